This is an optimization exercise on Yosys and OpenROAD, whose aim is small area and a short achievable clock period, not a production implementation.
Where RTL was checked, it was by simulation tests only, not by an equivalence proof against the original.
Runs are listed by start time; runs that overlapped did not see each other's results, and the first one shown may already differ from the original design.
The series may have gaps, and a smaller design here may also do less where the tests do not look.
Function not checked in runs 5 and 6: the RTL went through the layout flow alone.

File: design/flow/run.sh
#!/bin/bash
# synth_recipe.tcl (not shown) runs the flow's synth.tcl, then flattens the netlist and writes it again
# the make line also repeats each setting of config.mk as NAME=value (left out here)
make -C /OpenROAD-flow-scripts/flow DESIGN_CONFIG=/design/flow/config.mk WORK_HOME=/design/flow/orfs CLKGATE_MAP_FILE= SYNTH_SCRIPT=/design/flow/synth_recipe.tcl finish
File: design/flow/config.mk
export PLATFORM = sky130hd
export DESIGN_NAME = CPU
export DESIGN_NICKNAME = CPU
export VERILOG_FILES = /design/flow/design.v
export SDC_FILE = /design/flow/constraint.sdc
export NUM_CORES = 4
export LEC_CHECK = 0
export CAP_MARGIN = 20
export CORE_MARGIN = 2
export CORE_UTILIZATION = 40
export SLEW_MARGIN = 20
File: design/flow/constraint.sdc
create_clock -name core_clock -period 4.5 [get_ports {clk}]
set_input_delay 0.9000 -clock core_clock [delete_from_list [all_inputs] [get_ports {clk}]]
set_output_delay 0.9000 -clock core_clock [all_outputs]
set_load 0.01 [all_outputs]
File: design/flow/design.v
module CPU(
    clk,
    rst_n,
    in_valid,
    instruction,
    out_valid,
    instruction_fail,
    out_0,
    out_1,
    out_2,
    out_3,
    out_4,
    out_5
);
input clk;
input rst_n;
input in_valid;
input [31:0] instruction;
output logic out_valid, instruction_fail;
output logic [15:0] out_0, out_1, out_2, out_3, out_4, out_5;
typedef enum logic [2:0] { 
    ADD, MULT, LS, RS, RELU, LRELU, ADDI, IDLE
} op_t;
op_t op;
logic [2:0] des_1, des_2, des_3;
logic [5:0] shamt;
logic signed [15:0] rs, rt;
logic [15:0] imm, ans, out;
logic signed [15:0][10:0] out_m;
logic  flag, shift, shift_2;
always_ff @(posedge clk or negedge rst_n) begin
    if (!rst_n) begin
        op <= IDLE;
        imm <= 0;
        des_1 <= 6;
        shamt <= 0;
        flag <= 0;
    end
    else if(in_valid) begin
        if(instruction[31:26] == 6'b001000) begin
            op <= ADDI;
            imm <= instruction[15:0];
            case (instruction[25:21])  
                5'b10001: rs <= out_0;
                5'b10010: rs <= out_1;
                5'b01000: rs <= out_2;
                5'b10111: rs <= out_3;
                5'b11111: rs <= out_4;
                5'b10000: rs <= out_5;
            endcase
            case (instruction[20:16])  
                5'b10001: des_1 <= 0;
                5'b10010: des_1 <= 1;
                5'b01000: des_1 <= 2;
                5'b10111: des_1 <= 3;
                5'b11111: des_1 <= 4;
                5'b10000: des_1 <= 5;
            endcase
        end
        else if(instruction[31:26] == 6'b0) begin
            case (instruction[5:0])  
                6'b100000: begin
                    op <= ADD;
                    flag <= 0;
                end
                6'b011000: begin
                    op <= MULT;
                    flag <= 0;
                end
                6'b000000: begin
                    op <= LS;
                    flag <= 0;
                end
                6'b000010: begin
                    op <= RS;
                    flag <= 0;
                end
                6'b110001: begin
                    op <= RELU;
                    flag <= 0;
                end
                6'b110010: begin
                    op <= LRELU;
                    flag <= 0;
                end
                default: begin
                    op <= IDLE;
                    des_1 <= 7;
                    flag <= 1;
                end
            endcase
            case (instruction[25:21])  
                5'b10001: rs <= out_0;
                5'b10010: rs <= out_1;
                5'b01000: rs <= out_2;
                5'b10111: rs <= out_3;
                5'b11111: rs <= out_4;
                5'b10000: rs <= out_5;
            endcase
            case (instruction[20:16])  
                5'b10001: rt <= out_0;
                5'b10010: rt <= out_1;
                5'b01000: rt <= out_2;
                5'b10111: rt <= out_3;
                5'b11111: rt <= out_4;
                5'b10000: rt <= out_5;
            endcase
            case (instruction[15:11])  
                5'b10001: des_1 <= 0;
                5'b10010: des_1 <= 1;
                5'b01000: des_1 <= 2;
                5'b10111: des_1 <= 3;
                5'b11111: des_1 <= 4;
                5'b10000: des_1 <= 5;
            endcase
            shamt <= instruction[10:6];
        end
        else begin
            op <= IDLE;
            flag <= 1;
        end
    end
    else begin
        op <= IDLE;
        flag <= 0;
    end
end
always_ff @(posedge clk or negedge rst_n) begin
    if (!rst_n) begin
        des_2 <= 6;
    end
    else begin
        case (op)
            IDLE: begin
                shift <= 0;
                if (flag)
                    des_2 <= 7;
                else
                    des_2 <= 6;
            end
            ADD: begin
                shift <= 0;
                out <= rs + rt;
                des_2 <= des_1;
            end
            MULT: begin
                shift <= 1;
                des_2 <= des_1;
                out_m[0] <= $signed({1'b0, rs[3:0]}) * $signed({1'b0, rt[3:0]});
                out_m[1] <= $signed({1'b0, rs[7:4]}) * $signed({1'b0, rt[3:0]});
                out_m[2] <= $signed({1'b0, rs[11:8]}) * $signed({1'b0, rt[3:0]});
                out_m[3] <= $signed(rs[15:12]) * $signed({1'b0, rt[3:0]});
                out_m[4] <= $signed({1'b0, rs[3:0]}) * $signed({1'b0, rt[7:4]});
                out_m[5] <= $signed({1'b0, rs[7:4]}) * $signed({1'b0, rt[7:4]});
                out_m[6] <= $signed({1'b0, rs[11:8]}) * $signed({1'b0, rt[7:4]});
                out_m[7] <= $signed(rs[15:12]) * $signed({1'b0, rt[7:4]});
                out_m[8] <= $signed({1'b0, rs[3:0]}) * $signed({1'b0, rt[11:8]});
                out_m[9] <= $signed({1'b0, rs[7:4]}) * $signed({1'b0, rt[11:8]});
                out_m[10] <= $signed({1'b0, rs[11:8]}) * $signed({1'b0, rt[11:8]});
                out_m[11] <= $signed(rs[15:12]) * $signed({1'b0, rt[11:8]});
                out_m[12] <= $signed({1'b0, rs[3:0]}) * $signed(rt[15:12]);
                out_m[13] <= $signed({1'b0, rs[7:4]}) * $signed(rt[15:12]);
                out_m[14] <= $signed({1'b0, rs[11:8]}) * $signed(rt[15:12]);
                out_m[15] <= $signed(rs[15:12]) * $signed(rt[15:12]);
            end
            LS: begin
                shift <= 0;
                out <= rt << shamt;
                des_2 <= des_1;
            end
            RS: begin
                shift <= 0;
                out <= rt >>> shamt;
                des_2 <= des_1;
            end
            RELU: begin
                shift <= 0;
                des_2 <= des_1;
                if (!rt[15]) 
                    out <= rt;
                else
                    out <= 0;
            end
            LRELU: begin
                if (rt[15]) begin
                    shift <= 1;
                    des_2 <= des_1;
                    out_m[0] <= $signed({1'b0, rs[3:0]}) * $signed({1'b0, rt[3:0]});
                    out_m[1] <= $signed({1'b0, rs[7:4]}) * $signed({1'b0, rt[3:0]});
                    out_m[2] <= $signed({1'b0, rs[11:8]}) * $signed({1'b0, rt[3:0]});
                    out_m[3] <= $signed(rs[15:12]) * $signed({1'b0, rt[3:0]});
                    out_m[4] <= $signed({1'b0, rs[3:0]}) * $signed({1'b0, rt[7:4]});
                    out_m[5] <= $signed({1'b0, rs[7:4]}) * $signed({1'b0, rt[7:4]});
                    out_m[6] <= $signed({1'b0, rs[11:8]}) * $signed({1'b0, rt[7:4]});
                    out_m[7] <= $signed(rs[15:12]) * $signed({1'b0, rt[7:4]});
                    out_m[8] <= $signed({1'b0, rs[3:0]}) * $signed({1'b0, rt[11:8]});
                    out_m[9] <= $signed({1'b0, rs[7:4]}) * $signed({1'b0, rt[11:8]});
                    out_m[10] <= $signed({1'b0, rs[11:8]}) * $signed({1'b0, rt[11:8]});
                    out_m[11] <= $signed(rs[15:12]) * $signed({1'b0, rt[11:8]});
                    out_m[12] <= $signed({1'b0, rs[3:0]}) * $signed(rt[15:12]);
                    out_m[13] <= $signed({1'b0, rs[7:4]}) * $signed(rt[15:12]);
                    out_m[14] <= $signed({1'b0, rs[11:8]}) * $signed(rt[15:12]);
                    out_m[15] <= $signed(rs[15:12]) * $signed(rt[15:12]);
                end
                else begin
                    shift <= 0;
                    out <= rt;
                    des_2 <= des_1;
                end
            end
            ADDI: begin
                shift <= 0;
                out <= rs + imm;
                des_2 <= des_1;
            end
        endcase
    end
end
logic signed [30:0] wb_0, wb_1, wb_2, wb_3, wb_4, wb_5, wb_6;
always_ff @(posedge clk or negedge rst_n) begin
    if (!rst_n) begin
        des_3 <= 6;
    end
    else begin
        if (shift) begin
            wb_0 <= out_m[0];
            wb_1 <= (out_m[1] + out_m[4]) << 4;
            wb_2 <= (out_m[2] + out_m[5] + out_m[8]) << 8;
            wb_3 <= $signed(out_m[3] + out_m[6] + out_m[9] + out_m[12]) << 12;
            wb_4 <= $signed(out_m[7] + out_m[10] + out_m[13]) << 16;
            wb_5 <= $signed(out_m[11] + out_m[14]) << 20;
            wb_6 <= $signed(out_m[15]) << 24;
        end
        else begin
            wb_0 <= out;
        end
        des_3 <= des_2;
        shift_2 <= shift;
    end
end
logic signed [30:0] sum1, sum2, sum3;
logic signed [15:0] wb;
always_ff @(posedge clk or negedge rst_n) begin
    if (!rst_n) begin
        out_0 <= 0;
        out_1 <= 0;
        out_2 <= 0;
        out_3 <= 0;
        out_4 <= 0;
        out_5 <= 0;
        out_valid <= 0;
        instruction_fail <= 0;
    end
    else begin
        if (des_3 == 6) begin
            out_valid <= 0;
            instruction_fail <= 0;
            out_0 <= 0;
            out_1 <= 0;
            out_2 <= 0;
            out_3 <= 0;
            out_4 <= 0;
            out_5 <= 0;
        end
        else if (des_3 == 7) begin
            out_valid <= 1;
            instruction_fail <= 1;
        end
        else begin
            out_valid <= 1;
            instruction_fail <= 0;
            case (des_3)
                0: out_0 <= wb;
                1: out_1 <= wb;
                2: out_2 <= wb;
                3: out_3 <= wb;
                4: out_4 <= wb;
                5: out_5 <= wb;
            endcase
        end
    end
end
always_comb begin
    sum1 = wb_0 + wb_1 + wb_2;
    sum2 = wb_3 + wb_4;
    sum3 = wb_5 + wb_6;
    if (shift_2) begin
        wb = (sum1 + sum2 + sum3) >>> 15;
    end
    else 
        wb = wb_0;
end
endmodule
==> impl_metrics.ini, run 1 <==
[worst_hold_path]
hp-class = in -> async

[route]
vias = 23100
viasPerCell = 5.63
postRouteAntennaNets = 0
finalWirelength_mm = 94.4
avgRoutedWirePerCell_um = 23.0
drc_errors = 0
drtIter0Drc = 1977
drt_pass1_iterations = 6

[setup_path]
setup.worst_path.start = wb_3[22]$_DFFE_PP_
cp_data_arrival_time_ns = 4.47
critPathKind = reg -> reg
ff2ff_path_depth = 13
reg2reg_slack_ns = 0.49
critPathCaptureType = flop
timing.rr.start = wb_3[22]$_DFFE_PP_
critPathLaunchType = flop
crit_required_ns = 4.95
cp_max_fo = 11

[logic_synthesis]
synth-seq-area-share_pct = 36.7
synth_async_sr_flop_share_pct = 33.8
synth_warnings = 1
synth_cell_types = 86
syn-instance-count = 2969
netlist.top_cell.by_area = edfxtp_1
syn_avg_cell_area_um2 = 10.2
ys_ff_latch = 390
synth_edf_count = 258
synth_area_um2 = 30200
synth_top_area_share_pct = 25.7
netlist_top_cells_area = edfxtp_1 26%, ha_1 14%, dfrtp_1 10%
ys.flop_type = edfxtp_1
synth.net_count = 3485

[timing]
rsz0062_at_grt = false
skew_ns = 0.0368
final-setup-viol-count = 0
worst_slew_pin_slew_ns = 1.03
timing.final.crit_share_pct = 89.2
fmaxAchievable_ghz = 0.249
setup_ws_ns = 0.487
drv_slew = 0
hold_viol_final = 0
relSlewSlack_pct = 31.2
finalCriticalPeriod_ns = 4.01

[global_route]
first_global_vias = 23400
grt_max_degree = 51
grt_pass1_wl_mm = 144
antenna_found_initial = 7
grt.overflow.total = 0
track_usage_pct = 24.3

[final_layout]
nets = 3613
nFillCells = 6864
layout-drive-gt1-share_pct = 8.87
area_growth_pct = 14.3

[cts]
cts-root-buf = clkbuf_16
clock_latency_ns = 0.60
path_clk_slew_ns = 0.06
cts_tree = built
cts_max_path_buffers = 3
cts_resized = 0
numCtsBuffers = 45
cts_hold_buf = 0
h-tree-depth = 2
clock_sinks = 390
postCtsSetupRepairBufs = 0

[floorplanning]
die_w_um = 279
rows = 100
dieArea_um2 = 77600
start_util_pct = 40.4
die_h_um = 279
coreArea_um2 = 74600
ios = 133

[place]
gp_congestion = 0.919
hpwlAfterDp_mm = 70.6
io_buffers = 132
dp_slack_ns = 0.485

[run_status]
run_status = timing/DRC/antenna clean

[run]
drv_cap = 0
## state kept, by name, summed over array words and instances (netlist names), 5 cells and up
name,count
out_m,133
imm,16
out,16
out_0,16
out_1,16
out_2,16
out_3,16
out_4,16
out_5,16
rs,16
rt,16
wb_0,16
wb_3,11
wb_4,11
wb_5,11
wb_2,10
wb_1,9
wb_6,7
shamt,5
## path summary, 6_finish.rpt
check                                                  end
worst max-delay path                 out_3[13]$_DFFE_PN0P_
worst min-delay path            instruction_fail$_DFF_PN0_
worst max register to register       out_3[13]$_DFFE_PN0P_
worst min register to register          des_3[1]$_DFF_PN1_
max in group asynchronous            out_0[12]$_DFFE_PN0P_
min in group core_clock                 des_3[1]$_DFF_PN1_
## critical path: stages, from the launching register on
cell      delay [ns]
edfxtp_1        0.49
inv_1           0.36
fa_1            0.47
inv_1           0.09
fa_1            0.42
ha_1            0.49
and4_1          0.28
and3_1          0.23
and3_1          0.17
a41oi_1         0.04
o21ai_1         0.16
o21ai_1         0.12
a31oi_2         0.41
o31ai_1         0.14
## synth_stat cells, types with 33 or more instances
cell type	n
ha_1	341
inv_1	328
edfxtp_1	258
nand2_1	231
a21oi_1	193
nor2_1	162
fa_1	140
clkbuf_1	134
and2_1	133
o21ai_0	131
dfrtp_1	123
xnor2_1	97
mux2i_1	62
mux2_2	56
a21o_1	55
nand2b_1	45
a221oi_1	40
xor2_1	35
nor3_1	33
## kinds of logic (layout without fill, tap and decap cells)
| group | after synthesis | after routing | share of synthesized area (%) |
|---|---|---|---|
| adder cells (fa/ha/maj) | 481 | 481 | 23.4 |
| AND/OR/NAND/NOR | 717 | 717 | 11.5 |
| flip-flops | 390 | 390 | 36.7 |
| buffers and inverters | 477 | 642 | 5.97 |
| multiplexers | 128 | 128 | 4.73 |
| AO/OA/AOI/OAI | 644 | 644 | 13.8 |
| other | 0 | 1 | 0 |
| XOR/XNOR | 132 | 132 | 3.83 |
## per-stage QoR
step                util [%]  instance area [µm²]  TNS (ns)  cells  hold slack (ns)
finish                  46.2                34500         0   4104            0.191
global route            46.2                34500         0   4103            0.208
CTS                     46.2                34500         0   4103            0.183
detailed placement      44.2                32900         0   4019            0.343
global placement        44.2                32900         0   4018            0.341
floorplan                  -                30200   -140.02   2969            0.331
## layer usage
metal | track usage (%) | up-vias | routed length, µm
li1 | - | 10600 | -
met1 | 32.6 | 11500 | 40500
met2 | 39.9 | 846 | 43700
met3 | 3.08 | 204 | 5940
met4 | 9.91 | 2 | 4250
met5 | 0 | - | 14
## layout make-up
type,count,area (µm²),area share [%]
repair buffers,229,2090,6.06
multi-input cells,2102,17300,50.3
clock buffers,60,1230,3.58
diodes,1,2.50,0.00726
well taps,969,1210,3.52
clock inverters,24,298,0.864
flip-flops and latches,390,11100,32.1
inverters,329,1240,3.59
## placed cells by master (no fill, tap or decap), drive strengths merged, types with 97 or more instances in the layout
| cell type | synthesis | routed |
|---|---|---|
| a21oi | 194 | 194 |
| and2 | 133 | 133 |
| buf | 14 | 98 |
| clkdlybuf4s50 | 0 | 131 |
| dfrtp | 123 | 123 |
| edfxtp | 258 | 258 |
| fa | 140 | 140 |
| ha | 341 | 341 |
| inv | 328 | 330 |
| nand2 | 231 | 231 |
| nor2 | 162 | 162 |
| o21ai | 160 | 160 |
| xnor2 | 97 | 97 |
Power of run 1 is not shown: the default activity estimate is doubtful for this run.
==> run 2: changes to the inputs <==
==> design/flow/design.v (replaced) <==
module CPU(
    clk,
    rst_n,
    in_valid,
    instruction,
    out_valid,
    instruction_fail,
    out_0,
    out_1,
    out_2,
    out_3,
    out_4,
    out_5
);
input clk;
input rst_n;
input in_valid;
input [31:0] instruction;
output logic out_valid, instruction_fail;
output logic [15:0] out_0, out_1, out_2, out_3, out_4, out_5;
function automatic [5:0] regsel(input [4:0] c);
    regsel[0] =  c[0] & ~c[1];
    regsel[1] = ~c[0] &  c[1];
    regsel[2] = ~c[4];
    regsel[3] =  c[2] & ~c[3];
    regsel[4] =  c[2] &  c[3];
    regsel[5] =  c[4] & ~c[0] & ~c[1] & ~c[2];
endfunction
wire [5:0] opc = instruction[31:26];
wire [5:0] fn  = instruction[5:0];
wire is_r    = (opc == 6'b000000);
wire is_addi = (opc == 6'b001000);
wire f_add   = is_r & (fn == 6'b100000);
wire f_mult  = is_r & (fn == 6'b011000);
wire f_sll   = is_r & (fn == 6'b000000);
wire f_sra   = is_r & (fn == 6'b000010);
wire f_relu  = is_r & (fn == 6'b110001);
wire f_lrelu = is_r & (fn == 6'b110010);
wire supported = is_addi | f_add | f_mult | f_sll | f_sra | f_relu | f_lrelu;
wire [5:0] sa = regsel(instruction[25:21]);
wire [5:0] sb = regsel(instruction[20:16]);
wire [15:0] rs_v = ({16{sa[0]}} & out_0) | ({16{sa[1]}} & out_1) | ({16{sa[2]}} & out_2) |
                   ({16{sa[3]}} & out_3) | ({16{sa[4]}} & out_4) | ({16{sa[5]}} & out_5);
wire [15:0] rt_v = ({16{sb[0]}} & out_0) | ({16{sb[1]}} & out_1) | ({16{sb[2]}} & out_2) |
                   ({16{sb[3]}} & out_3) | ({16{sb[4]}} & out_4) | ({16{sb[5]}} & out_5);
wire [4:0] dcode = is_addi ? instruction[20:16] : instruction[15:11];
logic [15:0] a0, b0;
logic [4:0]  sh0;
logic        add0, mul0, lrelu0, relu0, sll0, sra0;
logic [2:0]  d0;
logic        v0, f0;
always_ff @(posedge clk) begin
    a0 <= rs_v;
    b0 <= is_addi ? instruction[15:0] : rt_v;
    sh0 <= instruction[10:6];
    add0 <= is_addi | f_add;
    mul0 <= f_mult;
    lrelu0 <= f_lrelu;
    relu0 <= f_relu;
    sll0 <= f_sll;
    sra0 <= f_sra;
    d0 <= {dcode[3], dcode[1], dcode[0]};
end
always_ff @(posedge clk or negedge rst_n) begin
    if (!rst_n) begin
        v0 <= 1'b0;
        f0 <= 1'b0;
    end else begin
        v0 <= in_valid;
        f0 <= in_valid & ~supported;
    end
end
wire m1_d = mul0 | (lrelu0 & b0[15]);
wire [17:0] add_b = m1_d ? {a0[15], a0, 1'b0} : {{2{b0[15]}}, b0};
wire [17:0] sum1 = {{2{a0[15]}}, a0} + add_b;
wire [15:0] shl = (sh0[4]) ? 16'd0 : (b0 << sh0[3:0]);
wire [15:0] shr = $signed(b0) >>> sh0;
wire [15:0] res1 = add0 ? sum1[15:0] :
                   sll0 ? shl :
                   sra0 ? shr :
                   (relu0 & b0[15]) ? 16'd0 : b0;
function automatic [4:0] booth8(input [3:0] g);  
    case (g)
        4'b0000: booth8 = 5'b0_0000;
        4'b0001: booth8 = 5'b0_0001;
        4'b0010: booth8 = 5'b0_0001;
        4'b0011: booth8 = 5'b0_0010;
        4'b0100: booth8 = 5'b0_0010;
        4'b0101: booth8 = 5'b0_0100;
        4'b0110: booth8 = 5'b0_0100;
        4'b0111: booth8 = 5'b0_1000;
        4'b1000: booth8 = 5'b1_1000;
        4'b1001: booth8 = 5'b1_0100;
        4'b1010: booth8 = 5'b1_0100;
        4'b1011: booth8 = 5'b1_0010;
        4'b1100: booth8 = 5'b1_0010;
        4'b1101: booth8 = 5'b1_0001;
        4'b1110: booth8 = 5'b1_0001;
        default: booth8 = 5'b0_0000;
    endcase
endfunction
wire [16:0] bx = {b0, 1'b0};
wire [4:0] g0 = booth8(bx[3:0]);
wire [4:0] g1 = booth8(bx[6:3]);
wire [4:0] g2 = booth8(bx[9:6]);
wire [4:0] g3 = booth8(bx[12:9]);
wire [4:0] g4 = booth8(bx[15:12]);
wire [15:0] neg_a = ~a0 + 16'd1;
wire [15:0] r5_d = !m1_d ? res1 :
                   (b0[15] & ~b0[14]) ? neg_a :
                   (~b0[15] & b0[14]) ? a0 : 16'd0;
logic [15:0] a1, r5;
logic [17:0] t1;
logic [24:0] dg1;
logic [2:0]  d1;
logic        v1, f1;
always_ff @(posedge clk) begin
    a1 <= a0;
    t1 <= sum1;
    r5 <= r5_d;
    dg1 <= m1_d ? {g4, g3, g2, g1, g0} : 25'd0;
    d1 <= d0;
end
always_ff @(posedge clk or negedge rst_n) begin
    if (!rst_n) begin
        v1 <= 1'b0;
        f1 <= 1'b0;
    end else begin
        v1 <= v0;
        f1 <= f0;
    end
end
wire [18:0] m1x = {{3{a1[15]}}, a1};
wire [18:0] m2x = {{2{a1[15]}}, a1, 1'b0};
wire [18:0] m3x = {t1[17], t1};
wire [18:0] m4x = {a1[15], a1, 2'b0};
function automatic [18:0] ppsel(input [4:0] g, input [18:0] x1, input [18:0] x2,
                                input [18:0] x3, input [18:0] x4);
    ppsel = ({19{g[0]}} & x1) | ({19{g[1]}} & x2) | ({19{g[2]}} & x3) | ({19{g[3]}} & x4);
    ppsel = ppsel ^ {19{g[4]}};
endfunction
wire [18:0] pp0 = ppsel(dg1[4:0],   m1x, m2x, m3x, m4x);
wire [18:0] pp1 = ppsel(dg1[9:5],   m1x, m2x, m3x, m4x);
wire [18:0] pp2 = ppsel(dg1[14:10], m1x, m2x, m3x, m4x);
wire [18:0] pp3 = ppsel(dg1[19:15], m1x, m2x, m3x, m4x);
wire [18:0] pp4 = ppsel(dg1[24:20], m1x, m2x, m3x, m4x);
wire [4:0]  ng  = {dg1[24], dg1[19], dg1[14], dg1[9], dg1[4]};
wire [30:0] tx, ty;
wire ts1, tc2, ts3, tc4, ts5, tc6, ts7, tc8, ts9, tc10, ts11, tc12, ts13, tc14, ts15, tc16, ts17, tc18, ts19, tc20, ts21, tc22, ts23, tc24, ts25, tc26, ts27, tc28, ts29, tc30, ts31, tc32, ts33, tc34, ts35, tc36, ts37, tc38, ts39, tc40, ts41, tc42, ts43, tc44, ts45, tc46, ts47, tc48, ts49, tc50, ts51, tc52, ts53, tc54, ts55, tc56, ts57, tc58, ts59, tc60, ts61, tc62, ts63, tc64, ts65, tc66, ts67, tc68, ts69, tc70, ts71, tc72, ts73, tc74, ts75, tc76, ts77, tc78, ts79, tc80, ts81, tc82, ts83, tc84, ts85, tc86, ts87, tc88, ts89, tc90, ts91, tc92, ts93, tc94, ts95, tc96, ts97, tc98, ts99, tc100, ts101, tc102, ts103, tc104, ts105, tc106, ts107, tc108, ts109, tc110, ts111, tc112, ts113, tc114, ts115, tc116, ts117, tc118, ts119, tc120, ts121, tc122, ts123, tc124, ts125, tc126, ts127, tc128, ts129, tc130, ts131, tc132, ts133, tc134, ts135, tc136, ts137, tc138, ts139, tc140, ts141, tc142, ts143, tc144, ts145, tc146, ts147, tc148, ts149, tc150, ts151, tc152, ts153, tc154, ts155, tc156, ts157, tc158, ts159, tc160, ts161, tc162, ts163, tc164, ts165, tc166;
assign ts1 = pp0[9] ^ pp1[6];
assign tc2 = pp0[9] & pp1[6];
assign ts3 = pp0[10] ^ pp1[7];
assign tc4 = pp0[10] & pp1[7];
assign ts5 = pp0[11] ^ pp1[8];
assign tc6 = pp0[11] & pp1[8];
assign ts7 = pp0[12] ^ pp1[9] ^ pp2[6];
assign tc8 = (pp0[12] & pp1[9]) | (pp0[12] & pp2[6]) | (pp1[9] & pp2[6]);
assign ts9 = pp3[3] ^ pp4[0];
assign tc10 = pp3[3] & pp4[0];
assign ts11 = pp0[13] ^ pp1[10] ^ pp2[7];
assign tc12 = (pp0[13] & pp1[10]) | (pp0[13] & pp2[7]) | (pp1[10] & pp2[7]);
assign ts13 = pp3[4] ^ pp4[1];
assign tc14 = pp3[4] & pp4[1];
assign ts15 = pp0[14] ^ pp1[11] ^ pp2[8];
assign tc16 = (pp0[14] & pp1[11]) | (pp0[14] & pp2[8]) | (pp1[11] & pp2[8]);
assign ts17 = pp3[5] ^ pp4[2];
assign tc18 = pp3[5] & pp4[2];
assign ts19 = pp0[15] ^ pp1[12] ^ pp2[9];
assign tc20 = (pp0[15] & pp1[12]) | (pp0[15] & pp2[9]) | (pp1[12] & pp2[9]);
assign ts21 = pp3[6] ^ pp4[3] ^ r5[0];
assign tc22 = (pp3[6] & pp4[3]) | (pp3[6] & r5[0]) | (pp4[3] & r5[0]);
assign ts23 = pp0[16] ^ pp1[13] ^ pp2[10];
assign tc24 = (pp0[16] & pp1[13]) | (pp0[16] & pp2[10]) | (pp1[13] & pp2[10]);
assign ts25 = pp3[7] ^ pp4[4] ^ r5[1];
assign tc26 = (pp3[7] & pp4[4]) | (pp3[7] & r5[1]) | (pp4[4] & r5[1]);
assign ts27 = pp0[17] ^ pp1[14] ^ pp2[11];
assign tc28 = (pp0[17] & pp1[14]) | (pp0[17] & pp2[11]) | (pp1[14] & pp2[11]);
assign ts29 = pp3[8] ^ pp4[5] ^ r5[2];
assign tc30 = (pp3[8] & pp4[5]) | (pp3[8] & r5[2]) | (pp4[5] & r5[2]);
assign ts31 = pp0[18] ^ pp1[15] ^ pp2[12];
assign tc32 = (pp0[18] & pp1[15]) | (pp0[18] & pp2[12]) | (pp1[15] & pp2[12]);
assign ts33 = pp3[9] ^ pp4[6] ^ r5[3];
assign tc34 = (pp3[9] & pp4[6]) | (pp3[9] & r5[3]) | (pp4[6] & r5[3]);
assign ts35 = pp0[18] ^ pp1[16] ^ pp2[13];
assign tc36 = (pp0[18] & pp1[16]) | (pp0[18] & pp2[13]) | (pp1[16] & pp2[13]);
assign ts37 = pp3[10] ^ pp4[7] ^ r5[4];
assign tc38 = (pp3[10] & pp4[7]) | (pp3[10] & r5[4]) | (pp4[7] & r5[4]);
assign ts39 = pp0[18] ^ pp1[17] ^ pp2[14];
assign tc40 = (pp0[18] & pp1[17]) | (pp0[18] & pp2[14]) | (pp1[17] & pp2[14]);
assign ts41 = pp3[11] ^ pp4[8] ^ r5[5];
assign tc42 = (pp3[11] & pp4[8]) | (pp3[11] & r5[5]) | (pp4[8] & r5[5]);
assign ts43 = ~pp0[18] ^ ~pp1[18] ^ pp2[15];
assign tc44 = (~pp0[18] & ~pp1[18]) | (~pp0[18] & pp2[15]) | (~pp1[18] & pp2[15]);
assign ts45 = pp3[12] ^ pp4[9] ^ r5[6];
assign tc46 = (pp3[12] & pp4[9]) | (pp3[12] & r5[6]) | (pp4[9] & r5[6]);
assign ts47 = pp2[16] ^ pp3[13] ^ pp4[10];
assign tc48 = (pp2[16] & pp3[13]) | (pp2[16] & pp4[10]) | (pp3[13] & pp4[10]);
assign ts49 = r5[7] ^ 1'b1;
assign tc50 = r5[7] & 1'b1;
assign ts51 = pp2[17] ^ pp3[14] ^ pp4[11];
assign tc52 = (pp2[17] & pp3[14]) | (pp2[17] & pp4[11]) | (pp3[14] & pp4[11]);
assign ts53 = r5[8] ^ 1'b1;
assign tc54 = r5[8] & 1'b1;
assign ts55 = ~pp2[18] ^ pp3[15] ^ pp4[12];
assign tc56 = (~pp2[18] & pp3[15]) | (~pp2[18] & pp4[12]) | (pp3[15] & pp4[12]);
assign ts57 = pp3[16] ^ pp4[13];
assign tc58 = pp3[16] & pp4[13];
assign ts59 = pp3[17] ^ pp4[14];
assign tc60 = pp3[17] & pp4[14];
assign ts61 = pp0[6] ^ pp1[3];
assign tc62 = pp0[6] & pp1[3];
assign ts63 = pp0[7] ^ pp1[4];
assign tc64 = pp0[7] & pp1[4];
assign ts65 = pp0[8] ^ pp1[5];
assign tc66 = pp0[8] & pp1[5];
assign ts67 = pp2[3] ^ pp3[0] ^ ng[3];
assign tc68 = (pp2[3] & pp3[0]) | (pp2[3] & ng[3]) | (pp3[0] & ng[3]);
assign ts69 = pp2[4] ^ pp3[1] ^ tc2;
assign tc70 = (pp2[4] & pp3[1]) | (pp2[4] & tc2) | (pp3[1] & tc2);
assign ts71 = pp2[5] ^ pp3[2] ^ tc4;
assign tc72 = (pp2[5] & pp3[2]) | (pp2[5] & tc4) | (pp3[2] & tc4);
assign ts73 = ng[4] ^ tc6 ^ ts7;
assign tc74 = (ng[4] & tc6) | (ng[4] & ts7) | (tc6 & ts7);
assign ts75 = tc8 ^ tc10 ^ ts11;
assign tc76 = (tc8 & tc10) | (tc8 & ts11) | (tc10 & ts11);
assign ts77 = tc12 ^ tc14 ^ ts15;
assign tc78 = (tc12 & tc14) | (tc12 & ts15) | (tc14 & ts15);
assign ts79 = tc16 ^ tc18 ^ ts19;
assign tc80 = (tc16 & tc18) | (tc16 & ts19) | (tc18 & ts19);
assign ts81 = tc20 ^ tc22 ^ ts23;
assign tc82 = (tc20 & tc22) | (tc20 & ts23) | (tc22 & ts23);
assign ts83 = tc24 ^ tc26 ^ ts27;
assign tc84 = (tc24 & tc26) | (tc24 & ts27) | (tc26 & ts27);
assign ts85 = tc28 ^ tc30 ^ ts31;
assign tc86 = (tc28 & tc30) | (tc28 & ts31) | (tc30 & ts31);
assign ts87 = tc32 ^ tc34 ^ ts35;
assign tc88 = (tc32 & tc34) | (tc32 & ts35) | (tc34 & ts35);
assign ts89 = tc36 ^ tc38 ^ ts39;
assign tc90 = (tc36 & tc38) | (tc36 & ts39) | (tc38 & ts39);
assign ts91 = tc40 ^ tc42 ^ ts43;
assign tc92 = (tc40 & tc42) | (tc40 & ts43) | (tc42 & ts43);
assign ts93 = tc44 ^ tc46 ^ ts47;
assign tc94 = (tc44 & tc46) | (tc44 & ts47) | (tc46 & ts47);
assign ts95 = tc48 ^ tc50 ^ ts51;
assign tc96 = (tc48 & tc50) | (tc48 & ts51) | (tc50 & ts51);
assign ts97 = r5[9] ^ tc52 ^ tc54;
assign tc98 = (r5[9] & tc52) | (r5[9] & tc54) | (tc52 & tc54);
assign ts99 = r5[10] ^ 1'b1 ^ tc56;
assign tc100 = (r5[10] & 1'b1) | (r5[10] & tc56) | (1'b1 & tc56);
assign ts101 = r5[11] ^ 1'b1 ^ tc58;
assign tc102 = (r5[11] & 1'b1) | (r5[11] & tc58) | (1'b1 & tc58);
assign ts103 = ~pp3[18] ^ pp4[15] ^ r5[12];
assign tc104 = (~pp3[18] & pp4[15]) | (~pp3[18] & r5[12]) | (pp4[15] & r5[12]);
assign ts105 = pp4[16] ^ r5[13];
assign tc106 = pp4[16] & r5[13];
assign ts107 = pp4[17] ^ r5[14];
assign tc108 = pp4[17] & r5[14];
assign ts109 = pp4[18] ^ r5[15];
assign tc110 = pp4[18] & r5[15];
assign ts111 = pp0[3] ^ pp1[0];
assign tc112 = pp0[3] & pp1[0];
assign ts113 = pp0[4] ^ pp1[1];
assign tc114 = pp0[4] & pp1[1];
assign ts115 = pp0[5] ^ pp1[2];
assign tc116 = pp0[5] & pp1[2];
assign ts117 = pp2[0] ^ ng[2] ^ ts61;
assign tc118 = (pp2[0] & ng[2]) | (pp2[0] & ts61) | (ng[2] & ts61);
assign ts119 = pp2[1] ^ tc62 ^ ts63;
assign tc120 = (pp2[1] & tc62) | (pp2[1] & ts63) | (tc62 & ts63);
assign ts121 = pp2[2] ^ tc64 ^ ts65;
assign tc122 = (pp2[2] & tc64) | (pp2[2] & ts65) | (tc64 & ts65);
assign ts123 = ts1 ^ tc66 ^ ts67;
assign tc124 = (ts1 & tc66) | (ts1 & ts67) | (tc66 & ts67);
assign ts125 = ts3 ^ tc68 ^ ts69;
assign tc126 = (ts3 & tc68) | (ts3 & ts69) | (tc68 & ts69);
assign ts127 = ts5 ^ tc70 ^ ts71;
assign tc128 = (ts5 & tc70) | (ts5 & ts71) | (tc70 & ts71);
assign ts129 = ts9 ^ tc72 ^ ts73;
assign tc130 = (ts9 & tc72) | (ts9 & ts73) | (tc72 & ts73);
assign ts131 = ts13 ^ tc74 ^ ts75;
assign tc132 = (ts13 & tc74) | (ts13 & ts75) | (tc74 & ts75);
assign ts133 = ts17 ^ tc76 ^ ts77;
assign tc134 = (ts17 & tc76) | (ts17 & ts77) | (tc76 & ts77);
assign ts135 = ts21 ^ tc78 ^ ts79;
assign tc136 = (ts21 & tc78) | (ts21 & ts79) | (tc78 & ts79);
assign ts137 = ts25 ^ tc80 ^ ts81;
assign tc138 = (ts25 & tc80) | (ts25 & ts81) | (tc80 & ts81);
assign ts139 = ts29 ^ tc82 ^ ts83;
assign tc140 = (ts29 & tc82) | (ts29 & ts83) | (tc82 & ts83);
assign ts141 = ts33 ^ tc84 ^ ts85;
assign tc142 = (ts33 & tc84) | (ts33 & ts85) | (tc84 & ts85);
assign ts143 = ts37 ^ tc86 ^ ts87;
assign tc144 = (ts37 & tc86) | (ts37 & ts87) | (tc86 & ts87);
assign ts145 = ts41 ^ tc88 ^ ts89;
assign tc146 = (ts41 & tc88) | (ts41 & ts89) | (tc88 & ts89);
assign ts147 = ts45 ^ tc90 ^ ts91;
assign tc148 = (ts45 & tc90) | (ts45 & ts91) | (tc90 & ts91);
assign ts149 = ts49 ^ tc92 ^ ts93;
assign tc150 = (ts49 & tc92) | (ts49 & ts93) | (tc92 & ts93);
assign ts151 = ts53 ^ tc94 ^ ts95;
assign tc152 = (ts53 & tc94) | (ts53 & ts95) | (tc94 & ts95);
assign ts153 = ts55 ^ tc96 ^ ts97;
assign tc154 = (ts55 & tc96) | (ts55 & ts97) | (tc96 & ts97);
assign ts155 = ts57 ^ tc98 ^ ts99;
assign tc156 = (ts57 & tc98) | (ts57 & ts99) | (tc98 & ts99);
assign ts157 = ts59 ^ tc100 ^ ts101;
assign tc158 = (ts59 & tc100) | (ts59 & ts101) | (tc100 & ts101);
assign ts159 = tc60 ^ tc102 ^ ts103;
assign tc160 = (tc60 & tc102) | (tc60 & ts103) | (tc102 & ts103);
assign ts161 = 1'b1 ^ tc104 ^ ts105;
assign tc162 = (1'b1 & tc104) | (1'b1 & ts105) | (tc104 & ts105);
assign ts163 = 1'b1 ^ tc106 ^ ts107;
assign tc164 = (1'b1 & tc106) | (1'b1 & ts107) | (tc106 & ts107);
assign ts165 = 1'b1 ^ tc108 ^ ts109;
assign tc166 = (1'b1 & tc108) | (1'b1 & ts109) | (tc108 & ts109);
assign tx[0] = pp0[0];
assign ty[0] = ng[0];
assign tx[1] = pp0[1];
assign ty[1] = 1'b0;
assign tx[2] = pp0[2];
assign ty[2] = 1'b0;
assign tx[3] = ng[1];
assign ty[3] = ts111;
assign tx[4] = tc112;
assign ty[4] = ts113;
assign tx[5] = tc114;
assign ty[5] = ts115;
assign tx[6] = tc116;
assign ty[6] = ts117;
assign tx[7] = tc118;
assign ty[7] = ts119;
assign tx[8] = tc120;
assign ty[8] = ts121;
assign tx[9] = tc122;
assign ty[9] = ts123;
assign tx[10] = tc124;
assign ty[10] = ts125;
assign tx[11] = tc126;
assign ty[11] = ts127;
assign tx[12] = tc128;
assign ty[12] = ts129;
assign tx[13] = tc130;
assign ty[13] = ts131;
assign tx[14] = tc132;
assign ty[14] = ts133;
assign tx[15] = tc134;
assign ty[15] = ts135;
assign tx[16] = tc136;
assign ty[16] = ts137;
assign tx[17] = tc138;
assign ty[17] = ts139;
assign tx[18] = tc140;
assign ty[18] = ts141;
assign tx[19] = tc142;
assign ty[19] = ts143;
assign tx[20] = tc144;
assign ty[20] = ts145;
assign tx[21] = tc146;
assign ty[21] = ts147;
assign tx[22] = tc148;
assign ty[22] = ts149;
assign tx[23] = tc150;
assign ty[23] = ts151;
assign tx[24] = tc152;
assign ty[24] = ts153;
assign tx[25] = tc154;
assign ty[25] = ts155;
assign tx[26] = tc156;
assign ty[26] = ts157;
assign tx[27] = tc158;
assign ty[27] = ts159;
assign tx[28] = tc160;
assign ty[28] = ts161;
assign tx[29] = tc162;
assign ty[29] = ts163;
assign tx[30] = tc164;
assign ty[30] = ts165;
wire [9:0] lo2 = {1'b0, tx[8:0]} + {1'b0, ty[8:0]};
logic [21:0] x2, y2;
logic        c2;
logic [2:0]  d2;
logic        v2, f2;
always_ff @(posedge clk) begin
    x2 <= tx[30:9];
    y2 <= ty[30:9];
    c2 <= lo2[9];
    d2 <= d1;
end
always_ff @(posedge clk or negedge rst_n) begin
    if (!rst_n) begin
        v2 <= 1'b0;
        f2 <= 1'b0;
    end else begin
        v2 <= v1;
        f2 <= f1;
    end
end
wire [21:0] sum3 = x2 + y2 + {21'd0, c2};
wire [15:0] wb = sum3[21:6];
wire wr = v2 & ~f2;
wire [5:0] we;
assign we[0] = wr & ~d2[2] & ~d2[1] &  d2[0];
assign we[1] = wr & ~d2[2] &  d2[1] & ~d2[0];
assign we[2] = wr &  d2[2] & ~d2[1];
assign we[3] = wr & ~d2[2] &  d2[1] &  d2[0];
assign we[4] = wr &  d2[2] &  d2[1];
assign we[5] = wr & ~d2[2] & ~d2[1] & ~d2[0];
always_ff @(posedge clk or negedge rst_n) begin
    if (!rst_n) begin
        out_valid <= 1'b0;
        instruction_fail <= 1'b0;
        out_0 <= 16'd0;
        out_1 <= 16'd0;
        out_2 <= 16'd0;
        out_3 <= 16'd0;
        out_4 <= 16'd0;
        out_5 <= 16'd0;
    end else begin
        out_valid <= v2;
        instruction_fail <= v2 & f2;
        out_0 <= !v2 ? 16'd0 : we[0] ? wb : out_0;
        out_1 <= !v2 ? 16'd0 : we[1] ? wb : out_1;
        out_2 <= !v2 ? 16'd0 : we[2] ? wb : out_2;
        out_3 <= !v2 ? 16'd0 : we[3] ? wb : out_3;
        out_4 <= !v2 ? 16'd0 : we[4] ? wb : out_4;
        out_5 <= !v2 ? 16'd0 : we[5] ? wb : out_5;
    end
end
endmodule
==> impl_metrics.ini, run 2 <==
[route]
vias = 15800
drc_errors = 0
finalWirelength_mm = 62.4
avgRoutedWirePerCell_um = 24.0
drtIter0Drc = 1884
viasPerCell = 6.09
drt_pass1_iterations = 7
postRouteAntennaNets = 0

[logic_synthesis]
netlist_top_cells_area = dfxtp_1 19%, dfrtp_1 15%, fa_1 6.0%
synth_area_um2 = 17800
ys.flop_type = dfxtp_1
ys_ff_latch = 276
synth.net_count = 2093
yosys.cell_count.top_type = nand2_1
synth-seq-area-share_pct = 33.9
synth_async_sr_flop_share_pct = 37.7
synth_cell_types = 75
syn-instance-count = 1928
netlist.top_cell.by_area = dfxtp_1
synth_commonest_cells = 182 x nand2_1, 172 x dfxtp_1, 126 x clkbuf_1, 118 x o21ai_0, 109 x inv_1
syn_avg_cell_area_um2 = 9.24
synth_warnings = 1
synth_top_area_share_pct = 19.3
synth_edf_count = 0

[cts]
h-tree-depth = 1
postCtsSetupRepairBufs = 0
clock_sinks = 276
cts_hold_buf = 0
cts-root-buf = clkbuf_16
cts_resized = 0
clock_latency_ns = 0.59
numCtsBuffers = 31
path_clk_slew_ns = 0.06
cts_tree = built
cts_max_path_buffers = 3

[setup_path]
timing.rr.start = b0[15]$_DFF_P_
cp_max_fo = 20
cp_data_arrival_time_ns = 3.79
critPathKind = reg -> reg
crit_path_top_delay_cell = a21oi_2
ff2ff_path_depth = 12
worstPathCellList = a21oi_2, buf_4, nand2_1, o21ai_0, ha_1, o21ai_0, o21ai_0, a31oi_1, o21bai_1, xor2_1, o221ai_1, o21ai_0
cp_top_family = compound AO/OA/AOI/OAI gates
crit_buf_inv = 1
critPathLaunchType = flop
critPathCaptureType = flop
crit_required_ns = 4.93
r2r-end = r5[13]$_DFF_P_
max_stage_delay_ns = 0.53
reg2reg_slack_ns = 1.14
crit_path_frequent_cell = o21ai_0

[global_route]
first_global_vias = 15100
track_usage_pct = 26.2
antenna_found_initial = 0
grt_pass1_wl_mm = 94.2
grt.overflow.total = 0
grt_max_degree = 70

[timing]
relSlewSlack_pct = 17.5
tns_ns = 0
drv_slew = 0
skew_ns = 0.0303
fmaxAchievable_ghz = 0.297
worst_slew_pin_slew_ns = 1.23
hold_viol_final = 0
final-setup-viol-count = 0
rsz0062_at_grt = false
finalCriticalPeriod_ns = 3.36
timing.final.crit_share_pct = 74.7

[run]
drv_cap = 0

[floorplanning]
die_w_um = 215
start_util_pct = 40.4
dieArea_um2 = 46200
die_h_um = 215
ios = 133
coreArea_um2 = 44100
rows = 77

[worst_hold_path]
hp-class = reg -> reg
min_to = d1[1]$_DFF_P_
worstHoldStart = d0[1]$_DFF_P_
holdPathStages = 0

[final_layout]
layout-drive-gt1-share_pct = 10.7
largest_reg_flops = 25
finish.utilization_pct = 47.0
top_register = dg1
mostFrequentLayoutCell = nand2_1
area_growth_pct = 16.5
nets = 2147
layout.cells.most_common_list = 182 x nand2_1, 171 x dfxtp_1, 131 x clkdlybuf4s50_1
reg_top3 = dg1 x25, x2 x22, y2 x22
nFillCells = 4238

[place]
gp_congestion = 0.955
io_buffers = 132
hpwlAfterDp_mm = 46.3

[run_status]
run_status = timing/DRC/antenna clean
==> run 2: cell families after synthesis <==
| family | after synthesis | synth area share [%] |
|---|---|---|
| xor+xnor | 133 | 6.54 |
| fa+ha+maj | 131 | 11.4 |
| flops | 276 | 33.9 |
| buf+inv | 263 | 5.79 |
| mux | 117 | 8.56 |
| compound gates | 567 | 22.4 |
| simple gates | 441 | 11.3 |
==> run 2: worst max-delay path by stage <==
stage	depth (start not counted)	start	slack, ns	endpoint
floorplan	14	b0[15]$_DFF_P_	1.44	r5[14]$_DFF_P_
finish	12	b0[15]$_DFF_P_	1.14	r5[13]$_DFF_P_
global route	12	b0[15]$_DFF_P_	0.86	r5[13]$_DFF_P_
CTS	12	b0[15]$_DFF_P_	1.14	r5[13]$_DFF_P_
global placement	12	b0[15]$_DFF_P_	1.23	r5[10]$_DFF_P_
detailed placement	12	b0[15]$_DFF_P_	1.18	r5[13]$_DFF_P_
==> run 2: per-stage QoR <==
step	setup WS, ns	hold WS, ns	instance area, µm²	instances
finish	1.14	0.327	20800	2599
CTS	1.14	0.328	20800	2598
detailed placement	1.18	0.313	19600	2541
global route	0.862	0.332	20800	2598
global placement	1.23	0.312	19600	2541
floorplan	1.44	0.310	17800	1928
==> run 2: cell type report <==
type	count	area [µm²]	area share, %
Multi-Input combinational cell	1389	10800	51.9
Timing Repair Buffer	174	1630	7.87
Inverter	110	413	1.99
Sequential cell	276	6050	29.1
Antenna cell	1	2.50	0.0121
Tap cell	592	741	3.57
Clock buffer	44	967	4.66
Clock inverter	13	188	0.904
==> run 2: worst register-to-register path, delay by kind of cell (launching register included) <==
kind / cells / cell delay [ns]
DFF: 1 / 0.35
AOI/OAI and AO/OA: 8 / 1.93
xor gates and xnor gates: 1 / 0.21
adders and majority gates: 1 / 0.30
buffers and inverters: 1 / 0.35
and+or+nand+nor: 1 / 0.07
==> run 2: routing by layer <==
layer  track usage [%]  vias to the layer above  wire length, µm
met2              40.8                      847            27600
met4              9.01                        0             2450
met1              37.3                     7732            27200
met3              3.85                      144             5140
li1                  -                     7112                -
met5                 0                        -                0
Power of run 2 is not shown: the default activity estimate is doubtful for this run.
==> run 3: changes to the inputs <==
--- a/design/flow/config.mk
+++ b/design/flow/config.mk
@@ -10,2 +10,3 @@
 export CORE_UTILIZATION = 40
+export SETUP_SLACK_MARGIN = 2.5
 export SLEW_MARGIN = 20
==> impl_metrics.ini, run 3 <==
[cts]
h-tree-depth = 1
numCtsBuffers = 31
cts_tree = built
clock_sinks = 276
clock_latency_ns = 0.59
path_clk_slew_ns = 0.07
cts-root-buf = clkbuf_16
cts_max_path_buffers = 3

[route]
avgRoutedWirePerCell_um = 25.1
viasPerCell = 6.16
drtIter0Drc = 1923
postRouteAntennaNets = 0
drt_pass1_iterations = 8
vias = 17600
drc_errors = 0
finalWirelength_mm = 72.1

[floorplanning]
coreArea_um2 = 44100
dieArea_um2 = 46200
rows = 77
die_w_um = 215
start_util_pct = 40.4
ios = 133
die_h_um = 215

[run]
drv_cap = 0

[timing]
worst_slew_pin_slew_ns = 1.08
rsz0062_at_grt = true
final-setup-viol-count = 0
tns_ns = 0
skew_ns = 0.0239
finalCriticalPeriod_ns = 2.87
timing.final.crit_share_pct = 63.8
fmaxAchievable_ghz = 0.349
hold_viol_final = 0
drv_slew = 0
relSlewSlack_pct = 28.1

[worst_hold_path]
worstHoldStart = d1[1]$_DFF_P_
hp-class = reg -> reg
holdPathStages = 0

[global_route]
first_global_vias = 17000
grt_pass1_wl_mm = 106
antenna_found_initial = 2
grt.overflow.total = 0
track_usage_pct = 29.6
grt_max_degree = 74

[final_layout]
mostFrequentLayoutCell = buf_4
area_growth_pct = 40.8
top_register = dg1
layout-drive-gt1-share_pct = 42.8
reg_top3 = dg1 x25, x2 x22, y2 x22
largest_reg_flops = 25
nets = 2413
layout.cells.most_common_list = 239 x buf_4, 173 x nand2_1, 98 x inv_1

[logic_synthesis]
ys_ff_latch = 276
synth_commonest_cells = 182 x nand2_1, 172 x dfxtp_1, 126 x clkbuf_1, 118 x o21ai_0, 109 x inv_1
ys.flop_type = dfxtp_1
synth-seq-area-share_pct = 33.9
syn-instance-count = 1928
yosys.cell_count.top_type = nand2_1
synth_area_um2 = 17800
synth_async_sr_flop_share_pct = 37.7
synth_warnings = 1
synth_edf_count = 0
netlist.top_cell.by_area = dfxtp_1
synth_top_area_share_pct = 19.3
synth.net_count = 2093
netlist_top_cells_area = dfxtp_1 19%, dfrtp_1 15%, fa_1 6.0%
syn_avg_cell_area_um2 = 9.24
synth_cell_types = 75

[setup_path]
max_stage_delay_ns = 0.56
setup.worst_path.start = dg1[10]$_SDFF_PN0_
timing.rr.start = dg1[10]$_SDFF_PN0_
critPathKind = reg -> reg
critPathCaptureType = flop
crit_path_top_delay_cell = fa_2
worstPathCellList = buf_12, or2_4, o21a_1, a21oi_2, xor2_2, fa_2, inv_1, fa_1, inv_1, fa_1, inv_1
cp_data_arrival_time_ns = 3.35
crit_path_frequent_cell = inv_1
cp_max_fo = 3
critPathLaunchType = flop
crit_required_ns = 4.98
ff2ff_path_depth = 11

[place]
io_buffers = 132
gp_congestion = 0.902
hpwlAfterDp_mm = 47.9

[run_status]
run_status = timing/DRC/antenna clean
==> run 3: cell counts after synthesis <==
Identical to the previous run, type by type.
==> run 3: final cells by class <==
type | instances | area, µm²
Timing Repair Buffer | 437 | 3760
Clock inverter | 20 | 184
Tap cell | 592 | 741
Inverter | 110 | 419
Fill cell | 3860 | 19000
Sequential cell | 276 | 6240
Multi-Input combinational cell | 1392 | 12900
Antenna cell | 1 | 2.50
Clock buffer | 38 | 842
==> run 3: worst max-delay path, delay by kind of cell (launching register included) <==
| kind | cells | cell delay, ns |
|---|---|---|
| AO/OA/AOI/OAI | 2 | 0.31 |
| XOR/XNOR | 1 | 0.11 |
| adder cells (fa/ha/maj) | 3 | 1.51 |
| buffers and inverters | 4 | 0.27 |
| flip-flops | 1 | 0.36 |
| AND/OR/NAND/NOR | 1 | 0.22 |
==> run 3: layer usage <==
| layer | part of all wire, % | track usage (%) | vias to the layer above |
|---|---|---|---|
| met5 | 0.025 | 0 | - |
| met4 | 5.4 | 13.0 | 2 |
| li1 | - | - | 7669 |
| met1 | 40 | 39.6 | 8758 |
| met2 | 46 | 47.5 | 978 |
| met3 | 8.6 | 4.49 | 237 |
==> run 3: worst paths after layout <==
| path | endpoint | slack, ns |
|---|---|---|
| setup / recovery | y2[14]$_DFF_P_ | 1.63 |
| hold / removal | d2[1]$_DFF_P_ | 0.33 |
| setup reg to reg | y2[14]$_DFF_P_ | 1.63 |
| hold reg to reg | d2[1]$_DFF_P_ | 0.33 |
| max in group asynchronous | out_4[3]$_DFFE_PN0P_ | 2.96 |
| min in group asynchronous | out_5[11]$_DFFE_PN0P_ | 0.48 |
==> run 3: what timing repair did <==
item,4_1_cts,5_1_grt
cloned,2,2
hold buffers,0,0
gates resized for setup,789,217
buffers inserted,187,77
pin swaps,125,125
endpoints found under the setup margin,308,284
==> run 3: logic make-up after synthesis <==
logic type / after synthesis / share of synthesized area, %
buffers and inverters: 263 / 5.79
and+or+nand+nor: 441 / 11.3
muxes: 117 / 8.56
adders and majority gates: 131 / 11.4
DFF: 276 / 33.9
AOI/OAI and AO/OA: 567 / 22.4
xor gates and xnor gates: 133 / 6.54
==> run 3: per-stage QoR <==
step	hold WS [ns]	setup slack (ns)	instances	instance area, µm²	utilization, %
floorplan	0.310	1.79	1928	18700	-
global placement	0.312	1.14	2539	20200	45.7
detailed placement	0.312	1.14	2539	20200	45.7
CTS	0.328	1.69	2786	23600	53.5
global route	0.329	1.57	2865	25100	56.9
finish	0.327	1.63	2866	25100	56.9
Power of run 3 is not shown: the default activity estimate is doubtful for this run.
==> run 4: changes to the inputs <==
--- a/design/flow/config.mk
+++ b/design/flow/config.mk
@@ -10,3 +10,3 @@
 export CORE_UTILIZATION = 40
-export SETUP_SLACK_MARGIN = 2.5
+export SETUP_SLACK_MARGIN = 2.0
 export SLEW_MARGIN = 20
==> impl_metrics.ini, run 4 <==
[place]
placed_area_um2 = 19900
gp_congestion = 0.924
io_buffers = 132
hpwlAfterDp_mm = 46.7

[logic_synthesis]
netlist.top_cell.by_area = dfxtp_1
synth.net_count = 2093
muxShareOfSynthArea_pct = 8.56
synth_top_family_by_area = compound AO/OA/AOI/OAI gates
synth_top_area_share_pct = 19.3
yosys.cell_count.top_type = nand2_1
syn_avg_cell_area_um2 = 9.24
ys_ff_latch = 276
synth_warnings = 1
synth_area_um2 = 17800
netlist_top_cells_area = dfxtp_1 19%, dfrtp_1 15%, fa_1 6.0%
synth_xor_xnor_area_share_pct = 6.54
ys.flop_type = dfxtp_1
synth_compound_area_share_pct = 22.4
synth_fa_ha_area_share_pct = 11.4
syn-instance-count = 1928
synth_commonest_cells = 182 x nand2_1, 172 x dfxtp_1, 126 x clkbuf_1, 118 x o21ai_0, 109 x inv_1
synthSimpleGateAreaFrac_pct = 11.3
synth-seq-area-share_pct = 33.9
synth_cell_types = 75
synth_edf_count = 0
synth_async_sr_flop_share_pct = 37.7

[setup_path]
crit_required_ns = 5.01
cp_data_arrival_time_ns = 3.38
critPathLaunchType = flop
cp_max_fo = 3
critPathCaptureType = flop
reg2reg_slack_ns = 1.63
r2r-end = y2[7]$_DFF_P_
timing.rr.start = dg1[0]$_SDFF_PN0_
ff2ff_path_depth = 7
critPathKind = reg -> reg

[floorplanning]
die_h_um = 215
die_w_um = 215
ios = 133
coreArea_um2 = 44100
start_util_pct = 40.4
dieArea_um2 = 46200
rows = 77

[global_route]
grt.overflow.total = 0
first_global_vias = 15900
grt_pass1_wl_mm = 100
grt_max_degree = 81
antenna_found_initial = 0
track_usage_pct = 28.1

[timing]
finalCriticalPeriod_ns = 2.87
skew_ns = 0.0189
tns_ns = 0
worst_slew_pin_slew_ns = 1.16
final-setup-viol-count = 0
hold_viol_final = 0
drv_slew = 0
fmaxAchievable_ghz = 0.349
relSlewSlack_pct = 22.1
rsz0062_at_grt = true
timing.final.crit_share_pct = 63.7

[final_layout]
largest_reg_flops = 25
nets = 2236
top_register = dg1
register_area_um2 = 6220
reg_top3 = dg1 x25, x2 x22, y2 x22
layout-drive-gt1-share_pct = 26.2
fin_area_um2 = 22900
nFillCells = 4062
antennaDiodeCount = 0
area_growth_pct = 28.6
multi_input_area_um2 = 12000
mostFrequentLayoutCell = nand2_1
layout.cells.most_common_list = 179 x nand2_1, 111 x dfxtp_1, 109 x clkdlybuf4s50_1

[route]
postRouteAntennaNets = 0
viasPerCell = 6.15
drt_pass1_iterations = 10
drc_errors = 0
vias = 16500
drtIter0Drc = 1803
finalWirelength_mm = 67.6
avgRoutedWirePerCell_um = 25.2

[run]
drv_cap = 0

[cts]
cts-root-buf = clkbuf_16
path_clk_slew_ns = 0.07
h-tree-depth = 1
cts_max_path_buffers = 3
clock_latency_ns = 0.58
clock_sinks = 276
numCtsBuffers = 30
cts_tree = built

[worst_hold_path]
holdPathStages = 0
worstHoldStart = d1[2]$_DFF_P_
min_to = d2[2]$_DFF_P_
hp-class = reg -> reg

[run_status]
run_status = timing/DRC/antenna clean
==> run 4: how the worst max path moves through the flow <==
stage,end,cells past startpoint,startpoint,slack (ns)
6_report,y2[7]$_DFF_P_,7,dg1[0]$_SDFF_PN0_,1.63
3_5_place_dp,r5[14]$_DFF_P_,10,b0[15]$_DFF_P_,1.27
3_3_place_gp,r5[14]$_DFF_P_,11,b0[15]$_DFF_P_,1.29
5_1_grt,y2[7]$_DFF_P_,7,dg1[0]$_SDFF_PN0_,1.57
2_1_floorplan,y2[14]$_DFF_P_,11,dg1[17]$_SDFF_PN0_,1.79
4_1_cts,y2[7]$_DFF_P_,7,dg1[0]$_SDFF_PN0_,1.65
==> run 4: metrics by stage <==
| stage | utilization (%) | hold slack (ns) | worst slack, ns | std cells |
|---|---|---|---|---|
| after floorplan | - | 0.310 | 1.79 | 1928 |
| after global placement | 45.0 | 0.310 | 1.29 | 2532 |
| after detailed placement | 45.0 | 0.312 | 1.27 | 2532 |
| after CTS | 50.0 | 0.326 | 1.65 | 2648 |
| after global routing | 51.9 | 0.332 | 1.57 | 2687 |
| final | 51.9 | 0.324 | 1.63 | 2687 |
==> run 4: critical path, stage by stage (launching register included) <==
cell      delay (ns)
dfxtp_4         0.35
or2_4           0.27
a222oi_1        0.43
xor2_1          0.23
fa_2            0.47
fa_1            0.49
inv_1           0.05
fa_2            0.50
==> run 4: metal layers <==
metal	vias up	part of all wire (%)	wire [µm]	global-route usage [%]
li1	7294	-	-	-
met1	8157	41	28100	38.4
met2	878	45	30600	44.0
met3	185	8.3	5630	4.73
met4	0	4.9	3330	11.9
met5	-	0	0	0
==> run 4: cells by family (layout without fill, tap and decap cells) <==
group                    after synthesis  after routing
XOR/XNOR                             133            133
multiplexers                         117            117
AND/OR/NAND/NOR                      441            441
flip-flops                           276            276
AO/OA/AOI/OAI                        567            570
buffers and inverters                263            427
adder cells (fa/ha/maj)              131            131
==> run 4: cell type report <==
cell class                      count  share of cell area (%)
Clock buffer                       39                    3.78
Clock inverter                     17                   0.786
Inverter                          110                    1.83
Multi-Input combinational cell   1392                    52.2
Sequential cell                   276                    27.1
Tap cell                          592                    3.23
Timing Repair Buffer              261                    11.0
==> run 4: timing repair <==
action | 4_1_cts | 5_1_grt
hold buffers | 0 | 0
gates resized for setup | 199 | 123
gates cloned | 4 | 0
setup buffers | 56 | 39
endpoints found under the setup margin | 166 | 152
pin swaps | 53 | 66
Power of run 4 is not shown: the default activity estimate is doubtful for this run.
==> run 5: changes to the inputs <==
==> design/flow/design.v (replaced) <==
module ks_add #(parameter W = 8) (
    input  [W-1:0] a,
    input  [W-1:0] b,
    input          cin,
    output [W-1:0] s,
    output         cout
);
    localparam L = $clog2(W);
    wire [W-1:0] p0;
    wire [W-1:0] gg [0:L];
    wire [W-1:0] pp [0:L];
    genvar i, l;
    for (i = 0; i < W; i = i + 1) begin : g_in
        assign p0[i] = a[i] ? ~b[i] : b[i];
        if (i == 0) begin : g_c
            assign gg[0][i] = p0[i] ? cin : a[i];
        end else begin : g_n
            assign gg[0][i] = a[i] & b[i];
        end
        assign pp[0][i] = p0[i];
    end
    for (l = 0; l < L; l = l + 1) begin : g_lv
        for (i = 0; i < W; i = i + 1) begin : g_b
            if (i >= (1 << l)) begin : g_m
                assign gg[l+1][i] = pp[l][i] ? gg[l][i - (1 << l)] : gg[l][i];
                assign pp[l+1][i] = pp[l][i] & pp[l][i - (1 << l)];
            end else begin : g_p
                assign gg[l+1][i] = gg[l][i];
                assign pp[l+1][i] = pp[l][i];
            end
        end
    end
    for (i = 0; i < W; i = i + 1) begin : g_s
        if (i == 0) begin : g_s0
            assign s[i] = p0[i] ? ~cin : cin;
        end else begin : g_sn
            assign s[i] = p0[i] ? ~gg[L][i-1] : gg[L][i-1];
        end
    end
    assign cout = gg[L][W-1];
endmodule
module CPU(
    clk,
    rst_n,
    in_valid,
    instruction,
    out_valid,
    instruction_fail,
    out_0,
    out_1,
    out_2,
    out_3,
    out_4,
    out_5
);
input clk;
input rst_n;
input in_valid;
input [31:0] instruction;
output logic out_valid, instruction_fail;
output logic [15:0] out_0, out_1, out_2, out_3, out_4, out_5;
function automatic [5:0] regsel(input [4:0] c);
    regsel[0] =  c[0] & ~c[1];
    regsel[1] = ~c[0] &  c[1];
    regsel[2] = ~c[4];
    regsel[3] =  c[2] & ~c[3];
    regsel[4] =  c[2] &  c[3];
    regsel[5] =  c[4] & ~c[0] & ~c[1] & ~c[2];
endfunction
wire [5:0] opc = instruction[31:26];
wire [5:0] fn  = instruction[5:0];
wire is_r    = (opc == 6'b000000);
wire is_addi = (opc == 6'b001000);
wire f_add   = is_r & (fn == 6'b100000);
wire f_mult  = is_r & (fn == 6'b011000);
wire f_sll   = is_r & (fn == 6'b000000);
wire f_sra   = is_r & (fn == 6'b000010);
wire f_relu  = is_r & (fn == 6'b110001);
wire f_lrelu = is_r & (fn == 6'b110010);
wire supported = is_addi | f_add | f_mult | f_sll | f_sra | f_relu | f_lrelu;
wire [5:0] sa = regsel(instruction[25:21]);
wire [5:0] sb = regsel(instruction[20:16]);
wire [15:0] rs_v = ({16{sa[0]}} & out_0) | ({16{sa[1]}} & out_1) | ({16{sa[2]}} & out_2) |
                   ({16{sa[3]}} & out_3) | ({16{sa[4]}} & out_4) | ({16{sa[5]}} & out_5);
wire [15:0] rt_v = ({16{sb[0]}} & out_0) | ({16{sb[1]}} & out_1) | ({16{sb[2]}} & out_2) |
                   ({16{sb[3]}} & out_3) | ({16{sb[4]}} & out_4) | ({16{sb[5]}} & out_5);
wire [4:0] dcode = is_addi ? instruction[20:16] : instruction[15:11];
logic [15:0] a0, b0;
logic [4:0]  sh0;
logic        add0, mul0, lrelu0, relu0, sll0, sra0;
logic [2:0]  d0;
logic        v0, f0;
always_ff @(posedge clk) begin
    a0 <= is_addi ? instruction[15:0] : rt_v;
    b0 <= rs_v;
    sh0 <= instruction[10:6];
    add0 <= is_addi | f_add;
    mul0 <= f_mult;
    lrelu0 <= f_lrelu;
    relu0 <= f_relu;
    sll0 <= f_sll;
    sra0 <= f_sra;
    d0 <= {dcode[3], dcode[1], dcode[0]};
end
always_ff @(posedge clk or negedge rst_n) begin
    if (!rst_n) begin
        v0 <= 1'b0;
        f0 <= 1'b0;
    end else begin
        v0 <= in_valid;
        f0 <= in_valid & ~supported;
    end
end
wire m1_d = mul0 | (lrelu0 & a0[15]);
wire [18:0] a0x = {{3{a0[15]}}, a0};
wire [18:0] tri_a;                       
ks_add #(.W(19)) u_tri (.a(a0x), .b({a0x[17:0], 1'b0}), .cin(1'b0), .s(tri_a), .cout());
wire [15:0] neg_a;                       
ks_add #(.W(16)) u_neg (.a(~a0), .b(16'd0), .cin(1'b1), .s(neg_a), .cout());
wire [15:0] shl = (sh0[4]) ? 16'd0 : (a0 << sh0[3:0]);
function automatic [4:0] booth8(input [3:0] g);
    logic [2:0] c;
    c = g[2:0] ^ {3{g[3]}};
    booth8[0] = ~c[2] & (c[1] ^ c[0]);
    booth8[1] = (~c[2] & c[1] & c[0]) | (c[2] & ~c[1] & ~c[0]);
    booth8[2] = c[2] & (c[1] ^ c[0]);
    booth8[3] = c[2] & c[1] & c[0];
    booth8[4] = g[3] & (c[2] | c[1] | c[0]);
endfunction
wire [16:0] bx = {b0, 1'b0};
wire [24:0] gm = {booth8(bx[15:12]), booth8(bx[12:9]), booth8(bx[9:6]),
                  booth8(bx[6:3]), booth8(bx[3:0])};
wire [3:0] sk = sh0[4] ? 4'd15 : sh0[3:0];    
wire [24:0] sd;
assign sd[0] = (sk == 4'd15);
assign sd[1] = (sk == 4'd14);
assign sd[2] = 1'b0;
assign sd[3] = (sk == 4'd13);
assign sd[4] = 1'b0;
assign sd[5] = (sk == 4'd12);
assign sd[6] = (sk == 4'd11);
assign sd[7] = 1'b0;
assign sd[8] = (sk == 4'd10);
assign sd[9] = 1'b0;
assign sd[10] = (sk == 4'd9);
assign sd[11] = (sk == 4'd8);
assign sd[12] = 1'b0;
assign sd[13] = (sk == 4'd7);
assign sd[14] = 1'b0;
assign sd[15] = (sk == 4'd6);
assign sd[16] = (sk == 4'd5);
assign sd[17] = 1'b0;
assign sd[18] = (sk == 4'd4);
assign sd[19] = 1'b0;
assign sd[20] = (sk == 4'd3);
assign sd[21] = (sk == 4'd2);
assign sd[22] = 1'b0;
assign sd[23] = (sk == 4'd1);
assign sd[24] = 1'b0;
wire [24:0] ad = 25'd1 << 22;
wire [15:0] r5_d = m1_d ? ((b0[15] & ~b0[14]) ? neg_a : (~b0[15] & b0[14]) ? a0 : 16'd0) :
                   add0 ? b0 :
                   sra0 ? ((sk == 4'd0) ? a0 : 16'd0) :
                   sll0 ? shl :
                   (relu0 & a0[15]) ? 16'd0 : a0;
logic [15:0] a1, r5;
logic [18:0] t1;
logic [24:0] dg1;
logic [2:0]  d1;
logic        v1, f1;
always_ff @(posedge clk) begin
    a1 <= a0;
    t1 <= m1_d ? tri_a : {a0, 3'b000};
    r5 <= r5_d;
    dg1 <= m1_d ? gm : sra0 ? sd : add0 ? ad : 25'd0;
    d1 <= d0;
end
always_ff @(posedge clk or negedge rst_n) begin
    if (!rst_n) begin
        v1 <= 1'b0;
        f1 <= 1'b0;
    end else begin
        v1 <= v0;
        f1 <= f0;
    end
end
wire [18:0] m1x = {{3{a1[15]}}, a1};
wire [18:0] m2x = {{2{a1[15]}}, a1, 1'b0};
wire [18:0] m3x = t1;
wire [18:0] m4x = {a1[15], a1, 2'b0};
function automatic [18:0] ppsel(input [4:0] g, input [18:0] x1, input [18:0] x2,
                                input [18:0] x3, input [18:0] x4);
    ppsel = ({19{g[0]}} & x1) | ({19{g[1]}} & x2) | ({19{g[2]}} & x3) | ({19{g[3]}} & x4);
    ppsel = ppsel ^ {19{g[4]}};
endfunction
wire [18:0] pp0 = ppsel(dg1[4:0],   m1x, m2x, m3x, m4x);
wire [18:0] pp1 = ppsel(dg1[9:5],   m1x, m2x, m3x, m4x);
wire [18:0] pp2 = ppsel(dg1[14:10], m1x, m2x, m3x, m4x);
wire [18:0] pp3 = ppsel(dg1[19:15], m1x, m2x, m3x, m4x);
wire [18:0] pp4 = ppsel(dg1[24:20], m1x, m2x, m3x, m4x);
wire [4:0]  ng  = {dg1[24], dg1[19], dg1[14], dg1[9], dg1[4]};
wire [30:0] tx, ty;
wire ts1, tc2, ts3, tc4, ts5, tc6, ts7, tc8, tp9, ts10, tc11, ts12, tc13, tp14, ts15, tc16, ts17, tc18, tp19, ts20, tc21, ts22, tc23, tp24, ts25, tc26, tp27, ts28, tc29, tp30, ts31, tc32, tp33, ts34, tc35, tp36, ts37, tc38, tp39, ts40, tc41, tp42, ts43, tc44, tp45, ts46, tc47, tp48, ts49, tc50, tp51, ts52, tc53, tp54, ts55, tc56, tp57, ts58, tc59, tp60, ts61, tc62, tp63, ts64, tc65, tp66, ts67, tc68, ts69, tc70, tp71, ts72, tc73, ts74, tc75, tp76, ts77, tc78, ts79, tc80, ts81, tc82, ts83, tc84, ts85, tc86, ts87, tc88, tp89, ts90, tc91, tp92, ts93, tc94, tp95, ts96, tc97, tp98, ts99, tc100, tp101, ts102, tc103, tp104, ts105, tc106, tp107, ts108, tc109, tp110, ts111, tc112, tp113, ts114, tc115, tp116, ts117, tc118, tp119, ts120, tc121, tp122, ts123, tc124, tp125, ts126, tc127, tp128, ts129, tc130, tp131, ts132, tc133, tp134, ts135, tc136, tp137, ts138, tc139, tp140, ts141, tc142, tp143, ts144, tc145, ts146, tc147, ts148, tc149, ts150, tc151, ts152, tc153, ts154, tc155, ts156, tc157, tp158, ts159, tc160, tp161, ts162, tc163, tp164, ts165, tc166, tp167, ts168, tc169, tp170, ts171, tc172, tp173, ts174, tc175, tp176, ts177, tc178, tp179, ts180, tc181, tp182, ts183, tc184, tp185, ts186, tc187, tp188, ts189, tc190, tp191, ts192, tc193, tp194, ts195, tc196, tp197, ts198, tc199, tp200, ts201, tc202, tp203, ts204, tc205, tp206, ts207, tc208, tp209, ts210, tc211, tp212, ts213, tc214, tp215, ts216, tc217, tp218, ts219, tc220, tp221, ts222, tc223, tp224, ts225, tc226, tp227, ts228, tc229, tp230;
assign ts1 = pp0[9] ? ~pp1[6] : pp1[6];
assign tc2 = pp0[9] & pp1[6];
assign ts3 = pp0[10] ? ~pp1[7] : pp1[7];
assign tc4 = pp0[10] & pp1[7];
assign ts5 = pp0[11] ? ~pp1[8] : pp1[8];
assign tc6 = pp0[11] & pp1[8];
assign tp9 = pp0[12] ? ~pp1[9] : pp1[9];
assign ts7 = tp9 ? ~pp2[6] : pp2[6];
assign tc8 = tp9 ? pp2[6] : pp0[12];
assign ts10 = pp3[3] ? ~pp4[0] : pp4[0];
assign tc11 = pp3[3] & pp4[0];
assign tp14 = pp0[13] ? ~pp1[10] : pp1[10];
assign ts12 = tp14 ? ~pp2[7] : pp2[7];
assign tc13 = tp14 ? pp2[7] : pp0[13];
assign ts15 = pp3[4] ? ~pp4[1] : pp4[1];
assign tc16 = pp3[4] & pp4[1];
assign tp19 = pp0[14] ? ~pp1[11] : pp1[11];
assign ts17 = tp19 ? ~pp2[8] : pp2[8];
assign tc18 = tp19 ? pp2[8] : pp0[14];
assign ts20 = pp3[5] ? ~pp4[2] : pp4[2];
assign tc21 = pp3[5] & pp4[2];
assign tp24 = pp0[15] ? ~pp1[12] : pp1[12];
assign ts22 = tp24 ? ~pp2[9] : pp2[9];
assign tc23 = tp24 ? pp2[9] : pp0[15];
assign tp27 = pp3[6] ? ~pp4[3] : pp4[3];
assign ts25 = tp27 ? ~r5[0] : r5[0];
assign tc26 = tp27 ? r5[0] : pp3[6];
assign tp30 = pp0[16] ? ~pp1[13] : pp1[13];
assign ts28 = tp30 ? ~pp2[10] : pp2[10];
assign tc29 = tp30 ? pp2[10] : pp0[16];
assign tp33 = pp3[7] ? ~pp4[4] : pp4[4];
assign ts31 = tp33 ? ~r5[1] : r5[1];
assign tc32 = tp33 ? r5[1] : pp3[7];
assign tp36 = pp0[17] ? ~pp1[14] : pp1[14];
assign ts34 = tp36 ? ~pp2[11] : pp2[11];
assign tc35 = tp36 ? pp2[11] : pp0[17];
assign tp39 = pp3[8] ? ~pp4[5] : pp4[5];
assign ts37 = tp39 ? ~r5[2] : r5[2];
assign tc38 = tp39 ? r5[2] : pp3[8];
assign tp42 = pp0[18] ? ~pp1[15] : pp1[15];
assign ts40 = tp42 ? ~pp2[12] : pp2[12];
assign tc41 = tp42 ? pp2[12] : pp0[18];
assign tp45 = pp3[9] ? ~pp4[6] : pp4[6];
assign ts43 = tp45 ? ~r5[3] : r5[3];
assign tc44 = tp45 ? r5[3] : pp3[9];
assign tp48 = pp0[18] ? ~pp1[16] : pp1[16];
assign ts46 = tp48 ? ~pp2[13] : pp2[13];
assign tc47 = tp48 ? pp2[13] : pp0[18];
assign tp51 = pp3[10] ? ~pp4[7] : pp4[7];
assign ts49 = tp51 ? ~r5[4] : r5[4];
assign tc50 = tp51 ? r5[4] : pp3[10];
assign tp54 = pp0[18] ? ~pp1[17] : pp1[17];
assign ts52 = tp54 ? ~pp2[14] : pp2[14];
assign tc53 = tp54 ? pp2[14] : pp0[18];
assign tp57 = pp3[11] ? ~pp4[8] : pp4[8];
assign ts55 = tp57 ? ~r5[5] : r5[5];
assign tc56 = tp57 ? r5[5] : pp3[11];
assign tp60 = ~pp0[18] ? ~~pp1[18] : ~pp1[18];
assign ts58 = tp60 ? ~pp2[15] : pp2[15];
assign tc59 = tp60 ? pp2[15] : ~pp0[18];
assign tp63 = pp3[12] ? ~pp4[9] : pp4[9];
assign ts61 = tp63 ? ~r5[6] : r5[6];
assign tc62 = tp63 ? r5[6] : pp3[12];
assign tp66 = pp2[16] ? ~pp3[13] : pp3[13];
assign ts64 = tp66 ? ~pp4[10] : pp4[10];
assign tc65 = tp66 ? pp4[10] : pp2[16];
assign ts67 = r5[7] ? ~1'b1 : 1'b1;
assign tc68 = r5[7] & 1'b1;
assign tp71 = pp2[17] ? ~pp3[14] : pp3[14];
assign ts69 = tp71 ? ~pp4[11] : pp4[11];
assign tc70 = tp71 ? pp4[11] : pp2[17];
assign ts72 = r5[8] ? ~1'b1 : 1'b1;
assign tc73 = r5[8] & 1'b1;
assign tp76 = ~pp2[18] ? ~pp3[15] : pp3[15];
assign ts74 = tp76 ? ~pp4[12] : pp4[12];
assign tc75 = tp76 ? pp4[12] : ~pp2[18];
assign ts77 = pp3[16] ? ~pp4[13] : pp4[13];
assign tc78 = pp3[16] & pp4[13];
assign ts79 = pp3[17] ? ~pp4[14] : pp4[14];
assign tc80 = pp3[17] & pp4[14];
assign ts81 = pp0[6] ? ~pp1[3] : pp1[3];
assign tc82 = pp0[6] & pp1[3];
assign ts83 = pp0[7] ? ~pp1[4] : pp1[4];
assign tc84 = pp0[7] & pp1[4];
assign ts85 = pp0[8] ? ~pp1[5] : pp1[5];
assign tc86 = pp0[8] & pp1[5];
assign tp89 = pp2[3] ? ~pp3[0] : pp3[0];
assign ts87 = tp89 ? ~ng[3] : ng[3];
assign tc88 = tp89 ? ng[3] : pp2[3];
assign tp92 = pp2[4] ? ~pp3[1] : pp3[1];
assign ts90 = tp92 ? ~tc2 : tc2;
assign tc91 = tp92 ? tc2 : pp2[4];
assign tp95 = pp2[5] ? ~pp3[2] : pp3[2];
assign ts93 = tp95 ? ~tc4 : tc4;
assign tc94 = tp95 ? tc4 : pp2[5];
assign tp98 = ng[4] ? ~tc6 : tc6;
assign ts96 = tp98 ? ~ts7 : ts7;
assign tc97 = tp98 ? ts7 : ng[4];
assign tp101 = tc8 ? ~tc11 : tc11;
assign ts99 = tp101 ? ~ts12 : ts12;
assign tc100 = tp101 ? ts12 : tc8;
assign tp104 = tc13 ? ~tc16 : tc16;
assign ts102 = tp104 ? ~ts17 : ts17;
assign tc103 = tp104 ? ts17 : tc13;
assign tp107 = tc18 ? ~tc21 : tc21;
assign ts105 = tp107 ? ~ts22 : ts22;
assign tc106 = tp107 ? ts22 : tc18;
assign tp110 = tc23 ? ~tc26 : tc26;
assign ts108 = tp110 ? ~ts28 : ts28;
assign tc109 = tp110 ? ts28 : tc23;
assign tp113 = tc29 ? ~tc32 : tc32;
assign ts111 = tp113 ? ~ts34 : ts34;
assign tc112 = tp113 ? ts34 : tc29;
assign tp116 = tc35 ? ~tc38 : tc38;
assign ts114 = tp116 ? ~ts40 : ts40;
assign tc115 = tp116 ? ts40 : tc35;
assign tp119 = tc41 ? ~tc44 : tc44;
assign ts117 = tp119 ? ~ts46 : ts46;
assign tc118 = tp119 ? ts46 : tc41;
assign tp122 = tc47 ? ~tc50 : tc50;
assign ts120 = tp122 ? ~ts52 : ts52;
assign tc121 = tp122 ? ts52 : tc47;
assign tp125 = tc53 ? ~tc56 : tc56;
assign ts123 = tp125 ? ~ts58 : ts58;
assign tc124 = tp125 ? ts58 : tc53;
assign tp128 = tc59 ? ~tc62 : tc62;
assign ts126 = tp128 ? ~ts64 : ts64;
assign tc127 = tp128 ? ts64 : tc59;
assign tp131 = tc65 ? ~tc68 : tc68;
assign ts129 = tp131 ? ~ts69 : ts69;
assign tc130 = tp131 ? ts69 : tc65;
assign tp134 = r5[9] ? ~tc70 : tc70;
assign ts132 = tp134 ? ~tc73 : tc73;
assign tc133 = tp134 ? tc73 : r5[9];
assign tp137 = r5[10] ? ~1'b1 : 1'b1;
assign ts135 = tp137 ? ~tc75 : tc75;
assign tc136 = tp137 ? tc75 : r5[10];
assign tp140 = r5[11] ? ~1'b1 : 1'b1;
assign ts138 = tp140 ? ~tc78 : tc78;
assign tc139 = tp140 ? tc78 : r5[11];
assign tp143 = ~pp3[18] ? ~pp4[15] : pp4[15];
assign ts141 = tp143 ? ~r5[12] : r5[12];
assign tc142 = tp143 ? r5[12] : ~pp3[18];
assign ts144 = pp4[16] ? ~r5[13] : r5[13];
assign tc145 = pp4[16] & r5[13];
assign ts146 = pp4[17] ? ~r5[14] : r5[14];
assign tc147 = pp4[17] & r5[14];
assign ts148 = pp4[18] ? ~r5[15] : r5[15];
assign tc149 = pp4[18] & r5[15];
assign ts150 = pp0[3] ? ~pp1[0] : pp1[0];
assign tc151 = pp0[3] & pp1[0];
assign ts152 = pp0[4] ? ~pp1[1] : pp1[1];
assign tc153 = pp0[4] & pp1[1];
assign ts154 = pp0[5] ? ~pp1[2] : pp1[2];
assign tc155 = pp0[5] & pp1[2];
assign tp158 = pp2[0] ? ~ng[2] : ng[2];
assign ts156 = tp158 ? ~ts81 : ts81;
assign tc157 = tp158 ? ts81 : pp2[0];
assign tp161 = pp2[1] ? ~tc82 : tc82;
assign ts159 = tp161 ? ~ts83 : ts83;
assign tc160 = tp161 ? ts83 : pp2[1];
assign tp164 = pp2[2] ? ~tc84 : tc84;
assign ts162 = tp164 ? ~ts85 : ts85;
assign tc163 = tp164 ? ts85 : pp2[2];
assign tp167 = ts1 ? ~tc86 : tc86;
assign ts165 = tp167 ? ~ts87 : ts87;
assign tc166 = tp167 ? ts87 : ts1;
assign tp170 = ts3 ? ~tc88 : tc88;
assign ts168 = tp170 ? ~ts90 : ts90;
assign tc169 = tp170 ? ts90 : ts3;
assign tp173 = ts5 ? ~tc91 : tc91;
assign ts171 = tp173 ? ~ts93 : ts93;
assign tc172 = tp173 ? ts93 : ts5;
assign tp176 = ts10 ? ~tc94 : tc94;
assign ts174 = tp176 ? ~ts96 : ts96;
assign tc175 = tp176 ? ts96 : ts10;
assign tp179 = ts15 ? ~tc97 : tc97;
assign ts177 = tp179 ? ~ts99 : ts99;
assign tc178 = tp179 ? ts99 : ts15;
assign tp182 = ts20 ? ~tc100 : tc100;
assign ts180 = tp182 ? ~ts102 : ts102;
assign tc181 = tp182 ? ts102 : ts20;
assign tp185 = ts25 ? ~tc103 : tc103;
assign ts183 = tp185 ? ~ts105 : ts105;
assign tc184 = tp185 ? ts105 : ts25;
assign tp188 = ts31 ? ~tc106 : tc106;
assign ts186 = tp188 ? ~ts108 : ts108;
assign tc187 = tp188 ? ts108 : ts31;
assign tp191 = ts37 ? ~tc109 : tc109;
assign ts189 = tp191 ? ~ts111 : ts111;
assign tc190 = tp191 ? ts111 : ts37;
assign tp194 = ts43 ? ~tc112 : tc112;
assign ts192 = tp194 ? ~ts114 : ts114;
assign tc193 = tp194 ? ts114 : ts43;
assign tp197 = ts49 ? ~tc115 : tc115;
assign ts195 = tp197 ? ~ts117 : ts117;
assign tc196 = tp197 ? ts117 : ts49;
assign tp200 = ts55 ? ~tc118 : tc118;
assign ts198 = tp200 ? ~ts120 : ts120;
assign tc199 = tp200 ? ts120 : ts55;
assign tp203 = ts61 ? ~tc121 : tc121;
assign ts201 = tp203 ? ~ts123 : ts123;
assign tc202 = tp203 ? ts123 : ts61;
assign tp206 = ts67 ? ~tc124 : tc124;
assign ts204 = tp206 ? ~ts126 : ts126;
assign tc205 = tp206 ? ts126 : ts67;
assign tp209 = ts72 ? ~tc127 : tc127;
assign ts207 = tp209 ? ~ts129 : ts129;
assign tc208 = tp209 ? ts129 : ts72;
assign tp212 = ts74 ? ~tc130 : tc130;
assign ts210 = tp212 ? ~ts132 : ts132;
assign tc211 = tp212 ? ts132 : ts74;
assign tp215 = ts77 ? ~tc133 : tc133;
assign ts213 = tp215 ? ~ts135 : ts135;
assign tc214 = tp215 ? ts135 : ts77;
assign tp218 = ts79 ? ~tc136 : tc136;
assign ts216 = tp218 ? ~ts138 : ts138;
assign tc217 = tp218 ? ts138 : ts79;
assign tp221 = tc80 ? ~tc139 : tc139;
assign ts219 = tp221 ? ~ts141 : ts141;
assign tc220 = tp221 ? ts141 : tc80;
assign tp224 = 1'b1 ? ~tc142 : tc142;
assign ts222 = tp224 ? ~ts144 : ts144;
assign tc223 = tp224 ? ts144 : 1'b1;
assign tp227 = 1'b1 ? ~tc145 : tc145;
assign ts225 = tp227 ? ~ts146 : ts146;
assign tc226 = tp227 ? ts146 : 1'b1;
assign tp230 = 1'b1 ? ~tc147 : tc147;
assign ts228 = tp230 ? ~ts148 : ts148;
assign tc229 = tp230 ? ts148 : 1'b1;
assign tx[0] = pp0[0];
assign ty[0] = ng[0];
assign tx[1] = pp0[1];
assign ty[1] = 1'b0;
assign tx[2] = pp0[2];
assign ty[2] = 1'b0;
assign tx[3] = ng[1];
assign ty[3] = ts150;
assign tx[4] = tc151;
assign ty[4] = ts152;
assign tx[5] = tc153;
assign ty[5] = ts154;
assign tx[6] = tc155;
assign ty[6] = ts156;
assign tx[7] = tc157;
assign ty[7] = ts159;
assign tx[8] = tc160;
assign ty[8] = ts162;
assign tx[9] = tc163;
assign ty[9] = ts165;
assign tx[10] = tc166;
assign ty[10] = ts168;
assign tx[11] = tc169;
assign ty[11] = ts171;
assign tx[12] = tc172;
assign ty[12] = ts174;
assign tx[13] = tc175;
assign ty[13] = ts177;
assign tx[14] = tc178;
assign ty[14] = ts180;
assign tx[15] = tc181;
assign ty[15] = ts183;
assign tx[16] = tc184;
assign ty[16] = ts186;
assign tx[17] = tc187;
assign ty[17] = ts189;
assign tx[18] = tc190;
assign ty[18] = ts192;
assign tx[19] = tc193;
assign ty[19] = ts195;
assign tx[20] = tc196;
assign ty[20] = ts198;
assign tx[21] = tc199;
assign ty[21] = ts201;
assign tx[22] = tc202;
assign ty[22] = ts204;
assign tx[23] = tc205;
assign ty[23] = ts207;
assign tx[24] = tc208;
assign ty[24] = ts210;
assign tx[25] = tc211;
assign ty[25] = ts213;
assign tx[26] = tc214;
assign ty[26] = ts216;
assign tx[27] = tc217;
assign ty[27] = ts219;
assign tx[28] = tc220;
assign ty[28] = ts222;
assign tx[29] = tc223;
assign ty[29] = ts225;
assign tx[30] = tc226;
assign ty[30] = ts228;
wire c9;
ks_add #(.W(9)) u_lo (.a(tx[8:0]), .b(ty[8:0]), .cin(1'b0), .s(), .cout(c9));
logic [21:0] x2, y2;
logic        c2;
logic [2:0]  d2;
logic        v2, f2;
always_ff @(posedge clk) begin
    x2 <= tx[30:9];
    y2 <= ty[30:9];
    c2 <= c9;
    d2 <= d1;
end
always_ff @(posedge clk or negedge rst_n) begin
    if (!rst_n) begin
        v2 <= 1'b0;
        f2 <= 1'b0;
    end else begin
        v2 <= v1;
        f2 <= f1;
    end
end
wire [21:0] sum3;
ks_add #(.W(22)) u_fin (.a(x2), .b(y2), .cin(c2), .s(sum3), .cout());
wire [15:0] wb = sum3[21:6];
wire [15:0] wd = v2 ? wb : 16'd0;
wire [5:0] we;
assign we[0] = ~v2 | (~f2 & ~d2[2] & ~d2[1] &  d2[0]);
assign we[1] = ~v2 | (~f2 & ~d2[2] &  d2[1] & ~d2[0]);
assign we[2] = ~v2 | (~f2 &  d2[2] & ~d2[1]);
assign we[3] = ~v2 | (~f2 & ~d2[2] &  d2[1] &  d2[0]);
assign we[4] = ~v2 | (~f2 &  d2[2] &  d2[1]);
assign we[5] = ~v2 | (~f2 & ~d2[2] & ~d2[1] & ~d2[0]);
always_ff @(posedge clk or negedge rst_n) begin
    if (!rst_n) begin
        out_valid <= 1'b0;
        instruction_fail <= 1'b0;
        out_0 <= 16'd0;
        out_1 <= 16'd0;
        out_2 <= 16'd0;
        out_3 <= 16'd0;
        out_4 <= 16'd0;
        out_5 <= 16'd0;
    end else begin
        out_valid <= v2;
        instruction_fail <= v2 & f2;
        if (we[0]) out_0 <= wd;
        if (we[1]) out_1 <= wd;
        if (we[2]) out_2 <= wd;
        if (we[3]) out_3 <= wd;
        if (we[4]) out_4 <= wd;
        if (we[5]) out_5 <= wd;
    end
end
endmodule
==> impl_metrics.ini, run 5 <==
[setup_path]
cp_max_fo = 8
cp_top_family = simple AND/OR/NAND/NOR gates
max_stage_delay_ns = 0.42
worstPathCellList = buf_4, or3_4, o21ai_4, xor2_4, or3_1, o21ai_2, xor3_1, maj3_2
critPathCaptureType = flop
critPathKind = reg -> reg
crit_path_top_delay_cell = or3_1
crit_required_ns = 4.95
crit_buf_inv = 1
critPathLaunchType = flop
cp_data_arrival_time_ns = 2.97

[global_route]
use_met2_pct = 40.6
antenna_found_initial = 1
use_met3_pct = 3.77
grt_max_degree = 82
grt.overflow.total = 0
grt_pass1_wl_mm = 94.8
track_usage_pct = 25.7
grt_use_met1_pct = 35.8
busiest_layer = met2
first_global_vias = 15500

[cts]
cts_max_path_buffers = 3
clock_latency_ns = 0.57
cts_tree = built
cts_hold_buf = 0
numCtsBuffers = 30
h-tree-depth = 1
path_clk_slew_ns = 0.06
cts-root-buf = clkbuf_16
clock_sinks = 276

[final_layout]
largest_reg_flops = 25
nFillCells = 4149
nets = 2241
area_growth_pct = 24.3
antennaDiodeCount = 0
top_register = dg1
fin_cells = 2756
reg_top3 = dg1 x25, x2 x22, y2 x22
layout-drive-gt1-share_pct = 21.3
mostFrequentLayoutCell = nand2_1
layout.cells.most_common_list = 254 x nand2_1, 180 x xnor2_1, 120 x clkdlybuf4s50_1
finish.utilization_pct = 50.1

[timing]
timing.final.crit_share_pct = 56.1
tns_ns = 0
fmaxAchievable_ghz = 0.396
hold_viol_final = 0
rsz0062_at_grt = true
relSlewSlack_pct = 25.8
skew_ns = 0.0108
drv_slew = 0
final-setup-viol-count = 0
worst_slew_pin_slew_ns = 1.11
finalCriticalPeriod_ns = 2.52

[logic_synthesis]
synth_edf_count = 0
synth_warnings = 5
synth.net_count = 2151
synth-seq-area-share_pct = 33.3
syn_avg_cell_area_um2 = 8.89
netlist_top_cells_area = dfxtp_1 19%, dfrtp_1 14%, xnor2_1 9.4%
synth_cell_types = 79
ys.flop_type = dfxtp_1
synth_area_um2 = 18200
netlist.top_cell.by_area = dfxtp_1
ys_ff_latch = 276
synth_top_area_share_pct = 19.0
synth_commonest_cells = 255 x nand2_1, 195 x xnor2_1, 172 x dfxtp_1, 116 x nor2_1, 104 x dfrtp_1
synth_async_sr_flop_share_pct = 37.7
syn-instance-count = 2042
yosys.cell_count.top_type = nand2_1

[place]
hpwlAfterDp_mm = 45.6
gp_congestion = 0.912
io_buffers = 132
dpl.cell_count = 2640

[floorplanning]
die_h_um = 217
rows = 78
die_w_um = 217
ios = 133
dieArea_um2 = 47100
start_util_pct = 40.3
coreArea_um2 = 45100

[route]
drc_errors = 0
drt_pass1_iterations = 8
vias = 16500
avgRoutedWirePerCell_um = 22.9
drtIter0Drc = 1831
finalWirelength_mm = 63.2
viasPerCell = 6.00
postRouteAntennaNets = 0

[run_status]
run_status = timing/DRC/antenna clean

[worst_hold_path]
hp-class = reg -> reg

[run]
drv_cap = 0
[run 5: per-layer routing]
metal	vias to the layer above	wire length, µm
li1	7573	-
met1	8078	27500
met2	733	28900
met3	144	4420
met4	0	2410
met5	-	0
[run 5: final cells by class]
cell class | instances | area [µm²] | area share, %
clock inverters | 10 | 158 | 0.698
clock buffers | 46 | 902 | 4.00
well taps | 600 | 751 | 3.33
flip-flops and latches | 276 | 6220 | 27.5
inverters | 47 | 188 | 0.832
repair buffers | 220 | 2050 | 9.07
multi-input cells | 1557 | 12300 | 54.5
[run 5: per-stage QoR]
step,cell area [µm²],hold WS (ns),setup WS (ns)
after global routing,22600,0.331,1.84
after detailed placement,19800,0.312,1.42
after global placement,19800,0.312,1.43
after CTS,21600,0.316,1.87
final,22600,0.323,1.98
after floorplan,18200,0.310,1.98
[run 5: path summary, 6_finish.rpt]
check | from | to | slack (ns) | cells after the start
worst max-delay path | dg1[3]$_DFF_P_ | x2[11]$_DFF_P_ | 1.98 | 8
worst min-delay path | d0[0]$_DFF_P_ | d1[0]$_DFF_P_ | 0.32 | 0
worst max register to register | dg1[3]$_DFF_P_ | x2[11]$_DFF_P_ | 1.98 | 8
worst min register to register | d0[0]$_DFF_P_ | d1[0]$_DFF_P_ | 0.32 | 0
max in group asynchronous | rst_n | out_4[8]$_DFFE_PN0P_ | 3.20 | 2
min in group asynchronous | rst_n | out_4[1]$_DFFE_PN0P_ | 0.34 | 1
[run 5: cell families after synthesis]
family	share of synthesized area (%)
DFF	33.3
and+or+nand+nor	13.3
buffers and inverters	4.93
muxes	5.33
adders and majority gates	7.74
xor gates and xnor gates	12.9
AOI/OAI and AO/OA	22.4
[run 5: repair_timing]
item	in CTS	in global routing
setup buffers	22	37
setup endpoints to repair	167	139
resized for setup	161	144
pin swaps	24	43
[run 5: worst register-to-register path: cells and delay by family, from the launching register on]
family,cells,cell delay [ns]
simple gates,2,0.79
xor+xnor,2,0.44
flops,1,0.37
compound gates,2,0.35
fa+ha+maj,1,0.31
buf+inv,1,0.15
Power of run 5 is not shown: the default activity estimate is doubtful for this run.
==> run 6: changes to the inputs <==
--- a/design/flow/config.mk
+++ b/design/flow/config.mk
@@ -10,3 +10,3 @@
 export CORE_UTILIZATION = 40
-export SETUP_SLACK_MARGIN = 2.0
+export SETUP_SLACK_MARGIN = 2.6
 export SLEW_MARGIN = 20
==> impl_metrics.ini, run 6 <==
[timing]
skew_ns = 0.0161
drv_slew = 0
rsz0062_at_grt = true
finalCriticalPeriod_ns = 2.45
relSlewSlack_pct = 31.4
fmaxAchievable_ghz = 0.408
worst_slew_pin_slew_ns = 1.03
timing.final.crit_share_pct = 54.5
hold_viol_final = 0
tns_ns = 0
final-setup-viol-count = 0

[cts]
numCtsBuffers = 31
cts_max_path_buffers = 3
cts-root-buf = clkbuf_16
cts_tree = built
path_clk_slew_ns = 0.06
clock_latency_ns = 0.61
cts_hold_buf = 0
clock_sinks = 276
h-tree-depth = 1

[route]
drc_errors = 0
vias = 18300
drt_pass1_iterations = 9
drtIter0Drc = 2429
postRouteAntennaNets = 0
finalWirelength_mm = 72.5
viasPerCell = 6.04
avgRoutedWirePerCell_um = 23.9

[setup_path]
cp_top_family = adder cells
worstPathCellList = buf_4, or3_4, buf_6, a22oi_2, xnor2_2, maj3_2, maj3_2, maj3_2
r2r-end = x2[11]$_DFF_P_
reg2reg_slack_ns = 2.05
critPathLaunchType = flop
critPathKind = reg -> reg
ff2ff_path_depth = 8
crit_buf_inv = 2
max_stage_delay_ns = 0.37
cp_max_fo = 6
setup.worst_path.start = dg1[3]$_DFF_P_
crit_required_ns = 4.99
cp.depth = 8
crit_path_top_delay_cell = dfxtp_4
timing.rr.start = dg1[3]$_DFF_P_
crit_path_frequent_cell = maj3_2
critPathCaptureType = flop
cp_data_arrival_time_ns = 2.94
cp-endpoint = x2[11]$_DFF_P_

[logic_synthesis]
netlist.top_cell.by_area = dfxtp_1
synth_warnings = 5
ys_ff_latch = 276
synth.net_count = 2151
syn_avg_cell_area_um2 = 8.89
syn-instance-count = 2042
synth_async_sr_flop_share_pct = 37.7
synth_cell_types = 79
synth-seq-area-share_pct = 33.3
synth_edf_count = 0
synth_top_area_share_pct = 19.0
ys.flop_type = dfxtp_1
synth_area_um2 = 18200
yosys.cell_count.top_type = nand2_1
synth_commonest_cells = 255 x nand2_1, 195 x xnor2_1, 172 x dfxtp_1, 116 x nor2_1, 104 x dfrtp_1
netlist_top_cells_area = dfxtp_1 19%, dfrtp_1 14%, xnor2_1 9.4%

[floorplanning]
dieArea_um2 = 47100
die_w_um = 217
die_h_um = 217
rows = 78
coreArea_um2 = 45100
start_util_pct = 40.3
ios = 133

[final_layout]
top_register = dg1
reg_top3 = dg1 x25, x2 x22, y2 x22
largest_reg_flops = 25
layout-drive-gt1-share_pct = 47.3
nFillCells = 3704
antennaDiodeCount = 0
mostFrequentLayoutCell = buf_4
nets = 2513
layout.cells.most_common_list = 275 x buf_4, 233 x nand2_1, 137 x xnor2_1
area_growth_pct = 46.9

[global_route]
first_global_vias = 17500
grt_max_degree = 45
track_usage_pct = 29.1
antenna_found_initial = 0
grt_pass1_wl_mm = 106
grt.overflow.total = 0

[place]
io_buffers = 132
hpwlAfterDp_mm = 46.6
gp_congestion = 0.937

[run_status]
run_status = timing/DRC/antenna clean

[worst_hold_path]
hp-class = in -> async

[run]
drv_cap = 0
## run 6: cell count changes in the layout (fill, tap and decap cells not counted), sizes merged, moves of 2 or more
cell | previous run | this run
inv | 44 | 46
buf | 87 | 455
clkinvlp | 1 | 4
dlymetal6s2s | 8 | 4
clkdlybuf4s50 | 120 | 23
bufinv | 4 | 1
## run 6: kinds of logic (layout without fill, tap and decap cells)
| group | after synthesis | count (layout) | synth area share, % |
|---|---|---|---|
| AND/OR/NAND/NOR | 541 | 541 | 13.3 |
| buffers and inverters | 209 | 594 | 4.93 |
| multiplexers | 80 | 80 | 5.33 |
| adder cells (fa/ha/maj) | 119 | 119 | 7.74 |
| flip-flops | 276 | 276 | 33.3 |
| XOR/XNOR | 263 | 263 | 12.9 |
| AO/OA/AOI/OAI | 554 | 555 | 22.4 |
## run 6: worst min-delay path by stage
| stage | endpoint | slack (ns) | cells past startpoint |
|---|---|---|---|
| global route | f1$_DFF_PN0_ | 0.29 | 1 |
| floorplan | d1[0]$_DFF_P_ | 0.31 | 0 |
| finish | out_3[1]$_DFFE_PN0P_ | 0.27 | 1 |
| CTS | f1$_DFF_PN0_ | 0.26 | 1 |
| detailed placement | d1[1]$_DFF_P_ | 0.31 | 0 |
| global placement | d1[2]$_DFF_P_ | 0.31 | 0 |
## run 6: timing repair
| item | in CTS | in global routing |
|---|---|---|
| resized for setup | 893 | 258 |
| buffers inserted | 255 | 78 |
| pin swaps | 201 | 186 |
| endpoints found under the setup margin | 331 | 301 |
| gates cloned | 2 | 1 |
## run 6: layer usage
| layer | share of wire, % | global-route usage [%] |
|---|---|---|
| met2 | 47 | 47.8 |
| met1 | 40 | 38.2 |
| met4 | 4.1 | 10.8 |
| met5 | 0 | 0 |
| met3 | 9.1 | 5.13 |
## run 6: final cells by class
cell class,count,area [µm²],area share (%)
well taps,600,751,2.81
multi-input cells,1558,14200,53.2
inverters,47,201,0.755
clock buffers,45,940,3.52
flip-flops and latches,276,6310,23.6
repair buffers,490,4170,15.6
clock inverters,12,114,0.427
## run 6: worst reg2reg max path, delay by kind of cell, from the launching register on
kind / cells / cell delay (ns)
AND/OR/NAND/NOR: 1 / 0.36
flip-flops: 1 / 0.37
adder cells (fa/ha/maj): 3 / 0.99
XOR/XNOR: 1 / 0.10
buffers and inverters: 2 / 0.29
AO/OA/AOI/OAI: 1 / 0.22
## run 6: stage by stage
stage | setup slack (ns) | hold slack (ns) | utilization (%) | area [µm²] | cells
final | 2.05 | 0.268 | 59.2 | 26700 | 3028
after CTS | 2.04 | 0.262 | 55.2 | 24900 | 2949
after global routing | 1.90 | 0.285 | 59.2 | 26700 | 3028
after global placement | 1.32 | 0.312 | 44.9 | 20200 | 2635
after detailed placement | 1.22 | 0.312 | 44.9 | 20200 | 2635
after floorplan | 2.10 | 0.310 | - | 19000 | 2042
Power of run 6 is not shown: the default activity estimate is doubtful for this run.
==> run 7: changes to the inputs <==
--- a/design/flow/design.v
+++ b/design/flow/design.v
@@ -1,2 +1,2 @@
-module ks_add #(parameter W = 8) (
+module ks_add #(parameter W = 8, parameter L = 3) (   
     input  [W-1:0] a,
@@ -7,3 +7,2 @@
 );
-    localparam L = $clog2(W);
     wire [W-1:0] p0;
@@ -116,5 +115,5 @@
 wire [18:0] tri_a;                       
-ks_add #(.W(19)) u_tri (.a(a0x), .b({a0x[17:0], 1'b0}), .cin(1'b0), .s(tri_a), .cout());
+ks_add #(.W(19), .L(5)) u_tri (.a(a0x), .b({a0x[17:0], 1'b0}), .cin(1'b0), .s(tri_a), .cout());
 wire [15:0] neg_a;                       
-ks_add #(.W(16)) u_neg (.a(~a0), .b(16'd0), .cin(1'b1), .s(neg_a), .cout());
+ks_add #(.W(16), .L(4)) u_neg (.a(~a0), .b(16'd0), .cin(1'b1), .s(neg_a), .cout());
 wire [15:0] shl = (sh0[4]) ? 16'd0 : (a0 << sh0[3:0]);
@@ -496,3 +495,3 @@
 wire c9;
-ks_add #(.W(9)) u_lo (.a(tx[8:0]), .b(ty[8:0]), .cin(1'b0), .s(), .cout(c9));
+ks_add #(.W(9), .L(4)) u_lo (.a(tx[8:0]), .b(ty[8:0]), .cin(1'b0), .s(), .cout(c9));
 logic [21:0] x2, y2;
@@ -517,3 +516,3 @@
 wire [21:0] sum3;
-ks_add #(.W(22)) u_fin (.a(x2), .b(y2), .cin(c2), .s(sum3), .cout());
+ks_add #(.W(22), .L(5)) u_fin (.a(x2), .b(y2), .cin(c2), .s(sum3), .cout());
 wire [15:0] wb = sum3[21:6];
--- a/design/flow/config.mk
+++ b/design/flow/config.mk
@@ -9,4 +9,4 @@
 export CORE_MARGIN = 2
-export CORE_UTILIZATION = 40
-export SETUP_SLACK_MARGIN = 2.6
+export CORE_UTILIZATION = 65
+export SETUP_SLACK_MARGIN = 2.0
 export SLEW_MARGIN = 20
==> impl_metrics.ini, run 7 <==
[run_status]
run_status = timing/DRC/antenna clean

[logic_synthesis]
synth_top_area_share_pct = 19.0
netlist.top_cell.by_area = dfxtp_1
synth_area_um2 = 18200
syn-instance-count = 2042
synth_cell_types = 79
ys.flop_type = dfxtp_1
synth_warnings = 5
yosys.cell_count.top_type = nand2_1
synth-seq-area-share_pct = 33.3
synth.net_count = 2151
synth_async_sr_flop_share_pct = 37.7
synth_edf_count = 0
synth_commonest_cells = 255 x nand2_1, 195 x xnor2_1, 172 x dfxtp_1, 116 x nor2_1, 104 x dfrtp_1
syn_avg_cell_area_um2 = 8.89
netlist_top_cells_area = dfxtp_1 19%, dfrtp_1 14%, xnor2_1 9.4%
ys_ff_latch = 276

[cts]
clock_latency_ns = 0.57
numCtsBuffers = 29
cts_tree = built
cts_max_path_buffers = 3
h-tree-depth = 1
clock_sinks = 276
path_clk_slew_ns = 0.06
cts-root-buf = clkbuf_16

[global_route]
grt.overflow.total = 0
busiest_layer = met2
grt_pass1_wl_mm = 92.3
antenna_found_initial = 0
track_usage_pct = 41.0
first_global_vias = 15900
grt_max_degree = 79
grt_use_met1_pct = 55.9
use_met3_pct = 11.9
use_met2_pct = 62.1

[timing]
final-setup-viol-count = 0
drv_slew = 0
relSlewSlack_pct = 24.0
timing.final.crit_share_pct = 60.8
rsz0062_at_grt = true
tns_ns = 0
skew_ns = 0.0218
worst_slew_pin_slew_ns = 1.14
setup_ws_ns = 1.77
fmaxAchievable_ghz = 0.366
finalCriticalPeriod_ns = 2.73
hold_viol_final = 0

[route]
vias = 17300
finalWirelength_mm = 63.0
drc_errors = 0
postRouteAntennaNets = 0
viasPerCell = 6.85
drtIter0Drc = 2793
avgRoutedWirePerCell_um = 25.0
drt_pass1_iterations = 10

[worst_hold_path]
hp-class = reg -> reg
worstHoldStart = d1[0]$_DFF_P_

[setup_path]
cp_max_fo = 8
setup.worst_path.start = dg1[3]$_DFF_P_
crit_required_ns = 4.93
cp_top_family = simple AND/OR/NAND/NOR gates
cp_data_arrival_time_ns = 3.17
timing.rr.start = dg1[3]$_DFF_P_
crit_buf_inv = 3
worstPathCellList = buf_4, buf_8, or3_4, o21ai_4, xor2_4, buf_6, nor4_1, a221oi_4, maj3_2
max_stage_delay_ns = 0.63
critPathKind = reg -> reg
critPathCaptureType = flop
critPathLaunchType = flop
crit_path_top_delay_cell = nor4_1

[floorplanning]
rows = 61
ios = 133
start_util_pct = 65.7
die_w_um = 171
coreArea_um2 = 27600
dieArea_um2 = 29300
die_h_um = 171

[final_layout]
layout-drive-gt1-share_pct = 22.1
reg_top3 = dg1 x25, x2 x22, y2 x22
largest_reg_flops = 25
layout.cells.most_common_list = 254 x nand2_1, 176 x xnor2_1, 127 x clkdlybuf4s50_1
area_growth_pct = 22.0
mostFrequentLayoutCell = nand2_1
top_register = dg1
nets = 2228
antennaDiodeCount = 0
finish.utilization_pct = 80.2
fin_cells = 2520

[place]
hpwlAfterDp_mm = 42.9
dpl.cell_count = 2416
dp_slack_ns = 1.37
gp_congestion = 0.974
io_buffers = 132

[run]
drv_cap = 0
[run 7: final timing paths]
path,cells after the start,end,slack [ns]
worst min-delay path,0,d2[0]$_DFF_P_,0.33
worst max register to register,9,x2[12]$_DFF_P_,1.77
min in group asynchronous,1,out_2[4]$_DFFE_PN0P_,0.47
worst min register to register,0,d2[0]$_DFF_P_,0.33
worst max-delay path,9,x2[12]$_DFF_P_,1.77
max in group asynchronous,2,out_1[6]$_DFFE_PN0P_,3.10
[run 7: metal layers]
layer | part of all wire [%] | vias up
met5 | 0 | -
met4 | 4.8 | 0
met3 | 13 | 273
met2 | 44 | 1247
met1 | 38 | 8203
li1 | - | 7545
[run 7: layout make-up]
type	instances	area (µm²)
clock buffers	39	877
clock inverters	15	185
fillers	1738	5480
inverters	47	185
multi-input cells	1557	12300
flip-flops and latches	276	6220
well taps	378	473
repair buffers	208	1930
[run 7: repair_timing]
item	4_1_cts	5_1_grt
hold endpoints to repair	0	0
buffers inserted	26	24
resized for setup	138	172
pin swaps	22	47
setup endpoints to repair	136	143
hold buffers	0	0
[run 7: worst reg2reg max path: stages, from the launching register on]
cell	delay (ns)
dfxtp_4	0.36
buf_4	0.14
buf_8	0.13
or3_4	0.40
o21ai_4	0.24
xor2_4	0.13
buf_6	0.16
nor4_1	0.63
a221oi_4	0.09
maj3_2	0.34
[run 7: cells by family after synthesis]
group                      count (synthesis)  synth area share [%]
and+or+nand+nor                          541                  13.3
adders and majority gates                119                  7.74
xor gates and xnor gates                 263                  12.9
muxes                                     80                  5.33
AOI/OAI and AO/OA                        554                  22.4
buffers and inverters                    209                  4.93
DFF                                      276                  33.3
[run 7: per-stage QoR]
stage	hold WS (ns)	area, µm²
finish	0.333	22100
global route	0.345	22100
CTS	0.334	21200
detailed placement	0.314	19500
global placement	0.314	19500
floorplan	0.310	18200
Power of run 7 is not shown: the default activity estimate is doubtful for this run.
==> run 8: changes to the inputs <==
--- a/design/flow/config.mk
+++ b/design/flow/config.mk
@@ -10,3 +10,3 @@
 export CORE_UTILIZATION = 65
-export SETUP_SLACK_MARGIN = 2.0
+export SETUP_SLACK_MARGIN = 2.3
 export SLEW_MARGIN = 20
==> impl_metrics.ini, run 8 <==
[timing]
worst-ep-kind = register data pin
worst_endpoint = c2$_DFF_P_/D

[place]
gp_congestion = 0.973
io_buffers = 132
hpwlAfterDp_mm = 43.9

[logic_synthesis]
synth_xor_xnor_area_share_pct = 12.9
synth_top_family_by_area = compound AO/OA/AOI/OAI gates
syn-instance-count = 2042
synth_fa_ha_area_share_pct = 7.74
synth_async_sr_flop_share_pct = 37.7
synth_warnings = 5
ys_ff_latch = 276
synthSimpleGateAreaFrac_pct = 13.3
synth_top_area_share_pct = 19.0
synth_cell_types = 79
muxShareOfSynthArea_pct = 5.33
synth_area_um2 = 18200
ys.flop_type = dfxtp_1
synth-seq-area-share_pct = 33.3
syn_avg_cell_area_um2 = 8.89
synth_commonest_cells = 255 x nand2_1, 195 x xnor2_1, 172 x dfxtp_1, 116 x nor2_1, 104 x dfrtp_1
netlist_top_cells_area = dfxtp_1 19%, dfrtp_1 14%, xnor2_1 9.4%
synth_compound_area_share_pct = 22.4
netlist.top_cell.by_area = dfxtp_1
yosys.cell_count.top_type = nand2_1
synth.net_count = 2151
synth_edf_count = 0

[cts]
h-tree-depth = 1
clock_sinks = 276
cts-root-buf = clkbuf_16
numCtsBuffers = 29
cts_hold_buf = 0
cts_max_path_buffers = 3

[run_status]
stop_stage = global routing (5_1_grt)
run_status = aborted with a tool error
stop_error = [ERROR GRT-0232] Routing congestion too high. Check the congestion heatmap in the GUI.

[floorplanning]
ios = 133
rows = 61
die_w_um = 171
die_h_um = 171
start_util_pct = 65.7

[global_route]
grt_max_degree = 74
grt.overflow.total = 114
antenna_found_initial = 10
track_usage_pct = 81.0
[run 8: cell counts after synthesis]
No cell type changed its count.
[run 8: metrics by stage]
stage / util, % / instances / setup WS, ns / hold WS (ns) / instance area, µm²
after detailed placement: 70.8 / 2411 / 1.29 / 0.314 / 19600
after global placement: 70.8 / 2411 / 1.29 / 0.310 / 19600
after floorplan: - / 2042 / 2.10 / 0.310 / 18400
after CTS: 83.6 / 2627 / 1.95 / 0.328 / 23100
[run 8: metal layers]
metal | overflow | global-route usage, %
met1 | 6 | 80.3
met2 | 45 | 91.8
met3 | 18 | 71.9
met4 | 42 | 79.4
met5 | 3 | 56.3
[run 8: repair_timing]
item / in CTS
pin swaps: 131
cloned: 1
setup buffers: 161
setup endpoints to repair: 279
resized for setup: 479
[run 8: kinds of logic after synthesis]
| logic type | after synthesis |
|---|---|
| AO/OA/AOI/OAI | 554 |
| AND/OR/NAND/NOR | 541 |
| flip-flops | 276 |
| XOR/XNOR | 263 |
| buffers and inverters | 209 |
| adder cells (fa/ha/maj) | 119 |
| multiplexers | 80 |
[run 8: worst min-delay path by stage]
stage          depth (start not counted)             to  slack, ns
4_1_cts                                0  d2[2]$_DFF_P_       0.33
3_3_place_gp                           0  d2[2]$_DFF_P_       0.31
3_5_place_dp                           0  d2[0]$_DFF_P_       0.31
2_1_floorplan                          0  d1[0]$_DFF_P_       0.31
==> run 9: changes to the inputs <==
==> design/flow/flow/run.sh (new file) <==
#!/bin/bash
# The standard layout, with plain buf_2 cells as the port buffers (the default
# port buffer here is the slower and larger clkdlybuf4s50_1).
set -euo pipefail
bash standard.sh BUFFER_PORTS_ARGS="-buffer_cell sky130_fd_sc_hd__buf_2" finish > run_standard.log 2>&1
==> design/flow/standard.sh (new file) <==
#!/bin/bash
# synth_recipe.tcl (not shown) runs the flow's synth.tcl, then flattens the netlist and writes it again
# the make line also repeats each setting of config.mk as NAME=value (left out here)
make -C /OpenROAD-flow-scripts/flow DESIGN_CONFIG=/design/flow/config.mk WORK_HOME=/design/flow/orfs CLKGATE_MAP_FILE= SYNTH_SCRIPT=/design/flow/synth_recipe.tcl "${@:-finish}"
--- a/design/flow/config.mk
+++ b/design/flow/config.mk
@@ -9,4 +9,4 @@
 export CORE_MARGIN = 2
-export CORE_UTILIZATION = 65
-export SETUP_SLACK_MARGIN = 2.3
+export CORE_UTILIZATION = 50
+export SETUP_SLACK_MARGIN = 2.0
 export SLEW_MARGIN = 20
removed: design/flow/run.sh
==> impl_metrics.ini, run 9 <==
[global_route]
track_usage_pct = 32.2
grt.overflow.total = 0
antenna_found_initial = 2
grt_max_degree = 79
first_global_vias = 15300
grt_pass1_wl_mm = 95.2

[route]
drtIter0Drc = 2118
postRouteAntennaNets = 0
viasPerCell = 6.37
drc_errors = 0
drt_pass1_iterations = 9
finalWirelength_mm = 63.7
vias = 16600
avgRoutedWirePerCell_um = 24.5

[setup_path]
crit_required_ns = 4.95
cp_max_fo = 13
cp_top_family = adder cells
crit_path_top_delay_cell = a222oi_1
worstPathCellList = buf_4, a222oi_1, xnor2_1, ha_2, maj3_2, maj3_1
critPathLaunchType = flop
timing.rr.start = a1[1]$_DFF_P_
reg2reg_slack_ns = 1.94
max_stage_delay_ns = 0.74
critPathKind = reg -> reg
crit_buf_inv = 1
ff2ff_path_depth = 6
critPathCaptureType = flop
r2r-end = x2[7]$_DFF_P_
cp_data_arrival_time_ns = 3.01

[logic_synthesis]
syn-instance-count = 2042
netlist.top_cell.by_area = dfxtp_1
synth-seq-area-share_pct = 33.3
syn_avg_cell_area_um2 = 8.89
netlist_top_cells_area = dfxtp_1 19%, dfrtp_1 14%, xnor2_1 9.4%
synth.net_count = 2151
synth_top_area_share_pct = 19.0
synth_area_um2 = 18200
synth_commonest_cells = 255 x nand2_1, 195 x xnor2_1, 172 x dfxtp_1, 116 x nor2_1, 104 x dfrtp_1
yosys.cell_count.top_type = nand2_1
synth_cell_types = 79
ys.flop_type = dfxtp_1
synth_edf_count = 0
synth_warnings = 5
synth_async_sr_flop_share_pct = 37.7
ys_ff_latch = 276

[final_layout]
area_growth_pct = 17.4
fin_cells = 2605
layout-drive-gt1-share_pct = 25.6
top_register = dg1
largest_reg_flops = 25
nets = 2227
mostFrequentLayoutCell = nand2_1
reg_top3 = dg1 x25, x2 x22, y2 x22
layout.cells.most_common_list = 255 x nand2_1, 185 x xnor2_1, 131 x buf_2

[timing]
finalCriticalPeriod_ns = 2.56
timing.final.crit_share_pct = 57.0
rsz0062_at_grt = true
final-setup-viol-count = 0
fmaxAchievable_ghz = 0.390
relSlewSlack_pct = 26.3
drv_slew = 0
worst_slew_pin_slew_ns = 1.10
tns_ns = 0
skew_ns = 0.0344
hold_viol_final = 0

[cts]
clock_latency_ns = 0.59
cts_tree = built
cts_max_path_buffers = 3
numCtsBuffers = 31
cts-root-buf = clkbuf_16
path_clk_slew_ns = 0.06
h-tree-depth = 1
clock_sinks = 276

[place]
hpwlAfterDp_mm = 45.8
gp_congestion = 0.939
io_buffers = 132
dpl.cell_count = 2496

[floorplanning]
coreArea_um2 = 35700
rows = 69
die_w_um = 195
start_util_pct = 50.9
ios = 133
die_h_um = 195
dieArea_um2 = 37800

[run_status]
run_status = timing/DRC/antenna clean

[run]
drv_cap = 0

[worst_hold_path]
hp-class = in -> async
run 9: logic make-up (layout without fill, tap and decap cells):
family / count (synthesis) / after routing / synth area share [%]
xor gates and xnor gates: 263 / 263 / 12.9
muxes: 80 / 80 / 5.33
DFF: 276 / 276 / 33.3
adders and majority gates: 119 / 119 / 7.74
buffers and inverters: 209 / 309 / 4.93
and+or+nand+nor: 541 / 541 / 13.3
other: 0 / 1 / 0
AOI/OAI and AO/OA: 554 / 555 / 22.4
run 9: layer usage:
| layer | GRT usage (%) | share of wire (%) | wire length [µm] |
|---|---|---|---|
| met5 | 0 | 0 | 0 |
| met4 | 8.69 | 3.1 | 1950 |
| met3 | 5.14 | 9.3 | 5960 |
| met1 | 47.2 | 44 | 27700 |
| met2 | 49.2 | 44 | 28100 |
run 9: final cells by class:
cell class,count,area [µm²]
antenna,1,2.50
clock buffer,38,842
clock inverter,20,208
fill,3191,14300
inverter,47,180
multi-input combinational,1558,12100
sequential,276,6190
tap,461,577
timing repair buffer,204,1220
run 9: how the worst max path moves through the flow:
stage                     cells past startpoint  slack, ns              start                     to
after floorplan                              13       1.98  dg1[2]$_SDFF_PP0_             c2$_DFF_P_
after global placement                        9       1.62      y2[1]$_DFF_P_  out_1[13]$_DFFE_PN0P_
after detailed placement                      9       1.54      y2[1]$_DFF_P_  out_3[13]$_DFFE_PN0P_
after CTS                                     7       1.92     dg1[0]$_DFF_P_         x2[11]$_DFF_P_
after global routing                         10       1.83      t1[6]$_DFF_P_             c2$_DFF_P_
final                                         6       1.94      a1[1]$_DFF_P_          x2[7]$_DFF_P_
run 9: through the flow:
stage | worst slack, ns | hold slack (ns) | utilization [%] | instance area (µm²)
5_1_grt | 1.83 | 0.332 | 59.8 | 21300
3_3_place_gp | 1.62 | 0.311 | 53.0 | 18900
4_1_cts | 1.92 | 0.325 | 57.2 | 20400
3_5_place_dp | 1.54 | 0.312 | 53.0 | 18900
6_report | 1.94 | 0.327 | 59.8 | 21300
2_1_floorplan | 1.98 | 0.310 | - | 18200
run 9: repair_timing:
item / 4_1_cts / 5_1_grt
setup buffers: 17 / 32
setup endpoints to repair: 121 / 117
gates cloned: 0 / 1
resized for setup: 108 / 133
hold buffers: 0 / 0
pin swaps: 13 / 39
Power of run 9 is not shown: the default activity estimate is doubtful for this run.
==> run 10: changes to the inputs <==
==> design/flow/run.sh (new file) <==
#!/bin/bash
# synth_recipe.tcl (not shown) runs the flow's synth.tcl, then flattens the netlist and writes it again
# the make line also repeats each setting of config.mk as NAME=value (left out here)
make -C /OpenROAD-flow-scripts/flow DESIGN_CONFIG=/design/flow/config.mk WORK_HOME=/design/flow/orfs CLKGATE_MAP_FILE= SYNTH_SCRIPT=/design/flow/synth_recipe.tcl finish
--- a/design/flow/config.mk
+++ b/design/flow/config.mk
@@ -9,3 +9,4 @@
 export CORE_MARGIN = 2
-export CORE_UTILIZATION = 50
+export CORE_UTILIZATION = 45
+export CTS_BUF_LIST = sky130_fd_sc_hd__clkbuf_4 sky130_fd_sc_hd__clkbuf_8
 export SETUP_SLACK_MARGIN = 2.0
removed: design/flow/flow/run.sh
removed: design/flow/standard.sh
==> impl_metrics.ini, run 10 <==
[run_status]
run_status = timing/DRC/antenna clean

[cts]
numCtsBuffers = 50
h-tree-depth = 2
cts_hold_buf = 0
cts-root-buf = clkbuf_8
clock_latency_ns = 0.65
cts_tree = built
cts_max_path_buffers = 3
clock_sinks = 276
path_clk_slew_ns = 0.06

[final_layout]
reg_top3 = dg1 x25, x2 x22, y2 x22
nets = 2278
fin_area_um2 = 22400
antennaDiodeCount = 0
mostFrequentLayoutCell = nand2_1
area_growth_pct = 23.3
layout.cells.most_common_list = 255 x nand2_1, 180 x xnor2_1, 120 x dfxtp_1
top_register = dg1
layout-drive-gt1-share_pct = 23.0
nFillCells = 3643
largest_reg_flops = 25

[setup_path]
worstPathCellList = a22o_1, a221oi_2, xnor2_1, ha_1, ha_4, nor2b_1, a41oi_1, a211o_1, a31oi_1, mux2i_1, a21oi_2
crit_required_ns = 5.02
cp_max_fo = 5
timing.rr.start = t1[3]$_DFF_P_
r2r-end = c2$_DFF_P_
reg2reg_slack_ns = 1.97
max_stage_delay_ns = 0.40
cp_data_arrival_time_ns = 3.06
ff2ff_path_depth = 11
critPathLaunchType = flop
critPathKind = reg -> reg
crit_path_top_delay_cell = dfxtp_1
critPathCaptureType = flop

[timing]
timing.final.crit_share_pct = 56.3
tns_ns = 0
hold_viol_final = 0
rsz0062_at_grt = true
worst_slew_pin_slew_ns = 1.08
skew_ns = 0.0472
finalCriticalPeriod_ns = 2.53
fmaxAchievable_ghz = 0.395
relSlewSlack_pct = 27.6
drv_slew = 0
final-setup-viol-count = 0

[global_route]
track_usage_pct = 30.3
first_global_vias = 15800
antenna_found_initial = 3
grt.overflow.total = 0
grt_max_degree = 61
grt_pass1_wl_mm = 97.0

[logic_synthesis]
synth_cell_types = 79
netlist_top_cells_area = dfxtp_1 19%, dfrtp_1 14%, xnor2_1 9.4%
synth_commonest_cells = 255 x nand2_1, 195 x xnor2_1, 172 x dfxtp_1, 116 x nor2_1, 104 x dfrtp_1
yosys.cell_count.top_type = nand2_1
synth.net_count = 2151
syn_avg_cell_area_um2 = 8.89
synth-seq-area-share_pct = 33.3
syn-instance-count = 2042
synth_area_um2 = 18200
ys_ff_latch = 276
netlist.top_cell.by_area = dfxtp_1
synth_async_sr_flop_share_pct = 37.7
ys.flop_type = dfxtp_1
synth_edf_count = 0
synth_top_area_share_pct = 19.0
synth_warnings = 5

[route]
avgRoutedWirePerCell_um = 23.7
drtIter0Drc = 1745
vias = 16800
drc_errors = 0
drt_pass1_iterations = 7
finalWirelength_mm = 64.7
postRouteAntennaNets = 0
viasPerCell = 6.13

[floorplanning]
coreArea_um2 = 39800
start_util_pct = 45.6
die_w_um = 205
ios = 133
die_h_um = 205
rows = 73
dieArea_um2 = 42000

[run]
drv_cap = 0

[place]
hpwlAfterDp_mm = 46.4
placed_area_um2 = 19700
io_buffers = 132
gp_congestion = 0.946

[worst_hold_path]
hp-class = reg -> reg
worstHoldStart = d1[2]$_DFF_P_
min_to = d2[2]$_DFF_P_
holdPathStages = 0
==> run 10: cell counts after synthesis <==
Identical to the previous run, type by type.
==> run 10: cell families after synthesis <==
group,count (synthesis),share of synthesized area [%]
mux,80,5.33
xor+xnor,263,12.9
fa+ha+maj,119,7.74
buf+inv,209,4.93
simple gates,541,13.3
flops,276,33.3
compound gates,554,22.4
==> run 10: layout make-up <==
type,instances,area (µm²),share of cell area (%)
clock buffers,77,978,4.37
clock inverters,15,224,1.00
inverters,47,179,0.799
multi-input cells,1557,12100,54.0
flip-flops and latches,276,6230,27.8
well taps,525,657,2.93
repair buffers,237,2030,9.07
==> run 10: layer usage <==
layer  global-route usage, %  part of all wire [%]  vias to the layer above
li1                        -                     -                     7661
met1                    42.5                    43                     8042
met2                    46.1                    44                      886
met3                    5.90                   9.6                      171
met4                    11.3                   3.5                        6
met5                       0                 0.060                        -
==> run 10: repair_timing <==
item	in CTS	in global routing
pin swaps	33	29
setup buffers	56	18
setup endpoints to repair	231	122
gates resized for setup	253	109
==> run 10: worst max-delay path by stage <==
stage	slack (ns)	to	start	cells after the start
final	1.97	c2$_DFF_P_	t1[3]$_DFF_P_	11
after global routing	1.84	c2$_DFF_P_	dg1[3]$_DFF_P_	11
after CTS	1.94	x2[12]$_DFF_P_	dg1[14]$_SDFF_PP0_	6
after detailed placement	1.34	out_4[13]$_DFFE_PN0P_	y2[1]$_DFF_P_	9
after global placement	1.38	a0[0]$_DFF_P_	instruction[19]	4
after floorplan	1.98	c2$_DFF_P_	dg1[2]$_SDFF_PP0_	13
==> run 10: through the flow <==
stage	util [%]	worst slack [ns]	hold WS (ns)	std cells
detailed placement	49.4	1.34	0.313	2568
CTS	54.5	1.94	0.328	2716
global route	56.2	1.84	0.330	2734
floorplan	-	1.98	0.310	2042
global placement	49.4	1.38	0.310	2568
finish	56.2	1.97	0.327	2734
==> run 10: critical path: cells and delay by family (launching register included) <==
kind,cells,cell delay [ns]
AND/OR/NAND/NOR,1,0.11
flip-flops,1,0.40
AO/OA/AOI/OAI,6,1.14
XOR/XNOR,1,0.11
adder cells (fa/ha/maj),2,0.57
multiplexers,1,0.12
Power of run 10 is not shown: the default activity estimate is doubtful for this run.
==> run 11: changes to the inputs <==
--- a/design/flow/design.v
+++ b/design/flow/design.v
@@ -158,9 +158,12 @@
 assign sd[24] = 1'b0;
-wire [24:0] ad = 25'd1 << 22;
-wire [15:0] r5_d = m1_d ? ((b0[15] & ~b0[14]) ? neg_a : (~b0[15] & b0[14]) ? a0 : 16'd0) :
-                   add0 ? b0 :
-                   sra0 ? ((sk == 4'd0) ? a0 : 16'd0) :
-                   sll0 ? shl :
-                   (relu0 & a0[15]) ? 16'd0 : a0;
-logic [15:0] a1, r5;
+wire [24:0] ad = 25'd1 << 23;
+wire r5_neg = m1_d & b0[15] & ~b0[14];
+wire r5_a   = (m1_d & ~b0[15] & b0[14]) | (sra0 & (sk == 4'd0)) |
+              (~m1_d & ~add0 & ~sra0 & ~sll0 & ~(relu0 & a0[15]));
+wire r5_b   = add0;
+wire r5_sh  = sll0;
+wire [15:0] r5_d = ({16{r5_neg}} & neg_a) | ({16{r5_a}} & a0) |
+                   ({16{r5_b}} & b0) | ({16{r5_sh}} & shl);
+logic [16:0] a1;
+logic [15:0] r5;
 logic [18:0] t1;
@@ -170,4 +173,4 @@
 always_ff @(posedge clk) begin
-    a1 <= a0;
-    t1 <= m1_d ? tri_a : {a0, 3'b000};
+    a1 <= add0 ? {a0, 1'b0} : {a0[15], a0};
+    t1 <= tri_a;
     r5 <= r5_d;
@@ -185,6 +188,6 @@
 end
-wire [18:0] m1x = {{3{a1[15]}}, a1};
-wire [18:0] m2x = {{2{a1[15]}}, a1, 1'b0};
+wire [18:0] m1x = {{2{a1[16]}}, a1};
+wire [18:0] m2x = {a1[16], a1, 1'b0};
 wire [18:0] m3x = t1;
-wire [18:0] m4x = {a1[15], a1, 2'b0};
+wire [18:0] m4x = {a1, 2'b0};
 function automatic [18:0] ppsel(input [4:0] g, input [18:0] x1, input [18:0] x2,
@@ -200,4 +203,4 @@
 wire [4:0]  ng  = {dg1[24], dg1[19], dg1[14], dg1[9], dg1[4]};
-wire [30:0] tx, ty;
-wire ts1, tc2, ts3, tc4, ts5, tc6, ts7, tc8, tp9, ts10, tc11, ts12, tc13, tp14, ts15, tc16, ts17, tc18, tp19, ts20, tc21, ts22, tc23, tp24, ts25, tc26, tp27, ts28, tc29, tp30, ts31, tc32, tp33, ts34, tc35, tp36, ts37, tc38, tp39, ts40, tc41, tp42, ts43, tc44, tp45, ts46, tc47, tp48, ts49, tc50, tp51, ts52, tc53, tp54, ts55, tc56, tp57, ts58, tc59, tp60, ts61, tc62, tp63, ts64, tc65, tp66, ts67, tc68, ts69, tc70, tp71, ts72, tc73, ts74, tc75, tp76, ts77, tc78, ts79, tc80, ts81, tc82, ts83, tc84, ts85, tc86, ts87, tc88, tp89, ts90, tc91, tp92, ts93, tc94, tp95, ts96, tc97, tp98, ts99, tc100, tp101, ts102, tc103, tp104, ts105, tc106, tp107, ts108, tc109, tp110, ts111, tc112, tp113, ts114, tc115, tp116, ts117, tc118, tp119, ts120, tc121, tp122, ts123, tc124, tp125, ts126, tc127, tp128, ts129, tc130, tp131, ts132, tc133, tp134, ts135, tc136, tp137, ts138, tc139, tp140, ts141, tc142, tp143, ts144, tc145, ts146, tc147, ts148, tc149, ts150, tc151, ts152, tc153, ts154, tc155, ts156, tc157, tp158, ts159, tc160, tp161, ts162, tc163, tp164, ts165, tc166, tp167, ts168, tc169, tp170, ts171, tc172, tp173, ts174, tc175, tp176, ts177, tc178, tp179, ts180, tc181, tp182, ts183, tc184, tp185, ts186, tc187, tp188, ts189, tc190, tp191, ts192, tc193, tp194, ts195, tc196, tp197, ts198, tc199, tp200, ts201, tc202, tp203, ts204, tc205, tp206, ts207, tc208, tp209, ts210, tc211, tp212, ts213, tc214, tp215, ts216, tc217, tp218, ts219, tc220, tp221, ts222, tc223, tp224, ts225, tc226, tp227, ts228, tc229, tp230;
+wire [30:0] tx, ty, tz;
+wire ts1, tc2, ts3, tc4, ts5, tc6, ts7, tc8, tp9, ts10, tc11, ts12, tc13, tp14, ts15, tc16, ts17, tc18, tp19, ts20, tc21, ts22, tc23, tp24, ts25, tc26, tp27, ts28, tc29, tp30, ts31, tc32, tp33, ts34, tc35, tp36, ts37, tc38, tp39, ts40, tc41, tp42, ts43, tc44, tp45, ts46, tc47, tp48, ts49, tc50, tp51, ts52, tc53, tp54, ts55, tc56, tp57, ts58, tc59, tp60, ts61, tc62, tp63, ts64, tc65, tp66, ts67, tc68, ts69, tc70, tp71, ts72, tc73, ts74, tc75, tp76, ts77, tc78, ts79, tc80, ts81, tc82, ts83, tc84, ts85, tc86, ts87, tc88, tp89, ts90, tc91, tp92, ts93, tc94, tp95, ts96, tc97, tp98, ts99, tc100, tp101, ts102, tc103, tp104, ts105, tc106, tp107, ts108, tc109, tp110, ts111, tc112, tp113, ts114, tc115, tp116, ts117, tc118, tp119, ts120, tc121, tp122, ts123, tc124, tp125, ts126, tc127, tp128, ts129, tc130, tp131, ts132, tc133, tp134, ts135, tc136, tp137, ts138, tc139, tp140, ts141, tc142, tp143, ts144, tc145, ts146, tc147, ts148, tc149;
 assign ts1 = pp0[9] ? ~pp1[6] : pp1[6];
@@ -351,149 +354,96 @@
 assign tc149 = pp4[18] & r5[15];
-assign ts150 = pp0[3] ? ~pp1[0] : pp1[0];
-assign tc151 = pp0[3] & pp1[0];
-assign ts152 = pp0[4] ? ~pp1[1] : pp1[1];
-assign tc153 = pp0[4] & pp1[1];
-assign ts154 = pp0[5] ? ~pp1[2] : pp1[2];
-assign tc155 = pp0[5] & pp1[2];
-assign tp158 = pp2[0] ? ~ng[2] : ng[2];
-assign ts156 = tp158 ? ~ts81 : ts81;
-assign tc157 = tp158 ? ts81 : pp2[0];
-assign tp161 = pp2[1] ? ~tc82 : tc82;
-assign ts159 = tp161 ? ~ts83 : ts83;
-assign tc160 = tp161 ? ts83 : pp2[1];
-assign tp164 = pp2[2] ? ~tc84 : tc84;
-assign ts162 = tp164 ? ~ts85 : ts85;
-assign tc163 = tp164 ? ts85 : pp2[2];
-assign tp167 = ts1 ? ~tc86 : tc86;
-assign ts165 = tp167 ? ~ts87 : ts87;
-assign tc166 = tp167 ? ts87 : ts1;
-assign tp170 = ts3 ? ~tc88 : tc88;
-assign ts168 = tp170 ? ~ts90 : ts90;
-assign tc169 = tp170 ? ts90 : ts3;
-assign tp173 = ts5 ? ~tc91 : tc91;
-assign ts171 = tp173 ? ~ts93 : ts93;
-assign tc172 = tp173 ? ts93 : ts5;
-assign tp176 = ts10 ? ~tc94 : tc94;
-assign ts174 = tp176 ? ~ts96 : ts96;
-assign tc175 = tp176 ? ts96 : ts10;
-assign tp179 = ts15 ? ~tc97 : tc97;
-assign ts177 = tp179 ? ~ts99 : ts99;
-assign tc178 = tp179 ? ts99 : ts15;
-assign tp182 = ts20 ? ~tc100 : tc100;
-assign ts180 = tp182 ? ~ts102 : ts102;
-assign tc181 = tp182 ? ts102 : ts20;
-assign tp185 = ts25 ? ~tc103 : tc103;
-assign ts183 = tp185 ? ~ts105 : ts105;
-assign tc184 = tp185 ? ts105 : ts25;
-assign tp188 = ts31 ? ~tc106 : tc106;
-assign ts186 = tp188 ? ~ts108 : ts108;
-assign tc187 = tp188 ? ts108 : ts31;
-assign tp191 = ts37 ? ~tc109 : tc109;
-assign ts189 = tp191 ? ~ts111 : ts111;
-assign tc190 = tp191 ? ts111 : ts37;
-assign tp194 = ts43 ? ~tc112 : tc112;
-assign ts192 = tp194 ? ~ts114 : ts114;
-assign tc193 = tp194 ? ts114 : ts43;
-assign tp197 = ts49 ? ~tc115 : tc115;
-assign ts195 = tp197 ? ~ts117 : ts117;
-assign tc196 = tp197 ? ts117 : ts49;
-assign tp200 = ts55 ? ~tc118 : tc118;
-assign ts198 = tp200 ? ~ts120 : ts120;
-assign tc199 = tp200 ? ts120 : ts55;
-assign tp203 = ts61 ? ~tc121 : tc121;
-assign ts201 = tp203 ? ~ts123 : ts123;
-assign tc202 = tp203 ? ts123 : ts61;
-assign tp206 = ts67 ? ~tc124 : tc124;
-assign ts204 = tp206 ? ~ts126 : ts126;
-assign tc205 = tp206 ? ts126 : ts67;
-assign tp209 = ts72 ? ~tc127 : tc127;
-assign ts207 = tp209 ? ~ts129 : ts129;
-assign tc208 = tp209 ? ts129 : ts72;
-assign tp212 = ts74 ? ~tc130 : tc130;
-assign ts210 = tp212 ? ~ts132 : ts132;
-assign tc211 = tp212 ? ts132 : ts74;
-assign tp215 = ts77 ? ~tc133 : tc133;
-assign ts213 = tp215 ? ~ts135 : ts135;
-assign tc214 = tp215 ? ts135 : ts77;
-assign tp218 = ts79 ? ~tc136 : tc136;
-assign ts216 = tp218 ? ~ts138 : ts138;
-assign tc217 = tp218 ? ts138 : ts79;
-assign tp221 = tc80 ? ~tc139 : tc139;
-assign ts219 = tp221 ? ~ts141 : ts141;
-assign tc220 = tp221 ? ts141 : tc80;
-assign tp224 = 1'b1 ? ~tc142 : tc142;
-assign ts222 = tp224 ? ~ts144 : ts144;
-assign tc223 = tp224 ? ts144 : 1'b1;
-assign tp227 = 1'b1 ? ~tc145 : tc145;
-assign ts225 = tp227 ? ~ts146 : ts146;
-assign tc226 = tp227 ? ts146 : 1'b1;
-assign tp230 = 1'b1 ? ~tc147 : tc147;
-assign ts228 = tp230 ? ~ts148 : ts148;
-assign tc229 = tp230 ? ts148 : 1'b1;
 assign tx[0] = pp0[0];
 assign ty[0] = ng[0];
+assign tz[0] = 1'b0;
 assign tx[1] = pp0[1];
 assign ty[1] = 1'b0;
+assign tz[1] = 1'b0;
 assign tx[2] = pp0[2];
 assign ty[2] = 1'b0;
-assign tx[3] = ng[1];
-assign ty[3] = ts150;
-assign tx[4] = tc151;
-assign ty[4] = ts152;
-assign tx[5] = tc153;
-assign ty[5] = ts154;
-assign tx[6] = tc155;
-assign ty[6] = ts156;
-assign tx[7] = tc157;
-assign ty[7] = ts159;
-assign tx[8] = tc160;
-assign ty[8] = ts162;
-assign tx[9] = tc163;
-assign ty[9] = ts165;
-assign tx[10] = tc166;
-assign ty[10] = ts168;
-assign tx[11] = tc169;
-assign ty[11] = ts171;
-assign tx[12] = tc172;
-assign ty[12] = ts174;
-assign tx[13] = tc175;
-assign ty[13] = ts177;
-assign tx[14] = tc178;
-assign ty[14] = ts180;
-assign tx[15] = tc181;
-assign ty[15] = ts183;
-assign tx[16] = tc184;
-assign ty[16] = ts186;
-assign tx[17] = tc187;
-assign ty[17] = ts189;
-assign tx[18] = tc190;
-assign ty[18] = ts192;
-assign tx[19] = tc193;
-assign ty[19] = ts195;
-assign tx[20] = tc196;
-assign ty[20] = ts198;
-assign tx[21] = tc199;
-assign ty[21] = ts201;
-assign tx[22] = tc202;
-assign ty[22] = ts204;
-assign tx[23] = tc205;
-assign ty[23] = ts207;
-assign tx[24] = tc208;
-assign ty[24] = ts210;
-assign tx[25] = tc211;
-assign ty[25] = ts213;
-assign tx[26] = tc214;
-assign ty[26] = ts216;
-assign tx[27] = tc217;
-assign ty[27] = ts219;
-assign tx[28] = tc220;
-assign ty[28] = ts222;
-assign tx[29] = tc223;
-assign ty[29] = ts225;
-assign tx[30] = tc226;
-assign ty[30] = ts228;
-wire c9;
-ks_add #(.W(9), .L(4)) u_lo (.a(tx[8:0]), .b(ty[8:0]), .cin(1'b0), .s(), .cout(c9));
-logic [21:0] x2, y2;
-logic        c2;
+assign tz[2] = 1'b0;
+assign tx[3] = pp0[3];
+assign ty[3] = pp1[0];
+assign tz[3] = ng[1];
+assign tx[4] = pp0[4];
+assign ty[4] = pp1[1];
+assign tz[4] = 1'b0;
+assign tx[5] = pp0[5];
+assign ty[5] = pp1[2];
+assign tz[5] = 1'b0;
+assign tx[6] = pp2[0];
+assign ty[6] = ng[2];
+assign tz[6] = ts81;
+assign tx[7] = pp2[1];
+assign ty[7] = tc82;
+assign tz[7] = ts83;
+assign tx[8] = pp2[2];
+assign ty[8] = tc84;
+assign tz[8] = ts85;
+assign tx[9] = ts1;
+assign ty[9] = tc86;
+assign tz[9] = ts87;
+assign tx[10] = ts3;
+assign ty[10] = tc88;
+assign tz[10] = ts90;
+assign tx[11] = ts5;
+assign ty[11] = tc91;
+assign tz[11] = ts93;
+assign tx[12] = ts10;
+assign ty[12] = tc94;
+assign tz[12] = ts96;
+assign tx[13] = ts15;
+assign ty[13] = tc97;
+assign tz[13] = ts99;
+assign tx[14] = ts20;
+assign ty[14] = tc100;
+assign tz[14] = ts102;
+assign tx[15] = ts25;
+assign ty[15] = tc103;
+assign tz[15] = ts105;
+assign tx[16] = ts31;
+assign ty[16] = tc106;
+assign tz[16] = ts108;
+assign tx[17] = ts37;
+assign ty[17] = tc109;
+assign tz[17] = ts111;
+assign tx[18] = ts43;
+assign ty[18] = tc112;
+assign tz[18] = ts114;
+assign tx[19] = ts49;
+assign ty[19] = tc115;
+assign tz[19] = ts117;
+assign tx[20] = ts55;
+assign ty[20] = tc118;
+assign tz[20] = ts120;
+assign tx[21] = ts61;
+assign ty[21] = tc121;
+assign tz[21] = ts123;
+assign tx[22] = ts67;
+assign ty[22] = tc124;
+assign tz[22] = ts126;
+assign tx[23] = ts72;
+assign ty[23] = tc127;
+assign tz[23] = ts129;
+assign tx[24] = ts74;
+assign ty[24] = tc130;
+assign tz[24] = ts132;
+assign tx[25] = ts77;
+assign ty[25] = tc133;
+assign tz[25] = ts135;
+assign tx[26] = ts79;
+assign ty[26] = tc136;
+assign tz[26] = ts138;
+assign tx[27] = tc80;
+assign ty[27] = tc139;
+assign tz[27] = ts141;
+assign tx[28] = 1'b1;
+assign ty[28] = tc142;
+assign tz[28] = ts144;
+assign tx[29] = 1'b1;
+assign ty[29] = tc145;
+assign tz[29] = ts146;
+assign tx[30] = 1'b1;
+assign ty[30] = tc147;
+assign tz[30] = ts148;
+logic [30:0] x2, y2, z2;
 logic [2:0]  d2;
@@ -501,5 +451,5 @@
 always_ff @(posedge clk) begin
-    x2 <= tx[30:9];
-    y2 <= ty[30:9];
-    c2 <= c9;
+    x2 <= tx;
+    y2 <= ty;
+    z2 <= tz;
     d2 <= d1;
@@ -515,5 +465,12 @@
 end
-wire [21:0] sum3;
-ks_add #(.W(22), .L(5)) u_fin (.a(x2), .b(y2), .cin(c2), .s(sum3), .cout());
-wire [15:0] wb = sum3[21:6];
+wire [30:0] p3, s3, c3;
+genvar gi;
+for (gi = 0; gi < 31; gi = gi + 1) begin : g_csa
+    assign p3[gi] = x2[gi] ? ~y2[gi] : y2[gi];
+    assign s3[gi] = p3[gi] ? ~z2[gi] : z2[gi];
+    assign c3[gi] = p3[gi] ? z2[gi] : x2[gi];
+end
+wire [30:0] sum3;
+ks_add #(.W(31), .L(5)) u_fin (.a(s3), .b({c3[29:0], 1'b0}), .cin(1'b0), .s(sum3), .cout());
+wire [15:0] wb = sum3[30:15];
 wire [15:0] wd = v2 ? wb : 16'd0;
==> design/flow/flow/run.sh (new file) <==
#!/bin/bash
# The standard layout, with plain buf_2 cells as the port buffers (the default
# port buffer here is the slower and larger clkdlybuf4s50_1).
set -euo pipefail
bash standard.sh BUFFER_PORTS_ARGS="-buffer_cell sky130_fd_sc_hd__buf_2" finish > run_standard.log 2>&1
==> design/flow/standard.sh (new file) <==
#!/bin/bash
# synth_recipe.tcl (not shown) runs the flow's synth.tcl, then flattens the netlist and writes it again
# the make line also repeats each setting of config.mk as NAME=value (left out here)
make -C /OpenROAD-flow-scripts/flow DESIGN_CONFIG=/design/flow/config.mk WORK_HOME=/design/flow/orfs CLKGATE_MAP_FILE= SYNTH_SCRIPT=/design/flow/synth_recipe.tcl "${@:-finish}"
--- a/design/flow/config.mk
+++ b/design/flow/config.mk
@@ -10,3 +10,2 @@
 export CORE_UTILIZATION = 45
-export CTS_BUF_LIST = sky130_fd_sc_hd__clkbuf_4 sky130_fd_sc_hd__clkbuf_8
 export SETUP_SLACK_MARGIN = 2.0
removed: design/flow/run.sh
==> impl_metrics.ini, run 11 <==
[timing]
rsz0062_at_grt = true
tns_ns = 0
final-setup-viol-count = 0
setup_ws_ns = 1.56
fmaxAchievable_ghz = 0.340
worst_slew_pin_slew_ns = 1.17
finalCriticalPeriod_ns = 2.94
hold_viol_final = 0
drv_slew = 0
relSlewSlack_pct = 22.0
timing.final.crit_share_pct = 65.4
skew_ns = 0.0281

[logic_synthesis]
synth_async_sr_flop_share_pct = 33.1
syn-instance-count = 2034
synth_area_um2 = 18500
synth_warnings = 4
synth-seq-area-share_pct = 36.9
synth_edf_count = 0
netlist.top_cell.by_area = dfxtp_1
syn_avg_cell_area_um2 = 9.07
netlist_top_cells_area = dfxtp_1 23%, dfrtp_1 14%, xnor2_1 10%
yosys.cell_count.top_type = xnor2_1
synth_commonest_cells = 211 x xnor2_1, 210 x dfxtp_1, 200 x nand2_1, 131 x clkbuf_1, 106 x nor2_1
synth.net_count = 2143
ys_ff_latch = 314
synth_cell_types = 77
synth_top_area_share_pct = 22.8
ys.flop_type = dfxtp_1

[setup_path]
critPathKind = reg -> reg
setup.worst_path.start = y2[3]$_DFF_P_
timing.rr.start = y2[3]$_DFF_P_
r2r-end = out_3[4]$_DFFE_PN0P_
cp-endpoint = out_3[4]$_DFFE_PN0P_
max_stage_delay_ns = 0.43
critPathLaunchType = flop
crit_buf_inv = 3
worstPathCellList = maj3_2, ha_4, inv_2, or4_4, a311oi_4, o41ai_4, buf_4, buf_6, a21oi_4, xnor2_4, nand2b_4, o21ai_2
cp_data_arrival_time_ns = 3.36
critPathCaptureType = flop
cp_max_fo = 3
ff2ff_path_depth = 12
crit_path_top_delay_cell = or4_4
crit_required_ns = 4.91
cp.depth = 12
cp_top_family = compound AO/OA/AOI/OAI gates
reg2reg_slack_ns = 1.56

[floorplanning]
die_w_um = 207
die_h_um = 207
start_util_pct = 45.4
coreArea_um2 = 40600
dieArea_um2 = 42700
ios = 133
rows = 74

[final_layout]
mostFrequentLayoutCell = nand2_1
top_register = y2
layout.cells.most_common_list = 185 x nand2_1, 172 x xnor2_1, 171 x dfxtp_1
reg_top3 = y2 x29, x2 x28, z2 x26
layout-drive-gt1-share_pct = 27.8
register_area_um2 = 6870
nets = 2247
largest_reg_flops = 29
nFillCells = 3542
area_growth_pct = 23.3
multi_input_area_um2 = 12500

[worst_hold_path]
hp-class = in -> async

[route]
viasPerCell = 6.38
finalWirelength_mm = 68.1
avgRoutedWirePerCell_um = 25.2
vias = 17200
drc_errors = 0
drtIter0Drc = 1863
postRouteAntennaNets = 0
drt_pass1_iterations = 8

[global_route]
grt_max_degree = 57
grt_pass1_wl_mm = 99.7
grt.overflow.total = 0
first_global_vias = 16200
antenna_found_initial = 2
track_usage_pct = 31.0

[cts]
cts_max_path_buffers = 3
h-tree-depth = 2
cts_tree = built
cts_hold_buf = 0
cts-root-buf = clkbuf_16
clock_latency_ns = 0.56
clock_sinks = 314
path_clk_slew_ns = 0.06
numCtsBuffers = 36

[place]
dp_slack_ns = 1.39
hpwlAfterDp_mm = 47.6
gp_congestion = 0.931
io_buffers = 132

[run]
drv_cap = 0

[run_status]
run_status = timing/DRC/antenna clean
[run 11: cell types whose count changed in the layout (fill, tap and decap cells not counted), moves of 27 or more]
cell | previous run | this run
buf_2 | 0 | 131
dlygate4sd2_1 | 89 | 0
nand2_1 | 255 | 185
clkbuf_8 | 64 | 6
dfxtp_1 | 120 | 171
a22oi_1 | 68 | 28
clkbuf_16 | 0 | 39
clkdlybuf4s50_1 | 39 | 0
a221oi_1 | 39 | 75
buf_4 | 100 | 65
dfrtp_1 | 72 | 104
dfrtp_2 | 32 | 0
a221oi_2 | 27 | 0
[run 11: worst register-to-register path: stages, from the launching register on]
cell	delay, ns
dfxtp_2	0.32
maj3_2	0.35
ha_4	0.29
inv_2	0.03
or4_4	0.43
a311oi_4	0.37
o41ai_4	0.11
buf_4	0.17
buf_6	0.11
a21oi_4	0.17
xnor2_4	0.19
nand2b_4	0.21
o21ai_2	0.06
[run 11: cells by family (layout without fill, tap and decap cells)]
group | Yosys count | in the layout | synth area share (%)
compound gates | 570 | 570 | 22.0
simple gates | 503 | 503 | 12.7
flops | 314 | 314 | 36.9
xor+xnor | 254 | 254 | 12.3
buf+inv | 195 | 326 | 3.97
fa+ha+maj | 130 | 130 | 8.14
mux | 68 | 68 | 4.03
other cells | 0 | 1 | 0
[run 11: area by class of cell]
class | instances | area share (%)
Antenna cell | 1 | 0.0110
Multi-Input combinational cell | 1525 | 54.9
Clock buffer | 50 | 4.73
Sequential cell | 314 | 30.2
Clock inverter | 15 | 0.561
Timing Repair Buffer | 210 | 5.83
Inverter | 51 | 0.874
Tap cell | 532 | 2.92
[run 11: timing repair]
item,in CTS,in global routing
pin swaps,61,87
setup buffers,37,22
setup endpoints to repair,109,115
gates resized for setup,165,167
[run 11: per-layer routing]
layer | global-route usage [%] | wire length (µm)
met1 | 39.4 | 26400
met2 | 51.0 | 32200
met3 | 5.77 | 5870
met4 | 14.6 | 3540
met5 | 0 | 15
[run 11: worst min-delay path by stage]
stage                   from                    end  depth (start not counted)
5_1_grt                rst_n  out_1[14]$_DFFE_PN0P_                          1
6_report               rst_n  out_1[14]$_DFFE_PN0P_                          1
3_5_place_dp   d0[0]$_DFF_P_          d1[0]$_DFF_P_                          0
4_1_cts                rst_n  out_1[14]$_DFFE_PN0P_                          1
3_3_place_gp   d0[0]$_DFF_P_          d1[0]$_DFF_P_                          0
2_1_floorplan  d0[0]$_DFF_P_          d1[0]$_DFF_P_                          0
[run 11: through the flow]
step / cell area (µm²) / utilization, % / std cells / hold WS, ns
finish: 22800 / 56.0 / 2698 / 0.158
global route: 22800 / 56.0 / 2697 / 0.151
CTS: 21900 / 53.9 / 2675 / 0.138
detailed placement: 19600 / 48.2 / 2573 / 0.312
global placement: 19600 / 48.2 / 2573 / 0.312
floorplan: 18600 / - / 2034 / 0.310
Power of run 11 is not shown: the default activity estimate is doubtful for this run.
==> run 12: changes to the inputs <==
--- a/design/flow/design.v
+++ b/design/flow/design.v
@@ -203,4 +203,4 @@
 wire [4:0]  ng  = {dg1[24], dg1[19], dg1[14], dg1[9], dg1[4]};
-wire [30:0] tx, ty, tz;
-wire ts1, tc2, ts3, tc4, ts5, tc6, ts7, tc8, tp9, ts10, tc11, ts12, tc13, tp14, ts15, tc16, ts17, tc18, tp19, ts20, tc21, ts22, tc23, tp24, ts25, tc26, tp27, ts28, tc29, tp30, ts31, tc32, tp33, ts34, tc35, tp36, ts37, tc38, tp39, ts40, tc41, tp42, ts43, tc44, tp45, ts46, tc47, tp48, ts49, tc50, tp51, ts52, tc53, tp54, ts55, tc56, tp57, ts58, tc59, tp60, ts61, tc62, tp63, ts64, tc65, tp66, ts67, tc68, ts69, tc70, tp71, ts72, tc73, ts74, tc75, tp76, ts77, tc78, ts79, tc80, ts81, tc82, ts83, tc84, ts85, tc86, ts87, tc88, tp89, ts90, tc91, tp92, ts93, tc94, tp95, ts96, tc97, tp98, ts99, tc100, tp101, ts102, tc103, tp104, ts105, tc106, tp107, ts108, tc109, tp110, ts111, tc112, tp113, ts114, tc115, tp116, ts117, tc118, tp119, ts120, tc121, tp122, ts123, tc124, tp125, ts126, tc127, tp128, ts129, tc130, tp131, ts132, tc133, tp134, ts135, tc136, tp137, ts138, tc139, tp140, ts141, tc142, tp143, ts144, tc145, ts146, tc147, ts148, tc149;
+wire [30:0] tx, ty;
+wire ts1, tc2, ts3, tc4, ts5, tc6, ts7, tc8, tp9, ts10, tc11, ts12, tc13, tp14, ts15, tc16, ts17, tc18, tp19, ts20, tc21, ts22, tc23, tp24, ts25, tc26, tp27, ts28, tc29, tp30, ts31, tc32, tp33, ts34, tc35, tp36, ts37, tc38, tp39, ts40, tc41, tp42, ts43, tc44, tp45, ts46, tc47, tp48, ts49, tc50, tp51, ts52, tc53, tp54, ts55, tc56, tp57, ts58, tc59, tp60, ts61, tc62, tp63, ts64, tc65, tp66, ts67, tc68, ts69, tc70, tp71, ts72, tc73, ts74, tc75, tp76, ts77, tc78, ts79, tc80, ts81, tc82, ts83, tc84, ts85, tc86, ts87, tc88, tp89, ts90, tc91, tp92, ts93, tc94, tp95, ts96, tc97, tp98, ts99, tc100, tp101, ts102, tc103, tp104, ts105, tc106, tp107, ts108, tc109, tp110, ts111, tc112, tp113, ts114, tc115, tp116, ts117, tc118, tp119, ts120, tc121, tp122, ts123, tc124, tp125, ts126, tc127, tp128, ts129, tc130, tp131, ts132, tc133, tp134, ts135, tc136, tp137, ts138, tc139, tp140, ts141, tc142, tp143, ts144, tc145, ts146, tc147, ts148, tc149, ts150, tc151, ts152, tc153, ts154, tc155, ts156, tc157, tp158, ts159, tc160, tp161, ts162, tc163, tp164, ts165, tc166, tp167, ts168, tc169, tp170, ts171, tc172, tp173, ts174, tc175, tp176, ts177, tc178, tp179, ts180, tc181, tp182, ts183, tc184, tp185, ts186, tc187, tp188, ts189, tc190, tp191, ts192, tc193, tp194, ts195, tc196, tp197, ts198, tc199, tp200, ts201, tc202, tp203, ts204, tc205, tp206, ts207, tc208, tp209, ts210, tc211, tp212, ts213, tc214, tp215, ts216, tc217, tp218, ts219, tc220, tp221, ts222, tc223, tp224, ts225, tc226, tp227, ts228, tc229, tp230;
 assign ts1 = pp0[9] ? ~pp1[6] : pp1[6];
@@ -354,96 +354,149 @@
 assign tc149 = pp4[18] & r5[15];
+assign ts150 = pp0[3] ? ~pp1[0] : pp1[0];
+assign tc151 = pp0[3] & pp1[0];
+assign ts152 = pp0[4] ? ~pp1[1] : pp1[1];
+assign tc153 = pp0[4] & pp1[1];
+assign ts154 = pp0[5] ? ~pp1[2] : pp1[2];
+assign tc155 = pp0[5] & pp1[2];
+assign tp158 = pp2[0] ? ~ng[2] : ng[2];
+assign ts156 = tp158 ? ~ts81 : ts81;
+assign tc157 = tp158 ? ts81 : pp2[0];
+assign tp161 = pp2[1] ? ~tc82 : tc82;
+assign ts159 = tp161 ? ~ts83 : ts83;
+assign tc160 = tp161 ? ts83 : pp2[1];
+assign tp164 = pp2[2] ? ~tc84 : tc84;
+assign ts162 = tp164 ? ~ts85 : ts85;
+assign tc163 = tp164 ? ts85 : pp2[2];
+assign tp167 = ts1 ? ~tc86 : tc86;
+assign ts165 = tp167 ? ~ts87 : ts87;
+assign tc166 = tp167 ? ts87 : ts1;
+assign tp170 = ts3 ? ~tc88 : tc88;
+assign ts168 = tp170 ? ~ts90 : ts90;
+assign tc169 = tp170 ? ts90 : ts3;
+assign tp173 = ts5 ? ~tc91 : tc91;
+assign ts171 = tp173 ? ~ts93 : ts93;
+assign tc172 = tp173 ? ts93 : ts5;
+assign tp176 = ts10 ? ~tc94 : tc94;
+assign ts174 = tp176 ? ~ts96 : ts96;
+assign tc175 = tp176 ? ts96 : ts10;
+assign tp179 = ts15 ? ~tc97 : tc97;
+assign ts177 = tp179 ? ~ts99 : ts99;
+assign tc178 = tp179 ? ts99 : ts15;
+assign tp182 = ts20 ? ~tc100 : tc100;
+assign ts180 = tp182 ? ~ts102 : ts102;
+assign tc181 = tp182 ? ts102 : ts20;
+assign tp185 = ts25 ? ~tc103 : tc103;
+assign ts183 = tp185 ? ~ts105 : ts105;
+assign tc184 = tp185 ? ts105 : ts25;
+assign tp188 = ts31 ? ~tc106 : tc106;
+assign ts186 = tp188 ? ~ts108 : ts108;
+assign tc187 = tp188 ? ts108 : ts31;
+assign tp191 = ts37 ? ~tc109 : tc109;
+assign ts189 = tp191 ? ~ts111 : ts111;
+assign tc190 = tp191 ? ts111 : ts37;
+assign tp194 = ts43 ? ~tc112 : tc112;
+assign ts192 = tp194 ? ~ts114 : ts114;
+assign tc193 = tp194 ? ts114 : ts43;
+assign tp197 = ts49 ? ~tc115 : tc115;
+assign ts195 = tp197 ? ~ts117 : ts117;
+assign tc196 = tp197 ? ts117 : ts49;
+assign tp200 = ts55 ? ~tc118 : tc118;
+assign ts198 = tp200 ? ~ts120 : ts120;
+assign tc199 = tp200 ? ts120 : ts55;
+assign tp203 = ts61 ? ~tc121 : tc121;
+assign ts201 = tp203 ? ~ts123 : ts123;
+assign tc202 = tp203 ? ts123 : ts61;
+assign tp206 = ts67 ? ~tc124 : tc124;
+assign ts204 = tp206 ? ~ts126 : ts126;
+assign tc205 = tp206 ? ts126 : ts67;
+assign tp209 = ts72 ? ~tc127 : tc127;
+assign ts207 = tp209 ? ~ts129 : ts129;
+assign tc208 = tp209 ? ts129 : ts72;
+assign tp212 = ts74 ? ~tc130 : tc130;
+assign ts210 = tp212 ? ~ts132 : ts132;
+assign tc211 = tp212 ? ts132 : ts74;
+assign tp215 = ts77 ? ~tc133 : tc133;
+assign ts213 = tp215 ? ~ts135 : ts135;
+assign tc214 = tp215 ? ts135 : ts77;
+assign tp218 = ts79 ? ~tc136 : tc136;
+assign ts216 = tp218 ? ~ts138 : ts138;
+assign tc217 = tp218 ? ts138 : ts79;
+assign tp221 = tc80 ? ~tc139 : tc139;
+assign ts219 = tp221 ? ~ts141 : ts141;
+assign tc220 = tp221 ? ts141 : tc80;
+assign tp224 = 1'b1 ? ~tc142 : tc142;
+assign ts222 = tp224 ? ~ts144 : ts144;
+assign tc223 = tp224 ? ts144 : 1'b1;
+assign tp227 = 1'b1 ? ~tc145 : tc145;
+assign ts225 = tp227 ? ~ts146 : ts146;
+assign tc226 = tp227 ? ts146 : 1'b1;
+assign tp230 = 1'b1 ? ~tc147 : tc147;
+assign ts228 = tp230 ? ~ts148 : ts148;
+assign tc229 = tp230 ? ts148 : 1'b1;
 assign tx[0] = pp0[0];
 assign ty[0] = ng[0];
-assign tz[0] = 1'b0;
 assign tx[1] = pp0[1];
 assign ty[1] = 1'b0;
-assign tz[1] = 1'b0;
 assign tx[2] = pp0[2];
 assign ty[2] = 1'b0;
-assign tz[2] = 1'b0;
-assign tx[3] = pp0[3];
-assign ty[3] = pp1[0];
-assign tz[3] = ng[1];
-assign tx[4] = pp0[4];
-assign ty[4] = pp1[1];
-assign tz[4] = 1'b0;
-assign tx[5] = pp0[5];
-assign ty[5] = pp1[2];
-assign tz[5] = 1'b0;
-assign tx[6] = pp2[0];
-assign ty[6] = ng[2];
-assign tz[6] = ts81;
-assign tx[7] = pp2[1];
-assign ty[7] = tc82;
-assign tz[7] = ts83;
-assign tx[8] = pp2[2];
-assign ty[8] = tc84;
-assign tz[8] = ts85;
-assign tx[9] = ts1;
-assign ty[9] = tc86;
-assign tz[9] = ts87;
-assign tx[10] = ts3;
-assign ty[10] = tc88;
-assign tz[10] = ts90;
-assign tx[11] = ts5;
-assign ty[11] = tc91;
-assign tz[11] = ts93;
-assign tx[12] = ts10;
-assign ty[12] = tc94;
-assign tz[12] = ts96;
-assign tx[13] = ts15;
-assign ty[13] = tc97;
-assign tz[13] = ts99;
-assign tx[14] = ts20;
-assign ty[14] = tc100;
-assign tz[14] = ts102;
-assign tx[15] = ts25;
-assign ty[15] = tc103;
-assign tz[15] = ts105;
-assign tx[16] = ts31;
-assign ty[16] = tc106;
-assign tz[16] = ts108;
-assign tx[17] = ts37;
-assign ty[17] = tc109;
-assign tz[17] = ts111;
-assign tx[18] = ts43;
-assign ty[18] = tc112;
-assign tz[18] = ts114;
-assign tx[19] = ts49;
-assign ty[19] = tc115;
-assign tz[19] = ts117;
-assign tx[20] = ts55;
-assign ty[20] = tc118;
-assign tz[20] = ts120;
-assign tx[21] = ts61;
-assign ty[21] = tc121;
-assign tz[21] = ts123;
-assign tx[22] = ts67;
-assign ty[22] = tc124;
-assign tz[22] = ts126;
-assign tx[23] = ts72;
-assign ty[23] = tc127;
-assign tz[23] = ts129;
-assign tx[24] = ts74;
-assign ty[24] = tc130;
-assign tz[24] = ts132;
-assign tx[25] = ts77;
-assign ty[25] = tc133;
-assign tz[25] = ts135;
-assign tx[26] = ts79;
-assign ty[26] = tc136;
-assign tz[26] = ts138;
-assign tx[27] = tc80;
-assign ty[27] = tc139;
-assign tz[27] = ts141;
-assign tx[28] = 1'b1;
-assign ty[28] = tc142;
-assign tz[28] = ts144;
-assign tx[29] = 1'b1;
-assign ty[29] = tc145;
-assign tz[29] = ts146;
-assign tx[30] = 1'b1;
-assign ty[30] = tc147;
-assign tz[30] = ts148;
-logic [30:0] x2, y2, z2;
+assign tx[3] = ng[1];
+assign ty[3] = ts150;
+assign tx[4] = tc151;
+assign ty[4] = ts152;
+assign tx[5] = tc153;
+assign ty[5] = ts154;
+assign tx[6] = tc155;
+assign ty[6] = ts156;
+assign tx[7] = tc157;
+assign ty[7] = ts159;
+assign tx[8] = tc160;
+assign ty[8] = ts162;
+assign tx[9] = tc163;
+assign ty[9] = ts165;
+assign tx[10] = tc166;
+assign ty[10] = ts168;
+assign tx[11] = tc169;
+assign ty[11] = ts171;
+assign tx[12] = tc172;
+assign ty[12] = ts174;
+assign tx[13] = tc175;
+assign ty[13] = ts177;
+assign tx[14] = tc178;
+assign ty[14] = ts180;
+assign tx[15] = tc181;
+assign ty[15] = ts183;
+assign tx[16] = tc184;
+assign ty[16] = ts186;
+assign tx[17] = tc187;
+assign ty[17] = ts189;
+assign tx[18] = tc190;
+assign ty[18] = ts192;
+assign tx[19] = tc193;
+assign ty[19] = ts195;
+assign tx[20] = tc196;
+assign ty[20] = ts198;
+assign tx[21] = tc199;
+assign ty[21] = ts201;
+assign tx[22] = tc202;
+assign ty[22] = ts204;
+assign tx[23] = tc205;
+assign ty[23] = ts207;
+assign tx[24] = tc208;
+assign ty[24] = ts210;
+assign tx[25] = tc211;
+assign ty[25] = ts213;
+assign tx[26] = tc214;
+assign ty[26] = ts216;
+assign tx[27] = tc217;
+assign ty[27] = ts219;
+assign tx[28] = tc220;
+assign ty[28] = ts222;
+assign tx[29] = tc223;
+assign ty[29] = ts225;
+assign tx[30] = tc226;
+assign ty[30] = ts228;
+wire c9;
+ks_add #(.W(9), .L(4)) u_lo (.a(tx[8:0]), .b(ty[8:0]), .cin(1'b0), .s(), .cout(c9));
+logic [21:0] x2, y2;
+logic        c2;
 logic [2:0]  d2;
@@ -451,5 +504,5 @@
 always_ff @(posedge clk) begin
-    x2 <= tx;
-    y2 <= ty;
-    z2 <= tz;
+    x2 <= tx[30:9];
+    y2 <= ty[30:9];
+    c2 <= c9;
     d2 <= d1;
@@ -465,12 +518,5 @@
 end
-wire [30:0] p3, s3, c3;
-genvar gi;
-for (gi = 0; gi < 31; gi = gi + 1) begin : g_csa
-    assign p3[gi] = x2[gi] ? ~y2[gi] : y2[gi];
-    assign s3[gi] = p3[gi] ? ~z2[gi] : z2[gi];
-    assign c3[gi] = p3[gi] ? z2[gi] : x2[gi];
-end
-wire [30:0] sum3;
-ks_add #(.W(31), .L(5)) u_fin (.a(s3), .b({c3[29:0], 1'b0}), .cin(1'b0), .s(sum3), .cout());
-wire [15:0] wb = sum3[30:15];
+wire [21:0] sum3;
+ks_add #(.W(22), .L(5)) u_fin (.a(x2), .b(y2), .cin(c2), .s(sum3), .cout());
+wire [15:0] wb = sum3[21:6];
 wire [15:0] wd = v2 ? wb : 16'd0;
==> impl_metrics.ini, run 12 <==
[setup_path]
cp_data_arrival_time_ns = 2.91
critPathCaptureType = flop
critPathKind = reg -> reg
crit_required_ns = 4.89
critPathLaunchType = flop
cp_max_fo = 6

[route]
vias = 16500
avgRoutedWirePerCell_um = 23.8
postRouteAntennaNets = 0
drtIter0Drc = 2130
drc_errors = 0
drt_pass1_iterations = 6
finalWirelength_mm = 62.4
viasPerCell = 6.31

[timing]
final-setup-viol-count = 0
tns_ns = 0
timing.final.crit_share_pct = 55.8
rsz0062_at_grt = true
fmaxAchievable_ghz = 0.398
drv_slew = 0
skew_ns = 0.0399
finalCriticalPeriod_ns = 2.51
hold_viol_final = 0
relSlewSlack_pct = 28.1
worst_slew_pin_slew_ns = 1.08

[place]
io_buffers = 132
hpwlAfterDp_mm = 45.1
gp_congestion = 0.961

[worst_hold_path]
hp-class = reg -> reg

[logic_synthesis]
synth.net_count = 2095
synth_top_area_share_pct = 19.4
synth_async_sr_flop_share_pct = 37.7
synth_cell_types = 78
yosys.cell_count.top_type = nand2_1
synth_edf_count = 0
synth_commonest_cells = 193 x nand2_1, 175 x xnor2_1, 172 x dfxtp_1, 130 x o21ai_0, 118 x clkbuf_1
ys.flop_type = dfxtp_1
synth_area_um2 = 17800
netlist_top_cells_area = dfxtp_1 19%, dfrtp_1 15%, xnor2_1 8.6%
syn-instance-count = 1986
ys_ff_latch = 276
synth-seq-area-share_pct = 34.0
netlist.top_cell.by_area = dfxtp_1
synth_warnings = 5
syn_avg_cell_area_um2 = 8.94

[cts]
clock_sinks = 276
cts_hold_buf = 0
cts_max_path_buffers = 3
h-tree-depth = 2
cts_tree = built
numCtsBuffers = 34
cts-root-buf = clkbuf_16
clock_latency_ns = 0.56
path_clk_slew_ns = 0.06

[global_route]
grt_max_degree = 82
grt_pass1_wl_mm = 93.5
first_global_vias = 15400
grt.overflow.total = 0
track_usage_pct = 29.3
antenna_found_initial = 3

[run_status]
run_status = timing/DRC/antenna clean

[final_layout]
mostFrequentLayoutCell = nand2_1
nets = 2184
reg_top3 = dg1 x25, x2 x22, y2 x22
area_growth_pct = 19.0
largest_reg_flops = 25
layout.cells.most_common_list = 191 x nand2_1, 161 x xnor2_1, 132 x buf_2
top_register = dg1
finish.utilization_pct = 54.4
layout-drive-gt1-share_pct = 22.4

[floorplanning]
die_w_um = 203
dieArea_um2 = 41100
rows = 72
ios = 133
start_util_pct = 45.7
die_h_um = 203
coreArea_um2 = 38800

[run]
drv_cap = 0
-- run 12: changes by cell type after synthesis, moves of 13 or more --
cell	previous run	this run
buf_2	1	20
xnor2_1	211	175
dfxtp_1	210	172
a22o_1	73	60
clkbuf_1	131	118
o21ai_0	100	130
a22oi_1	28	56
o22ai_1	20	37
-- run 12: kinds of logic (layout without fill, tap and decap cells) --
kind of cell               Yosys count  after routing  share of synthesized area (%)
AOI/OAI and AO/OA                  601            601                           23.9
xor gates and xnor gates           237            237                           13.1
adders and majority gates          121            121                           7.91
buffers and inverters              197            309                           4.31
DFF                                276            276                           34.0
muxes                               60             60                           3.76
other                                0              1                              0
and+or+nand+nor                    494            494                           13.0
-- run 12: final timing paths --
path | from | to | slack, ns | cells past startpoint
worst max-delay path | dg1[7]$_SDFF_PP0_ | x2[6]$_DFF_P_ | 1.99 | 8
worst min-delay path | d1[1]$_DFF_P_ | d2[1]$_DFF_P_ | 0.32 | 0
worst max register to register | dg1[7]$_SDFF_PP0_ | x2[6]$_DFF_P_ | 1.99 | 8
worst min register to register | d1[1]$_DFF_P_ | d2[1]$_DFF_P_ | 0.32 | 0
max in group asynchronous | rst_n | v1$_DFF_PN0_ | 3.26 | 2
min in group asynchronous | rst_n | instruction_fail$_DFF_PN0_ | 0.39 | 1
-- run 12: per-stage QoR --
step / setup WS, ns / hold slack [ns] / instance area, µm² / instances
2_1_floorplan: 2.02 / 0.310 / 17800 / 1986
3_3_place_gp: 1.54 / 0.311 / 18700 / 2504
3_5_place_dp: 1.51 / 0.312 / 18700 / 2504
4_1_cts: 1.90 / 0.326 / 20300 / 2572
5_1_grt: 1.92 / 0.331 / 21100 / 2616
6_report: 1.99 / 0.325 / 21100 / 2617
-- run 12: what timing repair did --
action                     in CTS  in global routing
buffers inserted                9                 44
gates resized for setup       120                105
setup endpoints to repair     127                120
pin swaps                      14                 49
-- run 12: area by class of cell --
| type | count | area (µm²) |
|---|---|---|
| Clock inverter | 17 | 178 |
| Antenna cell | 1 | 2.50 |
| Timing Repair Buffer | 203 | 1260 |
| Multi-Input combinational cell | 1513 | 11800 |
| Inverter | 47 | 176 |
| Tap cell | 518 | 648 |
| Clock buffer | 42 | 932 |
| Sequential cell | 276 | 6180 |
| Fill cell | 3521 | 17700 |
-- run 12: per-layer routing --
| layer | wire length [µm] | track usage (%) |
|---|---|---|
| met5 | 7 | 0 |
| met4 | 2200 | 9.85 |
| met2 | 28600 | 47.0 |
| met3 | 5490 | 5.67 |
| met1 | 26100 | 39.6 |
-- run 12: worst max-delay path: stages, from the launching register on --
cell,delay (ns)
dfxtp_4,0.38
buf_2,0.18
buf_4,0.16
a221oi_4,0.31
xor2_1,0.22
xnor2_1,0.17
xnor2_1,0.14
maj3_1,0.41
maj3_1,0.40
Power of run 12 is not shown: the default activity estimate is doubtful for this run.
==> run 13: changes to the inputs <==
--- a/design/flow/config.mk
+++ b/design/flow/config.mk
@@ -10,3 +10,3 @@
 export CORE_UTILIZATION = 45
-export SETUP_SLACK_MARGIN = 2.0
+export SETUP_SLACK_MARGIN = 2.2
 export SLEW_MARGIN = 20
==> impl_metrics.ini, run 13 <==
[logic_synthesis]
synth_warnings = 5
synth_edf_count = 0
synth_cell_types = 78
syn_avg_cell_area_um2 = 8.94
ys_ff_latch = 276
syn-instance-count = 1986
synth_commonest_cells = 193 x nand2_1, 175 x xnor2_1, 172 x dfxtp_1, 130 x o21ai_0, 118 x clkbuf_1
synth_top_area_share_pct = 19.4
netlist_top_cells_area = dfxtp_1 19%, dfrtp_1 15%, xnor2_1 8.6%
synth_area_um2 = 17800
yosys.cell_count.top_type = nand2_1
ys.flop_type = dfxtp_1
synth.net_count = 2095
synth-seq-area-share_pct = 34.0
netlist.top_cell.by_area = dfxtp_1
synth_async_sr_flop_share_pct = 37.7

[final_layout]
layout-drive-gt1-share_pct = 35.5
reg_top3 = dg1 x25, x2 x22, y2 x22
area_growth_pct = 31.3
nets = 2296
finish.utilization_pct = 60.1
top_register = dg1
mostFrequentLayoutCell = nand2_1
largest_reg_flops = 25
fin_area_um2 = 23300
layout.cells.most_common_list = 180 x nand2_1, 151 x buf_4, 133 x xnor2_1

[cts]
clock_latency_ns = 0.61
cts-root-buf = clkbuf_16
path_clk_slew_ns = 0.06
h-tree-depth = 1
cts_max_path_buffers = 3
clock_sinks = 276
numCtsBuffers = 31
cts_hold_buf = 0
cts_tree = built

[timing]
skew_ns = 0.0401
worst_slew_pin_slew_ns = 1.03
fmaxAchievable_ghz = 0.396
final-setup-viol-count = 0
timing.final.crit_share_pct = 56.2
holdWs_ns = 0.321
drv_slew = 0
finalCriticalPeriod_ns = 2.53
rsz0062_at_grt = true
relSlewSlack_pct = 31.3
hold_viol_final = 0
tns_ns = 0

[global_route]
track_usage_pct = 30.2
first_global_vias = 16300
grt_pass1_wl_mm = 97.2
grt.overflow.total = 0
antenna_found_initial = 2
grt_max_degree = 78

[setup_path]
critPathLaunchType = flop
critPathKind = reg -> reg
cp_data_arrival_time_ns = 2.99
critPathCaptureType = flop
cp_max_fo = 7
crit_required_ns = 4.96

[place]
hpwlAfterDp_mm = 44.7
io_buffers = 132
gp_congestion = 0.934
placed_area_um2 = 18800

[floorplanning]
ios = 133
rows = 72
coreArea_um2 = 38800
die_w_um = 203
start_util_pct = 45.7
dieArea_um2 = 41100
die_h_um = 203

[route]
vias = 17400
drtIter0Drc = 1876
avgRoutedWirePerCell_um = 24.5
postRouteAntennaNets = 0
finalWirelength_mm = 66.9
viasPerCell = 6.38
drt_pass1_iterations = 9
drc_errors = 0

[worst_hold_path]
hp-class = reg -> reg

[run_status]
run_status = timing/DRC/antenna clean

[run]
drv_cap = 0
run 13: cell counts after synthesis:
No cell type changed its count.
run 13: kinds of logic (layout without fill, tap and decap cells):
kind of cell | after synthesis | count (layout) | share of synthesized area (%)
other | 0 | 1 | 0
multiplexers | 60 | 60 | 3.76
AND/OR/NAND/NOR | 494 | 494 | 13.0
XOR/XNOR | 237 | 237 | 13.1
adder cells (fa/ha/maj) | 121 | 121 | 7.91
AO/OA/AOI/OAI | 601 | 601 | 23.9
buffers and inverters | 197 | 422 | 4.31
flip-flops | 276 | 276 | 34.0
run 13: path summary, 6_finish.rpt:
| path | cells after the start | slack (ns) | startpoint | endpoint |
|---|---|---|---|---|
| max | 10 | 1.97 | dg1[3]$_DFF_P_ | c2$_DFF_P_ |
| min | 0 | 0.32 | d0[2]$_DFF_P_ | d1[2]$_DFF_P_ |
| max reg2reg | 10 | 1.97 | dg1[3]$_DFF_P_ | c2$_DFF_P_ |
| min reg2reg | 0 | 0.32 | d0[2]$_DFF_P_ | d1[2]$_DFF_P_ |
| max in group asynchronous | 2 | 3.06 | rst_n | v2$_DFF_PN0_ |
| min in group asynchronous | 1 | 0.46 | rst_n | instruction_fail$_DFF_PN0_ |
run 13: what timing repair did:
action | 4_1_cts | 5_1_grt
pin swaps | 82 | 108
buffers inserted | 89 | 80
endpoints found under the setup margin | 154 | 143
endpoints found under the hold margin | 0 | 0
resized for setup | 260 | 248
run 13: per-layer routing:
layer  global-route usage, %  vias up  share of wire [%]
met2                    48.5     1044                 46
met3                    5.99      236                9.2
met1                    40.3     8378                 40
met4                    11.5        2                5.1
li1                        -     7745                  -
met5                       0        -              0.012
run 13: area by class of cell:
class	instances	area, µm²
Fill cell	3188	15500
Multi-Input combinational cell	1513	12900
Sequential cell	276	6240
Timing Repair Buffer	318	2300
Clock buffer	44	905
Tap cell	518	648
Inverter	47	190
Clock inverter	13	119
Antenna cell	1	2.50
run 13: critical path, cell delays in order, from the launching register on:
cell	delay [ns]
dfxtp_4	0.40
buf_4	0.19
a22o_1	0.25
a221oi_1	0.29
xnor2_1	0.19
ha_1	0.30
xnor2_1	0.17
xnor2_1	0.14
ha_1	0.27
nor2_1	0.14
a21oi_2	0.06
run 13: metrics by stage:
step | worst slack (ns) | cells
2_1_floorplan | 2.09 | 1986
3_3_place_gp | 1.49 | 2503
3_5_place_dp | 1.45 | 2503
4_1_cts | 2.05 | 2649
5_1_grt | 1.87 | 2729
6_report | 1.97 | 2730
Power of run 13 is not shown: the default activity estimate is doubtful for this run.
==> run 14: changes to the inputs <==
--- a/design/flow/design.v
+++ b/design/flow/design.v
@@ -128,33 +128,31 @@
 endfunction
+function automatic [3:0] dcode4(input [4:0] g);
+    dcode4 = {g[4], g[3], g[0] | g[2], g[1] | g[2]};
+endfunction
 wire [16:0] bx = {b0, 1'b0};
-wire [24:0] gm = {booth8(bx[15:12]), booth8(bx[12:9]), booth8(bx[9:6]),
-                  booth8(bx[6:3]), booth8(bx[3:0])};
+wire [19:0] gm = {dcode4(booth8(bx[15:12])), dcode4(booth8(bx[12:9])), dcode4(booth8(bx[9:6])),
+                  dcode4(booth8(bx[6:3])), dcode4(booth8(bx[3:0]))};
 wire [3:0] sk = sh0[4] ? 4'd15 : sh0[3:0];    
-wire [24:0] sd;
-assign sd[0] = (sk == 4'd15);
-assign sd[1] = (sk == 4'd14);
-assign sd[2] = 1'b0;
-assign sd[3] = (sk == 4'd13);
-assign sd[4] = 1'b0;
+wire [19:0] sd;
+assign sd[0] = (sk == 4'd14);
+assign sd[1] = (sk == 4'd15);
+assign sd[2] = (sk == 4'd13);
+assign sd[3] = 1'b0;
+assign sd[4] = (sk == 4'd11);
 assign sd[5] = (sk == 4'd12);
-assign sd[6] = (sk == 4'd11);
+assign sd[6] = (sk == 4'd10);
 assign sd[7] = 1'b0;
-assign sd[8] = (sk == 4'd10);
-assign sd[9] = 1'b0;
-assign sd[10] = (sk == 4'd9);
-assign sd[11] = (sk == 4'd8);
-assign sd[12] = 1'b0;
-assign sd[13] = (sk == 4'd7);
-assign sd[14] = 1'b0;
-assign sd[15] = (sk == 4'd6);
-assign sd[16] = (sk == 4'd5);
-assign sd[17] = 1'b0;
-assign sd[18] = (sk == 4'd4);
+assign sd[8] = (sk == 4'd8);
+assign sd[9] = (sk == 4'd9);
+assign sd[10] = (sk == 4'd7);
+assign sd[11] = 1'b0;
+assign sd[12] = (sk == 4'd5);
+assign sd[13] = (sk == 4'd6);
+assign sd[14] = (sk == 4'd4);
+assign sd[15] = 1'b0;
+assign sd[16] = (sk == 4'd2);
+assign sd[17] = (sk == 4'd3);
+assign sd[18] = (sk == 4'd1);
 assign sd[19] = 1'b0;
-assign sd[20] = (sk == 4'd3);
-assign sd[21] = (sk == 4'd2);
-assign sd[22] = 1'b0;
-assign sd[23] = (sk == 4'd1);
-assign sd[24] = 1'b0;
-wire [24:0] ad = 25'd1 << 23;
+wire [19:0] ad = 20'd1 << 18;
 wire r5_neg = m1_d & b0[15] & ~b0[14];
@@ -169,3 +167,3 @@
 logic [18:0] t1;
-logic [24:0] dg1;
+logic [19:0] dg1;
 logic [2:0]  d1;
@@ -176,3 +174,3 @@
     r5 <= r5_d;
-    dg1 <= m1_d ? gm : sra0 ? sd : add0 ? ad : 25'd0;
+    dg1 <= m1_d ? gm : sra0 ? sd : add0 ? ad : 20'd0;
     d1 <= d0;
@@ -197,8 +195,11 @@
 endfunction
-wire [18:0] pp0 = ppsel(dg1[4:0],   m1x, m2x, m3x, m4x);
-wire [18:0] pp1 = ppsel(dg1[9:5],   m1x, m2x, m3x, m4x);
-wire [18:0] pp2 = ppsel(dg1[14:10], m1x, m2x, m3x, m4x);
-wire [18:0] pp3 = ppsel(dg1[19:15], m1x, m2x, m3x, m4x);
-wire [18:0] pp4 = ppsel(dg1[24:20], m1x, m2x, m3x, m4x);
-wire [4:0]  ng  = {dg1[24], dg1[19], dg1[14], dg1[9], dg1[4]};
+function automatic [4:0] ddec(input [3:0] c);  
+    ddec = {c[3], c[2], c[1] & c[0], ~c[1] & c[0], c[1] & ~c[0]};
+endfunction
+wire [18:0] pp0 = ppsel(ddec(dg1[3:0]),   m1x, m2x, m3x, m4x);
+wire [18:0] pp1 = ppsel(ddec(dg1[7:4]),   m1x, m2x, m3x, m4x);
+wire [18:0] pp2 = ppsel(ddec(dg1[11:8]),  m1x, m2x, m3x, m4x);
+wire [18:0] pp3 = ppsel(ddec(dg1[15:12]), m1x, m2x, m3x, m4x);
+wire [18:0] pp4 = ppsel(ddec(dg1[19:16]), m1x, m2x, m3x, m4x);
+wire [4:0]  ng  = {dg1[19], dg1[15], dg1[11], dg1[7], dg1[3]};
 wire [30:0] tx, ty;
--- a/design/flow/config.mk
+++ b/design/flow/config.mk
@@ -10,3 +10,3 @@
 export CORE_UTILIZATION = 45
-export SETUP_SLACK_MARGIN = 2.2
+export SETUP_SLACK_MARGIN = 2.0
 export SLEW_MARGIN = 20
==> impl_metrics.ini, run 14 <==
[timing]
worst_slew_pin_slew_ns = 1.10
finalCriticalPeriod_ns = 2.70
rsz0062_at_grt = true
fmaxAchievable_ghz = 0.371
tns_ns = 0
final-setup-viol-count = 0
skew_ns = 0.0407
drv_slew = 0
relSlewSlack_pct = 26.3
timing.final.crit_share_pct = 60.0
hold_viol_final = 0

[global_route]
use_met3_pct = 5.90
grt_max_degree = 83
busiest_layer = met2
grt.overflow.total = 0
use_met2_pct = 46.9
grt_pass1_wl_mm = 94.0
grt_use_met1_pct = 40.4
first_global_vias = 15400
antenna_found_initial = 0
track_usage_pct = 29.7

[final_layout]
mostFrequentLayoutCell = nand2_1
antennaDiodeCount = 0
reg_top3 = x2 x22, y2 x22, dg1 x20
nets = 2164
fin_cells = 2597
nFillCells = 3368
finish.utilization_pct = 56.1
multi_input_area_um2 = 12000
area_growth_pct = 22.8
register_area_um2 = 6030
layout.cells.most_common_list = 171 x nand2_1, 162 x xnor2_1, 131 x buf_2
layout-drive-gt1-share_pct = 30.7

[logic_synthesis]
ys.flop_type = dfxtp_1
synth_edf_count = 0
synth-seq-area-share_pct = 33.7
synth_area_um2 = 17700
synth_cell_types = 71
synth_async_sr_flop_share_pct = 38.4
syn_avg_cell_area_um2 = 9.19
synth_commonest_cells = 192 x xnor2_1, 174 x nand2_1, 167 x dfxtp_1, 137 x o21ai_0, 121 x nor2_1
synth_top_area_share_pct = 18.9
synth_warnings = 5
ys_ff_latch = 271
netlist_top_cells_area = dfxtp_1 19%, dfrtp_1 15%, xnor2_1 9.5%
netlist.top_cell.by_area = dfxtp_1
yosys.cell_count.top_type = xnor2_1
syn-instance-count = 1921
synth.net_count = 2030

[setup_path]
cp_data_arrival_time_ns = 3.15
critPathCaptureType = flop
critPathLaunchType = flop
crit_path_top_delay_cell = dfxtp_4
crit_buf_inv = 4
crit_path_frequent_cell = xnor2_2
crit_required_ns = 4.96
cp_max_fo = 5
max_stage_delay_ns = 0.36
cp_top_family = adder cells
worstPathCellList = buf_8, buf_6, mux2_4, a222oi_1, buf_4, xnor2_2, maj3_2, xnor2_2, xnor2_2, buf_4, maj3_2
critPathKind = reg -> reg

[route]
avgRoutedWirePerCell_um = 24.2
finalWirelength_mm = 62.8
drtIter0Drc = 2039
postRouteAntennaNets = 0
viasPerCell = 6.27
drc_errors = 0
drt_pass1_iterations = 13
vias = 16300

[cts]
cts_hold_buf = 0
path_clk_slew_ns = 0.06
numCtsBuffers = 30
cts_tree = built
cts_max_path_buffers = 3
h-tree-depth = 1
clock_sinks = 271
clock_latency_ns = 0.61
cts-root-buf = clkbuf_16

[worst_hold_path]
hp-class = reg -> reg

[run_status]
run_status = timing/DRC/antenna clean

[place]
dpl.cell_count = 2456
gp_congestion = 0.950
io_buffers = 132
hpwlAfterDp_mm = 43.7

[floorplanning]
coreArea_um2 = 38600
rows = 72
ios = 133
die_w_um = 202
die_h_um = 202
dieArea_um2 = 40800
start_util_pct = 45.7

[run]
drv_cap = 0
run 14: changes by cell type after synthesis, sizes merged, moves of 14 or more:
| cell | before | now |
|---|---|---|
| a22o | 60 | 0 |
| nand2 | 193 | 174 |
| o22ai | 37 | 15 |
| nand3 | 37 | 23 |
| mux2 | 33 | 127 |
| xnor2 | 176 | 193 |
| a22oi | 56 | 22 |
| a221oi | 66 | 2 |
| a222oi | 41 | 115 |
run 14: per-stage QoR:
step	hold slack, ns	setup slack [ns]	instance area [µm²]
after global routing	0.334	1.73	21700
after CTS	0.330	1.75	20800
after detailed placement	0.315	1.32	18600
after global placement	0.310	1.37	18600
after floorplan	0.310	1.90	17700
final	0.328	1.80	21700
run 14: worst reg2reg max path: cells and delay by family (launching register included):
kind | cells | cell delay (ns)
fa+ha+maj | 2 | 0.65
mux | 1 | 0.30
flops | 1 | 0.36
xor+xnor | 3 | 0.38
buf+inv | 4 | 0.61
compound gates | 1 | 0.26
run 14: what timing repair did:
action                     CTS  global route
setup endpoints to repair  155           139
resized for setup          165           139
gates cloned                 3             0
setup buffers               60            22
pin swaps                   99           116
run 14: cells by family after synthesis:
group | Yosys count | share of synthesized area (%)
adders and majority gates | 126 | 8.32
buffers and inverters | 188 | 4.19
DFF | 271 | 33.7
muxes | 150 | 9.59
and+or+nand+nor | 455 | 11.9
AOI/OAI and AO/OA | 489 | 19.3
xor gates and xnor gates | 242 | 13.0
run 14: layout make-up:
cell class / count / share of cell area (%)
clock buffers: 43 / 4.12
inverters: 46 / 0.855
well taps: 518 / 2.99
multi-input cells: 1462 / 55.4
clock inverters: 13 / 0.849
repair buffers: 244 / 7.98
flip-flops and latches: 271 / 27.8
run 14: path summary, 6_finish.rpt:
| check | start | endpoint | slack, ns | depth (start not counted) |
|---|---|---|---|---|
| hold reg to reg | d1[2]$_DFF_P_ | d2[2]$_DFF_P_ | 0.33 | 0 |
| max in group asynchronous | rst_n | out_1[3]$_DFFE_PN0P_ | 3.32 | 2 |
| setup reg to reg | dg1[5]$_DFF_P_ | x2[6]$_DFF_P_ | 1.80 | 11 |
| min in group asynchronous | rst_n | out_4[3]$_DFFE_PN0P_ | 0.36 | 1 |
| hold / removal | d1[2]$_DFF_P_ | d2[2]$_DFF_P_ | 0.33 | 0 |
| setup / recovery | dg1[5]$_DFF_P_ | x2[6]$_DFF_P_ | 1.80 | 11 |
run 14: metal layers:
layer  part of all wire, %  wire, µm  vias up
met5                     0         0        -
li1                      -         -     7312
met2                    45     28500      968
met4                   3.7      2350        0
met3                   9.5      5980      157
met1                    41     25900     7855
Power of run 14 is not shown: the default activity estimate is doubtful for this run.
==> run 15: changes to the inputs <==
==> design/flow/flow/run.sh (replaced) <==
#!/bin/bash
# The standard layout, with plain buf_1 cells as the port buffers (the default
# port buffer here is the slower and larger clkdlybuf4s50_1).
set -euo pipefail
bash standard.sh BUFFER_PORTS_ARGS="-buffer_cell sky130_fd_sc_hd__buf_1" finish > run_standard.log 2>&1
--- a/design/flow/config.mk
+++ b/design/flow/config.mk
@@ -10,2 +10,3 @@
 export CORE_UTILIZATION = 45
+export CTS_CLUSTER_SIZE = 30
 export SETUP_SLACK_MARGIN = 2.0
==> impl_metrics.ini, run 15 <==
[run_status]
run_status = timing/DRC/antenna clean

[final_layout]
layout.cells.most_common_list = 170 x nand2_1, 161 x xnor2_1, 131 x buf_1
mostFrequentLayoutCell = nand2_1
nFillCells = 3376
area_growth_pct = 21.6
nets = 2170
layout-drive-gt1-share_pct = 24.7
reg_top3 = x2 x22, y2 x22, dg1 x20

[global_route]
grt_max_degree = 50
track_usage_pct = 29.3
grt_pass1_wl_mm = 92.9
grt.overflow.total = 0
first_global_vias = 15400
antenna_found_initial = 0

[logic_synthesis]
yosys.cell_count.top_type = xnor2_1
synth.net_count = 2030
syn-instance-count = 1921
synth_warnings = 5
synth_edf_count = 0
ys_ff_latch = 271
synth-seq-area-share_pct = 33.7
syn_avg_cell_area_um2 = 9.19
netlist_top_cells_area = dfxtp_1 19%, dfrtp_1 15%, xnor2_1 9.5%
synth_cell_types = 71
synth_area_um2 = 17700
netlist.top_cell.by_area = dfxtp_1
ys.flop_type = dfxtp_1
synth_async_sr_flop_share_pct = 38.4
synth_top_area_share_pct = 18.9
synth_commonest_cells = 192 x xnor2_1, 174 x nand2_1, 167 x dfxtp_1, 137 x o21ai_0, 121 x nor2_1

[floorplanning]
die_h_um = 202
dieArea_um2 = 40800
die_w_um = 202
coreArea_um2 = 38600
ios = 133
rows = 72
start_util_pct = 45.7

[cts]
numCtsBuffers = 30
cts-root-buf = clkbuf_16
clock_sinks = 271
cts_max_path_buffers = 3
clock_latency_ns = 0.61
h-tree-depth = 1
path_clk_slew_ns = 0.06
cts_tree = built

[setup_path]
critPathLaunchType = flop
critPathCaptureType = flop
cp_max_fo = 5
crit_required_ns = 5.03
critPathKind = reg -> reg
cp_data_arrival_time_ns = 3.27

[route]
drt_pass1_iterations = 12
vias = 16400
viasPerCell = 6.31
drtIter0Drc = 2338
avgRoutedWirePerCell_um = 24.0
drc_errors = 0
finalWirelength_mm = 62.6
postRouteAntennaNets = 0

[place]
gp_congestion = 0.967
hpwlAfterDp_mm = 43.4
io_buffers = 132

[timing]
relSlewSlack_pct = 26.8
drv_slew = 0
timing.final.crit_share_pct = 60.9
tns_ns = 0
fmaxAchievable_ghz = 0.365
worst_slew_pin_slew_ns = 1.09
skew_ns = 0.0373
hold_viol_final = 0
rsz0062_at_grt = true
finalCriticalPeriod_ns = 2.74
final-setup-viol-count = 0

[run]
drv_cap = 0

[worst_hold_path]
hp-class = reg -> reg
## run 15: cell counts after synthesis
No cell type changed its count.
## run 15: per-stage QoR
step	setup slack, ns	area (µm²)	std cells	utilization, %	hold slack [ns]
after floorplan	1.90	17700	1921	-	0.310
after global placement	1.27	18500	2460	47.9	0.310
after detailed placement	1.18	18500	2460	47.9	0.312
after CTS	1.77	20600	2575	53.3	0.325
after global routing	1.64	21500	2602	55.5	0.330
final	1.76	21500	2603	55.5	0.324
## run 15: final cells by class
class                           instances  area [µm²]  share of cell area, %
Clock buffer                           39         836                   3.90
Multi-Input combinational cell       1462       12000                   55.8
Sequential cell                       271        6030                   28.1
Antenna cell                            1        2.50                 0.0117
Clock inverter                         16         196                  0.916
Tap cell                              518         648                   3.02
Timing Repair Buffer                  250        1580                   7.38
Inverter                               46         180                  0.840
## run 15: layer usage
metal	up-vias	GRT usage, %	part of all wire, %	routed length [µm]
met1	7928	39.8	40	25100
met4	0	12.0	5.0	3160
met5	-	0	0	0
li1	7349	-	-	-
met2	942	45.7	44	27700
met3	207	5.82	11	6650
## run 15: cell families (layout without fill, tap and decap cells)
| group | count (synthesis) | count (layout) | synth area share, % |
|---|---|---|---|
| xor gates and xnor gates | 242 | 242 | 13.0 |
| adders and majority gates | 126 | 126 | 8.32 |
| buffers and inverters | 188 | 351 | 4.19 |
| muxes | 150 | 150 | 9.59 |
| and+or+nand+nor | 455 | 455 | 11.9 |
| AOI/OAI and AO/OA | 489 | 489 | 19.3 |
| other | 0 | 1 | 0 |
| DFF | 271 | 271 | 33.7 |
## run 15: path summary, 6_finish.rpt
check | startpoint | endpoint | slack, ns | depth (start not counted)
setup / recovery | dg1[13]$_DFF_P_ | y2[11]$_DFF_P_ | 1.76 | 10
hold / removal | d0[0]$_DFF_P_ | d1[0]$_DFF_P_ | 0.32 | 0
max in group asynchronous | rst_n | out_1[15]$_DFFE_PN0P_ | 3.18 | 2
hold reg to reg | d0[0]$_DFF_P_ | d1[0]$_DFF_P_ | 0.32 | 0
setup reg to reg | dg1[13]$_DFF_P_ | y2[11]$_DFF_P_ | 1.76 | 10
min in group asynchronous | rst_n | instruction_fail$_DFF_PN0_ | 0.39 | 1
## run 15: critical path, stage by stage (launching register included)
cell and delay [ns]:
dfxtp_4 0.35, buf_12 0.13, buf_12 0.13, buf_6 0.12, mux2_4 0.28, a222oi_1 0.37, xnor2_1 0.19, maj3_2 0.40
maj3_2 0.36, xnor2_2 0.16, xnor2_1 0.20
## run 15: what timing repair did
action / in CTS / in global routing
buffers inserted: 57 / 27
pin swaps: 90 / 109
cloned: 3 / 0
setup endpoints to repair: 155 / 140
hold buffers: 0 / 0
resized for setup: 151 / 144
hold endpoints to repair: 0 / 0
Power of run 15 is not shown: the default activity estimate is doubtful for this run.
==> run 16: changes to the inputs <==
==> design/flow/design.v: back to that of run 12 <==
==> design/flow/flow/run.sh (replaced) <==
#!/bin/bash
# The standard layout, with plain buf_2 cells as the port buffers (the default
# port buffer here is the slower and larger clkdlybuf4s50_1).
set -euo pipefail
bash standard.sh BUFFER_PORTS_ARGS="-buffer_cell sky130_fd_sc_hd__buf_2" finish > run_standard.log 2>&1
--- a/design/flow/config.mk
+++ b/design/flow/config.mk
@@ -9,4 +9,3 @@
 export CORE_MARGIN = 2
-export CORE_UTILIZATION = 45
-export CTS_CLUSTER_SIZE = 30
+export CORE_UTILIZATION = 55
 export SETUP_SLACK_MARGIN = 2.0
==> impl_metrics.ini, run 16 <==
[run_status]
run_status = timing/DRC/antenna clean

[setup_path]
ff2ff_path_depth = 9
r2r-end = out_4[13]$_DFFE_PN0P_
worstPathCellList = maj3_2, a211o_1, a311oi_1, buf_4, a221oi_4, or4_4, o311ai_4, buf_6, o21ai_0
cp_max_fo = 6
crit_path_top_delay_cell = or4_4
critPathCaptureType = flop
reg2reg_slack_ns = 1.94
critPathKind = reg -> reg
cp_data_arrival_time_ns = 3.02
cp_top_family = compound AO/OA/AOI/OAI gates
timing.rr.start = y2[0]$_DFF_P_
crit_buf_inv = 2
critPathLaunchType = flop
max_stage_delay_ns = 0.44
crit_required_ns = 4.96

[final_layout]
nets = 2179
fin_cells = 2497
top_register = dg1
largest_reg_flops = 25
area_growth_pct = 17.8
nFillCells = 2645
reg_top3 = dg1 x25, x2 x22, y2 x22
mostFrequentLayoutCell = nand2_1
finish.utilization_pct = 66.1
layout.cells.most_common_list = 191 x nand2_1, 164 x xnor2_1, 131 x buf_2
register_area_um2 = 6180
multi_input_area_um2 = 11700
layout-drive-gt1-share_pct = 22.8

[logic_synthesis]
synth_async_sr_flop_share_pct = 37.7
syn-instance-count = 1986
synth.net_count = 2095
synth_top_area_share_pct = 19.4
synth_cell_types = 78
synth_warnings = 5
ys_ff_latch = 276
synth_edf_count = 0
synth_area_um2 = 17800
netlist.top_cell.by_area = dfxtp_1
netlist_top_cells_area = dfxtp_1 19%, dfrtp_1 15%, xnor2_1 8.6%
synth-seq-area-share_pct = 34.0
syn_avg_cell_area_um2 = 8.94
ys.flop_type = dfxtp_1
synth_commonest_cells = 193 x nand2_1, 175 x xnor2_1, 172 x dfxtp_1, 130 x o21ai_0, 118 x clkbuf_1
yosys.cell_count.top_type = nand2_1

[global_route]
first_global_vias = 15000
grt_pass1_wl_mm = 92.8
antenna_found_initial = 1
grt.overflow.total = 0
track_usage_pct = 35.9
grt_max_degree = 54

[timing]
drv_slew = 0
holdWs_ns = 0.0992
finalCriticalPeriod_ns = 2.56
hold_viol_final = 0
timing.final.crit_share_pct = 56.9
skew_ns = 0.0177
rsz0062_at_grt = true
worst_slew_pin_slew_ns = 1.08
final-setup-viol-count = 0
tns_ns = 0
fmaxAchievable_ghz = 0.390
relSlewSlack_pct = 27.6

[run]
drv_cap = 0

[route]
finalWirelength_mm = 63.0
drt_pass1_iterations = 7
drtIter0Drc = 2139
viasPerCell = 6.68
avgRoutedWirePerCell_um = 25.2
drc_errors = 0
postRouteAntennaNets = 0
vias = 16700

[floorplanning]
coreArea_um2 = 31600
die_h_um = 184
ios = 133
dieArea_um2 = 33700
rows = 65
die_w_um = 184
start_util_pct = 56.1

[cts]
path_clk_slew_ns = 0.06
clock_latency_ns = 0.59
h-tree-depth = 1
clock_sinks = 276
numCtsBuffers = 30
cts_max_path_buffers = 3
cts_tree = built
cts-root-buf = clkbuf_16

[worst_hold_path]
hp-class = in -> async

[place]
hpwlAfterDp_mm = 45.6
dpl.cell_count = 2388
io_buffers = 132
gp_congestion = 0.959
## run 16: kinds of logic after synthesis
kind of cell             synth area share, %
XOR/XNOR                                13.1
adder cells (fa/ha/maj)                 7.91
buffers and inverters                   4.31
AO/OA/AOI/OAI                           23.9
flip-flops                              34.0
AND/OR/NAND/NOR                         13.0
multiplexers                            3.76
## run 16: layout make-up
| cell class | instances | share of cell area [%] |
|---|---|---|
| multi-input cells | 1513 | 56.2 |
| repair buffers | 202 | 5.91 |
| diodes | 1 | 0.0120 |
| flip-flops and latches | 276 | 29.5 |
| clock buffers | 41 | 4.43 |
| well taps | 402 | 2.40 |
| inverters | 47 | 0.843 |
| clock inverters | 15 | 0.712 |
## run 16: repair_timing
item / in CTS / in global routing
buffers inserted: 6 / 46
setup endpoints to repair: 117 / 115
gates resized for setup: 109 / 122
pin swaps: 10 / 48
hold buffers: 0 / 0
## run 16: worst max path at each step
stage / start / end / slack, ns / cells after the start
floorplan: dg1[8]$_DFF_P_ / c2$_DFF_P_ / 2.02 / 13
global placement: a0[0]$_DFF_P_ / t1[15]$_DFF_P_ / 1.52 / 9
detailed placement: a0[0]$_DFF_P_ / t1[15]$_DFF_P_ / 1.43 / 9
CTS: a0[5]$_DFF_P_ / t1[15]$_DFF_P_ / 1.95 / 9
global route: y2[0]$_DFF_P_ / out_1[13]$_DFFE_PN0P_ / 1.92 / 9
finish: y2[0]$_DFF_P_ / out_4[13]$_DFFE_PN0P_ / 1.94 / 9
## run 16: metrics by stage
stage	worst slack, ns	cell area, µm²
after floorplan	2.02	17800
after global placement	1.52	18500
after detailed placement	1.43	18500
after CTS	1.95	20000
after global routing	1.92	20900
final	1.94	20900
## run 16: metal layers
metal / share of wire, % / wire, µm / vias up / global-route usage, %
met5: 0 / 0 / - / 0
met4: 4.1 / 2580 / 0 / 10.3
met3: 9.8 / 6180 / 173 / 7.23
met2: 44 / 27500 / 952 / 55.3
met1: 42 / 26700 / 8085 / 51.1
li1: - / - / 7479 / -
## run 16: worst reg2reg max path: stages (launching register included)
cell      delay (ns)
dfxtp_2         0.31
maj3_2          0.36
a211o_1         0.36
a311oi_1        0.34
buf_4           0.20
a221oi_4        0.07
or4_4           0.44
o311ai_4        0.10
buf_6           0.17
o21ai_0         0.09
Power of run 16 is not shown: the default activity estimate is doubtful for this run.
==> run 17: changes to the inputs <==
--- a/design/flow/config.mk
+++ b/design/flow/config.mk
@@ -7,6 +7,6 @@
 export LEC_CHECK = 0
-export CAP_MARGIN = 20
+export CAP_MARGIN = 0
 export CORE_MARGIN = 2
-export CORE_UTILIZATION = 55
+export CORE_UTILIZATION = 45
 export SETUP_SLACK_MARGIN = 2.0
-export SLEW_MARGIN = 20
+export SLEW_MARGIN = 0
==> impl_metrics.ini, run 17 <==
[run_status]
run_status = timing/DRC/antenna clean

[place]
gp_congestion = 0.961
io_buffers = 132
hpwlAfterDp_mm = 45.1

[timing]
final-setup-viol-count = 0
drv_slew = 0
worst_slew_pin_slew_ns = 1.11
hold_viol_final = 0
tns_ns = 0
relSlewSlack_pct = 26.1
skew_ns = 0.0400
timing.final.crit_share_pct = 55.8
finalCriticalPeriod_ns = 2.51
fmaxAchievable_ghz = 0.398
rsz0062_at_grt = true

[cts]
numCtsBuffers = 34
cts_tree = built
h-tree-depth = 2
clock_latency_ns = 0.56
path_clk_slew_ns = 0.06
cts-root-buf = clkbuf_16
cts_hold_buf = 0
clock_sinks = 276
cts_max_path_buffers = 3

[final_layout]
top_register = dg1
mostFrequentLayoutCell = nand2_1
area_growth_pct = 19.0
nets = 2184
reg_top3 = dg1 x25, x2 x22, y2 x22
layout.cells.most_common_list = 191 x nand2_1, 161 x xnor2_1, 132 x buf_2
largest_reg_flops = 25
layout-drive-gt1-share_pct = 22.4

[logic_synthesis]
synth_edf_count = 0
synth_area_um2 = 17800
synth-seq-area-share_pct = 34.0
synth_commonest_cells = 193 x nand2_1, 175 x xnor2_1, 172 x dfxtp_1, 130 x o21ai_0, 118 x clkbuf_1
netlist.top_cell.by_area = dfxtp_1
synth_cell_types = 78
synth.net_count = 2095
ys.flop_type = dfxtp_1
syn-instance-count = 1986
yosys.cell_count.top_type = nand2_1
ys_ff_latch = 276
synth_top_area_share_pct = 19.4
netlist_top_cells_area = dfxtp_1 19%, dfrtp_1 15%, xnor2_1 8.6%
synth_async_sr_flop_share_pct = 37.7
synth_warnings = 5
syn_avg_cell_area_um2 = 8.94

[route]
postRouteAntennaNets = 0
drt_pass1_iterations = 10
avgRoutedWirePerCell_um = 23.9
drtIter0Drc = 2130
drc_errors = 0
vias = 16500
viasPerCell = 6.31
finalWirelength_mm = 62.5

[setup_path]
cp_data_arrival_time_ns = 2.91
critPathCaptureType = flop
crit_buf_inv = 2
critPathLaunchType = flop
cp_top_family = adder cells
max_stage_delay_ns = 0.41
critPathKind = reg -> reg
crit_path_top_delay_cell = maj3_1
worstPathCellList = buf_2, buf_4, a221oi_4, xor2_1, xnor2_1, xnor2_1, maj3_1, maj3_1
crit_required_ns = 4.90
cp_max_fo = 6

[run]
drv_cap = 0

[global_route]
grt.overflow.total = 0
grt_max_degree = 82
grt_pass1_wl_mm = 93.5
first_global_vias = 15400
track_usage_pct = 29.3
antenna_found_initial = 3

[floorplanning]
die_w_um = 203
die_h_um = 203
start_util_pct = 45.7
dieArea_um2 = 41100
coreArea_um2 = 38800
ios = 133
rows = 72

[worst_hold_path]
hp-class = reg -> reg
==> run 17: through the flow <==
step           setup slack [ns]  util [%]  cells  hold WS (ns)  cell area (µm²)
6_report                   1.99      54.4   2617         0.325            21100
5_1_grt                    1.92      54.4   2616         0.331            21100
2_1_floorplan              2.02         -   1986         0.310            17800
4_1_cts                    1.90      52.2   2572         0.326            20300
3_3_place_gp               1.54      48.0   2504         0.311            18700
3_5_place_dp               1.51      48.0   2504         0.312            18700
==> run 17: final cells by class <==
class                           count  area (µm²)
Antenna cell                        1        2.50
Clock buffer                       42         932
Clock inverter                     17         178
Fill cell                        3520       17700
Inverter                           47         176
Multi-Input combinational cell   1513       11800
Sequential cell                   276        6180
Tap cell                          518         648
Timing Repair Buffer              203        1250
==> run 17: worst paths after layout <==
kind / slack, ns / endpoint / start / depth (start not counted)
min in group asynchronous: 0.54 / instruction_fail$_DFF_PN0_ / rst_n / 1
max: 1.99 / x2[6]$_DFF_P_ / dg1[7]$_SDFF_PP0_ / 8
max in group asynchronous: 3.03 / v1$_DFF_PN0_ / rst_n / 2
min reg2reg: 0.32 / d2[1]$_DFF_P_ / d1[1]$_DFF_P_ / 0
min: 0.32 / d2[1]$_DFF_P_ / d1[1]$_DFF_P_ / 0
max reg2reg: 1.99 / x2[6]$_DFF_P_ / dg1[7]$_SDFF_PP0_ / 8
==> run 17: what timing repair did <==
action                     in CTS  in global routing
gates resized for setup       120                105
setup buffers                   9                 44
pin swaps                      14                 49
setup endpoints to repair     127                120
==> run 17: logic make-up (layout without fill, tap and decap cells) <==
kind of cell | after synthesis | count (layout) | share of synthesized area (%)
mux | 60 | 60 | 3.76
other cells | 0 | 1 | 0
compound gates | 601 | 601 | 23.9
fa+ha+maj | 121 | 121 | 7.91
buf+inv | 197 | 309 | 4.31
flops | 276 | 276 | 34.0
simple gates | 494 | 494 | 13.0
xor+xnor | 237 | 237 | 13.1
==> run 17: worst reg2reg max path: cells and delay by family, from the launching register on <==
kind / cells / cell delay [ns]
buffers and inverters: 2 / 0.34
adders and majority gates: 2 / 0.81
AOI/OAI and AO/OA: 1 / 0.31
DFF: 1 / 0.38
xor gates and xnor gates: 3 / 0.53
==> run 17: routing by layer <==
| layer | track usage (%) | share of wire (%) | vias to the layer above |
|---|---|---|---|
| li1 | - | - | 7491 |
| met1 | 39.6 | 42 | 7910 |
| met2 | 47.0 | 46 | 914 |
| met5 | 0 | 0.011 | - |
| met4 | 9.85 | 3.5 | 2 |
| met3 | 5.67 | 8.8 | 191 |
Power of run 17 is not shown: the default activity estimate is doubtful for this run.
==> run 18: changes to the inputs <==
--- a/design/flow/config.mk
+++ b/design/flow/config.mk
@@ -7,6 +7,6 @@
 export LEC_CHECK = 0
-export CAP_MARGIN = 0
+export CAP_MARGIN = 20
 export CORE_MARGIN = 2
 export CORE_UTILIZATION = 45
-export SETUP_SLACK_MARGIN = 2.0
-export SLEW_MARGIN = 0
+export SETUP_SLACK_MARGIN = 1.7
+export SLEW_MARGIN = 20
==> impl_metrics.ini, run 18 <==
[global_route]
grt_use_met1_pct = 39.4
track_usage_pct = 28.4
busiest_layer = met2
use_met2_pct = 45.2
antenna_found_initial = 1
grt_max_degree = 80
grt_pass1_wl_mm = 92.0
grt.overflow.total = 0
first_global_vias = 15300
use_met3_pct = 4.09

[logic_synthesis]
yosys.cell_count.top_type = nand2_1
synth_top_area_share_pct = 19.4
ys.flop_type = dfxtp_1
synth_warnings = 5
netlist_top_cells_area = dfxtp_1 19%, dfrtp_1 15%, xnor2_1 8.6%
synth_async_sr_flop_share_pct = 37.7
synth_edf_count = 0
synth-seq-area-share_pct = 34.0
netlist.top_cell.by_area = dfxtp_1
synth_cell_types = 78
synth.net_count = 2095
synth_commonest_cells = 193 x nand2_1, 175 x xnor2_1, 172 x dfxtp_1, 130 x o21ai_0, 118 x clkbuf_1
ys_ff_latch = 276
syn-instance-count = 1986
syn_avg_cell_area_um2 = 8.94
synth_area_um2 = 17800

[setup_path]
crit_required_ns = 4.98
cp_data_arrival_time_ns = 3.26
critPathLaunchType = flop
cp_max_fo = 18
crit_buf_inv = 0
max_stage_delay_ns = 0.81
critPathCaptureType = flop
crit_path_top_delay_cell = dfxtp_1
cp_top_family = adder cells
critPathKind = reg -> reg
crit_path_frequent_cell = xnor2_1
worstPathCellList = a221oi_1, xnor2_1, maj3_1, maj3_1, xnor2_1, xnor2_1

[floorplanning]
die_w_um = 203
die_h_um = 203
coreArea_um2 = 38800
dieArea_um2 = 41100
start_util_pct = 45.7
ios = 133
rows = 72

[timing]
hold_viol_final = 0
relSlewSlack_pct = 22.4
rsz0062_at_grt = true
tns_ns = 0
setup_ws_ns = 1.71
timing.final.crit_share_pct = 61.9
skew_ns = 0.0572
drv_slew = 0
finalCriticalPeriod_ns = 2.79
final-setup-viol-count = 0
worst_slew_pin_slew_ns = 1.16
holdWs_ns = 0.327
fmaxAchievable_ghz = 0.359

[cts]
numCtsBuffers = 30
path_clk_slew_ns = 0.07
cts_tree = built
h-tree-depth = 1
clock_latency_ns = 0.61
cts_max_path_buffers = 3
clock_sinks = 276
cts-root-buf = clkbuf_16
cts_hold_buf = 0

[final_layout]
layout.cells.most_common_list = 193 x nand2_1, 172 x xnor2_1, 146 x dfxtp_1
antennaDiodeCount = 0
area_growth_pct = 12.1
nFillCells = 3665
top_register = dg1
layout-drive-gt1-share_pct = 15.0
mostFrequentLayoutCell = nand2_1
nets = 2130
largest_reg_flops = 25
fin_cells = 2562
reg_top3 = dg1 x25, x2 x22, y2 x22

[place]
dpl.cell_count = 2506
io_buffers = 132
gp_congestion = 0.954
hpwlAfterDp_mm = 44.9
dp_slack_ns = 1.50

[route]
viasPerCell = 6.30
postRouteAntennaNets = 0
drtIter0Drc = 1849
drc_errors = 0
finalWirelength_mm = 59.8
drt_pass1_iterations = 9
avgRoutedWirePerCell_um = 23.4
vias = 16100

[run_status]
run_status = timing/DRC/antenna clean

[run]
drv_cap = 0

[worst_hold_path]
hp-class = in -> async
==> run 18: cell counts after synthesis <==
Identical to the previous run, type by type.
==> run 18: worst register-to-register path, delay by kind of cell (launching register included) <==
family	cells	cell delay, ns
compound gates	1	0.24
flops	1	0.81
fa+ha+maj	2	0.91
xor+xnor	3	0.69
==> run 18: area by class of cell <==
cell class	count	area [µm²]	share of cell area (%)
Clock buffer	44	905	4.54
Sequential cell	276	6080	30.6
Timing Repair Buffer	153	828	4.16
Clock inverter	11	150	0.754
Tap cell	518	648	3.26
Multi-Input combinational cell	1513	11100	55.8
Inverter	47	176	0.886
==> run 18: cell families after synthesis <==
| logic type | Yosys count | synth area share, % |
|---|---|---|
| AO/OA/AOI/OAI | 601 | 23.9 |
| AND/OR/NAND/NOR | 494 | 13.0 |
| flip-flops | 276 | 34.0 |
| XOR/XNOR | 237 | 13.1 |
| buffers and inverters | 197 | 4.31 |
| adder cells (fa/ha/maj) | 121 | 7.91 |
| multiplexers | 60 | 3.76 |
==> run 18: per-stage QoR <==
step / cell area [µm²] / util [%]
after detailed placement: 18700 / 48.1
after global routing: 19900 / 51.3
after CTS: 19800 / 50.9
final: 19900 / 51.3
after floorplan: 17800 / -
after global placement: 18700 / 48.1
==> run 18: worst paths after layout <==
| path | slack (ns) | from | to | cells after the start |
|---|---|---|---|---|
| setup / recovery | 1.71 | dg1[17]$_SDFF_PP0_ | y2[8]$_DFF_P_ | 6 |
| min in group core_clock | 0.33 | d0[0]$_DFF_P_ | d1[0]$_DFF_P_ | 0 |
| hold reg to reg | 0.33 | d0[0]$_DFF_P_ | d1[0]$_DFF_P_ | 0 |
| max in group asynchronous | 3.31 | rst_n | out_5[7]$_DFFE_PN0P_ | 2 |
| setup reg to reg | 1.71 | dg1[17]$_SDFF_PP0_ | y2[8]$_DFF_P_ | 6 |
| hold / removal | 0.33 | rst_n | instruction_fail$_DFF_PN0_ | 1 |
==> run 18: repair_timing <==
| item | CTS | global route |
|---|---|---|
| gates resized for setup | 16 | 37 |
| cloned | 0 | 0 |
| endpoints found under the setup margin | 36 | 75 |
| buffers inserted | 0 | 1 |
| pin swaps | 0 | 2 |
==> run 18: routing by layer <==
metal / vias to the layer above / part of all wire, %
met1: 7759 / 43
met4: 2 / 3.5
met3: 129 / 8.6
met2: 861 / 45
met5: - / 0.022
li1: 7382 / -
Power of run 18 is not shown: the default activity estimate is doubtful for this run.
==> run 19: changes to the inputs <==
--- a/design/flow/design.v
+++ b/design/flow/design.v
@@ -1,2 +1,2 @@
-module ks_add #(parameter W = 8, parameter L = 3) (   
+module ks_add #(parameter W = 8, parameter L = 3, parameter GA = 1) (
     input  [W-1:0] a,
@@ -16,3 +16,3 @@
         end else begin : g_n
-            assign gg[0][i] = a[i] & b[i];
+            assign gg[0][i] = GA ? a[i] : (a[i] & b[i]);
         end
@@ -498,3 +498,3 @@
 wire c9;
-ks_add #(.W(9), .L(4)) u_lo (.a(tx[8:0]), .b(ty[8:0]), .cin(1'b0), .s(), .cout(c9));
+ks_add #(.W(9), .L(4), .GA(0)) u_lo (.a(tx[8:0]), .b(ty[8:0]), .cin(1'b0), .s(), .cout(c9));
 logic [21:0] x2, y2;
--- a/design/flow/config.mk
+++ b/design/flow/config.mk
@@ -10,3 +10,3 @@
 export CORE_UTILIZATION = 45
-export SETUP_SLACK_MARGIN = 1.7
+export SETUP_SLACK_MARGIN = 2.0
 export SLEW_MARGIN = 20
==> impl_metrics.ini, run 19 <==
[logic_synthesis]
synth_warnings = 5
synth_async_sr_flop_share_pct = 37.7
synth_commonest_cells = 189 x nand2_1, 186 x xnor2_1, 172 x dfxtp_1, 143 x o21ai_0, 110 x clkbuf_1
netlist.top_cell.by_area = dfxtp_1
ys.flop_type = dfxtp_1
synth_top_area_share_pct = 19.3
syn_avg_cell_area_um2 = 9.14
synth_edf_count = 0
ys_ff_latch = 276
syn-instance-count = 1950
synth.net_count = 2052
synth_area_um2 = 17800
synth-seq-area-share_pct = 33.9
synth_cell_types = 84
yosys.cell_count.top_type = nand2_1
netlist_top_cells_area = dfxtp_1 19%, dfrtp_1 15%, xnor2_1 9.1%

[worst_hold_path]
hp-class = reg -> reg
holdPathStages = 0
min_to = d1[0]$_DFF_P_
worstHoldStart = d0[0]$_DFF_P_

[setup_path]
ff2ff_path_depth = 8
crit_required_ns = 4.97
crit_path_top_delay_cell = xnor2_1
cp_max_fo = 6
r2r-end = out_0[13]$_DFFE_PN0P_
critPathKind = reg -> reg
max_stage_delay_ns = 0.56
critPathCaptureType = flop
worstPathCellList = xnor2_1, nor2_1, o211a_4, o311ai_4, buf_4, a311o_2, nor3_2, a311o_1
reg2reg_slack_ns = 1.95
critPathLaunchType = flop
timing.rr.start = x2[6]$_DFF_P_
cp_data_arrival_time_ns = 3.03

[global_route]
grt_pass1_wl_mm = 93.0
antenna_found_initial = 2
grt_max_degree = 54
first_global_vias = 15400
track_usage_pct = 29.1
grt.overflow.total = 0

[cts]
cts-root-buf = clkbuf_16
path_clk_slew_ns = 0.06
cts_max_path_buffers = 3
numCtsBuffers = 31
clock_latency_ns = 0.60
clock_sinks = 276
h-tree-depth = 1
cts_hold_buf = 0
cts_tree = built

[final_layout]
antennaDiodeCount = 0
mostFrequentLayoutCell = nand2_1
reg_top3 = dg1 x25, x2 x22, y2 x22
nets = 2188
layout-drive-gt1-share_pct = 27.5
largest_reg_flops = 25
nFillCells = 3459
layout.cells.most_common_list = 183 x nand2_1, 163 x xnor2_1, 131 x buf_2
area_growth_pct = 21.9
top_register = dg1

[timing]
tns_ns = 0
skew_ns = 0.0221
finalCriticalPeriod_ns = 2.55
relSlewSlack_pct = 43.3
rsz0062_at_grt = true
worst_slew_pin_slew_ns = 0.846
timing.final.crit_share_pct = 56.7
holdWs_ns = 0.328
hold_viol_final = 0
final-setup-viol-count = 0
fmaxAchievable_ghz = 0.392
drv_slew = 0

[floorplanning]
ios = 133
die_h_um = 203
die_w_um = 203
rows = 72
coreArea_um2 = 38800
start_util_pct = 45.9
dieArea_um2 = 41200

[route]
postRouteAntennaNets = 0
viasPerCell = 6.24
avgRoutedWirePerCell_um = 23.8
drt_pass1_iterations = 6
vias = 16400
drtIter0Drc = 1643
finalWirelength_mm = 62.5
drc_errors = 0

[run_status]
run_status = timing/DRC/antenna clean

[place]
io_buffers = 132
gp_congestion = 0.942
hpwlAfterDp_mm = 44.4

[run]
drv_cap = 0
[run 19: worst max-delay path, delay by kind of cell (launching register included)]
family,cells,cell delay [ns]
XOR/XNOR,1,0.56
flip-flops,1,0.37
AO/OA/AOI/OAI,4,1.11
buffers and inverters,1,0.18
AND/OR/NAND/NOR,2,0.21
[run 19: layout make-up]
class	count	area [µm²]	area share, %
clock buffer	43	902	4.15
clock inverter	15	131	0.605
inverter	38	158	0.726
multi-input combinational	1491	12000	55.4
sequential	276	6240	28.7
tap	518	648	2.98
timing repair buffer	248	1610	7.39
[run 19: how the worst max path moves through the flow]
| stage | start | end | slack, ns | depth (start not counted) |
|---|---|---|---|---|
| floorplan | dg1[16]$_DFF_P_ | y2[13]$_DFF_P_ | 2.01 | 8 |
| global placement | instruction[26] | a0[5]$_DFF_P_ | 1.38 | 5 |
| detailed placement | instruction[26] | a0[5]$_DFF_P_ | 1.40 | 5 |
| CTS | c2$_DFF_P_ | out_4[12]$_DFFE_PN0P_ | 1.98 | 8 |
| global route | dg1[2]$_SDFF_PP0_ | c2$_DFF_P_ | 1.84 | 10 |
| finish | x2[6]$_DFF_P_ | out_0[13]$_DFFE_PN0P_ | 1.95 | 8 |
[run 19: kinds of logic (layout without fill, tap and decap cells)]
| kind of cell | count (synthesis) | after routing | synth area share, % |
|---|---|---|---|
| flip-flops | 276 | 276 | 33.9 |
| AO/OA/AOI/OAI | 590 | 591 | 23.7 |
| XOR/XNOR | 261 | 261 | 14.3 |
| AND/OR/NAND/NOR | 444 | 444 | 11.5 |
| adder cells (fa/ha/maj) | 122 | 122 | 7.82 |
| multiplexers | 73 | 73 | 4.67 |
| buffers and inverters | 184 | 344 | 4.09 |
[run 19: what timing repair did]
item	in CTS	in global routing
setup endpoints to repair	122	100
pin swaps	34	37
resized for setup	173	123
buffers inserted	48	40
gates cloned	0	1
hold endpoints to repair	0	0
[run 19: per-layer routing]
metal	vias up	track usage, %	share of wire, %
met5	-	0	0.037
met4	4	9.98	3.8
li1	7513	-	-
met3	145	5.70	8.9
met1	7962	40.0	43
met2	791	45.5	45
[run 19: metrics by stage]
| step | cells | area (µm²) | utilization (%) | setup WS, ns |
|---|---|---|---|---|
| 6_report | 2629 | 21700 | 56.0 | 1.95 |
| 5_1_grt | 2629 | 21700 | 56.0 | 1.84 |
| 4_1_cts | 2588 | 20800 | 53.6 | 1.98 |
| 3_5_place_dp | 2482 | 18800 | 48.4 | 1.40 |
| 2_1_floorplan | 1950 | 17800 | - | 2.01 |
| 3_3_place_gp | 2482 | 18800 | 48.4 | 1.38 |
Power of run 19 is not shown: the default activity estimate is doubtful for this run.
==> run 20: changes to the inputs <==
--- a/design/flow/design.v
+++ b/design/flow/design.v
@@ -519,3 +519,3 @@
 wire [21:0] sum3;
-ks_add #(.W(22), .L(5)) u_fin (.a(x2), .b(y2), .cin(c2), .s(sum3), .cout());
+ks_add #(.W(22), .L(5), .GA(0)) u_fin (.a(x2), .b(y2), .cin(c2), .s(sum3), .cout());
 wire [15:0] wb = sum3[21:6];
==> impl_metrics.ini, run 20 <==
[place]
gp_congestion = 0.936
hpwlAfterDp_mm = 42.9
dpl.cell_count = 2458
io_buffers = 132
dp_slack_ns = 1.17

[logic_synthesis]
synth.net_count = 2058
synth_edf_count = 0
syn_avg_cell_area_um2 = 9.18
ys.flop_type = dfxtp_1
synth_warnings = 5
ys_ff_latch = 276
netlist.top_cell.by_area = dfxtp_1
synth_top_area_share_pct = 19.4
synth_commonest_cells = 193 x nand2_1, 172 x dfxtp_1, 171 x xnor2_1, 129 x o21ai_0, 104 x dfrtp_1
synth_area_um2 = 17800
synth_async_sr_flop_share_pct = 37.7
syn-instance-count = 1936
yosys.cell_count.top_type = nand2_1
synth_cell_types = 82
netlist_top_cells_area = dfxtp_1 19%, dfrtp_1 15%, xnor2_1 8.4%
synth-seq-area-share_pct = 34.0

[setup_path]
timing.rr.start = x2[2]$_DFF_P_
setup.worst_path.start = x2[2]$_DFF_P_
critPathKind = reg -> reg
cp_top_family = compound AO/OA/AOI/OAI gates
worstPathCellList = ha_4, or3b_4, o2111a_2, a211oi_4, o211ai_1, a21oi_2, buf_4, o311a_4, a21oi_2
crit_path_top_delay_cell = or3b_4
crit_required_ns = 4.89
max_stage_delay_ns = 0.38
critPathCaptureType = flop
cp_data_arrival_time_ns = 2.95
critPathLaunchType = flop
crit_buf_inv = 1
crit_path_frequent_cell = a21oi_2
cp_max_fo = 6

[final_layout]
area_growth_pct = 20.5
layout.cells.most_common_list = 183 x nand2_1, 157 x xnor2_1, 132 x buf_2
largest_reg_flops = 25
nets = 2165
mostFrequentLayoutCell = nand2_1
layout-drive-gt1-share_pct = 26.1
nFillCells = 3430
reg_top3 = dg1 x25, x2 x22, y2 x22
top_register = dg1
fin_cells = 2587

[worst_hold_path]
hp-class = reg -> reg
worstHoldStart = d1[1]$_DFF_P_

[floorplanning]
start_util_pct = 45.8
die_w_um = 203
die_h_um = 203
coreArea_um2 = 38800
dieArea_um2 = 41100
rows = 72
ios = 133

[run]
drv_cap = 0

[route]
vias = 16200
drc_errors = 0
viasPerCell = 6.25
drt_pass1_iterations = 9
finalWirelength_mm = 60.9
drtIter0Drc = 1606
postRouteAntennaNets = 0
avgRoutedWirePerCell_um = 23.5

[timing]
timing.final.crit_share_pct = 57.0
skew_ns = 0.0225
drv_slew = 0
hold_viol_final = 0
finalCriticalPeriod_ns = 2.57
final-setup-viol-count = 0
relSlewSlack_pct = 30.4
setup_ws_ns = 1.93
fmaxAchievable_ghz = 0.390
tns_ns = 0
worst_slew_pin_slew_ns = 1.04
rsz0062_at_grt = true

[global_route]
antenna_found_initial = 2
track_usage_pct = 28.2
first_global_vias = 14900
grt.overflow.total = 0
grt_max_degree = 87
grt_pass1_wl_mm = 90.2

[cts]
h-tree-depth = 2
clock_latency_ns = 0.56
path_clk_slew_ns = 0.06
cts_tree = built
clock_sinks = 276
cts_max_path_buffers = 3
cts-root-buf = clkbuf_16
numCtsBuffers = 34
cts_hold_buf = 0

[run_status]
run_status = timing/DRC/antenna clean
[run 20: cell types whose count changed in the layout (fill, tap and decap cells not counted), moves of 8 or more]
cell / before / now
ha_4: 6 / 14
a31oi_1: 42 / 24
dfxtp_1: 103 / 119
nand4_1: 3 / 12
a221oi_2: 26 / 17
ha_1: 60 / 70
dfxtp_4: 42 / 29
o21ai_0: 126 / 112
a21oi_1: 69 / 78
a221oi_1: 40 / 49
buf_4: 108 / 77
[run 20: logic make-up after synthesis]
group,share of synthesized area [%]
AO/OA/AOI/OAI,23.2
AND/OR/NAND/NOR,11.8
flip-flops,34.0
XOR/XNOR,13.3
buffers and inverters,4.47
adder cells (fa/ha/maj),9.26
multiplexers,3.91
[run 20: cell type report]
class / count / area, µm² / area share [%]
antenna: 1 / 2.50 / 0.0117
clock buffer: 47 / 1030 / 4.83
clock inverter: 14 / 186 / 0.871
inverter: 44 / 180 / 0.841
multi-input combinational: 1470 / 11900 / 55.3
sequential: 276 / 6180 / 28.9
tap: 518 / 648 / 3.03
timing repair buffer: 217 / 1330 / 6.19
[run 20: repair_timing]
item	4_1_cts	5_1_grt
endpoints found under the hold margin	0	0
pin swaps	20	49
setup endpoints to repair	122	119
resized for setup	144	116
gates cloned	0	1
buffers inserted	19	47
[run 20: worst paths after layout]
path | to | slack (ns) | cells after the start
max | out_1[14]$_DFFE_PN0P_ | 1.93 | 9
min | d2[1]$_DFF_P_ | 0.32 | 0
max reg2reg | out_1[14]$_DFFE_PN0P_ | 1.93 | 9
min reg2reg | d2[1]$_DFF_P_ | 0.32 | 0
max in group asynchronous | out_2[2]$_DFFE_PN0P_ | 3.27 | 2
min in group asynchronous | out_3[6]$_DFFE_PN0P_ | 0.41 | 1
[run 20: layer usage]
metal	vias up	routed length, µm	track usage [%]
met4	0	2620	12.6
met3	154	4810	4.46
li1	7360	-	-
met5	-	0	0
met2	765	27700	44.5
met1	7889	25700	38.3
[run 20: worst register-to-register path, stage by stage, from the launching register on]
cell,delay [ns]
dfxtp_2,0.33
ha_4,0.27
or3b_4,0.38
o2111a_2,0.17
a211oi_4,0.32
o211ai_1,0.25
a21oi_2,0.26
buf_4,0.15
o311a_4,0.22
a21oi_2,0.07
[run 20: per-stage QoR]
stage                     utilization (%)  area (µm²)  hold WS, ns
after floorplan                         -       17800        0.310
after global placement               48.0       18600        0.310
after detailed placement             48.0       18600        0.313
after CTS                            52.9       20500        0.318
after global routing                 55.1       21400        0.324
final                                55.1       21400        0.319
Power of run 20 is not shown: the default activity estimate is doubtful for this run.
==> run 21: changes to the inputs <==
--- a/design/flow/design.v
+++ b/design/flow/design.v
@@ -1,2 +1,2 @@
-module ks_add #(parameter W = 8, parameter L = 3, parameter GA = 1) (
+module ks_add #(parameter W = 8, parameter L = 3) (   
     input  [W-1:0] a,
@@ -16,3 +16,3 @@
         end else begin : g_n
-            assign gg[0][i] = GA ? a[i] : (a[i] & b[i]);
+            assign gg[0][i] = a[i] & b[i];
         end
@@ -498,3 +498,3 @@
 wire c9;
-ks_add #(.W(9), .L(4), .GA(0)) u_lo (.a(tx[8:0]), .b(ty[8:0]), .cin(1'b0), .s(), .cout(c9));
+ks_add #(.W(9), .L(4)) u_lo (.a(tx[8:0]), .b(ty[8:0]), .cin(1'b0), .s(), .cout(c9));
 logic [21:0] x2, y2;
@@ -519,3 +519,3 @@
 wire [21:0] sum3;
-ks_add #(.W(22), .L(5), .GA(0)) u_fin (.a(x2), .b(y2), .cin(c2), .s(sum3), .cout());
+ks_add #(.W(22), .L(5)) u_fin (.a(x2), .b(y2), .cin(c2), .s(sum3), .cout());
 wire [15:0] wb = sum3[21:6];
--- a/design/flow/config.mk
+++ b/design/flow/config.mk
@@ -10,2 +10,3 @@
 export CORE_UTILIZATION = 45
+export PLACE_DENSITY = 0.8
 export SETUP_SLACK_MARGIN = 2.0
==> impl_metrics.ini, run 21 <==
[setup_path]
crit_buf_inv = 1
worstPathCellList = buf_4, o41ai_4, xor2_1, xnor3_2, and2_1, o21ai_1, o311ai_1, maj3_1
crit_required_ns = 4.94
critPathLaunchType = flop
max_stage_delay_ns = 0.41
crit_path_top_delay_cell = dfxtp_4
cp_top_family = compound AO/OA/AOI/OAI gates
cp_max_fo = 14
critPathCaptureType = flop
cp_data_arrival_time_ns = 3.01
critPathKind = reg -> reg

[final_layout]
mostFrequentLayoutCell = nand2_1
reg_top3 = dg1 x25, x2 x22, y2 x22
nets = 2171
area_growth_pct = 17.7
top_register = dg1
antennaDiodeCount = 0
layout-drive-gt1-share_pct = 21.5
largest_reg_flops = 25
layout.cells.most_common_list = 189 x nand2_1, 168 x xnor2_1, 131 x buf_2

[floorplanning]
ios = 133
rows = 72
start_util_pct = 45.7
dieArea_um2 = 41100
die_h_um = 203
coreArea_um2 = 38800
die_w_um = 203

[timing]
relSlewSlack_pct = 31.3
worst_slew_pin_slew_ns = 1.03
timing.final.crit_share_pct = 57.1
rsz0062_at_grt = true
drv_slew = 0
hold_viol_final = 0
finalCriticalPeriod_ns = 2.57
final-setup-viol-count = 0
tns_ns = 0
fmaxAchievable_ghz = 0.389
skew_ns = 0.0283

[cts]
cts_hold_buf = 0
cts_max_path_buffers = 3
clock_latency_ns = 0.58
cts_tree = built
h-tree-depth = 1
path_clk_slew_ns = 0.06
cts-root-buf = clkbuf_16
clock_sinks = 276
numCtsBuffers = 29

[global_route]
grt.overflow.total = 0
first_global_vias = 16100
grt_max_degree = 80
track_usage_pct = 27.1
grt_pass1_wl_mm = 90.0
antenna_found_initial = 0

[logic_synthesis]
syn_avg_cell_area_um2 = 8.94
netlist.top_cell.by_area = dfxtp_1
synth_fa_ha_area_share_pct = 7.91
synth_xor_xnor_area_share_pct = 13.1
synth-seq-area-share_pct = 34.0
synth_area_um2 = 17800
yosys.cell_count.top_type = nand2_1
ys.flop_type = dfxtp_1
synth_compound_area_share_pct = 23.9
synth_top_family_by_area = compound AO/OA/AOI/OAI gates
synthSimpleGateAreaFrac_pct = 13.0
netlist_top_cells_area = dfxtp_1 19%, dfrtp_1 15%, xnor2_1 8.6%
ys_ff_latch = 276
muxShareOfSynthArea_pct = 3.76
synth_async_sr_flop_share_pct = 37.7
synth_commonest_cells = 193 x nand2_1, 175 x xnor2_1, 172 x dfxtp_1, 130 x o21ai_0, 118 x clkbuf_1
syn-instance-count = 1986
synth_top_area_share_pct = 19.4
synth_cell_types = 78
synth.net_count = 2095
synth_warnings = 5
synth_edf_count = 0

[run_status]
run_status = timing/DRC/antenna clean

[route]
finalWirelength_mm = 59.7
vias = 17000
viasPerCell = 6.52
drc_errors = 0
avgRoutedWirePerCell_um = 22.9
drtIter0Drc = 2317
drt_pass1_iterations = 12
postRouteAntennaNets = 0

[worst_hold_path]
hp-class = reg -> reg

[place]
io_buffers = 132
gp_congestion = 0.998
hpwlAfterDp_mm = 41.8

[run]
drv_cap = 0
[run 21: changes by cell type in the layout (fill, tap and decap cells not counted), sizes merged, moves of 14 or more]
| cell | before | now |
|---|---|---|
| a22oi | 41 | 56 |
| buf | 215 | 194 |
| ha | 87 | 73 |
| nand3 | 19 | 37 |
| nor2 | 93 | 111 |
| o22ai | 17 | 37 |
[run 21: path summary, 6_finish.rpt]
| path | slack [ns] | startpoint | depth (start not counted) | endpoint |
|---|---|---|---|---|
| setup / recovery | 1.93 | dg1[7]$_SDFF_PP0_ | 8 | x2[14]$_DFF_P_ |
| hold / removal | 0.32 | d1[1]$_DFF_P_ | 0 | d2[1]$_DFF_P_ |
| setup reg to reg | 1.93 | dg1[7]$_SDFF_PP0_ | 8 | x2[14]$_DFF_P_ |
| hold reg to reg | 0.32 | d1[1]$_DFF_P_ | 0 | d2[1]$_DFF_P_ |
| max in group asynchronous | 3.03 | rst_n | 2 | out_4[7]$_DFFE_PN0P_ |
| min in group asynchronous | 0.49 | rst_n | 1 | f1$_DFF_PN0_ |
[run 21: final cells by class]
type	instances	area, µm²
clock inverters	15	136
fillers	3276	17900
flip-flops and latches	276	6170
well taps	518	648
inverters	47	181
multi-input cells	1513	11700
clock buffers	39	887
repair buffers	195	1200
[run 21: stage by stage]
step / area, µm² / setup WS (ns) / instances / hold WS (ns) / util [%]
2_1_floorplan: 17800 / 2.02 / 1986 / 0.310 / -
3_3_place_gp: 18600 / 1.51 / 2505 / 0.310 / 48.0
3_5_place_dp: 18600 / 1.41 / 2505 / 0.314 / 48.0
4_1_cts: 20100 / 1.88 / 2568 / 0.328 / 51.8
5_1_grt: 20900 / 1.84 / 2603 / 0.337 / 53.8
6_report: 20900 / 1.93 / 2603 / 0.325 / 53.8
[run 21: timing repair]
| action | 4_1_cts | 5_1_grt |
|---|---|---|
| setup endpoints to repair | 139 | 123 |
| pin swaps | 14 | 27 |
| resized for setup | 110 | 106 |
| setup buffers | 9 | 35 |
[run 21: cells by family (layout without fill, tap and decap cells)]
logic type               count (synthesis)  count (layout)
buffers and inverters                  197             296
multiplexers                            60              60
AO/OA/AOI/OAI                          601             601
adder cells (fa/ha/maj)                121             121
flip-flops                             276             276
AND/OR/NAND/NOR                        494             494
XOR/XNOR                               237             237
[run 21: layer usage]
metal	share of wire (%)	global-route usage [%]	up-vias
li1	-	-	7483
met1	38	34.3	8041
met2	46	44.4	1135
met3	10	5.96	302
met4	5.8	12.2	0
met5	0	0	-
Power of run 21 is not shown: the default activity estimate is doubtful for this run.
==> run 22: changes to the inputs <==
--- a/design/flow/config.mk
+++ b/design/flow/config.mk
@@ -10,3 +10,3 @@
 export CORE_UTILIZATION = 45
-export PLACE_DENSITY = 0.8
+export PLACE_DENSITY = 0.7
 export SETUP_SLACK_MARGIN = 2.0
==> impl_metrics.ini, run 22 <==
[final_layout]
reg_top3 = dg1 x25, x2 x22, y2 x22
register_area_um2 = 6150
largest_reg_flops = 25
multi_input_area_um2 = 11800
nets = 2172
nFillCells = 3371
layout-drive-gt1-share_pct = 22.1
area_growth_pct = 18.3
top_register = dg1
mostFrequentLayoutCell = nand2_1
layout.cells.most_common_list = 191 x nand2_1, 159 x xnor2_1, 132 x buf_2

[global_route]
grt_pass1_wl_mm = 90.1
grt_max_degree = 82
first_global_vias = 15600
grt.overflow.total = 0
antenna_found_initial = 2
track_usage_pct = 27.6

[route]
drtIter0Drc = 2342
drc_errors = 0
vias = 16700
drt_pass1_iterations = 8
finalWirelength_mm = 59.7
avgRoutedWirePerCell_um = 22.9
viasPerCell = 6.40
postRouteAntennaNets = 0

[timing]
relSlewSlack_pct = 20.5
hold_viol_final = 0
worst_slew_pin_slew_ns = 1.19
rsz0062_at_grt = true
timing.final.crit_share_pct = 56.8
fmaxAchievable_ghz = 0.391
skew_ns = 0.0672
final-setup-viol-count = 0
tns_ns = 0
drv_slew = 0
finalCriticalPeriod_ns = 2.56

[floorplanning]
start_util_pct = 45.7
die_h_um = 203
die_w_um = 203
coreArea_um2 = 38800
dieArea_um2 = 41100
ios = 133
rows = 72

[setup_path]
critPathLaunchType = flop
critPathKind = reg -> reg
worstPathCellList = buf_2, buf_4, a221oi_2, xnor2_1, maj3_1, maj3_1, xor3_1
r2r-end = y2[5]$_DFF_P_
crit_path_top_delay_cell = maj3_1
cp_data_arrival_time_ns = 2.97
setup.worst_path.start = dg1[3]$_DFF_P_
timing.rr.start = dg1[3]$_DFF_P_
critPathCaptureType = flop
ff2ff_path_depth = 7
cp_max_fo = 6
max_stage_delay_ns = 0.43
crit_required_ns = 4.92
reg2reg_slack_ns = 1.94
crit_path_frequent_cell = maj3_1

[cts]
clock_latency_ns = 0.61
cts_tree = built
clock_sinks = 276
cts_max_path_buffers = 3
cts-root-buf = clkbuf_16
numCtsBuffers = 30
cts_hold_buf = 0
path_clk_slew_ns = 0.07
h-tree-depth = 1

[worst_hold_path]
hp-class = reg -> reg
worstHoldStart = d1[1]$_DFF_P_
holdPathStages = 0
min_to = d2[1]$_DFF_P_

[place]
io_buffers = 132
hpwlAfterDp_mm = 42.3
gp_congestion = 0.958

[logic_synthesis]
ys_ff_latch = 276
synth_cell_types = 78
yosys.cell_count.top_type = nand2_1
synth_fa_ha_area_share_pct = 7.91
synth_warnings = 5
ys.flop_type = dfxtp_1
muxShareOfSynthArea_pct = 3.76
synth_commonest_cells = 193 x nand2_1, 175 x xnor2_1, 172 x dfxtp_1, 130 x o21ai_0, 118 x clkbuf_1
synth-seq-area-share_pct = 34.0
synth_async_sr_flop_share_pct = 37.7
netlist.top_cell.by_area = dfxtp_1
synth_edf_count = 0
syn-instance-count = 1986
synth_xor_xnor_area_share_pct = 13.1
synth_top_family_by_area = compound AO/OA/AOI/OAI gates
synth_area_um2 = 17800
syn_avg_cell_area_um2 = 8.94
synth.net_count = 2095
synth_compound_area_share_pct = 23.9
synthSimpleGateAreaFrac_pct = 13.0
synth_top_area_share_pct = 19.4
netlist_top_cells_area = dfxtp_1 19%, dfrtp_1 15%, xnor2_1 8.6%

[run_status]
run_status = timing/DRC/antenna clean

[run]
drv_cap = 0
run 22: layout make-up:
type / count / area share, %
antenna: 2 / 0.0238
tap: 518 / 3.08
sequential: 276 / 29.3
inverter: 47 / 0.845
multi-input combinational: 1513 / 56.1
timing repair buffer: 195 / 5.74
clock inverter: 18 / 0.875
clock buffer: 38 / 4.11
run 22: worst max path at each step:
stage                             to  slack (ns)  cells past startpoint
6_report               y2[5]$_DFF_P_        1.94                      7
5_1_grt                x2[6]$_DFF_P_        1.88                      7
4_1_cts        out_4[12]$_DFFE_PN0P_        1.97                      8
3_5_place_dp   out_4[13]$_DFFE_PN0P_        1.48                      8
3_3_place_gp   out_0[11]$_DFFE_PN0P_        1.58                      7
2_1_floorplan             c2$_DFF_P_        2.02                     13
run 22: kinds of logic (layout without fill, tap and decap cells):
logic type / count (synthesis) / count (layout)
compound gates: 601 / 601
xor+xnor: 237 / 237
fa+ha+maj: 121 / 121
buf+inv: 197 / 298
flops: 276 / 276
mux: 60 / 60
other cells: 0 / 2
simple gates: 494 / 494
run 22: stage by stage:
stage	instances	hold slack [ns]	instance area (µm²)	setup slack (ns)	util, %
6_report	2607	0.327	21000	1.94	54.1
3_3_place_gp	2507	0.311	18700	1.58	48.1
2_1_floorplan	1986	0.310	17800	2.02	-
3_5_place_dp	2507	0.314	18700	1.48	48.1
4_1_cts	2577	0.329	20200	1.97	52.1
5_1_grt	2606	0.333	21000	1.88	54.1
run 22: metal layers:
metal / up-vias / track usage (%) / share of wire (%)
li1: 7479 / - / -
met1: 8011 / 36.7 / 40
met4: 0 / 9.65 / 3.5
met2: 1020 / 44.6 / 47
met5: - / 0 / 0
met3: 169 / 5.44 / 10
run 22: what timing repair did:
action | in CTS | in global routing
pin swaps | 11 | 46
setup buffers | 14 | 27
endpoints found under the setup margin | 133 | 133
resized for setup | 115 | 112
run 22: critical path, delay by kind of cell, from the launching register on:
family,cells,cell delay [ns]
buffers and inverters,2,0.34
xor gates and xnor gates,2,0.54
DFF,1,0.39
AOI/OAI and AO/OA,1,0.32
adders and majority gates,2,0.83
Power of run 22 is not shown: the default activity estimate is doubtful for this run.

==> separate check: timing with driven ports <==
In the flow no input, the clock included, has a driving cell. The finished layouts below were timed again as built, in two steps. Step 1 sets driving cells, clkbuf_16 on the clock port and buf_2 on the other inputs (assumed; they add their load-dependent delay and slew). Step 2 also shifts input and output timing later by t, the mid clock arrival at the registers, as if the neighbouring blocks saw the same clock. Three values: no drivers, after step 1, after step 2; two values: the first two.
run	t, ns	setup slack, ns	hold WS [ns]
run 1	0.648	0.487 / 0.487 / 0.487	0.191 / 0.168 / 0.356
run 2	0.627	1.138 / 1.138 / 1.138	0.327 / 0.327 / 0.327
run 3	0.631	1.631 / 1.631 / 1.631	0.327 / 0.327 / 0.327
run 4	0.628	1.632 / 1.632 / 1.431	0.324 / 0.324 / 0.324
run 5	0.619	1.975 / 1.966 / 1.538	0.323 / 0.323 / 0.323
run 6	0.661	2.048 / 2.048 / 1.999	0.268 / 0.235 / 0.324
run 7	0.611	1.765 / 1.765 / 1.625	0.333 / 0.333 / 0.333
run 9	0.629	1.937 / 1.937 / 1.777	0.327 / 0.313 / 0.327
run 10	0.673	1.966 / 1.966 / 1.491	0.327 / 0.315 / 0.327
run 11	0.601	1.555 / 1.555 / 1.555	0.158 / 0.132 / 0.326
run 12	0.598	1.988 / 1.988 / 1.688	0.325 / 0.325 / 0.325
run 13	0.640	1.973 / 1.973 / 1.713	0.321 / 0.321 / 0.321
run 14	0.641	1.802 / 1.802 / 1.672	0.328 / 0.328 / 0.328
run 15	0.649	1.758 / 1.758 / 1.494	0.324 / 0.324 / 0.324
run 16	0.633	1.938 / 1.938 / 1.678	0.099 / 0.069 / 0.327
run 17	0.600	1.990 / 1.990 / 1.683	0.325 / 0.325 / 0.325
run 18	0.635	1.715 / 1.715 / 1.715	0.327 / 0.319 / 0.327
run 19	0.645	1.947 / 1.947 / 1.516	0.328 / 0.301 / 0.328
run 20	0.602	1.935 / 1.935 / 1.682	0.319 / 0.319 / 0.319
run 21	0.618	1.929 / 1.929 / 1.715	0.325 / 0.325 / 0.325
run 22	0.628	1.944 / 1.944 / 1.691	0.327 / 0.327 / 0.327
After both steps setup and hold are still met in every run listed. For run 10, which loses most, drivers alone change the setup slack by 0.000 ns; drivers and shift together by -0.475 ns.
